This is an optimization exercise on Yosys and OpenROAD, whose aim is small area, a short achievable clock period and few clock cycles, not a production implementation. Function was checked by simulation only, so behaviour that the tests miss may differ from the original. The runs stand in the order in which they began. Some may have run side by side, so a run need not build on the results above it, and the first need not be the original design. Not every run is shown, and edits may drop behaviour that the tests do not exercise.

$ cat design/flow/config.mk
export PLATFORM = sky130hd
export DESIGN_NAME = feedforward
export DESIGN_NICKNAME = feedforward
export VERILOG_FILES = /design/flow/design.v
export SDC_FILE = /design/flow/constraint.sdc
export NUM_CORES = 4
export LEC_CHECK = 0
export CAP_MARGIN = 20
export CORE_MARGIN = 2
export CORE_UTILIZATION = 40
export SLEW_MARGIN = 20
$ cat design/flow/constraint.sdc
create_clock -name core_clock -period 10.0 [get_ports {clk}]
set_input_delay 2.0000 -clock core_clock [delete_from_list [all_inputs] [get_ports {clk}]]
set_output_delay 2.0000 -clock core_clock [all_outputs]
set_load 0.01 [all_outputs]
$ cat design/flow/design.v
`timescale 1ns / 1ps
module multiplier(
    input [31:0] x_data,
    input [31:0] y_data,
    input clk,
    input rst,
    input x_rdy,
    input y_rdy,
    output reg [31:0] z_data,
    output reg done
    );
    reg x_s, y_s, z_s;  
    reg [9:0] x_e, y_e, z_e;  
    reg [23:0] x_m, y_m, z_m;  
    reg [49:0] product;
    reg guard, sticky, round;
    reg [3:0] state;
    always @(posedge clk) begin
        if (rst) begin
            state <= 11;
            done <= 0;
        end else
        case(state)
            0:  
                begin
                    x_e <= x_data[30:23] - 127;
                    y_e <= y_data[30:23] - 127;
                    x_s <= x_data[31];
                    y_s <= y_data[31];
                    x_m <= x_data[22:0];
                    y_m <= y_data[22:0];
                    state <= 1;
                end
            1:  
                begin 
                   if ((x_data[30:0] == 0) || (y_data[30:0] == 0)) begin  
                        z_data[31] <= x_s ^ y_s;
                        z_data[30:23] <= 0;
                        z_data[22:0] <= 0;
                        state <= 10;  
                   end else begin
                        state <= 2;
                   end
                   if ($signed(x_e) == -127) begin
                        x_e <= -126;
                   end else begin
                        x_m[23] <= 1;
                   end
                   if ($signed(y_e) == -127) begin
                        y_e <= -126;
                   end else begin
                        y_m[23] <= 1;
                   end
                end
            2:  
                begin
                    if (x_m[23]) begin
                        state <= 3;
                    end else begin
                        x_m <= x_m << 1;
                        x_e <= x_e - 1;
                    end  
                end
            3:  
                begin
                    if (y_m[23]) begin
                        state <= 4;
                    end else begin
                        y_m <= y_m << 1;
                        y_e <= y_e - 1;
                    end
                end
            4:  
                begin
                    z_s <=  x_s ^ y_s;  
                    z_e <= x_e + y_e + 1;  
                    product <= x_m * y_m * 4;  
                    state <= 5;
                end
            5:
                begin
                  z_m <= product[49:26];
                  guard <= product[25];
                  round <= product[24];
                  sticky <= (product[23:0]!= 0);
                  state <= 6;
                end
            6:
                begin
                    if (z_m[23] == 0) begin
                        z_e <= z_e - 1;
                        z_m <= z_m << 1;
                        z_m[0] <= guard;
                        guard <= round;
                        round <= 0;
                     end else begin
                        state <= 7;
                     end
                end
            7:
                begin
                    if($signed(z_e) < -126) begin
                       z_e <= z_e + 1;
                       z_m <= z_m >> 1;
                       guard <= z_m[0];
                       round <= guard;
                       sticky <= sticky | round;
                    end else begin
                        state <= 8;
                    end
                end
            8: 
                begin
                    if (guard && (round | sticky | z_m[0])) begin
                        z_m <= z_m + 1;
                        if (z_m == 24'hffffff) begin
                            z_e <= z_e + 1;
                        end
                    end
                    state <= 9;
                end
            9: 
                begin
                    z_data[31] <= z_s;
                    z_data[30:23] <= z_e + 127;
                    z_data[22:0] <= z_m[22:0];
                    state <= 10;
                end
           10:  
                begin
                    done <= 1;
                    state <= 10;
                end
           11:  
                begin
                    if (x_rdy && y_rdy) begin
                        state <= 0;
                    end else begin
                        state <= 11;
                    end
                end
        endcase
    end
endmodule
`timescale 1ns / 1ps
module adder(
    input [31:0] x_data,
    input [31:0] y_data,
    input clk,
    input rst,
    input x_rdy,
    input y_rdy,
    output reg [31:0] z_data,
    output reg done
    );
    reg x_s, y_s, z_s;  
    reg [9:0] x_e, y_e, z_e;  
    reg [26:0] x_m, y_m, z_m;  
    reg guard, round, sticky;
    reg [27:0] sum;
    reg [3:0] state;
    always @(posedge clk) begin
        if (rst) begin
            state <= 0;
            done <= 0;
        end else
        case(state)
            0:  
                begin
                    if(x_rdy && y_rdy) begin
                        state <= 1;
                    end
                end
            1:  
                begin
                    x_s <= x_data[31];
                    y_s <= y_data[31];
                    x_e <= x_data[30:23] - 127;  
                    y_e <= y_data[30:23] - 127;
                    x_m <= {x_data[22:0], 3'b000};
                    y_m <= {y_data[22:0], 3'b000};
                    state <= 2;
                end
            2:  
                begin
                    if (x_data[30:0] == 0) begin  
                        z_data[31] <= y_data[31];
                        z_data[30:23] <= y_data[30:23];
                        z_data[22:0] <= y_data[22:0];
                        state <= 10;  
                    end else if (y_data[30:0] == 0) begin  
                        z_data[31] <= x_data[31];
                        z_data[30:23] <= x_data[30:23];
                        z_data[22:0] <= x_data[22:0];
                        state <= 10;  
                    end
                    if ($signed(x_e) == -127) begin
                        x_e <= -126;
                    end else begin
                        x_m[26] <= 1;
                    end
                    if ($signed(y_e) == -127) begin
                        y_e <= -126;
                    end else begin
                        y_m[26] <= 1;
                    end
                    state <= 3;
                end
            3:  
                begin
                    if ($signed(x_e) > $signed(y_e)) begin  
                        y_e <= y_e + 1;  
                        y_m <= y_m >> 1;  
                        y_m[0] <= y_m[0] | y_m[1];
                    end else if ($signed(y_e) > $signed(x_e)) begin  
                        x_e <= x_e + 1;
                        x_m <= x_m >> 1;
                        x_m[0] <= x_m[0] | x_m[1];
                    end else begin
                        state <= 4;  
                    end
                end
            4:  
                begin
                    z_e <= x_e;
                    if(x_s == y_s) begin  
                        sum <= x_m + y_m;
                        z_s <= x_s; 
                    end else begin  
                        if(x_m >= y_m) begin
                            sum <= x_m - y_m;
                            z_s <= x_s;
                        end else begin
                            sum <= y_m - x_m;
                            z_s <= y_s;
                        end
                    end
                    state <= 5;
                end
            5:
                begin
                    if(sum[27]) begin
                        z_m <= sum[27:4];
                        guard <= sum[3];
                        round <= sum[2];
                        sticky <= sum[1] | sum[0];
                        z_e <= z_e + 1;
                    end else begin
                        z_m <= sum[26:3];
                        guard <= sum[2];
                        round <= sum[1];
                        sticky <= sum[0];
                    end
                    state <= 6;
                end
            6:  
                begin
                    if (z_m[23] == 0 && $signed(z_e) > -126) begin
                        z_e <= z_e - 1;
                        z_m <= z_m << 1;
                        z_m[0] <= guard;
                        guard <= round;
                        round <= 0;
                    end else begin
                        state <= 7;
                    end
                end
            7:  
                begin
                    if ($signed(z_e) < -126) begin
                        z_e <= z_e + 1;
                        z_m <= z_m >> 1;
                        guard <= z_m[0];
                        round <= guard;
                        sticky <= sticky | round;
                    end else begin
                        state <= 8;
                    end
                end
            8:  
                begin
                    if (guard && (round | sticky | z_m[0])) begin
                        z_m <= z_m + 1;
                        if (z_m == 24'hffffff) begin
                            z_e <= z_e + 1;
                        end
                    end
                    state <= 9;
                end
            9:  
                begin
                    z_data[22:0] <= z_m[22:0];
                    z_data[30:23] <= z_e[7:0] + 127;
                    z_data[31] <= z_s;
                    if ($signed(z_e) == -126 && z_m[23] == 0) begin
                        z_data[30:23] <= 0;
                    end
                    state <= 10;
                end
            10:  
                begin
                    state <= 10;
                    done <= 1;
                end
        endcase
    end
endmodule
`timescale 1ns / 1ps
module relu(
    input [31:0] x_data,
    input clk,
    input rst,
    input deriv,
    input rdy,
    output reg [31:0] z_data,
    output reg done
    );
    reg zero;
    reg negative;
    reg [2:0] state;
    always @(posedge clk) begin
        if (rst) begin
            state <= 4;
            done <= 0;
        end else
        case(state)
            0:  
                begin
                    if (x_data[30:0] == 0) begin
                        zero <= 1;
                    end else begin
                        zero <= 0;
                    end    
                    if (x_data[31]) begin
                        negative <= 1;
                    end else begin
                        negative <= 0;
                    end
                    if (deriv) begin
                        state <= 2;
                    end else begin
                        state <= 1;
                    end
                end
            1:  
                begin
                    if (negative || zero) begin
                        z_data[31] <= x_data[31];
                        z_data[30:0] <= 0;
                        state <= 3;
                    end else begin
                        z_data <= x_data;
                        state <= 3;
                    end
                end 
            2:  
                begin
                    if(negative || zero) begin
                        z_data <= 32'h00000000;  
                    end else begin
                         z_data <= 32'h3f800000;  
                    end
                end
            3:  
                begin
                    state <= 3;
                    done <= 1;
                end
            4:  
                begin
                    if (rdy) begin
                        state <= 0;
                    end else begin
                        state <= 4;
                    end
                end
         endcase
    end
endmodule
`timescale 1ns / 1ps
module feedforward(
    input [31:0] x1, x2, x3, x4,
    input [31:0] w1, w2, w3, w4,
    input clk,
    input rst,
    output wire [31:0] result,
    output wire done
    );
    wire [32:0] T1, T2, T3, T4, T5, T6, T7;
    wire rdy1 = 1'b1;
    wire rdy2 = 1'b1;
    wire deriv = 1'b0;
    multiplier m1(
        .clk(clk),
        .rst(rst),
        .x_rdy(rdy1),
        .y_rdy(rdy2),
        .x_data(x1),
        .y_data(w1),
        .z_data(T1[32:1]),
        .done(T1[0])
    );
    multiplier m2(
        .clk(clk),
        .rst(rst),
        .x_rdy(rdy1),
        .y_rdy(rdy2),
        .x_data(x2),
        .y_data(w2),
        .z_data(T2[32:1]),
        .done(T2[0])
    );
    multiplier m3(
        .clk(clk),
        .rst(rst),
        .x_rdy(rdy1),
        .y_rdy(rdy2),
        .x_data(x3),
        .y_data(w3),
        .z_data(T3[32:1]),
        .done(T3[0])
    );
    multiplier m4(
        .clk(clk),
        .rst(rst),
        .x_rdy(rdy1),
        .y_rdy(rdy2),
        .x_data(x4),
        .y_data(w4),
        .z_data(T4[32:1]),
        .done(T4[0])
    );  
    adder a1(
        .clk(clk),
        .rst(rst),
        .x_rdy(T1[0]),
        .y_rdy(T2[0]),
        .x_data(T1[32:1]),
        .y_data(T2[32:1]),
        .z_data(T5[32:1]),
        .done(T5[0])
    );
    adder a2(
        .clk(clk),
        .rst(rst),
        .x_rdy(T3[0]),
        .y_rdy(T4[0]),
        .x_data(T3[32:1]),
        .y_data(T4[32:1]),
        .z_data(T6[32:1]),
        .done(T6[0])
    );
    adder a3(
        .clk(clk),
        .rst(rst),
        .x_rdy(T5[0]),
        .y_rdy(T6[0]),
        .x_data(T5[32:1]),
        .y_data(T6[32:1]),
        .z_data(T7[32:1]),
        .done(T7[0])
    );
    relu r1(
        .clk(clk),
        .rst(rst),
        .rdy(T7[0]),
        .x_data(T7[32:1]),
        .z_data(result),
        .deriv(deriv),
        .done(done)
    );
endmodule
$ cat design/flow/run.sh
#!/bin/bash
# synth_recipe.tcl (not shown) runs the flow's synth.tcl, then flattens the netlist and writes it again
# the make line also repeats each setting of config.mk as NAME=value (left out here)
make -C /OpenROAD-flow-scripts/flow DESIGN_CONFIG=/design/flow/config.mk WORK_HOME=/design/flow/orfs CLKGATE_MAP_FILE= SYNTH_SCRIPT=/design/flow/synth_recipe.tcl finish
==> results.yml, run 1 <==
outcome:
  status: "no timing/DRC/antenna violations"
worst_setup_path:
  critical_path_class: "reg2reg"
  r2r-end: "m4.product[49]"
  cp-end-kind: "register"
  cp-start-kind: "register"
  path_max_fanout: 25
  arrival_ps: 9060
  reg2reg_from: "m4.y_m[3]"
  crit_required_ps: 10630
  reg2reg_slack_ps: 1570
  r2r_cells: 24
cts:
  tritoncts: "built"
  post_cts_buffers: 0
  cts_resized: 0
  cts_buffer_depth: 4
  cts_num_sinks: 1356
  cts_hold_buf: 0
  cts.reportedPaths.clkPinSlew_ps: 60
  insertion_delay_ps: 910
  root_buffer: "clkbuf_16"
  numCtsBuffers: 169
  htree_levels: 4
logic_synthesis:
  syn-cell-area_sq_um: 157000
  synthesis.yosys.warnings: 3
  synth.top_cell.area_share_pct: 25.20
  synth_commonest_cells: "2591 x inv_1, 2156 x nand2_1, 1948 x fa_1"
  synth_nets: 20072
  synth.largest_area_cell: "edfxtp_1"
  synth_compound_area_share_pct: 10.42
  synth_seq_cells: 1356
  synth_xor_area_share_pct: 4.073
  async_flop_share_pct: 0
  syn_inst: 16746
  synthSimpleGateAreaFrac_pct: 16.70
  synth_top_cells_by_area: "edfxtp_1 25%, fa_1 25%, ha_1 8.9%, inv_1 6.2%, nand2_1 5.2%"
  avgSynthCellArea_sq_um: 9.373
  synth_top_family_by_area: "adder cells"
  yosysSeqAreaShare_pct: 25.69
  synth_cell_types: 93
  synthFlopType: "edfxtp_1"
  synth-edff-count: 1317
  yosysMostFrequentCell: "inv_1"
  synthMuxAreaShare_pct: 1.047
  synth_adder_area_share_pct: 33.77
floorplanning:
  io_pins: 291
  core_sq_um: 391700
  dieWidth_um: 630.4
  rows: 230
  die_area_sq_um: 397400
  start_util_pct: 40.08
  die_h_um: 630.4
hold_path:
  hold_depth: 0
  min_path_type: "reg2reg"
  worstHoldEndpoint: "r1.negative"
  hold_start: "a3.z_data[31]"
sta:
  fin_setup_tns_ps: 0
  post-route-min-period_ps: 8434
  worst_pin_slew_ps: 1183
  finalHoldViolations: 0
  setup_viol: 0
  fmax_mhz: 118.6
  slew_headroom_pct: 21.14
  finalCritPeriodShare_pct: 84.34
  skew_ps: 57.78
  rsz0062_at_grt: "no"
  final_max_slew_viol_count: 0
drt:
  vias: 119278
  avgRoutedWirePerCell_um: 20.57
  via_per_inst: 5.434
  wl_mm: 451.4
  drt_iter0_drc: 11289
  ant_nets: 0
  drc: 0
  firstDrtPassIters: 9
global_route:
  grt_pass1_wl_mm: 709.6
  grt_max_degree: 115
  antenna_found_initial: 17
  grtUsageTotal_pct: 22.59
  grt_pass1_vias: 120596
  overflow: 0
place:
  port_buffers: 290
  hpwlAfterDp_mm: 348.9
  gp_congestion: 0.9356
flow_run:
  maxCapViolations: 0
finish:
  nets: 19922
  layout-drive-gt1-share_pct: 4.334
  syn2layout_area_growth_pct: 9.208
[worst max-delay path, cell delays in order, from the launching register on]
cell and delay, ps:
edfxtp_1 1030, nand2_1 190, fa_1 580, inv_1 50, fa_1 470, inv_1 50, fa_1 530, inv_1 50
fa_1 490, inv_1 50, fa_1 520, inv_1 50, fa_1 470, inv_1 50, fa_1 480, inv_1 50
ha_1 380, a211o_1 290, o31ai_1 920, a211oi_1 370, a41oi_1 560, o211a_1 220, o21bai_1 70, a21oi_1 170
xnor2_1 80
[routing by layer]
layer  up-vias  global-route usage (%)  routed length [um]
met4        10                   6.451               14130
met2      4117                   36.33              206200
li1      54610                       -                   -
met1     59868                   31.76              199200
met5         -                       0                  72
met3       673                   3.120               31830
[flip-flops by register name (all words and copies together), names as in the netlist, 28 cells and up]
name        flops
m1.product     48
m2.product     48
m3.product     48
m4.product     48
a1.z_data      32
a2.z_data      32
a3.z_data      32
m1.z_data      32
m2.z_data      32
m3.z_data      32
m4.z_data      32
r1.z_data      32
a1.sum         28
a2.sum         28
a3.sum         28
[layout make-up]
class,instances,area [sq um]
timing repair buffer,534,5077
multi-input combinational,11942,104000
tap,5220,6531
clock buffer,188,4332
fill,37854,220200
clock inverter,115,1365
antenna,3,7.507
sequential,1356,40330
inverter,2593,9733
[worst max path at each step]
stage | startpoint | end | cells after the start
2_1_floorplan | m2.y_m[3] | m2.product[49] | 26
3_3_place_gp | m4.y_m[3] | m4.product[49] | 24
3_5_place_dp | m2.x_m[10] | m2.product[48] | 24
4_1_cts | m2.x_m[10] | m2.product[48] | 24
5_1_grt | m2.y_m[9] | m2.product[48] | 24
6_report | m4.y_m[3] | m4.product[49] | 24
[logic make-up after synthesis]
family / count (synthesis)
flops: 1356
mux: 153
fa+ha+maj: 3068
compound gates: 2595
xor+xnor: 730
simple gates: 5396
buf+inv: 3448
[layout by cell type (no fill, tap or decap), drive strengths merged, types with 61 or more instances in the layout]
master / count
inv: 2608
nand2: 2156
fa: 1948
edfxtp: 1317
and2: 1234
ha: 1120
a21oi: 821
nor2: 703
o21ai: 644
xnor2: 482
clkdlybuf4s50: 289
xor2: 248
buf: 244
nand3: 236
nor3: 201
clkbuf: 189
nor4: 175
and3: 174
a21o: 170
nand4: 145
nor2b: 133
o22ai: 131
a211oi: 117
nand2b: 103
a222oi: 102
mux2: 90
o21bai: 70
clkinv: 67
mux2i: 63
a31oi: 63
o211ai: 61
[per-stage QoR]
step	setup WS [ps]	utilization [%]	std cells	hold slack, ps	area [sq um]
2_1_floorplan	2760	-	16746	418.0	157000
3_3_place_gp	1711	42.15	21613	430.5	165100
3_5_place_dp	1615	42.19	21620	443.4	165200
4_1_cts	1623	43.64	21923	454.0	170900
5_1_grt	1125	43.77	21950	470.7	171400
6_report	1566	43.77	21951	449.8	171400
Testbench counts, summed over its fixed seeds: cycles 68,208.
Power of run 1 is not shown: default switching activity piles up to over one toggle a cycle in this logic, so the estimate is an artifact.
==> run 2: changes to the inputs <==
==> design/flow/design.v (replaced) <==
module fmul_core(
    input  [23:0]       mx,
    input  [23:0]       my,
    input  signed [9:0] ex,      
    input  signed [9:0] ey,
    output [23:0]       m,
    output              g,
    output              st,
    output signed [9:0] e
    );
    wire [47:0] p = mx * my;
    assign m  = p[47] ? p[47:24] : p[46:23];
    assign g  = p[47] ? p[23]    : p[22];
    assign st = p[47] ? (|p[22:0]) : (|p[21:0]);
    assign e  = ex + ey - 10'sd126 - {9'd0, ~p[47]};
endmodule
module fadd_front(
    input  [31:0] x,
    input  [31:0] y,
    output [27:0] sum,
    output [7:0]  eb,      
    output        sign
    );
    wire        swap = y[30:0] > x[30:0];
    wire [31:0] b    = swap ? y : x;
    wire [31:0] a    = swap ? x : y;
    wire        hb   = |b[30:23];
    wire        ha   = |a[30:23];
    wire [7:0]  ea   = ha ? a[30:23] : 8'd1;
    wire [7:0]  d    = eb - ea;
    wire [26:0] mb   = {hb, b[22:0], 3'b000};
    wire [26:0] ma   = {ha, a[22:0], 3'b000};
    assign eb = hb ? b[30:23] : 8'd1;
    reg  [26:0] sa;
    always @* begin
        if (d > 26)
            sa = {26'd0, |ma};
        else
            sa = (ma >> d[4:0]) | {26'd0, |(ma & ~({27{1'b1}} << d[4:0]))};
    end
    wire sub = x[31] ^ y[31];
    assign sum  = sub ? {1'b0, mb} - {1'b0, sa} : {1'b0, mb} + {1'b0, sa};
    assign sign = b[31];
endmodule
module fadd_back(
    input  [27:0] sum,
    input  [7:0]  eb,
    input         sign,
    output [31:0] z
    );
    wire [9:0]  e0  = {2'b00, eb} + {9'd0, sum[27]};
    wire [25:0] v   = sum[27] ? sum[27:2] : sum[26:1];
    wire        st  = sum[27] ? (sum[1] | sum[0]) : sum[0];
    reg [4:0] lz;
    integer i;
    always @* begin
        lz = 26;
        for (i = 0; i < 26; i = i + 1)
            if (v[i]) lz = 25 - i;
    end
    wire [9:0]  lim = e0 - 10'd1;
    wire [4:0]  k   = ({5'd0, lz} > lim) ? lim[4:0] : lz;
    wire [25:0] vn  = v << k;
    wire [9:0]  e1  = (v == 0) ? 10'd1 : e0 - {5'd0, k};
    wire [23:0] m   = vn[25:2];
    wire        g   = vn[1];
    wire        r   = vn[0];
    wire        up  = g & (r | st | m[0]);
    wire [24:0] mr  = {1'b0, m} + {24'd0, up};
    wire [9:0]  e2  = e1 + {9'd0, mr[24]};
    wire [7:0]  ef  = (e2 == 10'd1 && !mr[23]) ? 8'd0 : e2[7:0];
    assign z = {sign, ef, mr[22:0]};
endmodule
module fround(
    input         s,
    input  [9:0]  e,
    input  [23:0] m,
    input         g,
    input         st,
    output [31:0] z
    );
    wire        up = g & (st | m[0]);
    wire [24:0] mr = {1'b0, m} + {24'd0, up};
    wire [7:0]  ef = e[7:0] + {7'd0, mr[24]};
    assign z = {s, ef, mr[22:0]};
endmodule
module relu(
    input  [31:0] x,
    output [31:0] z
    );
    wire clip = x[31] | (x[30:0] == 0);
    assign z = clip ? {x[31], 31'd0} : x;
endmodule
module feedforward(
    input [31:0] x1, x2, x3, x4,
    input [31:0] w1, w2, w3, w4,
    input clk,
    input rst,
    output wire [31:0] result,
    output wire done
    );
    localparam D_SR = 2'd0, D_UA = 2'd1, D_UB = 2'd2, D_RES = 2'd3;
    function [7:0] order;
        input [3:0] n;
        case (n)
            4'd0:  order = 8'b00000000;
            4'd1:  order = 8'b00000000;
            4'd2:  order = 8'b00000001;
            4'd3:  order = 8'b00000100;
            4'd4:  order = 8'b00000010;
            4'd5:  order = 8'b00001000;
            4'd6:  order = 8'b00001001;
            4'd7:  order = 8'b00100100;
            4'd8:  order = 8'b00000011;
            4'd9:  order = 8'b00001100;
            4'd10: order = 8'b00001101;
            4'd11: order = 8'b00110100;
            4'd12: order = 8'b00001110;
            4'd13: order = 8'b00001110;
            4'd14: order = 8'b00011110;
            default: order = 8'b11100100;
        endcase
    endfunction
    wire [3:0] nin = {(x4[30:0] != 0) && (w4[30:0] != 0),
                      (x3[30:0] != 0) && (w3[30:0] != 0),
                      (x2[30:0] != 0) && (w2[30:0] != 0),
                      (x1[30:0] != 0) && (w1[30:0] != 0)};
    wire sgn1 = x1[31] ^ w1[31];
    reg [3:0] nz;        
    reg [3:0] t;         
    reg       fin;       
    reg       v1;        
    reg       d1;        
    reg       v3;        
    reg [1:0] d3;        
    wire [7:0] ordr = order(nz);
    wire [2:0] kk   = {2'b00, nz[0]} + {2'b00, nz[1]} + {2'b00, nz[2]} + {2'b00, nz[3]};
    wire       lf   = nz[0] & nz[1];
    wire s2_act = !fin && (((kk == 3'd4) && (t == 4'd3 || t == 4'd5 || t == 4'd7)) ||
                           ((kk == 3'd3) && (t == 4'd3 || t == 4'd5)) ||
                           ((kk == 3'd2) && (t == 4'd3)) ||
                           ((kk == 3'd1) && (t == 4'd2)));
    wire opa_sr   = (kk == 3'd4) && (t == 4'd7);
    wire opb_zero = (kk == 3'd1);
    wire [1:0] s2_dest = (kk == 3'd4) ? ((t == 4'd3) ? D_SR : (t == 4'd5) ? D_UB : D_RES) :
                         (kk == 3'd3) ? ((t == 4'd3) ? (lf ? D_UA : D_UB) : D_RES) : D_RES;
    wire d1_next = (t == 4'd2) ? ((kk == 3'd4) ? 1'b0 : lf) : 1'b1;
    reg [23:0] nx, ny;
    reg signed [9:0] ex, ey;
    reg        ps;
    reg        ua_s, ub_s;
    reg [9:0]  ua_e, ub_e;
    reg [23:0] ua_m, ub_m;
    reg        ua_g, ub_g, ua_st, ub_st, ua_t, ub_t;
    reg [27:0] as_sum;
    reg [7:0]  as_eb;
    reg        as_sign, as_za;
    reg [31:0] sr;
    wire stall_n = v1 & (~nx[23] | ~ny[23]);
    wire stall_t = s2_act & ((~opa_sr & ua_t) | (~opb_zero & ub_t));
    wire adv     = !fin && !(stall_n | stall_t);
    reg [1:0] sel;
    always @* begin
        if (rst)
            sel = order(nin) & 2'b11;
        else case (t[1:0])
            2'd1:    sel = ordr[3:2];
            2'd2:    sel = ordr[5:4];
            default: sel = ordr[7:6];
        endcase
    end
    reg [31:0] ox, ow;
    always @* begin
        case (sel)
            2'd0: begin ox = x1; ow = w1; end
            2'd1: begin ox = x2; ow = w2; end
            2'd2: begin ox = x3; ow = w3; end
            default: begin ox = x4; ow = w4; end
        endcase
    end
    wire hx = |ox[30:23];
    wire hw = |ow[30:23];
    wire [23:0] pm;
    wire        pg, pst;
    wire signed [9:0] pe;
    fmul_core mc(.mx(nx), .my(ny), .ex(ex), .ey(ey), .m(pm), .g(pg), .st(pst), .e(pe));
    wire ptiny = pe[9] | (pe == 10'd0);
    wire [31:0] ra, rb;
    fround fra(.s(ua_s), .e(ua_e), .m(ua_m), .g(ua_g), .st(ua_st), .z(ra));
    fround frb(.s(ub_s), .e(ub_e), .m(ub_m), .g(ub_g), .st(ub_st), .z(rb));
    wire [31:0] opa = opa_sr ? sr : ra;
    wire [31:0] opb = opb_zero ? 32'd0 : rb;
    wire [27:0] fsum;
    wire [7:0]  feb;
    wire        fsign;
    fadd_front ff(.x(opa), .y(opb), .sum(fsum), .eb(feb), .sign(fsign));
    wire [31:0] sz;
    fadd_back fb(.sum(as_sum), .eb(as_eb), .sign(as_sign), .z(sz));
    wire outz = (sz[30:0] == 0);
    wire ovr  = !nz[0] && outz && (!nz[1] || as_za);
    wire [31:0] rv;
    relu rl(.x({ovr ? sgn1 : sz[31], sz[30:0]}), .z(rv));
    wire w3a = adv && v3 && (d3 == D_UA);
    wire w3b = adv && v3 && (d3 == D_UB);
    wire w1a = adv && v1 && !d1;
    wire w1b = adv && v1 && d1;
    always @(posedge clk) begin
        if (rst) begin
            nz  <= nin;
            t   <= 4'd1;
            fin <= 1'b0;
            v1  <= |nin;
            d1  <= 1'b0;
            v3  <= 1'b0;
            d3  <= D_SR;
        end else if (adv) begin
            t  <= t + 4'd1;
            v1 <= ({1'b0, t} < {2'b00, kk});
            d1 <= d1_next;
            v3 <= s2_act;
            d3 <= s2_dest;
            if ((v3 && d3 == D_RES) || kk == 3'd0)
                fin <= 1'b1;
        end
    end
    always @(posedge clk) begin
        if (rst || adv) begin
            nx <= {hx, ox[22:0]};
            ny <= {hw, ow[22:0]};
            ex <= hx ? {2'b00, ox[30:23]} : 10'sd1;
            ey <= hw ? {2'b00, ow[30:23]} : 10'sd1;
            ps <= ox[31] ^ ow[31];
        end else if (stall_n) begin
            if (!nx[23]) begin
                nx <= nx << 1;
                ex <= ex - 10'sd1;
            end
            if (!ny[23]) begin
                ny <= ny << 1;
                ey <= ey - 10'sd1;
            end
        end
    end
    always @(posedge clk) begin
        if (w1a) begin
            ua_s <= ps; ua_e <= pe; ua_m <= pm; ua_g <= pg; ua_st <= pst; ua_t <= ptiny;
        end else if (w3a) begin
            ua_s <= sz[31]; ua_e <= {2'b00, sz[30:23]}; ua_m <= {1'b0, sz[22:0]};
            ua_g <= 1'b0; ua_st <= 1'b0; ua_t <= 1'b0;
        end else if (stall_t && !opa_sr && ua_t) begin
            ua_m <= ua_m >> 1; ua_g <= ua_m[0]; ua_st <= ua_st | ua_g;
            ua_e <= ua_e + 10'd1; ua_t <= ua_e[9];
        end
    end
    always @(posedge clk) begin
        if (w1b) begin
            ub_s <= ps; ub_e <= pe; ub_m <= pm; ub_g <= pg; ub_st <= pst; ub_t <= ptiny;
        end else if (w3b) begin
            ub_s <= sz[31]; ub_e <= {2'b00, sz[30:23]}; ub_m <= {1'b0, sz[22:0]};
            ub_g <= 1'b0; ub_st <= 1'b0; ub_t <= 1'b0;
        end else if (stall_t && !opb_zero && ub_t) begin
            ub_m <= ub_m >> 1; ub_g <= ub_m[0]; ub_st <= ub_st | ub_g;
            ub_e <= ub_e + 10'd1; ub_t <= ub_e[9];
        end
    end
    always @(posedge clk) begin
        if (adv) begin
            as_sum  <= fsum;
            as_eb   <= feb;
            as_sign <= fsign;
            as_za   <= (opa[30:0] == 0);
        end
    end
    always @(posedge clk) begin
        if (adv && v3 && d3 == D_SR)
            sr <= sz;
        else if (adv && v3 && d3 == D_RES)
            sr <= rv;
        else if (adv && kk == 3'd0)
            sr <= {sgn1, 31'd0};
    end
    assign result = sr;
    assign done   = fin;
endmodule
==> run 2 against run 1 <==
Now fails the layout checks on setup timing. Fmax decreased by 17%. Final cell count decreased by 64%. Global-route usage increased by 7.3 points. Largest cell class unchanged. Clock skew grew 2.2 ps. Worst hold slack better by 130 ps. Critical path type unchanged.
==> results.yml, run 2 <==
outcome:
  status: "finished with violations"
  violations: "setup timing"
logic_synthesis:
  synthesis.yosys.warnings: 3
  yosysSeqAreaShare_pct: 15.19
  syn-cell-area_sq_um: 45330
  synth.top_cell.area_share_pct: 21.60
  synth-edff-count: 220
  synthFlopType: "edfxtp_1"
  synth.largest_area_cell: "fa_1"
  yosysMostFrequentCell: "nand2_1"
  synth_seq_cells: 234
  synth_nets: 6542
  synth_top_cells_by_area: "fa_1 22%, edfxtp_1 15%, ha_1 8.8%, nand2_1 6.3%, inv_1 5.4%"
  synth_cell_types: 106
  syn_inst: 5476
  async_flop_share_pct: 0
  avgSynthCellArea_sq_um: 8.277
  synth_commonest_cells: "758 x nand2_1, 651 x inv_1, 489 x fa_1"
finish:
  fill_cells: 10574
  nets: 7433
  syn2layout_area_growth_pct: 29.97
  utilization_pct: 52.37
  layout.cells.non_filler: 7896
global_route:
  grtUsageTotal_pct: 29.88
  overflow: 0
  grt_pass1_wl_mm: 268.5
  antenna_found_initial: 7
  grt_max_degree: 94
  grt_pass1_vias: 44622
cts:
  cts_buffer_depth: 3
  cts.reportedPaths.clkPinSlew_ps: 60
  numCtsBuffers: 30
  tritoncts: "built"
  cts_num_sinks: 234
  cts_hold_buf: 0
  insertion_delay_ps: 670
  root_buffer: "clkbuf_16"
  htree_levels: 1
floorplanning:
  start_util_pct: 40.29
  dieWidth_um: 340.6
  core_sq_um: 112500
  die_h_um: 340.6
  io_pins: 291
  rows: 123
  die_area_sq_um: 116000
worst_setup_path:
  slowest_delay_ps: 560
  path_max_fanout: 8
  arrival_ps: 10570
  r2r_cells: 50
  cp-end-kind: "register"
  r2r-end: "as_sum[25]"
  critical_path_class: "reg2reg"
  crit_required_ps: 10410
  critPathSlowestCell: "fa_1"
  reg2reg_from: "nz[3]"
  reg2reg_slack_ps: -170
  cp-start-kind: "register"
sta:
  rsz0062_at_grt: "yes"
  finalHoldViolations: 0
  slew_headroom_pct: 22.68
  skew_ps: 60.00
  worst_pin_slew_ps: 1159
  post-route-min-period_ps: 10170
  final_max_slew_viol_count: 0
  finalCritPeriodShare_pct: 101.7
  setup_viol: 10
  fmax_mhz: 98.36
  fin_setup_tns_ps: -1081
  whs_ps: 578.3
  setup_slack_ps: -166.4
drt:
  firstDrtPassIters: 6
  vias: 43997
  drc: 0
  drt_iter0_drc: 3477
  via_per_inst: 5.572
  wl_mm: 176.5
  avgRoutedWirePerCell_um: 22.36
  ant_nets: 0
place:
  gp_congestion: 1.010
  port_buffers: 290
  hpwlAfterDp_mm: 147.3
  placed_cells: 7731
hold_path:
  worstHoldEndpoint: "d1"
  hold_depth: 2
  min_path_type: "reg2reg"
  hold_start: "d1"
flow_run:
  maxCapViolations: 0
## run 2: through the flow
stage | area [sq um] | setup slack [ps]
6_report | 58910 | -166.4
5_1_grt | 58910 | -604.5
4_1_cts | 58020 | -352.0
3_5_place_dp | 55550 | -1062
3_3_place_gp | 55550 | -936.5
2_1_floorplan | 45780 | -271.1
## run 2: worst max path at each step
stage	slack, ps	from	end	cells past startpoint
6_report	-170	nz[3]	as_sum[25]	50
5_1_grt	-600	nz[3]	as_sum[25]	53
4_1_cts	-350	ny[16]	ub_t	44
3_5_place_dp	-1060	nz[3]	as_sum[25]	53
3_3_place_gp	-940	nz[3]	as_sum[25]	53
2_1_floorplan	-270	nz[1]	as_sum[23]	56
## run 2: kinds of logic after synthesis
| kind of cell | count (synthesis) | share of synthesized area (%) |
|---|---|---|
| adder cells (fa/ha/maj) | 809 | 30.43 |
| AO/OA/AOI/OAI | 1039 | 14.67 |
| flip-flops | 234 | 15.19 |
| multiplexers | 306 | 7.150 |
| buffers and inverters | 970 | 8.157 |
| AND/OR/NAND/NOR | 1928 | 20.74 |
| XOR/XNOR | 190 | 3.671 |
## run 2: area by class of cell
type,count,area [sq um],share of cell area [%]
diodes,6,15.01,0.02549
clock inverters,21,336.6,0.5713
multi-input cells,4274,36280,61.58
repair buffers,1171,10290,17.47
well taps,1500,1877,3.186
clock buffers,34,765.7,1.300
flip-flops and latches,234,6887,11.69
inverters,656,2462,4.180
## run 2: worst max-delay path: cells and delay by family (launching register included)
kind            cells  cell delay (ps)
compound gates     19             3220
mux                 1              300
simple gates       15             2750
fa+ha+maj           7             2010
buf+inv             6              800
xor+xnor            2              380
flops               1              420
## run 2: routing by layer
| metal | part of all wire (%) | track usage (%) | wire length, um |
|---|---|---|---|
| met1 | 40 | 37.16 | 71300 |
| met2 | 48 | 51.22 | 84240 |
| met3 | 6.1 | 3.866 | 10770 |
| met5 | 0 | 0 | 0 |
| met4 | 5.8 | 14.36 | 10220 |
## run 2: repair_timing
item / in CTS / in global routing
endpoints found under the setup margin: 28 / 64
pin swaps: 149 / 142
gates resized for setup: 170 / 136
setup buffers: 77 / 36
gates cloned: 4 / 1
Testbench counts for the RTL of run 2, summed over its fixed seeds: cycles 3,567.
Power of run 2 is left out for the same reason.
==> run 3: changes to the inputs <==
--- a/design/flow/design.v
+++ b/design/flow/design.v
@@ -3,4 +3,3 @@
     input  [23:0]       my,
-    input  signed [9:0] ex,      
-    input  signed [9:0] ey,
+    input  signed [9:0] es,      
     output [23:0]       m,
@@ -8,5 +7,44 @@
     output              st,
-    output signed [9:0] e
+    output signed [9:0] e,
+    output              tiny     
     );
-    wire [47:0] p = mx * my;
+    wire [26:0] yy = {3'b000, my};    
+    wire [12:0] one, two, neg;
+    genvar i;
+    generate
+        for (i = 0; i < 13; i = i + 1) begin : dig
+            wire y2 = yy[2*i+1];
+            wire y1 = yy[2*i];
+            wire y0;
+            if (i == 0) begin : lo
+                assign y0 = 1'b0;
+            end else begin : hi
+                assign y0 = yy[2*i-1];
+            end
+            assign one[i] = y1 ^ y0;
+            assign two[i] = (y2 & ~y1 & ~y0) | (~y2 & y1 & y0);
+            assign neg[i] = y2;
+        end
+    endgenerate
+    wire [47:0] row [0:12];
+    generate
+        for (i = 0; i < 13; i = i + 1) begin : pp
+            wire [24:0] a = one[i] ? {1'b0, mx} : (two[i] ? {mx, 1'b0} : 25'd0);
+            wire [25:0] r = {~neg[i], a ^ {25{neg[i]}}};
+            assign row[i] = {22'd0, r} << (2 * i);
+        end
+    endgenerate
+    wire [47:0] negs;
+    generate
+        for (i = 0; i < 48; i = i + 1) begin : nb
+            if (i % 2 == 0 && i / 2 < 13) begin : on
+                assign negs[i] = neg[i/2];
+            end else begin : off
+                assign negs[i] = 1'b0;
+            end
+        end
+    endgenerate
+    wire [47:0] p = row[0] + row[1] + row[2] + row[3] + row[4] + row[5] + row[6] +
+                    row[7] + row[8] + row[9] + row[10] + row[11] + row[12] +
+                    negs + 48'h555556000000;
     assign m  = p[47] ? p[47:24] : p[46:23];
@@ -14,3 +52,5 @@
     assign st = p[47] ? (|p[22:0]) : (|p[21:0]);
-    assign e  = ex + ey - 10'sd126 - {9'd0, ~p[47]};
+    wire signed [9:0] es1 = es - 10'sd1;
+    assign e    = p[47] ? es : es1;
+    assign tiny = p[47] ? (es < 10'sd1) : (es < 10'sd2);
 endmodule
@@ -21,3 +61,5 @@
     output [7:0]  eb,      
-    output        sign
+    output        sign,
+    output [4:0]  lim,     
+    output        nolim    
     );
@@ -33,2 +75,5 @@
     assign eb = hb ? b[30:23] : 8'd1;
+    wire [7:0] ebm1 = eb - 8'd1;
+    assign lim   = ebm1[4:0];
+    assign nolim = ebm1 > 8'd25;
     reg  [26:0] sa;
@@ -48,2 +93,4 @@
     input         sign,
+    input  [4:0]  lim,
+    input         nolim,
     output [31:0] z
@@ -60,4 +107,3 @@
     end
-    wire [9:0]  lim = e0 - 10'd1;
-    wire [4:0]  k   = ({5'd0, lz} > lim) ? lim[4:0] : lz;
+    wire [4:0]  k   = (!nolim && lz > lim) ? lim : lz;
     wire [25:0] vn  = v << k;
@@ -138,13 +184,27 @@
     wire       lf   = nz[0] & nz[1];
-    wire s2_act = !fin && (((kk == 3'd4) && (t == 4'd3 || t == 4'd5 || t == 4'd7)) ||
-                           ((kk == 3'd3) && (t == 4'd3 || t == 4'd5)) ||
-                           ((kk == 3'd2) && (t == 4'd3)) ||
-                           ((kk == 3'd1) && (t == 4'd2)));
-    wire opa_sr   = (kk == 3'd4) && (t == 4'd7);
-    wire opb_zero = (kk == 3'd1);
-    wire [1:0] s2_dest = (kk == 3'd4) ? ((t == 4'd3) ? D_SR : (t == 4'd5) ? D_UB : D_RES) :
-                         (kk == 3'd3) ? ((t == 4'd3) ? (lf ? D_UA : D_UB) : D_RES) : D_RES;
+    function [4:0] ctl;
+        input [3:0] n;
+        input [3:0] tt;
+        reg [2:0] k;
+        reg act, asr, bz;
+        reg [1:0] dst;
+        begin
+            k   = {2'b00, n[0]} + {2'b00, n[1]} + {2'b00, n[2]} + {2'b00, n[3]};
+            act = ((k == 3'd4) && (tt == 4'd3 || tt == 4'd5 || tt == 4'd7)) ||
+                  ((k == 3'd3) && (tt == 4'd3 || tt == 4'd5)) ||
+                  ((k == 3'd2) && (tt == 4'd3)) ||
+                  ((k == 3'd1) && (tt == 4'd2));
+            asr = (k == 3'd4) && (tt == 4'd7);
+            bz  = (k == 3'd1);
+            dst = (k == 3'd4) ? ((tt == 4'd3) ? D_SR : (tt == 4'd5) ? D_UB : D_RES) :
+                  (k == 3'd3) ? ((tt == 4'd3) ? ((n[0] & n[1]) ? D_UA : D_UB) : D_RES) : D_RES;
+            ctl = {act, asr, bz, dst};
+        end
+    endfunction
+    reg       s2_act, opa_sr, opb_zero;
+    reg [1:0] s2_dest;
+    wire [4:0] ctl_next = rst ? ctl(nin, 4'd1) : ctl(nz, t + 4'd1);
     wire d1_next = (t == 4'd2) ? ((kk == 3'd4) ? 1'b0 : lf) : 1'b1;
     reg [23:0] nx, ny;
-    reg signed [9:0] ex, ey;
+    reg signed [9:0] es;    
     reg        ps;
@@ -157,2 +217,4 @@
     reg        as_sign, as_za;
+    reg [4:0]  as_lim;
+    reg        as_nolim;
     reg [31:0] sr;
@@ -182,2 +244,3 @@
     wire hw = |ow[30:23];
+    wire [9:0] es_in = (hx ? {2'b00, ox[30:23]} : 10'd1) + (hw ? {2'b00, ow[30:23]} : 10'd1) - 10'd126;
     wire [23:0] pm;
@@ -185,4 +248,4 @@
     wire signed [9:0] pe;
-    fmul_core mc(.mx(nx), .my(ny), .ex(ex), .ey(ey), .m(pm), .g(pg), .st(pst), .e(pe));
-    wire ptiny = pe[9] | (pe == 10'd0);
+    wire        ptiny;
+    fmul_core mc(.mx(nx), .my(ny), .es(es), .m(pm), .g(pg), .st(pst), .e(pe), .tiny(ptiny));
     wire [31:0] ra, rb;
@@ -195,5 +258,7 @@
     wire        fsign;
-    fadd_front ff(.x(opa), .y(opb), .sum(fsum), .eb(feb), .sign(fsign));
+    wire [4:0]  flim;
+    wire        fnolim;
+    fadd_front ff(.x(opa), .y(opb), .sum(fsum), .eb(feb), .sign(fsign), .lim(flim), .nolim(fnolim));
     wire [31:0] sz;
-    fadd_back fb(.sum(as_sum), .eb(as_eb), .sign(as_sign), .z(sz));
+    fadd_back fb(.sum(as_sum), .eb(as_eb), .sign(as_sign), .lim(as_lim), .nolim(as_nolim), .z(sz));
     wire outz = (sz[30:0] == 0);
@@ -215,3 +280,5 @@
             d3  <= D_SR;
+            {s2_act, opa_sr, opb_zero, s2_dest} <= ctl_next;
         end else if (adv) begin
+            {s2_act, opa_sr, opb_zero, s2_dest} <= ctl_next;
             t  <= t + 4'd1;
@@ -229,14 +296,8 @@
             ny <= {hw, ow[22:0]};
-            ex <= hx ? {2'b00, ox[30:23]} : 10'sd1;
-            ey <= hw ? {2'b00, ow[30:23]} : 10'sd1;
+            es <= es_in;
             ps <= ox[31] ^ ow[31];
         end else if (stall_n) begin
-            if (!nx[23]) begin
-                nx <= nx << 1;
-                ex <= ex - 10'sd1;
-            end
-            if (!ny[23]) begin
-                ny <= ny << 1;
-                ey <= ey - 10'sd1;
-            end
+            if (!nx[23]) nx <= nx << 1;
+            if (!ny[23]) ny <= ny << 1;
+            es <= es - {9'd0, ~nx[23]} - {9'd0, ~ny[23]};
         end
@@ -271,2 +332,4 @@
             as_za   <= (opa[30:0] == 0);
+            as_lim  <= flim;
+            as_nolim <= fnolim;
         end
==> run 3 against run 2 <==
Register-to-register slack lost 270 ps. Utilization shrank 2.5 points. Critical path type unchanged. Highest routed layer unchanged. Clock skew shrank 26 ps. Non-clock buffer count shrank 189. Largest cell class unchanged. Worst setup slack lost 270 ps. Critical endpoint is now as_sum[13]. The layout still fails its checks (setup timing).
==> results.yml, run 3 <==
finish:
  nets: 7597
  syn2layout_area_growth_pct: 24.00
worst_setup_path:
  critical_path_class: "reg2reg"
  arrival_ps: 10810
  cp-end-kind: "register"
  cpMostUsedCell: "buf_4"
  path_max_fanout: 7
  cp-start-kind: "register"
  critPathSlowestCell: "or4_4"
  slowest_delay_ps: 540
  crit_required_ps: 10380
logic_synthesis:
  synth_nets: 7122
  avgSynthCellArea_sq_um: 7.244
  yosysSeqAreaShare_pct: 15.11
  synth_top_cells_by_area: "edfxtp_1 15%, fa_1 10%, nand2_1 9.2%, ha_1 8.7%, a21oi_1 5.6%"
  synth_commonest_cells: "1124 x nand2_1, 510 x a21oi_1, 481 x o21ai_0"
  synth.top_cell.area_share_pct: 14.50
  synthFlopType: "edfxtp_1"
  syn-cell-area_sq_um: 45760
  synthesis.yosys.warnings: 4
  yosysMostFrequentCell: "nand2_1"
  syn_inst: 6317
  synth_cell_types: 113
  synth_seq_cells: 235
  synth-edff-count: 221
  async_flop_share_pct: 0
  synth.largest_area_cell: "edfxtp_1"
cts:
  numCtsBuffers: 31
  cts_buffer_depth: 3
  root_buffer: "clkbuf_16"
  cts_hold_buf: 0
  htree_levels: 1
  insertion_delay_ps: 650
  cts_num_sinks: 235
  cts.reportedPaths.clkPinSlew_ps: 60
  tritoncts: "built"
place:
  gp_congestion: 1.045
  port_buffers: 290
  hpwlAfterDp_mm: 154.7
floorplanning:
  start_util_pct: 40.18
  die_h_um: 342.2
  rows: 124
  core_sq_um: 113900
  dieWidth_um: 342.2
  io_pins: 291
  die_area_sq_um: 117100
global_route:
  grt_pass1_wl_mm: 294.9
  grtUsageTotal_pct: 32.34
  grt_pass1_vias: 47284
  grt_max_degree: 92
  antenna_found_initial: 3
  overflow: 0
sta:
  fin_setup_tns_ps: -2311
  worst_pin_slew_ps: 1144
  finalHoldViolations: 0
  setup_viol: 9
  final_max_slew_viol_count: 0
  slew_headroom_pct: 23.07
  setup_slack_ps: -433.4
  finalCritPeriodShare_pct: 104.3
  whs_ps: 496.6
  rsz0062_at_grt: "yes"
  skew_ps: 33.71
  post-route-min-period_ps: 10430
  fmax_mhz: 95.85
drt:
  firstDrtPassIters: 8
  drt_iter0_drc: 5700
  vias: 50789
  via_per_inst: 6.098
  drc: 0
  avgRoutedWirePerCell_um: 23.70
  wl_mm: 197.4
  ant_nets: 0
flow_run:
  maxCapViolations: 0
outcome:
  violations: "setup timing"
  status: "finished with violations"
hold_path:
  min_path_type: "reg2reg"
run 3: cell count changes after synthesis, moves of 153 or more:
cell | previous run | this run
nand2_1 | 758 | 1124
inv_1 | 651 | 321
a21oi_1 | 248 | 510
fa_1 | 489 | 229
clkbuf_1 | 270 | 445
a221oi_1 | 9 | 176
nor2_1 | 308 | 463
o21ai_0 | 328 | 481
run 3: cell type report:
class	count	area, sq um
timing repair buffer	982	8454
fill	11023	57140
inverter	327	1232
multi-input combinational	5215	37230
clock buffer	47	929.6
sequential	235	6917
antenna	1	2.502
tap	1512	1892
clock inverter	10	82.58
run 3: cell families after synthesis:
group / share of synthesized area, %
flip-flops: 15.11
adder cells (fa/ha/maj): 18.73
multiplexers: 4.738
AO/OA/AOI/OAI: 26.05
buffers and inverters: 7.369
XOR/XNOR: 4.227
AND/OR/NAND/NOR: 23.77
run 3: timing repair:
action | 4_1_cts | 5_1_grt
endpoints found under the hold margin | 0 | 0
resized for setup | 79 | 294
setup buffers | 55 | 31
pin swaps | 29 | 162
endpoints found under the setup margin | 83 | 130
gates cloned | 2 | 2
run 3: worst max-delay path, delay by kind of cell, from the launching register on:
| family | cells | cell delay (ps) |
|---|---|---|
| buf+inv | 16 | 1910 |
| simple gates | 17 | 3380 |
| fa+ha+maj | 7 | 1740 |
| xor+xnor | 2 | 270 |
| flops | 1 | 360 |
| compound gates | 17 | 2490 |
run 3: final timing paths:
kind / startpoint / end / slack, ps / cells after the start
setup / recovery: ua_m[0] / as_sum[13] / -430 / 59
hold / removal: s2_dest[0] / d3[0] / 500 / 2
setup reg to reg: ua_m[0] / as_sum[13] / -430 / 59
hold reg to reg: s2_dest[0] / d3[0] / 500 / 2
run 3: metrics by stage:
step	cells	utilization (%)	setup slack (ps)	cell area, sq um
3_3_place_gp	8185	46.96	-378.6	53470
6_report	8329	49.83	-433.4	56740
4_1_cts	8298	48.54	-240.1	55280
2_1_floorplan	6317	-	-359.4	46130
5_1_grt	8328	49.82	-870.6	56740
3_5_place_dp	8185	46.96	-529.2	53470
run 3: per-layer routing:
metal | vias up | share of wire, % | wire, um | track usage (%)
met5 | - | 0 | 0 | 0
met4 | 0 | 6.7 | 13230 | 18.29
met3 | 479 | 7.9 | 15650 | 4.006
met2 | 2670 | 46 | 90590 | 52.84
met1 | 24034 | 39 | 77940 | 41.24
li1 | 23606 | - | - | -
Testbench counts for the RTL of run 3, summed over its fixed seeds: cycles 3,567.
Power of run 3 is left out for the same reason.
==> run 4: changes to the inputs <==
--- a/design/flow/design.v
+++ b/design/flow/design.v
@@ -51,3 +51,14 @@
     assign g  = p[47] ? p[23]    : p[22];
-    assign st = p[47] ? (|p[22:0]) : (|p[21:0]);
+    reg [4:0] tx, ty;
+    integer j;
+    always @* begin
+        tx = 0;
+        ty = 0;
+        for (j = 23; j >= 0; j = j - 1) begin
+            if (mx[j]) tx = j;
+            if (my[j]) ty = j;
+        end
+    end
+    wire [5:0] tz = {1'b0, tx} + {1'b0, ty};
+    assign st = p[47] ? (tz <= 6'd22) : (tz <= 6'd21);
     wire signed [9:0] es1 = es - 10'sd1;
@@ -56,5 +67,27 @@
 endmodule
+module finc #(parameter W = 24) (
+    input  [W-1:0] x,
+    input          c,
+    output [W:0]   z
+    );
+    genvar i;
+    generate
+        for (i = 0; i <= W; i = i + 1) begin : b
+            if (i == 0) begin : l
+                assign z[i] = x[0] ^ c;
+            end else if (i == W) begin : t
+                assign z[i] = c & (&x);
+            end else begin : m
+                assign z[i] = x[i] ^ (c & (&x[i-1:0]));
+            end
+        end
+    endgenerate
+endmodule
 module fadd_front(
-    input  [31:0] x,
-    input  [31:0] y,
+    input         xs,
+    input  [30:0] xa,
+    input         xu,
+    input         ys,
+    input  [30:0] ya,
+    input         yu,
     output [27:0] sum,
@@ -65,12 +98,26 @@
     );
-    wire        swap = y[30:0] > x[30:0];
-    wire [31:0] b    = swap ? y : x;
-    wire [31:0] a    = swap ? x : y;
-    wire        hb   = |b[30:23];
-    wire        ha   = |a[30:23];
-    wire [7:0]  ea   = ha ? a[30:23] : 8'd1;
-    wire [7:0]  d    = eb - ea;
-    wire [26:0] mb   = {hb, b[22:0], 3'b000};
-    wire [26:0] ma   = {ha, a[22:0], 3'b000};
-    assign eb = hb ? b[30:23] : 8'd1;
+    wire [31:0] px, py;
+    finc #(31) ix(.x(xa), .c(xu), .z(px));
+    finc #(31) iy(.x(ya), .c(yu), .z(py));
+    wire ovx = px[31];
+    wire ovy = py[31];
+    wire [31:0] xa1 = {1'b0, xa} + 32'd1;
+    wire gt  = ya > xa;
+    wire eq  = ya == xa;
+    wire eq1 = {1'b0, ya} == xa1;
+    wire sw0 = (gt & ~(eq1 & xu & ~yu)) | (eq & yu & ~xu);
+    wire swap = ovy ? 1'b0 : ovx ? ((|ya) | yu) : sw0;
+    wire [30:0] rx = px[30:0];
+    wire [30:0] ry = py[30:0];
+    wire hx = |rx[30:23];
+    wire hy = |ry[30:23];
+    wire [7:0] ex = hx ? rx[30:23] : 8'd1;
+    wire [7:0] ey = hy ? ry[30:23] : 8'd1;
+    wire [7:0] dxy = ex - ey;
+    wire [7:0] dyx = ey - ex;
+    wire [7:0] d = swap ? dyx : dxy;
+    wire [26:0] mb = swap ? {hy, ry[22:0], 3'b000} : {hx, rx[22:0], 3'b000};
+    wire [26:0] ma = swap ? {hx, rx[22:0], 3'b000} : {hy, ry[22:0], 3'b000};
+    assign eb   = swap ? ey : ex;
+    assign sign = swap ? ys : xs;
     wire [7:0] ebm1 = eb - 8'd1;
@@ -85,5 +132,4 @@
     end
-    wire sub = x[31] ^ y[31];
-    assign sum  = sub ? {1'b0, mb} - {1'b0, sa} : {1'b0, mb} + {1'b0, sa};
-    assign sign = b[31];
+    wire sub = xs ^ ys;
+    assign sum = sub ? {1'b0, mb} - {1'b0, sa} : {1'b0, mb} + {1'b0, sa};
 endmodule
@@ -114,3 +160,4 @@
     wire        up  = g & (r | st | m[0]);
-    wire [24:0] mr  = {1'b0, m} + {24'd0, up};
+    wire [24:0] mr;
+    finc #(24) im(.x(m), .c(up), .z(mr));
     wire [9:0]  e2  = e1 + {9'd0, mr[24]};
@@ -119,15 +166,2 @@
 endmodule
-module fround(
-    input         s,
-    input  [9:0]  e,
-    input  [23:0] m,
-    input         g,
-    input         st,
-    output [31:0] z
-    );
-    wire        up = g & (st | m[0]);
-    wire [24:0] mr = {1'b0, m} + {24'd0, up};
-    wire [7:0]  ef = e[7:0] + {7'd0, mr[24]};
-    assign z = {s, ef, mr[22:0]};
-endmodule
 module relu(
@@ -221,3 +255,3 @@
     wire stall_n = v1 & (~nx[23] | ~ny[23]);
-    wire stall_t = s2_act & ((~opa_sr & ua_t) | (~opb_zero & ub_t));
+    wire stall_t = s2_act & ((~opa_sr & (ua_t | qa)) | (~opb_zero & (ub_t | qb)));
     wire adv     = !fin && !(stall_n | stall_t);
@@ -250,7 +284,12 @@
     fmul_core mc(.mx(nx), .my(ny), .es(es), .m(pm), .g(pg), .st(pst), .e(pe), .tiny(ptiny));
-    wire [31:0] ra, rb;
-    fround fra(.s(ua_s), .e(ua_e), .m(ua_m), .g(ua_g), .st(ua_st), .z(ra));
-    fround frb(.s(ub_s), .e(ub_e), .m(ub_m), .g(ub_g), .st(ub_st), .z(rb));
-    wire [31:0] opa = opa_sr ? sr : ra;
-    wire [31:0] opb = opb_zero ? 32'd0 : rb;
+    wire ua_u = ua_g & (ua_st | ua_m[0]);
+    wire ub_u = ub_g & (ub_st | ub_m[0]);
+    wire qa = ~ua_m[23] & (&ua_m[22:0]) & ua_g;
+    wire qb = ~ub_m[23] & (&ub_m[22:0]) & ub_g;
+    wire        oas = opa_sr ? sr[31] : ua_s;
+    wire [30:0] oaa = opa_sr ? sr[30:0] : {ua_e[7:0], ua_m[22:0]};
+    wire        oau = opa_sr ? 1'b0 : ua_u;
+    wire        obs = opb_zero ? 1'b0 : ub_s;
+    wire [30:0] oba = opb_zero ? 31'd0 : {ub_e[7:0], ub_m[22:0]};
+    wire        obu = opb_zero ? 1'b0 : ub_u;
     wire [27:0] fsum;
@@ -260,3 +299,5 @@
     wire        fnolim;
-    fadd_front ff(.x(opa), .y(opb), .sum(fsum), .eb(feb), .sign(fsign), .lim(flim), .nolim(fnolim));
+    fadd_front ff(.xs(oas), .xa(oaa), .xu(oau), .ys(obs), .ya(oba), .yu(obu),
+                  .sum(fsum), .eb(feb), .sign(fsign), .lim(flim), .nolim(fnolim));
+    wire opa_zero = ((oaa == 31'd0) & ~oau) | ((&oaa) & oau);
     wire [31:0] sz;
@@ -313,2 +354,4 @@
             ua_e <= ua_e + 10'd1; ua_t <= ua_e[9];
+        end else if (stall_t && !opa_sr && qa) begin
+            ua_m <= 24'h800000; ua_g <= 1'b0; ua_st <= 1'b0;
         end
@@ -324,2 +367,4 @@
             ub_e <= ub_e + 10'd1; ub_t <= ub_e[9];
+        end else if (stall_t && !opb_zero && qb) begin
+            ub_m <= 24'h800000; ub_g <= 1'b0; ub_st <= 1'b0;
         end
@@ -331,3 +376,3 @@
             as_sign <= fsign;
-            as_za   <= (opa[30:0] == 0);
+            as_za   <= opa_zero;
             as_lim  <= flim;
==> run 4 against run 3 <==
Still fails the layout checks on setup timing. Clock skew rose by 30 ps. Area after synthesis grew 1.7%. Utilization fell by 0.96 points. Clock-buffer cell count shrank 14. Final area down 0.33%. Routed wire length is 4.6% higher. Via count is essentially flat. Register-to-register slack better by 40 ps. Worst setup slack better by 43 ps. Sequential share of layout area barely moved. Critical path depth down 14. Critical endpoint is now ua_m[20].
==> results.yml, run 4 <==
cts:
  htree_levels: 1
  root_buffer: "clkbuf_16"
  cts_num_sinks: 235
  tritoncts: "built"
  insertion_delay_ps: 640
  cts.reportedPaths.clkPinSlew_ps: 60
  cts_buffer_depth: 3
  numCtsBuffers: 30
  cts_hold_buf: 0
drt:
  wl_mm: 206.4
  firstDrtPassIters: 6
  drt_iter0_drc: 5755
  avgRoutedWirePerCell_um: 25.25
  ant_nets: 0
  via_per_inst: 6.215
  vias: 50804
  drc: 0
flow_run:
  maxCapViolations: 0
logic_synthesis:
  synth_commonest_cells: "794 x nand2_1, 521 x nor2_1, 482 x a21oi_1"
  synth_xor_area_share_pct: 5.608
  yosysSeqAreaShare_pct: 14.86
  synth_cell_types: 124
  synth_seq_cells: 235
  synthMuxAreaShare_pct: 7.379
  synth.top_cell.area_share_pct: 14.26
  synth.largest_area_cell: "edfxtp_1"
  syn-cell-area_sq_um: 46540
  synth_nets: 6974
  syn_inst: 6185
  avgSynthCellArea_sq_um: 7.525
  synth_top_family_by_area: "compound AO/OA/AOI/OAI gates"
  synth_compound_area_share_pct: 25.03
  yosysMostFrequentCell: "nand2_1"
  synthFlopType: "edfxtp_1"
  synth_top_cells_by_area: "edfxtp_1 14%, fa_1 9.9%, ha_1 8.1%, nand2_1 6.4%, a21oi_1 5.2%"
  async_flop_share_pct: 0
  synth_adder_area_share_pct: 18.01
  synthesis.yosys.warnings: 4
  synth-edff-count: 221
  synthSimpleGateAreaFrac_pct: 21.82
sta:
  fmax_mhz: 96.24
  worst_pin_slew_ps: 1215
  final_max_slew_viol_count: 0
  post-route-min-period_ps: 10390
  fin_setup_tns_ps: -15770
  setup_slack_ps: -390.4
  rsz0062_at_grt: "yes"
  slew_headroom_pct: 18.13
  setup_viol: 68
  skew_ps: 63.54
  finalCritPeriodShare_pct: 103.9
  finalHoldViolations: 0
  whs_ps: 491.9
worst_setup_path:
  cp-end-kind: "register"
  path_max_fanout: 6
  critPathSlowestCell: "fa_2"
  arrival_ps: 10840
  crit_required_ps: 10450
  cp-start-kind: "register"
  critical_path_class: "reg2reg"
  cpMostUsedCell: "a21oi_2"
  slowest_delay_ps: 580
floorplanning:
  core_sq_um: 115700
  dieWidth_um: 345.1
  io_pins: 291
  die_area_sq_um: 119100
  die_h_um: 345.1
  rows: 125
  start_util_pct: 40.22
global_route:
  antenna_found_initial: 7
  overflow: 0
  grt_pass1_wl_mm: 309.6
  grt_pass1_vias: 49052
  grt_max_degree: 93
  grtUsageTotal_pct: 33.32
finish:
  register_area_sq_um: 6917
  nets: 7411
  syn2layout_area_growth_pct: 21.51
  fill_cells: 11389
  multi_input_area_sq_um: 37320
outcome:
  violations: "setup timing"
  status: "finished with violations"
hold_path:
  min_path_type: "reg2reg"
place:
  hpwlAfterDp_mm: 164.5
  port_buffers: 290
  gp_congestion: 1.027
-- run 4: cell count changes after synthesis, sizes merged, moves of 37 or more --
cell / change
a211oi: +62
a21oi: -37
mux2: +42
mux2i: +50
nand2: -331
nor2: +57
o21ai: -49
xor2: +44
-- run 4: final timing paths --
path                                  from        to  slack [ps]  depth (start not counted)
worst min-delay path            s2_dest[0]     d3[0]         490                          2
worst max-delay path                 ny[1]  ua_m[20]        -390                         45
worst max register to register       ny[1]  ua_m[20]        -390                         45
worst min register to register  s2_dest[0]     d3[0]         490                          2
-- run 4: per-layer routing --
metal	up-vias	routed length (um)	track usage (%)
met1	24286	80810	41.45
met4	2	13750	18.73
met3	512	17000	4.992
li1	23338	-	-
met2	2666	94850	55.17
met5	-	12	0
-- run 4: repair_timing --
item | in CTS | in global routing
setup buffers | 15 | 25
gates resized for setup | 104 | 103
endpoints found under the setup margin | 96 | 111
pin swaps | 40 | 69
gates cloned | 2 | 1
-- run 4: cell families after synthesis --
family / Yosys count
and+or+nand+nor: 2160
AOI/OAI and AO/OA: 1788
buffers and inverters: 870
adders and majority gates: 532
muxes: 302
xor gates and xnor gates: 298
DFF: 235
-- run 4: layout make-up --
| type | instances | share of cell area (%) |
|---|---|---|
| inverter | 328 | 2.179 |
| multi-input combinational | 5080 | 65.99 |
| clock inverter | 23 | 0.4779 |
| clock buffer | 33 | 1.347 |
| sequential | 235 | 12.23 |
| antenna | 4 | 0.01770 |
| timing repair buffer | 947 | 14.39 |
| tap | 1524 | 3.372 |
-- run 4: metrics by stage --
| stage | worst slack, ps | instance area [sq um] | utilization, % | cells |
|---|---|---|---|---|
| final | -390.4 | 56560 | 48.87 | 8174 |
| after detailed placement | -478.4 | 54310 | 46.93 | 8071 |
| after CTS | -301.4 | 55880 | 48.28 | 8144 |
| after global placement | -387.6 | 54310 | 46.93 | 8071 |
| after floorplan | 3.934 | 46850 | - | 6185 |
| after global routing | -907.1 | 56550 | 48.86 | 8173 |
-- run 4: worst max-delay path, delay by kind of cell, from the launching register on --
family	cells	cell delay [ps]
AOI/OAI and AO/OA	29	4880
xor gates and xnor gates	2	380
adders and majority gates	7	2980
buffers and inverters	4	620
DFF	1	500
and+or+nand+nor	3	850
Testbench counts for the RTL of run 4, summed over its fixed seeds: cycles 3,567.
Power of run 4 is left out for the same reason.
==> run 5: changes to the inputs <==
==> design/flow/design.v (replaced) <==
module fmul_core(
    input  [23:0]       mx,
    input  [23:0]       my,
    input  signed [9:0] ex,      
    input  signed [9:0] ey,
    output [23:0]       m,
    output              g,
    output              st,
    output signed [9:0] e,
    output              tiny     
    );
    wire [26:0] yy = {3'b000, my};
    wire [12:0] one, two, neg;
    wire pp0_0, pp0_1, pp0_2, pp0_3, pp0_4, pp0_5, pp0_6, pp0_7, pp0_8, pp0_9, pp0_10, pp0_11;
    wire pp0_12, pp0_13, pp0_14, pp0_15, pp0_16, pp0_17, pp0_18, pp0_19, pp0_20, pp0_21, pp0_22, pp0_23;
    wire pp0_24, pp0_25, pp1_0, pp1_1, pp1_2, pp1_3, pp1_4, pp1_5, pp1_6, pp1_7, pp1_8, pp1_9;
    wire pp1_10, pp1_11, pp1_12, pp1_13, pp1_14, pp1_15, pp1_16, pp1_17, pp1_18, pp1_19, pp1_20, pp1_21;
    wire pp1_22, pp1_23, pp1_24, pp1_25, pp2_0, pp2_1, pp2_2, pp2_3, pp2_4, pp2_5, pp2_6, pp2_7;
    wire pp2_8, pp2_9, pp2_10, pp2_11, pp2_12, pp2_13, pp2_14, pp2_15, pp2_16, pp2_17, pp2_18, pp2_19;
    wire pp2_20, pp2_21, pp2_22, pp2_23, pp2_24, pp2_25, pp3_0, pp3_1, pp3_2, pp3_3, pp3_4, pp3_5;
    wire pp3_6, pp3_7, pp3_8, pp3_9, pp3_10, pp3_11, pp3_12, pp3_13, pp3_14, pp3_15, pp3_16, pp3_17;
    wire pp3_18, pp3_19, pp3_20, pp3_21, pp3_22, pp3_23, pp3_24, pp3_25, pp4_0, pp4_1, pp4_2, pp4_3;
    wire pp4_4, pp4_5, pp4_6, pp4_7, pp4_8, pp4_9, pp4_10, pp4_11, pp4_12, pp4_13, pp4_14, pp4_15;
    wire pp4_16, pp4_17, pp4_18, pp4_19, pp4_20, pp4_21, pp4_22, pp4_23, pp4_24, pp4_25, pp5_0, pp5_1;
    wire pp5_2, pp5_3, pp5_4, pp5_5, pp5_6, pp5_7, pp5_8, pp5_9, pp5_10, pp5_11, pp5_12, pp5_13;
    wire pp5_14, pp5_15, pp5_16, pp5_17, pp5_18, pp5_19, pp5_20, pp5_21, pp5_22, pp5_23, pp5_24, pp5_25;
    wire pp6_0, pp6_1, pp6_2, pp6_3, pp6_4, pp6_5, pp6_6, pp6_7, pp6_8, pp6_9, pp6_10, pp6_11;
    wire pp6_12, pp6_13, pp6_14, pp6_15, pp6_16, pp6_17, pp6_18, pp6_19, pp6_20, pp6_21, pp6_22, pp6_23;
    wire pp6_24, pp6_25, pp7_0, pp7_1, pp7_2, pp7_3, pp7_4, pp7_5, pp7_6, pp7_7, pp7_8, pp7_9;
    wire pp7_10, pp7_11, pp7_12, pp7_13, pp7_14, pp7_15, pp7_16, pp7_17, pp7_18, pp7_19, pp7_20, pp7_21;
    wire pp7_22, pp7_23, pp7_24, pp7_25, pp8_0, pp8_1, pp8_2, pp8_3, pp8_4, pp8_5, pp8_6, pp8_7;
    wire pp8_8, pp8_9, pp8_10, pp8_11, pp8_12, pp8_13, pp8_14, pp8_15, pp8_16, pp8_17, pp8_18, pp8_19;
    wire pp8_20, pp8_21, pp8_22, pp8_23, pp8_24, pp8_25, pp9_0, pp9_1, pp9_2, pp9_3, pp9_4, pp9_5;
    wire pp9_6, pp9_7, pp9_8, pp9_9, pp9_10, pp9_11, pp9_12, pp9_13, pp9_14, pp9_15, pp9_16, pp9_17;
    wire pp9_18, pp9_19, pp9_20, pp9_21, pp9_22, pp9_23, pp9_24, pp9_25, pp10_0, pp10_1, pp10_2, pp10_3;
    wire pp10_4, pp10_5, pp10_6, pp10_7, pp10_8, pp10_9, pp10_10, pp10_11, pp10_12, pp10_13, pp10_14, pp10_15;
    wire pp10_16, pp10_17, pp10_18, pp10_19, pp10_20, pp10_21, pp10_22, pp10_23, pp10_24, pp10_25, pp11_0, pp11_1;
    wire pp11_2, pp11_3, pp11_4, pp11_5, pp11_6, pp11_7, pp11_8, pp11_9, pp11_10, pp11_11, pp11_12, pp11_13;
    wire pp11_14, pp11_15, pp11_16, pp11_17, pp11_18, pp11_19, pp11_20, pp11_21, pp11_22, pp11_23, pp11_24, pp11_25;
    wire pp12_0, pp12_1, pp12_2, pp12_3, pp12_4, pp12_5, pp12_6, pp12_7, pp12_8, pp12_9, pp12_10, pp12_11;
    wire pp12_12, pp12_13, pp12_14, pp12_15, pp12_16, pp12_17, pp12_18, pp12_19, pp12_20, pp12_21, pp12_22, pp12_23;
    wire nneg0, hs0, hc0, hs1, hc1, fs0, fc0, hs2, hc2, fs1, fc1, hs3;
    wire hc3, fs2, fc2, fs3, fc3, hs4, hc4, fs4, fc4, fs5, fc5, hs5;
    wire hc5, fs6, fc6, fs7, fc7, fs8, fc8, hs6, hc6, fs9, fc9, fs10;
    wire fc10, fs11, fc11, hs7, hc7, fs12, fc12, fs13, fc13, fs14, fc14, fs15;
    wire fc15, fs16, fc16, fs17, fc17, fs18, fc18, fs19, fc19, fs20, fc20, fs21;
    wire fc21, fs22, fc22, fs23, fc23, fs24, fc24, fs25, fc25, fs26, fc26, fs27;
    wire fc27, fs28, fc28, fs29, fc29, fs30, fc30, hs8, hc8, fs31, fc31, fs32;
    wire fc32, fs33, fc33, fs34, fc34, fs35, fc35, hs9, hc9, fs36, fc36, fs37;
    wire fc37, fs38, fc38, hs10, hc10, fs39, fc39, hs11, hc11, hs12, hc12, hs13;
    wire hc13, fs40, fc40, hs14, hc14, fs41, fc41, hs15, hc15, fs42, fc42, fs43;
    wire fc43, hs16, hc16, fs44, fc44, fs45, fc45, hs17, hc17, fs46, fc46, fs47;
    wire fc47, fs48, fc48, fs49, fc49, fs50, fc50, fs51, fc51, fs52, fc52, fs53;
    wire fc53, fs54, fc54, fs55, fc55, fs56, fc56, fs57, fc57, fs58, fc58, fs59;
    wire fc59, fs60, fc60, fs61, fc61, fs62, fc62, fs63, fc63, fs64, fc64, fs65;
    wire fc65, fs66, fc66, fs67, fc67, fs68, fc68, fs69, fc69, fs70, fc70, fs71;
    wire fc71, fs72, fc72, fs73, fc73, fs74, fc74, fs75, fc75, fs76, fc76, fs77;
    wire fc77, fs78, fc78, fs79, fc79, fs80, fc80, fs81, fc81, fs82, fc82, fs83;
    wire fc83, fs84, fc84, fs85, fc85, fs86, fc86, fs87, fc87, fs88, fc88, fs89;
    wire fc89, fs90, fc90, fs91, fc91, fs92, fc92, fs93, fc93, fs94, fc94, fs95;
    wire fc95, fs96, fc96, fs97, fc97, fs98, fc98, fs99, fc99, fs100, fc100, fs101;
    wire fc101, fs102, fc102, fs103, fc103, fs104, fc104, fs105, fc105, fs106, fc106, fs107;
    wire fc107, hs18, hc18, fs108, fc108, fs109, fc109, fs110, fc110, hs19, hc19, fs111;
    wire fc111, hs20, hc20, hs21, hc21, hs22, hc22, fs112, fc112, hs23, hc23, fs113;
    wire fc113, hs24, hc24, fs114, fc114, fs115, fc115, fs116, fc116, fs117, fc117, fs118;
    wire fc118, fs119, fc119, fs120, fc120, fs121, fc121, fs122, fc122, fs123, fc123, fs124;
    wire fc124, fs125, fc125, fs126, fc126, fs127, fc127, fs128, fc128, fs129, fc129, fs130;
    wire fc130, fs131, fc131, fs132, fc132, fs133, fc133, fs134, fc134, fs135, fc135, fs136;
    wire fc136, fs137, fc137, fs138, fc138, fs139, fc139, fs140, fc140, fs141, fc141, fs142;
    wire fc142, fs143, fc143, fs144, fc144, fs145, fc145, fs146, fc146, fs147, fc147, fs148;
    wire fc148, fs149, fc149, fs150, fc150, fs151, fc151, fs152, fc152, fs153, fc153, fs154;
    wire fc154, fs155, fc155, fs156, fc156, fs157, fc157, fs158, fc158, fs159, fc159, fs160;
    wire fc160, fs161, fc161, fs162, fc162, fs163, fc163, fs164, fc164, fs165, fc165, fs166;
    wire fc166, fs167, fc167, fs168, fc168, fs169, fc169, fs170, fc170, fs171, fc171, fs172;
    wire fc172, fs173, fc173, fs174, fc174, fs175, fc175, fs176, fc176, fs177, fc177, fs178;
    wire fc178, hs25, hc25, fs179, fc179, hs26, hc26, hs27, hc27, hs28, hc28, fs180;
    wire fc180, fs181, fc181, fs182, fc182, fs183, fc183, fs184, fc184, fs185, fc185, fs186;
    wire fc186, fs187, fc187, fs188, fc188, fs189, fc189, fs190, fc190, fs191, fc191, fs192;
    wire fc192, fs193, fc193, fs194, fc194, fs195, fc195, fs196, fc196, fs197, fc197, fs198;
    wire fc198, fs199, fc199, fs200, fc200, fs201, fc201, fs202, fc202, fs203, fc203, fs204;
    wire fc204, fs205, fc205, fs206, fc206, fs207, fc207, fs208, fc208, fs209, fc209, fs210;
    wire fc210, fs211, fc211, fs212, fc212, fs213, fc213, fs214, fc214, fs215, fc215, fs216;
    wire fc216, fs217, fc217, fs218, fc218, fs219, fc219, hs29, hc29, hs30, hc30, hs31;
    wire hc31, fs220, fc220, fs221, fc221, fs222, fc222, fs223, fc223, fs224, fc224, fs225;
    wire fc225, fs226, fc226, fs227, fc227, fs228, fc228, fs229, fc229, fs230, fc230, fs231;
    wire fc231, fs232, fc232, fs233, fc233, fs234, fc234, fs235, fc235, fs236, fc236, fs237;
    wire fc237, fs238, fc238, fs239, fc239, fs240, fc240, fs241, fc241, fs242, fc242, fs243;
    wire fc243, fs244, fc244, fs245, fc245, fs246, fc246, fs247, fc247, fs248, fc248, fs249;
    wire fc249, fs250, fc250, fs251, fc251, fs252, fc252, fs253, fc253, fs254, fc254, fs255;
    wire fc255, fs256, fc256, fs257, fc257, fs258, fc258, fs259, fc259, fs260, fc260, fs261;
    wire fc261, fs262, fc262, fs263, fc263;
    assign one[0] = yy[0] ^ 1'b0;
    assign two[0] = (yy[1] & ~yy[0] & ~1'b0) | (~yy[1] & yy[0] & 1'b0);
    assign neg[0] = yy[1];
    assign pp0_0 = ((one[0] & mx[0]) | 1'b0) ^ neg[0];
    assign pp0_1 = ((one[0] & mx[1]) | (two[0] & mx[0])) ^ neg[0];
    assign pp0_2 = ((one[0] & mx[2]) | (two[0] & mx[1])) ^ neg[0];
    assign pp0_3 = ((one[0] & mx[3]) | (two[0] & mx[2])) ^ neg[0];
    assign pp0_4 = ((one[0] & mx[4]) | (two[0] & mx[3])) ^ neg[0];
    assign pp0_5 = ((one[0] & mx[5]) | (two[0] & mx[4])) ^ neg[0];
    assign pp0_6 = ((one[0] & mx[6]) | (two[0] & mx[5])) ^ neg[0];
    assign pp0_7 = ((one[0] & mx[7]) | (two[0] & mx[6])) ^ neg[0];
    assign pp0_8 = ((one[0] & mx[8]) | (two[0] & mx[7])) ^ neg[0];
    assign pp0_9 = ((one[0] & mx[9]) | (two[0] & mx[8])) ^ neg[0];
    assign pp0_10 = ((one[0] & mx[10]) | (two[0] & mx[9])) ^ neg[0];
    assign pp0_11 = ((one[0] & mx[11]) | (two[0] & mx[10])) ^ neg[0];
    assign pp0_12 = ((one[0] & mx[12]) | (two[0] & mx[11])) ^ neg[0];
    assign pp0_13 = ((one[0] & mx[13]) | (two[0] & mx[12])) ^ neg[0];
    assign pp0_14 = ((one[0] & mx[14]) | (two[0] & mx[13])) ^ neg[0];
    assign pp0_15 = ((one[0] & mx[15]) | (two[0] & mx[14])) ^ neg[0];
    assign pp0_16 = ((one[0] & mx[16]) | (two[0] & mx[15])) ^ neg[0];
    assign pp0_17 = ((one[0] & mx[17]) | (two[0] & mx[16])) ^ neg[0];
    assign pp0_18 = ((one[0] & mx[18]) | (two[0] & mx[17])) ^ neg[0];
    assign pp0_19 = ((one[0] & mx[19]) | (two[0] & mx[18])) ^ neg[0];
    assign pp0_20 = ((one[0] & mx[20]) | (two[0] & mx[19])) ^ neg[0];
    assign pp0_21 = ((one[0] & mx[21]) | (two[0] & mx[20])) ^ neg[0];
    assign pp0_22 = ((one[0] & mx[22]) | (two[0] & mx[21])) ^ neg[0];
    assign pp0_23 = ((one[0] & mx[23]) | (two[0] & mx[22])) ^ neg[0];
    assign pp0_24 = (1'b0 | (two[0] & mx[23])) ^ neg[0];
    assign pp0_25 = ~neg[0];
    assign one[1] = yy[2] ^ yy[1];
    assign two[1] = (yy[3] & ~yy[2] & ~yy[1]) | (~yy[3] & yy[2] & yy[1]);
    assign neg[1] = yy[3];
    assign pp1_0 = ((one[1] & mx[0]) | 1'b0) ^ neg[1];
    assign pp1_1 = ((one[1] & mx[1]) | (two[1] & mx[0])) ^ neg[1];
    assign pp1_2 = ((one[1] & mx[2]) | (two[1] & mx[1])) ^ neg[1];
    assign pp1_3 = ((one[1] & mx[3]) | (two[1] & mx[2])) ^ neg[1];
    assign pp1_4 = ((one[1] & mx[4]) | (two[1] & mx[3])) ^ neg[1];
    assign pp1_5 = ((one[1] & mx[5]) | (two[1] & mx[4])) ^ neg[1];
    assign pp1_6 = ((one[1] & mx[6]) | (two[1] & mx[5])) ^ neg[1];
    assign pp1_7 = ((one[1] & mx[7]) | (two[1] & mx[6])) ^ neg[1];
    assign pp1_8 = ((one[1] & mx[8]) | (two[1] & mx[7])) ^ neg[1];
    assign pp1_9 = ((one[1] & mx[9]) | (two[1] & mx[8])) ^ neg[1];
    assign pp1_10 = ((one[1] & mx[10]) | (two[1] & mx[9])) ^ neg[1];
    assign pp1_11 = ((one[1] & mx[11]) | (two[1] & mx[10])) ^ neg[1];
    assign pp1_12 = ((one[1] & mx[12]) | (two[1] & mx[11])) ^ neg[1];
    assign pp1_13 = ((one[1] & mx[13]) | (two[1] & mx[12])) ^ neg[1];
    assign pp1_14 = ((one[1] & mx[14]) | (two[1] & mx[13])) ^ neg[1];
    assign pp1_15 = ((one[1] & mx[15]) | (two[1] & mx[14])) ^ neg[1];
    assign pp1_16 = ((one[1] & mx[16]) | (two[1] & mx[15])) ^ neg[1];
    assign pp1_17 = ((one[1] & mx[17]) | (two[1] & mx[16])) ^ neg[1];
    assign pp1_18 = ((one[1] & mx[18]) | (two[1] & mx[17])) ^ neg[1];
    assign pp1_19 = ((one[1] & mx[19]) | (two[1] & mx[18])) ^ neg[1];
    assign pp1_20 = ((one[1] & mx[20]) | (two[1] & mx[19])) ^ neg[1];
    assign pp1_21 = ((one[1] & mx[21]) | (two[1] & mx[20])) ^ neg[1];
    assign pp1_22 = ((one[1] & mx[22]) | (two[1] & mx[21])) ^ neg[1];
    assign pp1_23 = ((one[1] & mx[23]) | (two[1] & mx[22])) ^ neg[1];
    assign pp1_24 = (1'b0 | (two[1] & mx[23])) ^ neg[1];
    assign pp1_25 = ~neg[1];
    assign one[2] = yy[4] ^ yy[3];
    assign two[2] = (yy[5] & ~yy[4] & ~yy[3]) | (~yy[5] & yy[4] & yy[3]);
    assign neg[2] = yy[5];
    assign pp2_0 = ((one[2] & mx[0]) | 1'b0) ^ neg[2];
    assign pp2_1 = ((one[2] & mx[1]) | (two[2] & mx[0])) ^ neg[2];
    assign pp2_2 = ((one[2] & mx[2]) | (two[2] & mx[1])) ^ neg[2];
    assign pp2_3 = ((one[2] & mx[3]) | (two[2] & mx[2])) ^ neg[2];
    assign pp2_4 = ((one[2] & mx[4]) | (two[2] & mx[3])) ^ neg[2];
    assign pp2_5 = ((one[2] & mx[5]) | (two[2] & mx[4])) ^ neg[2];
    assign pp2_6 = ((one[2] & mx[6]) | (two[2] & mx[5])) ^ neg[2];
    assign pp2_7 = ((one[2] & mx[7]) | (two[2] & mx[6])) ^ neg[2];
    assign pp2_8 = ((one[2] & mx[8]) | (two[2] & mx[7])) ^ neg[2];
    assign pp2_9 = ((one[2] & mx[9]) | (two[2] & mx[8])) ^ neg[2];
    assign pp2_10 = ((one[2] & mx[10]) | (two[2] & mx[9])) ^ neg[2];
    assign pp2_11 = ((one[2] & mx[11]) | (two[2] & mx[10])) ^ neg[2];
    assign pp2_12 = ((one[2] & mx[12]) | (two[2] & mx[11])) ^ neg[2];
    assign pp2_13 = ((one[2] & mx[13]) | (two[2] & mx[12])) ^ neg[2];
    assign pp2_14 = ((one[2] & mx[14]) | (two[2] & mx[13])) ^ neg[2];
    assign pp2_15 = ((one[2] & mx[15]) | (two[2] & mx[14])) ^ neg[2];
    assign pp2_16 = ((one[2] & mx[16]) | (two[2] & mx[15])) ^ neg[2];
    assign pp2_17 = ((one[2] & mx[17]) | (two[2] & mx[16])) ^ neg[2];
    assign pp2_18 = ((one[2] & mx[18]) | (two[2] & mx[17])) ^ neg[2];
    assign pp2_19 = ((one[2] & mx[19]) | (two[2] & mx[18])) ^ neg[2];
    assign pp2_20 = ((one[2] & mx[20]) | (two[2] & mx[19])) ^ neg[2];
    assign pp2_21 = ((one[2] & mx[21]) | (two[2] & mx[20])) ^ neg[2];
    assign pp2_22 = ((one[2] & mx[22]) | (two[2] & mx[21])) ^ neg[2];
    assign pp2_23 = ((one[2] & mx[23]) | (two[2] & mx[22])) ^ neg[2];
    assign pp2_24 = (1'b0 | (two[2] & mx[23])) ^ neg[2];
    assign pp2_25 = ~neg[2];
    assign one[3] = yy[6] ^ yy[5];
    assign two[3] = (yy[7] & ~yy[6] & ~yy[5]) | (~yy[7] & yy[6] & yy[5]);
    assign neg[3] = yy[7];
    assign pp3_0 = ((one[3] & mx[0]) | 1'b0) ^ neg[3];
    assign pp3_1 = ((one[3] & mx[1]) | (two[3] & mx[0])) ^ neg[3];
    assign pp3_2 = ((one[3] & mx[2]) | (two[3] & mx[1])) ^ neg[3];
    assign pp3_3 = ((one[3] & mx[3]) | (two[3] & mx[2])) ^ neg[3];
    assign pp3_4 = ((one[3] & mx[4]) | (two[3] & mx[3])) ^ neg[3];
    assign pp3_5 = ((one[3] & mx[5]) | (two[3] & mx[4])) ^ neg[3];
    assign pp3_6 = ((one[3] & mx[6]) | (two[3] & mx[5])) ^ neg[3];
    assign pp3_7 = ((one[3] & mx[7]) | (two[3] & mx[6])) ^ neg[3];
    assign pp3_8 = ((one[3] & mx[8]) | (two[3] & mx[7])) ^ neg[3];
    assign pp3_9 = ((one[3] & mx[9]) | (two[3] & mx[8])) ^ neg[3];
    assign pp3_10 = ((one[3] & mx[10]) | (two[3] & mx[9])) ^ neg[3];
    assign pp3_11 = ((one[3] & mx[11]) | (two[3] & mx[10])) ^ neg[3];
    assign pp3_12 = ((one[3] & mx[12]) | (two[3] & mx[11])) ^ neg[3];
    assign pp3_13 = ((one[3] & mx[13]) | (two[3] & mx[12])) ^ neg[3];
    assign pp3_14 = ((one[3] & mx[14]) | (two[3] & mx[13])) ^ neg[3];
    assign pp3_15 = ((one[3] & mx[15]) | (two[3] & mx[14])) ^ neg[3];
    assign pp3_16 = ((one[3] & mx[16]) | (two[3] & mx[15])) ^ neg[3];
    assign pp3_17 = ((one[3] & mx[17]) | (two[3] & mx[16])) ^ neg[3];
    assign pp3_18 = ((one[3] & mx[18]) | (two[3] & mx[17])) ^ neg[3];
    assign pp3_19 = ((one[3] & mx[19]) | (two[3] & mx[18])) ^ neg[3];
    assign pp3_20 = ((one[3] & mx[20]) | (two[3] & mx[19])) ^ neg[3];
    assign pp3_21 = ((one[3] & mx[21]) | (two[3] & mx[20])) ^ neg[3];
    assign pp3_22 = ((one[3] & mx[22]) | (two[3] & mx[21])) ^ neg[3];
    assign pp3_23 = ((one[3] & mx[23]) | (two[3] & mx[22])) ^ neg[3];
    assign pp3_24 = (1'b0 | (two[3] & mx[23])) ^ neg[3];
    assign pp3_25 = ~neg[3];
    assign one[4] = yy[8] ^ yy[7];
    assign two[4] = (yy[9] & ~yy[8] & ~yy[7]) | (~yy[9] & yy[8] & yy[7]);
    assign neg[4] = yy[9];
    assign pp4_0 = ((one[4] & mx[0]) | 1'b0) ^ neg[4];
    assign pp4_1 = ((one[4] & mx[1]) | (two[4] & mx[0])) ^ neg[4];
    assign pp4_2 = ((one[4] & mx[2]) | (two[4] & mx[1])) ^ neg[4];
    assign pp4_3 = ((one[4] & mx[3]) | (two[4] & mx[2])) ^ neg[4];
    assign pp4_4 = ((one[4] & mx[4]) | (two[4] & mx[3])) ^ neg[4];
    assign pp4_5 = ((one[4] & mx[5]) | (two[4] & mx[4])) ^ neg[4];
    assign pp4_6 = ((one[4] & mx[6]) | (two[4] & mx[5])) ^ neg[4];
    assign pp4_7 = ((one[4] & mx[7]) | (two[4] & mx[6])) ^ neg[4];
    assign pp4_8 = ((one[4] & mx[8]) | (two[4] & mx[7])) ^ neg[4];
    assign pp4_9 = ((one[4] & mx[9]) | (two[4] & mx[8])) ^ neg[4];
    assign pp4_10 = ((one[4] & mx[10]) | (two[4] & mx[9])) ^ neg[4];
    assign pp4_11 = ((one[4] & mx[11]) | (two[4] & mx[10])) ^ neg[4];
    assign pp4_12 = ((one[4] & mx[12]) | (two[4] & mx[11])) ^ neg[4];
    assign pp4_13 = ((one[4] & mx[13]) | (two[4] & mx[12])) ^ neg[4];
    assign pp4_14 = ((one[4] & mx[14]) | (two[4] & mx[13])) ^ neg[4];
    assign pp4_15 = ((one[4] & mx[15]) | (two[4] & mx[14])) ^ neg[4];
    assign pp4_16 = ((one[4] & mx[16]) | (two[4] & mx[15])) ^ neg[4];
    assign pp4_17 = ((one[4] & mx[17]) | (two[4] & mx[16])) ^ neg[4];
    assign pp4_18 = ((one[4] & mx[18]) | (two[4] & mx[17])) ^ neg[4];
    assign pp4_19 = ((one[4] & mx[19]) | (two[4] & mx[18])) ^ neg[4];
    assign pp4_20 = ((one[4] & mx[20]) | (two[4] & mx[19])) ^ neg[4];
    assign pp4_21 = ((one[4] & mx[21]) | (two[4] & mx[20])) ^ neg[4];
    assign pp4_22 = ((one[4] & mx[22]) | (two[4] & mx[21])) ^ neg[4];
    assign pp4_23 = ((one[4] & mx[23]) | (two[4] & mx[22])) ^ neg[4];
    assign pp4_24 = (1'b0 | (two[4] & mx[23])) ^ neg[4];
    assign pp4_25 = ~neg[4];
    assign one[5] = yy[10] ^ yy[9];
    assign two[5] = (yy[11] & ~yy[10] & ~yy[9]) | (~yy[11] & yy[10] & yy[9]);
    assign neg[5] = yy[11];
    assign pp5_0 = ((one[5] & mx[0]) | 1'b0) ^ neg[5];
    assign pp5_1 = ((one[5] & mx[1]) | (two[5] & mx[0])) ^ neg[5];
    assign pp5_2 = ((one[5] & mx[2]) | (two[5] & mx[1])) ^ neg[5];
    assign pp5_3 = ((one[5] & mx[3]) | (two[5] & mx[2])) ^ neg[5];
    assign pp5_4 = ((one[5] & mx[4]) | (two[5] & mx[3])) ^ neg[5];
    assign pp5_5 = ((one[5] & mx[5]) | (two[5] & mx[4])) ^ neg[5];
    assign pp5_6 = ((one[5] & mx[6]) | (two[5] & mx[5])) ^ neg[5];
    assign pp5_7 = ((one[5] & mx[7]) | (two[5] & mx[6])) ^ neg[5];
    assign pp5_8 = ((one[5] & mx[8]) | (two[5] & mx[7])) ^ neg[5];
    assign pp5_9 = ((one[5] & mx[9]) | (two[5] & mx[8])) ^ neg[5];
    assign pp5_10 = ((one[5] & mx[10]) | (two[5] & mx[9])) ^ neg[5];
    assign pp5_11 = ((one[5] & mx[11]) | (two[5] & mx[10])) ^ neg[5];
    assign pp5_12 = ((one[5] & mx[12]) | (two[5] & mx[11])) ^ neg[5];
    assign pp5_13 = ((one[5] & mx[13]) | (two[5] & mx[12])) ^ neg[5];
    assign pp5_14 = ((one[5] & mx[14]) | (two[5] & mx[13])) ^ neg[5];
    assign pp5_15 = ((one[5] & mx[15]) | (two[5] & mx[14])) ^ neg[5];
    assign pp5_16 = ((one[5] & mx[16]) | (two[5] & mx[15])) ^ neg[5];
    assign pp5_17 = ((one[5] & mx[17]) | (two[5] & mx[16])) ^ neg[5];
    assign pp5_18 = ((one[5] & mx[18]) | (two[5] & mx[17])) ^ neg[5];
    assign pp5_19 = ((one[5] & mx[19]) | (two[5] & mx[18])) ^ neg[5];
    assign pp5_20 = ((one[5] & mx[20]) | (two[5] & mx[19])) ^ neg[5];
    assign pp5_21 = ((one[5] & mx[21]) | (two[5] & mx[20])) ^ neg[5];
    assign pp5_22 = ((one[5] & mx[22]) | (two[5] & mx[21])) ^ neg[5];
    assign pp5_23 = ((one[5] & mx[23]) | (two[5] & mx[22])) ^ neg[5];
    assign pp5_24 = (1'b0 | (two[5] & mx[23])) ^ neg[5];
    assign pp5_25 = ~neg[5];
    assign one[6] = yy[12] ^ yy[11];
    assign two[6] = (yy[13] & ~yy[12] & ~yy[11]) | (~yy[13] & yy[12] & yy[11]);
    assign neg[6] = yy[13];
    assign pp6_0 = ((one[6] & mx[0]) | 1'b0) ^ neg[6];
    assign pp6_1 = ((one[6] & mx[1]) | (two[6] & mx[0])) ^ neg[6];
    assign pp6_2 = ((one[6] & mx[2]) | (two[6] & mx[1])) ^ neg[6];
    assign pp6_3 = ((one[6] & mx[3]) | (two[6] & mx[2])) ^ neg[6];
    assign pp6_4 = ((one[6] & mx[4]) | (two[6] & mx[3])) ^ neg[6];
    assign pp6_5 = ((one[6] & mx[5]) | (two[6] & mx[4])) ^ neg[6];
    assign pp6_6 = ((one[6] & mx[6]) | (two[6] & mx[5])) ^ neg[6];
    assign pp6_7 = ((one[6] & mx[7]) | (two[6] & mx[6])) ^ neg[6];
    assign pp6_8 = ((one[6] & mx[8]) | (two[6] & mx[7])) ^ neg[6];
    assign pp6_9 = ((one[6] & mx[9]) | (two[6] & mx[8])) ^ neg[6];
    assign pp6_10 = ((one[6] & mx[10]) | (two[6] & mx[9])) ^ neg[6];
    assign pp6_11 = ((one[6] & mx[11]) | (two[6] & mx[10])) ^ neg[6];
    assign pp6_12 = ((one[6] & mx[12]) | (two[6] & mx[11])) ^ neg[6];
    assign pp6_13 = ((one[6] & mx[13]) | (two[6] & mx[12])) ^ neg[6];
    assign pp6_14 = ((one[6] & mx[14]) | (two[6] & mx[13])) ^ neg[6];
    assign pp6_15 = ((one[6] & mx[15]) | (two[6] & mx[14])) ^ neg[6];
    assign pp6_16 = ((one[6] & mx[16]) | (two[6] & mx[15])) ^ neg[6];
    assign pp6_17 = ((one[6] & mx[17]) | (two[6] & mx[16])) ^ neg[6];
    assign pp6_18 = ((one[6] & mx[18]) | (two[6] & mx[17])) ^ neg[6];
    assign pp6_19 = ((one[6] & mx[19]) | (two[6] & mx[18])) ^ neg[6];
    assign pp6_20 = ((one[6] & mx[20]) | (two[6] & mx[19])) ^ neg[6];
    assign pp6_21 = ((one[6] & mx[21]) | (two[6] & mx[20])) ^ neg[6];
    assign pp6_22 = ((one[6] & mx[22]) | (two[6] & mx[21])) ^ neg[6];
    assign pp6_23 = ((one[6] & mx[23]) | (two[6] & mx[22])) ^ neg[6];
    assign pp6_24 = (1'b0 | (two[6] & mx[23])) ^ neg[6];
    assign pp6_25 = ~neg[6];
    assign one[7] = yy[14] ^ yy[13];
    assign two[7] = (yy[15] & ~yy[14] & ~yy[13]) | (~yy[15] & yy[14] & yy[13]);
    assign neg[7] = yy[15];
    assign pp7_0 = ((one[7] & mx[0]) | 1'b0) ^ neg[7];
    assign pp7_1 = ((one[7] & mx[1]) | (two[7] & mx[0])) ^ neg[7];
    assign pp7_2 = ((one[7] & mx[2]) | (two[7] & mx[1])) ^ neg[7];
    assign pp7_3 = ((one[7] & mx[3]) | (two[7] & mx[2])) ^ neg[7];
    assign pp7_4 = ((one[7] & mx[4]) | (two[7] & mx[3])) ^ neg[7];
    assign pp7_5 = ((one[7] & mx[5]) | (two[7] & mx[4])) ^ neg[7];
    assign pp7_6 = ((one[7] & mx[6]) | (two[7] & mx[5])) ^ neg[7];
    assign pp7_7 = ((one[7] & mx[7]) | (two[7] & mx[6])) ^ neg[7];
    assign pp7_8 = ((one[7] & mx[8]) | (two[7] & mx[7])) ^ neg[7];
    assign pp7_9 = ((one[7] & mx[9]) | (two[7] & mx[8])) ^ neg[7];
    assign pp7_10 = ((one[7] & mx[10]) | (two[7] & mx[9])) ^ neg[7];
    assign pp7_11 = ((one[7] & mx[11]) | (two[7] & mx[10])) ^ neg[7];
    assign pp7_12 = ((one[7] & mx[12]) | (two[7] & mx[11])) ^ neg[7];
    assign pp7_13 = ((one[7] & mx[13]) | (two[7] & mx[12])) ^ neg[7];
    assign pp7_14 = ((one[7] & mx[14]) | (two[7] & mx[13])) ^ neg[7];
    assign pp7_15 = ((one[7] & mx[15]) | (two[7] & mx[14])) ^ neg[7];
    assign pp7_16 = ((one[7] & mx[16]) | (two[7] & mx[15])) ^ neg[7];
    assign pp7_17 = ((one[7] & mx[17]) | (two[7] & mx[16])) ^ neg[7];
    assign pp7_18 = ((one[7] & mx[18]) | (two[7] & mx[17])) ^ neg[7];
    assign pp7_19 = ((one[7] & mx[19]) | (two[7] & mx[18])) ^ neg[7];
    assign pp7_20 = ((one[7] & mx[20]) | (two[7] & mx[19])) ^ neg[7];
    assign pp7_21 = ((one[7] & mx[21]) | (two[7] & mx[20])) ^ neg[7];
    assign pp7_22 = ((one[7] & mx[22]) | (two[7] & mx[21])) ^ neg[7];
    assign pp7_23 = ((one[7] & mx[23]) | (two[7] & mx[22])) ^ neg[7];
    assign pp7_24 = (1'b0 | (two[7] & mx[23])) ^ neg[7];
    assign pp7_25 = ~neg[7];
    assign one[8] = yy[16] ^ yy[15];
    assign two[8] = (yy[17] & ~yy[16] & ~yy[15]) | (~yy[17] & yy[16] & yy[15]);
    assign neg[8] = yy[17];
    assign pp8_0 = ((one[8] & mx[0]) | 1'b0) ^ neg[8];
    assign pp8_1 = ((one[8] & mx[1]) | (two[8] & mx[0])) ^ neg[8];
    assign pp8_2 = ((one[8] & mx[2]) | (two[8] & mx[1])) ^ neg[8];
    assign pp8_3 = ((one[8] & mx[3]) | (two[8] & mx[2])) ^ neg[8];
    assign pp8_4 = ((one[8] & mx[4]) | (two[8] & mx[3])) ^ neg[8];
    assign pp8_5 = ((one[8] & mx[5]) | (two[8] & mx[4])) ^ neg[8];
    assign pp8_6 = ((one[8] & mx[6]) | (two[8] & mx[5])) ^ neg[8];
    assign pp8_7 = ((one[8] & mx[7]) | (two[8] & mx[6])) ^ neg[8];
    assign pp8_8 = ((one[8] & mx[8]) | (two[8] & mx[7])) ^ neg[8];
    assign pp8_9 = ((one[8] & mx[9]) | (two[8] & mx[8])) ^ neg[8];
    assign pp8_10 = ((one[8] & mx[10]) | (two[8] & mx[9])) ^ neg[8];
    assign pp8_11 = ((one[8] & mx[11]) | (two[8] & mx[10])) ^ neg[8];
    assign pp8_12 = ((one[8] & mx[12]) | (two[8] & mx[11])) ^ neg[8];
    assign pp8_13 = ((one[8] & mx[13]) | (two[8] & mx[12])) ^ neg[8];
    assign pp8_14 = ((one[8] & mx[14]) | (two[8] & mx[13])) ^ neg[8];
    assign pp8_15 = ((one[8] & mx[15]) | (two[8] & mx[14])) ^ neg[8];
    assign pp8_16 = ((one[8] & mx[16]) | (two[8] & mx[15])) ^ neg[8];
    assign pp8_17 = ((one[8] & mx[17]) | (two[8] & mx[16])) ^ neg[8];
    assign pp8_18 = ((one[8] & mx[18]) | (two[8] & mx[17])) ^ neg[8];
    assign pp8_19 = ((one[8] & mx[19]) | (two[8] & mx[18])) ^ neg[8];
    assign pp8_20 = ((one[8] & mx[20]) | (two[8] & mx[19])) ^ neg[8];
    assign pp8_21 = ((one[8] & mx[21]) | (two[8] & mx[20])) ^ neg[8];
    assign pp8_22 = ((one[8] & mx[22]) | (two[8] & mx[21])) ^ neg[8];
    assign pp8_23 = ((one[8] & mx[23]) | (two[8] & mx[22])) ^ neg[8];
    assign pp8_24 = (1'b0 | (two[8] & mx[23])) ^ neg[8];
    assign pp8_25 = ~neg[8];
    assign one[9] = yy[18] ^ yy[17];
    assign two[9] = (yy[19] & ~yy[18] & ~yy[17]) | (~yy[19] & yy[18] & yy[17]);
    assign neg[9] = yy[19];
    assign pp9_0 = ((one[9] & mx[0]) | 1'b0) ^ neg[9];
    assign pp9_1 = ((one[9] & mx[1]) | (two[9] & mx[0])) ^ neg[9];
    assign pp9_2 = ((one[9] & mx[2]) | (two[9] & mx[1])) ^ neg[9];
    assign pp9_3 = ((one[9] & mx[3]) | (two[9] & mx[2])) ^ neg[9];
    assign pp9_4 = ((one[9] & mx[4]) | (two[9] & mx[3])) ^ neg[9];
    assign pp9_5 = ((one[9] & mx[5]) | (two[9] & mx[4])) ^ neg[9];
    assign pp9_6 = ((one[9] & mx[6]) | (two[9] & mx[5])) ^ neg[9];
    assign pp9_7 = ((one[9] & mx[7]) | (two[9] & mx[6])) ^ neg[9];
    assign pp9_8 = ((one[9] & mx[8]) | (two[9] & mx[7])) ^ neg[9];
    assign pp9_9 = ((one[9] & mx[9]) | (two[9] & mx[8])) ^ neg[9];
    assign pp9_10 = ((one[9] & mx[10]) | (two[9] & mx[9])) ^ neg[9];
    assign pp9_11 = ((one[9] & mx[11]) | (two[9] & mx[10])) ^ neg[9];
    assign pp9_12 = ((one[9] & mx[12]) | (two[9] & mx[11])) ^ neg[9];
    assign pp9_13 = ((one[9] & mx[13]) | (two[9] & mx[12])) ^ neg[9];
    assign pp9_14 = ((one[9] & mx[14]) | (two[9] & mx[13])) ^ neg[9];
    assign pp9_15 = ((one[9] & mx[15]) | (two[9] & mx[14])) ^ neg[9];
    assign pp9_16 = ((one[9] & mx[16]) | (two[9] & mx[15])) ^ neg[9];
    assign pp9_17 = ((one[9] & mx[17]) | (two[9] & mx[16])) ^ neg[9];
    assign pp9_18 = ((one[9] & mx[18]) | (two[9] & mx[17])) ^ neg[9];
    assign pp9_19 = ((one[9] & mx[19]) | (two[9] & mx[18])) ^ neg[9];
    assign pp9_20 = ((one[9] & mx[20]) | (two[9] & mx[19])) ^ neg[9];
    assign pp9_21 = ((one[9] & mx[21]) | (two[9] & mx[20])) ^ neg[9];
    assign pp9_22 = ((one[9] & mx[22]) | (two[9] & mx[21])) ^ neg[9];
    assign pp9_23 = ((one[9] & mx[23]) | (two[9] & mx[22])) ^ neg[9];
    assign pp9_24 = (1'b0 | (two[9] & mx[23])) ^ neg[9];
    assign pp9_25 = ~neg[9];
    assign one[10] = yy[20] ^ yy[19];
    assign two[10] = (yy[21] & ~yy[20] & ~yy[19]) | (~yy[21] & yy[20] & yy[19]);
    assign neg[10] = yy[21];
    assign pp10_0 = ((one[10] & mx[0]) | 1'b0) ^ neg[10];
    assign pp10_1 = ((one[10] & mx[1]) | (two[10] & mx[0])) ^ neg[10];
    assign pp10_2 = ((one[10] & mx[2]) | (two[10] & mx[1])) ^ neg[10];
    assign pp10_3 = ((one[10] & mx[3]) | (two[10] & mx[2])) ^ neg[10];
    assign pp10_4 = ((one[10] & mx[4]) | (two[10] & mx[3])) ^ neg[10];
    assign pp10_5 = ((one[10] & mx[5]) | (two[10] & mx[4])) ^ neg[10];
    assign pp10_6 = ((one[10] & mx[6]) | (two[10] & mx[5])) ^ neg[10];
    assign pp10_7 = ((one[10] & mx[7]) | (two[10] & mx[6])) ^ neg[10];
    assign pp10_8 = ((one[10] & mx[8]) | (two[10] & mx[7])) ^ neg[10];
    assign pp10_9 = ((one[10] & mx[9]) | (two[10] & mx[8])) ^ neg[10];
    assign pp10_10 = ((one[10] & mx[10]) | (two[10] & mx[9])) ^ neg[10];
    assign pp10_11 = ((one[10] & mx[11]) | (two[10] & mx[10])) ^ neg[10];
    assign pp10_12 = ((one[10] & mx[12]) | (two[10] & mx[11])) ^ neg[10];
    assign pp10_13 = ((one[10] & mx[13]) | (two[10] & mx[12])) ^ neg[10];
    assign pp10_14 = ((one[10] & mx[14]) | (two[10] & mx[13])) ^ neg[10];
    assign pp10_15 = ((one[10] & mx[15]) | (two[10] & mx[14])) ^ neg[10];
    assign pp10_16 = ((one[10] & mx[16]) | (two[10] & mx[15])) ^ neg[10];
    assign pp10_17 = ((one[10] & mx[17]) | (two[10] & mx[16])) ^ neg[10];
    assign pp10_18 = ((one[10] & mx[18]) | (two[10] & mx[17])) ^ neg[10];
    assign pp10_19 = ((one[10] & mx[19]) | (two[10] & mx[18])) ^ neg[10];
    assign pp10_20 = ((one[10] & mx[20]) | (two[10] & mx[19])) ^ neg[10];
    assign pp10_21 = ((one[10] & mx[21]) | (two[10] & mx[20])) ^ neg[10];
    assign pp10_22 = ((one[10] & mx[22]) | (two[10] & mx[21])) ^ neg[10];
    assign pp10_23 = ((one[10] & mx[23]) | (two[10] & mx[22])) ^ neg[10];
    assign pp10_24 = (1'b0 | (two[10] & mx[23])) ^ neg[10];
    assign pp10_25 = ~neg[10];
    assign one[11] = yy[22] ^ yy[21];
    assign two[11] = (yy[23] & ~yy[22] & ~yy[21]) | (~yy[23] & yy[22] & yy[21]);
    assign neg[11] = yy[23];
    assign pp11_0 = ((one[11] & mx[0]) | 1'b0) ^ neg[11];
    assign pp11_1 = ((one[11] & mx[1]) | (two[11] & mx[0])) ^ neg[11];
    assign pp11_2 = ((one[11] & mx[2]) | (two[11] & mx[1])) ^ neg[11];
    assign pp11_3 = ((one[11] & mx[3]) | (two[11] & mx[2])) ^ neg[11];
    assign pp11_4 = ((one[11] & mx[4]) | (two[11] & mx[3])) ^ neg[11];
    assign pp11_5 = ((one[11] & mx[5]) | (two[11] & mx[4])) ^ neg[11];
    assign pp11_6 = ((one[11] & mx[6]) | (two[11] & mx[5])) ^ neg[11];
    assign pp11_7 = ((one[11] & mx[7]) | (two[11] & mx[6])) ^ neg[11];
    assign pp11_8 = ((one[11] & mx[8]) | (two[11] & mx[7])) ^ neg[11];
    assign pp11_9 = ((one[11] & mx[9]) | (two[11] & mx[8])) ^ neg[11];
    assign pp11_10 = ((one[11] & mx[10]) | (two[11] & mx[9])) ^ neg[11];
    assign pp11_11 = ((one[11] & mx[11]) | (two[11] & mx[10])) ^ neg[11];
    assign pp11_12 = ((one[11] & mx[12]) | (two[11] & mx[11])) ^ neg[11];
    assign pp11_13 = ((one[11] & mx[13]) | (two[11] & mx[12])) ^ neg[11];
    assign pp11_14 = ((one[11] & mx[14]) | (two[11] & mx[13])) ^ neg[11];
    assign pp11_15 = ((one[11] & mx[15]) | (two[11] & mx[14])) ^ neg[11];
    assign pp11_16 = ((one[11] & mx[16]) | (two[11] & mx[15])) ^ neg[11];
    assign pp11_17 = ((one[11] & mx[17]) | (two[11] & mx[16])) ^ neg[11];
    assign pp11_18 = ((one[11] & mx[18]) | (two[11] & mx[17])) ^ neg[11];
    assign pp11_19 = ((one[11] & mx[19]) | (two[11] & mx[18])) ^ neg[11];
    assign pp11_20 = ((one[11] & mx[20]) | (two[11] & mx[19])) ^ neg[11];
    assign pp11_21 = ((one[11] & mx[21]) | (two[11] & mx[20])) ^ neg[11];
    assign pp11_22 = ((one[11] & mx[22]) | (two[11] & mx[21])) ^ neg[11];
    assign pp11_23 = ((one[11] & mx[23]) | (two[11] & mx[22])) ^ neg[11];
    assign pp11_24 = (1'b0 | (two[11] & mx[23])) ^ neg[11];
    assign pp11_25 = ~neg[11];
    assign one[12] = yy[24] ^ yy[23];
    assign two[12] = (yy[25] & ~yy[24] & ~yy[23]) | (~yy[25] & yy[24] & yy[23]);
    assign neg[12] = yy[25];
    assign pp12_0 = ((one[12] & mx[0]) | 1'b0) ^ neg[12];
    assign pp12_1 = ((one[12] & mx[1]) | (two[12] & mx[0])) ^ neg[12];
    assign pp12_2 = ((one[12] & mx[2]) | (two[12] & mx[1])) ^ neg[12];
    assign pp12_3 = ((one[12] & mx[3]) | (two[12] & mx[2])) ^ neg[12];
    assign pp12_4 = ((one[12] & mx[4]) | (two[12] & mx[3])) ^ neg[12];
    assign pp12_5 = ((one[12] & mx[5]) | (two[12] & mx[4])) ^ neg[12];
    assign pp12_6 = ((one[12] & mx[6]) | (two[12] & mx[5])) ^ neg[12];
    assign pp12_7 = ((one[12] & mx[7]) | (two[12] & mx[6])) ^ neg[12];
    assign pp12_8 = ((one[12] & mx[8]) | (two[12] & mx[7])) ^ neg[12];
    assign pp12_9 = ((one[12] & mx[9]) | (two[12] & mx[8])) ^ neg[12];
    assign pp12_10 = ((one[12] & mx[10]) | (two[12] & mx[9])) ^ neg[12];
    assign pp12_11 = ((one[12] & mx[11]) | (two[12] & mx[10])) ^ neg[12];
    assign pp12_12 = ((one[12] & mx[12]) | (two[12] & mx[11])) ^ neg[12];
    assign pp12_13 = ((one[12] & mx[13]) | (two[12] & mx[12])) ^ neg[12];
    assign pp12_14 = ((one[12] & mx[14]) | (two[12] & mx[13])) ^ neg[12];
    assign pp12_15 = ((one[12] & mx[15]) | (two[12] & mx[14])) ^ neg[12];
    assign pp12_16 = ((one[12] & mx[16]) | (two[12] & mx[15])) ^ neg[12];
    assign pp12_17 = ((one[12] & mx[17]) | (two[12] & mx[16])) ^ neg[12];
    assign pp12_18 = ((one[12] & mx[18]) | (two[12] & mx[17])) ^ neg[12];
    assign pp12_19 = ((one[12] & mx[19]) | (two[12] & mx[18])) ^ neg[12];
    assign pp12_20 = ((one[12] & mx[20]) | (two[12] & mx[19])) ^ neg[12];
    assign pp12_21 = ((one[12] & mx[21]) | (two[12] & mx[20])) ^ neg[12];
    assign pp12_22 = ((one[12] & mx[22]) | (two[12] & mx[21])) ^ neg[12];
    assign pp12_23 = ((one[12] & mx[23]) | (two[12] & mx[22])) ^ neg[12];
    assign nneg0 = ~neg[0];
    assign {hc0, hs0} = pp0_16 + pp1_14;
    assign {hc1, hs1} = pp0_17 + pp1_15;
    assign {fc0, fs0} = pp0_18 + pp1_16 + pp2_14;
    assign {hc2, hs2} = pp3_12 + pp4_10;
    assign {fc1, fs1} = pp0_19 + pp1_17 + pp2_15;
    assign {hc3, hs3} = pp3_13 + pp4_11;
    assign {fc2, fs2} = pp0_20 + pp1_18 + pp2_16;
    assign {fc3, fs3} = pp3_14 + pp4_12 + pp5_10;
    assign {hc4, hs4} = pp6_8 + pp7_6;
    assign {fc4, fs4} = pp0_21 + pp1_19 + pp2_17;
    assign {fc5, fs5} = pp3_15 + pp4_13 + pp5_11;
    assign {hc5, hs5} = pp6_9 + pp7_7;
    assign {fc6, fs6} = pp0_22 + pp1_20 + pp2_18;
    assign {fc7, fs7} = pp3_16 + pp4_14 + pp5_12;
    assign {fc8, fs8} = pp6_10 + pp7_8 + pp8_6;
    assign {hc6, hs6} = pp9_4 + pp10_2;
    assign {fc9, fs9} = pp0_23 + pp1_21 + pp2_19;
    assign {fc10, fs10} = pp3_17 + pp4_15 + pp5_13;
    assign {fc11, fs11} = pp6_11 + pp7_9 + pp8_7;
    assign {hc7, hs7} = pp9_5 + pp10_3;
    assign {fc12, fs12} = pp0_24 + pp1_22 + pp2_20;
    assign {fc13, fs13} = pp3_18 + pp4_16 + pp5_14;
    assign {fc14, fs14} = pp6_12 + pp7_10 + pp8_8;
    assign {fc15, fs15} = pp9_6 + pp10_4 + pp11_2;
    assign {fc16, fs16} = pp1_23 + pp2_21 + pp3_19;
    assign {fc17, fs17} = pp4_17 + pp5_15 + pp6_13;
    assign {fc18, fs18} = pp7_11 + pp8_9 + pp9_7;
    assign {fc19, fs19} = pp10_5 + pp11_3 + pp12_1;
    assign {fc20, fs20} = pp1_24 + pp2_22 + pp3_20;
    assign {fc21, fs21} = pp4_18 + pp5_16 + pp6_14;
    assign {fc22, fs22} = pp7_12 + pp8_10 + pp9_8;
    assign {fc23, fs23} = pp10_6 + pp11_4 + pp12_2;
    assign {fc24, fs24} = pp1_25 + pp2_23 + pp3_21;
    assign {fc25, fs25} = pp4_19 + pp5_17 + pp6_15;
    assign {fc26, fs26} = pp7_13 + pp8_11 + pp9_9;
    assign {fc27, fs27} = pp10_7 + pp11_5 + pp12_3;
    assign {fc28, fs28} = pp2_24 + pp3_22 + pp4_20;
    assign {fc29, fs29} = pp5_18 + pp6_16 + pp7_14;
    assign {fc30, fs30} = pp8_12 + pp9_10 + pp10_8;
    assign {hc8, hs8} = pp11_6 + pp12_4;
    assign {fc31, fs31} = pp2_25 + pp3_23 + pp4_21;
    assign {fc32, fs32} = pp5_19 + pp6_17 + pp7_15;
    assign {fc33, fs33} = pp8_13 + pp9_11 + pp10_9;
    assign {fc34, fs34} = pp3_24 + pp4_22 + pp5_20;
    assign {fc35, fs35} = pp6_18 + pp7_16 + pp8_14;
    assign {hc9, hs9} = pp9_12 + pp10_10;
    assign {fc36, fs36} = pp3_25 + pp4_23 + pp5_21;
    assign {fc37, fs37} = pp6_19 + pp7_17 + pp8_15;
    assign {fc38, fs38} = pp4_24 + pp5_22 + pp6_20;
    assign {hc10, hs10} = pp7_18 + pp8_16;
    assign {fc39, fs39} = pp4_25 + pp5_23 + pp6_21;
    assign {hc11, hs11} = pp5_24 + pp6_22;
    assign {hc12, hs12} = pp0_10 + pp1_8;
    assign {hc13, hs13} = pp0_11 + pp1_9;
    assign {fc40, fs40} = pp0_12 + pp1_10 + pp2_8;
    assign {hc14, hs14} = pp3_6 + pp4_4;
    assign {fc41, fs41} = pp0_13 + pp1_11 + pp2_9;
    assign {hc15, hs15} = pp3_7 + pp4_5;
    assign {fc42, fs42} = pp0_14 + pp1_12 + pp2_10;
    assign {fc43, fs43} = pp3_8 + pp4_6 + pp5_4;
    assign {hc16, hs16} = pp6_2 + pp7_0;
    assign {fc44, fs44} = pp0_15 + pp1_13 + pp2_11;
    assign {fc45, fs45} = pp3_9 + pp4_7 + pp5_5;
    assign {hc17, hs17} = pp6_3 + pp7_1;
    assign {fc46, fs46} = hs0 + pp2_12 + pp3_10;
    assign {fc47, fs47} = pp4_8 + pp5_6 + pp6_4;
    assign {fc48, fs48} = pp7_2 + pp8_0 + neg[8];
    assign {fc49, fs49} = hs1 + pp2_13 + pp3_11;
    assign {fc50, fs50} = pp4_9 + pp5_7 + pp6_5;
    assign {fc51, fs51} = pp7_3 + pp8_1 + hc0;
    assign {fc52, fs52} = fs0 + hs2 + pp5_8;
    assign {fc53, fs53} = pp6_6 + pp7_4 + pp8_2;
    assign {fc54, fs54} = pp9_0 + neg[9] + hc1;
    assign {fc55, fs55} = fs1 + hs3 + pp5_9;
    assign {fc56, fs56} = pp6_7 + pp7_5 + pp8_3;
    assign {fc57, fs57} = pp9_1 + fc0 + hc2;
    assign {fc58, fs58} = fs2 + fs3 + hs4;
    assign {fc59, fs59} = pp8_4 + pp9_2 + pp10_0;
    assign {fc60, fs60} = neg[10] + fc1 + hc3;
    assign {fc61, fs61} = fs4 + fs5 + hs5;
    assign {fc62, fs62} = pp8_5 + pp9_3 + pp10_1;
    assign {fc63, fs63} = fc2 + fc3 + hc4;
    assign {fc64, fs64} = fs6 + fs7 + fs8;
    assign {fc65, fs65} = hs6 + pp11_0 + neg[11];
    assign {fc66, fs66} = fc4 + fc5 + hc5;
    assign {fc67, fs67} = fs9 + fs10 + fs11;
    assign {fc68, fs68} = hs7 + pp11_1 + fc6;
    assign {fc69, fs69} = fc7 + fc8 + hc6;
    assign {fc70, fs70} = fs12 + fs13 + fs14;
    assign {fc71, fs71} = fs15 + pp12_0 + fc9;
    assign {fc72, fs72} = fc10 + fc11 + hc7;
    assign {fc73, fs73} = fs16 + fs17 + fs18;
    assign {fc74, fs74} = fs19 + neg[0] + fc12;
    assign {fc75, fs75} = fc13 + fc14 + fc15;
    assign {fc76, fs76} = fs20 + fs21 + fs22;
    assign {fc77, fs77} = fs23 + neg[0] + fc16;
    assign {fc78, fs78} = fc17 + fc18 + fc19;
    assign {fc79, fs79} = fs24 + fs25 + fs26;
    assign {fc80, fs80} = fs27 + nneg0 + fc20;
    assign {fc81, fs81} = fc21 + fc22 + fc23;
    assign {fc82, fs82} = fs28 + fs29 + fs30;
    assign {fc83, fs83} = hs8 + 1'b1 + fc24;
    assign {fc84, fs84} = fc25 + fc26 + fc27;
    assign {fc85, fs85} = fs31 + fs32 + fs33;
    assign {fc86, fs86} = pp11_7 + pp12_5 + fc28;
    assign {fc87, fs87} = fc29 + fc30 + hc8;
    assign {fc88, fs88} = fs34 + fs35 + hs9;
    assign {fc89, fs89} = pp11_8 + pp12_6 + 1'b1;
    assign {fc90, fs90} = fc31 + fc32 + fc33;
    assign {fc91, fs91} = fs36 + fs37 + pp9_13;
    assign {fc92, fs92} = pp10_11 + pp11_9 + pp12_7;
    assign {fc93, fs93} = fc34 + fc35 + hc9;
    assign {fc94, fs94} = fs38 + hs10 + pp9_14;
    assign {fc95, fs95} = pp10_12 + pp11_10 + pp12_8;
    assign {fc96, fs96} = 1'b1 + fc36 + fc37;
    assign {fc97, fs97} = fs39 + pp7_19 + pp8_17;
    assign {fc98, fs98} = pp9_15 + pp10_13 + pp11_11;
    assign {fc99, fs99} = pp12_9 + fc38 + hc10;
    assign {fc100, fs100} = hs11 + pp7_20 + pp8_18;
    assign {fc101, fs101} = pp9_16 + pp10_14 + pp11_12;
    assign {fc102, fs102} = pp12_10 + 1'b1 + fc39;
    assign {fc103, fs103} = pp5_25 + pp6_23 + pp7_21;
    assign {fc104, fs104} = pp8_19 + pp9_17 + pp10_15;
    assign {fc105, fs105} = pp11_13 + pp12_11 + hc11;
    assign {fc106, fs106} = pp6_24 + pp7_22 + pp8_20;
    assign {fc107, fs107} = pp9_18 + pp10_16 + pp11_14;
    assign {hc18, hs18} = pp12_12 + 1'b1;
    assign {fc108, fs108} = pp6_25 + pp7_23 + pp8_21;
    assign {fc109, fs109} = pp9_19 + pp10_17 + pp11_15;
    assign {fc110, fs110} = pp7_24 + pp8_22 + pp9_20;
    assign {hc19, hs19} = pp10_18 + pp11_16;
    assign {fc111, fs111} = pp7_25 + pp8_23 + pp9_21;
    assign {hc20, hs20} = pp8_24 + pp9_22;
    assign {hc21, hs21} = pp0_6 + pp1_4;
    assign {hc22, hs22} = pp0_7 + pp1_5;
    assign {fc112, fs112} = pp0_8 + pp1_6 + pp2_4;
    assign {hc23, hs23} = pp3_2 + pp4_0;
    assign {fc113, fs113} = pp0_9 + pp1_7 + pp2_5;
    assign {hc24, hs24} = pp3_3 + pp4_1;
    assign {fc114, fs114} = hs12 + pp2_6 + pp3_4;
    assign {fc115, fs115} = pp4_2 + pp5_0 + neg[5];
    assign {fc116, fs116} = hs13 + pp2_7 + pp3_5;
    assign {fc117, fs117} = pp4_3 + pp5_1 + hc12;
    assign {fc118, fs118} = fs40 + hs14 + pp5_2;
    assign {fc119, fs119} = pp6_0 + neg[6] + hc13;
    assign {fc120, fs120} = fs41 + hs15 + pp5_3;
    assign {fc121, fs121} = pp6_1 + fc40 + hc14;
    assign {fc122, fs122} = fs42 + fs43 + hs16;
    assign {fc123, fs123} = neg[7] + fc41 + hc15;
    assign {fc124, fs124} = fs44 + fs45 + hs17;
    assign {fc125, fs125} = fc42 + fc43 + hc16;
    assign {fc126, fs126} = fs46 + fs47 + fs48;
    assign {fc127, fs127} = fc44 + fc45 + hc17;
    assign {fc128, fs128} = fs49 + fs50 + fs51;
    assign {fc129, fs129} = fc46 + fc47 + fc48;
    assign {fc130, fs130} = fs52 + fs53 + fs54;
    assign {fc131, fs131} = fc49 + fc50 + fc51;
    assign {fc132, fs132} = fs55 + fs56 + fs57;
    assign {fc133, fs133} = fc52 + fc53 + fc54;
    assign {fc134, fs134} = fs58 + fs59 + fs60;
    assign {fc135, fs135} = fc55 + fc56 + fc57;
    assign {fc136, fs136} = fs61 + fs62 + fs63;
    assign {fc137, fs137} = fc58 + fc59 + fc60;
    assign {fc138, fs138} = fs64 + fs65 + fs66;
    assign {fc139, fs139} = fc61 + fc62 + fc63;
    assign {fc140, fs140} = fs67 + fs68 + fs69;
    assign {fc141, fs141} = fc64 + fc65 + fc66;
    assign {fc142, fs142} = fs70 + fs71 + fs72;
    assign {fc143, fs143} = fc67 + fc68 + fc69;
    assign {fc144, fs144} = fs73 + fs74 + fs75;
    assign {fc145, fs145} = fc70 + fc71 + fc72;
    assign {fc146, fs146} = fs76 + fs77 + fs78;
    assign {fc147, fs147} = fc73 + fc74 + fc75;
    assign {fc148, fs148} = fs79 + fs80 + fs81;
    assign {fc149, fs149} = fc76 + fc77 + fc78;
    assign {fc150, fs150} = fs82 + fs83 + fs84;
    assign {fc151, fs151} = fc79 + fc80 + fc81;
    assign {fc152, fs152} = fs85 + fs86 + fs87;
    assign {fc153, fs153} = fc82 + fc83 + fc84;
    assign {fc154, fs154} = fs88 + fs89 + fs90;
    assign {fc155, fs155} = fc85 + fc86 + fc87;
    assign {fc156, fs156} = fs91 + fs92 + fs93;
    assign {fc157, fs157} = fc88 + fc89 + fc90;
    assign {fc158, fs158} = fs94 + fs95 + fs96;
    assign {fc159, fs159} = fc91 + fc92 + fc93;
    assign {fc160, fs160} = fs97 + fs98 + fs99;
    assign {fc161, fs161} = fc94 + fc95 + fc96;
    assign {fc162, fs162} = fs100 + fs101 + fs102;
    assign {fc163, fs163} = fc97 + fc98 + fc99;
    assign {fc164, fs164} = fs103 + fs104 + fs105;
    assign {fc165, fs165} = fc100 + fc101 + fc102;
    assign {fc166, fs166} = fs106 + fs107 + hs18;
    assign {fc167, fs167} = fc103 + fc104 + fc105;
    assign {fc168, fs168} = fs108 + fs109 + pp12_13;
    assign {fc169, fs169} = fc106 + fc107 + hc18;
    assign {fc170, fs170} = fs110 + hs19 + pp12_14;
    assign {fc171, fs171} = 1'b1 + fc108 + fc109;
    assign {fc172, fs172} = fs111 + pp10_19 + pp11_17;
    assign {fc173, fs173} = pp12_15 + fc110 + hc19;
    assign {fc174, fs174} = hs20 + pp10_20 + pp11_18;
    assign {fc175, fs175} = pp12_16 + 1'b1 + fc111;
    assign {fc176, fs176} = pp8_25 + pp9_23 + pp10_21;
    assign {fc177, fs177} = pp11_19 + pp12_17 + hc20;
    assign {fc178, fs178} = pp9_24 + pp10_22 + pp11_20;
    assign {hc25, hs25} = pp12_18 + 1'b1;
    assign {fc179, fs179} = pp9_25 + pp10_23 + pp11_21;
    assign {hc26, hs26} = pp10_24 + pp11_22;
    assign {hc27, hs27} = pp0_4 + pp1_2;
    assign {hc28, hs28} = pp0_5 + pp1_3;
    assign {fc180, fs180} = hs21 + pp2_2 + pp3_0;
    assign {fc181, fs181} = hs22 + pp2_3 + pp3_1;
    assign {fc182, fs182} = fs112 + hs23 + neg[4];
    assign {fc183, fs183} = fs113 + hs24 + fc112;
    assign {fc184, fs184} = fs114 + fs115 + fc113;
    assign {fc185, fs185} = fs116 + fs117 + fc114;
    assign {fc186, fs186} = fs118 + fs119 + fc116;
    assign {fc187, fs187} = fs120 + fs121 + fc118;
    assign {fc188, fs188} = fs122 + fs123 + fc120;
    assign {fc189, fs189} = fs124 + fs125 + fc122;
    assign {fc190, fs190} = fs126 + fs127 + fc124;
    assign {fc191, fs191} = fs128 + fs129 + fc126;
    assign {fc192, fs192} = fs130 + fs131 + fc128;
    assign {fc193, fs193} = fs132 + fs133 + fc130;
    assign {fc194, fs194} = fs134 + fs135 + fc132;
    assign {fc195, fs195} = fs136 + fs137 + fc134;
    assign {fc196, fs196} = fs138 + fs139 + fc136;
    assign {fc197, fs197} = fs140 + fs141 + fc138;
    assign {fc198, fs198} = fs142 + fs143 + fc140;
    assign {fc199, fs199} = fs144 + fs145 + fc142;
    assign {fc200, fs200} = fs146 + fs147 + fc144;
    assign {fc201, fs201} = fs148 + fs149 + fc146;
    assign {fc202, fs202} = fs150 + fs151 + fc148;
    assign {fc203, fs203} = fs152 + fs153 + fc150;
    assign {fc204, fs204} = fs154 + fs155 + fc152;
    assign {fc205, fs205} = fs156 + fs157 + fc154;
    assign {fc206, fs206} = fs158 + fs159 + fc156;
    assign {fc207, fs207} = fs160 + fs161 + fc158;
    assign {fc208, fs208} = fs162 + fs163 + fc160;
    assign {fc209, fs209} = fs164 + fs165 + fc162;
    assign {fc210, fs210} = fs166 + fs167 + fc164;
    assign {fc211, fs211} = fs168 + fs169 + fc166;
    assign {fc212, fs212} = fs170 + fs171 + fc168;
    assign {fc213, fs213} = fs172 + fs173 + fc170;
    assign {fc214, fs214} = fs174 + fs175 + fc172;
    assign {fc215, fs215} = fs176 + fs177 + fc174;
    assign {fc216, fs216} = fs178 + hs25 + fc176;
    assign {fc217, fs217} = fs179 + pp12_19 + fc178;
    assign {fc218, fs218} = hs26 + pp12_20 + 1'b1;
    assign {fc219, fs219} = pp10_25 + pp11_23 + pp12_21;
    assign {hc29, hs29} = pp11_24 + pp12_22;
    assign {hc30, hs30} = pp0_2 + pp1_0;
    assign {hc31, hs31} = pp0_3 + pp1_1;
    assign {fc220, fs220} = hs27 + pp2_0 + neg[2];
    assign {fc221, fs221} = hs28 + pp2_1 + hc27;
    assign {fc222, fs222} = fs180 + neg[3] + hc28;
    assign {fc223, fs223} = fs181 + hc21 + fc180;
    assign {fc224, fs224} = fs182 + hc22 + fc181;
    assign {fc225, fs225} = fs183 + hc23 + fc182;
    assign {fc226, fs226} = fs184 + hc24 + fc183;
    assign {fc227, fs227} = fs185 + fc115 + fc184;
    assign {fc228, fs228} = fs186 + fc117 + fc185;
    assign {fc229, fs229} = fs187 + fc119 + fc186;
    assign {fc230, fs230} = fs188 + fc121 + fc187;
    assign {fc231, fs231} = fs189 + fc123 + fc188;
    assign {fc232, fs232} = fs190 + fc125 + fc189;
    assign {fc233, fs233} = fs191 + fc127 + fc190;
    assign {fc234, fs234} = fs192 + fc129 + fc191;
    assign {fc235, fs235} = fs193 + fc131 + fc192;
    assign {fc236, fs236} = fs194 + fc133 + fc193;
    assign {fc237, fs237} = fs195 + fc135 + fc194;
    assign {fc238, fs238} = fs196 + fc137 + fc195;
    assign {fc239, fs239} = fs197 + fc139 + fc196;
    assign {fc240, fs240} = fs198 + fc141 + fc197;
    assign {fc241, fs241} = fs199 + fc143 + fc198;
    assign {fc242, fs242} = fs200 + fc145 + fc199;
    assign {fc243, fs243} = fs201 + fc147 + fc200;
    assign {fc244, fs244} = fs202 + fc149 + fc201;
    assign {fc245, fs245} = fs203 + fc151 + fc202;
    assign {fc246, fs246} = fs204 + fc153 + fc203;
    assign {fc247, fs247} = fs205 + fc155 + fc204;
    assign {fc248, fs248} = fs206 + fc157 + fc205;
    assign {fc249, fs249} = fs207 + fc159 + fc206;
    assign {fc250, fs250} = fs208 + fc161 + fc207;
    assign {fc251, fs251} = fs209 + fc163 + fc208;
    assign {fc252, fs252} = fs210 + fc165 + fc209;
    assign {fc253, fs253} = fs211 + fc167 + fc210;
    assign {fc254, fs254} = fs212 + fc169 + fc211;
    assign {fc255, fs255} = fs213 + fc171 + fc212;
    assign {fc256, fs256} = fs214 + fc173 + fc213;
    assign {fc257, fs257} = fs215 + fc175 + fc214;
    assign {fc258, fs258} = fs216 + fc177 + fc215;
    assign {fc259, fs259} = fs217 + hc25 + fc216;
    assign {fc260, fs260} = fs218 + fc179 + fc217;
    assign {fc261, fs261} = fs219 + hc26 + fc218;
    assign {fc262, fs262} = hs29 + 1'b1 + fc219;
    assign {fc263, fs263} = pp11_25 + pp12_23 + hc29;
    wire [47:0] ra = {fs263, fs262, fs261, fs260, fs259, fs258, fs257, fs256, fs255, fs254, fs253, fs252, fs251, fs250, fs249, fs248, fs247, fs246, fs245, fs244, fs243, fs242, fs241, fs240, fs239, fs238, fs237, fs236, fs235, fs234, fs233, fs232, fs231, fs230, fs229, fs228, fs227, fs226, fs225, fs224, fs223, fs222, fs221, fs220, hs31, hs30, pp0_1, pp0_0};
    wire [47:0] rb = {fc262, fc261, fc260, fc259, fc258, fc257, fc256, fc255, fc254, fc253, fc252, fc251, fc250, fc249, fc248, fc247, fc246, fc245, fc244, fc243, fc242, fc241, fc240, fc239, fc238, fc237, fc236, fc235, fc234, fc233, fc232, fc231, fc230, fc229, fc228, fc227, fc226, fc225, fc224, fc223, fc222, fc221, fc220, hc31, hc30, neg[1], 1'b0, neg[0]};
    wire [47:0] p = ra + rb;
    assign m  = p[47] ? p[47:24] : p[46:23];
    assign g  = p[47] ? p[23]    : p[22];
    reg [4:0] tx, ty;
    integer j;
    always @* begin
        tx = 0;
        ty = 0;
        for (j = 23; j >= 0; j = j - 1) begin
            if (mx[j]) tx = j;
            if (my[j]) ty = j;
        end
    end
    wire [5:0] tz = {1'b0, tx} + {1'b0, ty};
    assign st = p[47] ? (tz <= 6'd22) : (tz <= 6'd21);
    wire signed [9:0] es  = ex + ey - 10'sd126;    
    wire signed [9:0] es1 = ex + ey - 10'sd127;
    assign e    = p[47] ? es : es1;
    assign tiny = p[47] ? (es < 10'sd1) : (es < 10'sd2);
endmodule
module finc #(parameter W = 24) (
    input  [W-1:0] x,
    input          c,
    output [W:0]   z
    );
    genvar i;
    generate
        for (i = 0; i <= W; i = i + 1) begin : b
            if (i == 0) begin : l
                assign z[i] = x[0] ^ c;
            end else if (i == W) begin : t
                assign z[i] = c & (&x);
            end else begin : m
                assign z[i] = x[i] ^ (c & (&x[i-1:0]));
            end
        end
    endgenerate
endmodule
module fadd_front(
    input         xs,
    input  [30:0] xa,
    input         xu,
    input         ys,
    input  [30:0] ya,
    input         yu,
    output [27:0] sum,
    output [7:0]  eb,      
    output        sign,
    output [4:0]  lim,     
    output        nolim    
    );
    wire [31:0] px, py;
    finc #(31) ix(.x(xa), .c(xu), .z(px));
    finc #(31) iy(.x(ya), .c(yu), .z(py));
    wire ovx = px[31];
    wire ovy = py[31];
    wire [31:0] xa1 = {1'b0, xa} + 32'd1;
    wire gt  = ya > xa;
    wire eq  = ya == xa;
    wire eq1 = {1'b0, ya} == xa1;
    wire sw0 = (gt & ~(eq1 & xu & ~yu)) | (eq & yu & ~xu);
    wire swap = ovy ? 1'b0 : ovx ? ((|ya) | yu) : sw0;
    wire [30:0] rx = px[30:0];
    wire [30:0] ry = py[30:0];
    wire hx = |rx[30:23];
    wire hy = |ry[30:23];
    wire [7:0] ex = hx ? rx[30:23] : 8'd1;
    wire [7:0] ey = hy ? ry[30:23] : 8'd1;
    wire [8:0] dxy = {1'b0, ex} - {1'b0, ey};
    wire [7:0] dyx = ey - ex;
    wire       ygt = dxy[8];
    wire       expeq = (ex == ey);
    wire [7:0] d = ygt ? dyx : dxy[7:0];
    wire [26:0] mx = {hx, rx[22:0], 3'b000};
    wire [26:0] my = {hy, ry[22:0], 3'b000};
    wire [26:0] ms = ygt ? mx : my;
    reg  [26:0] sh;
    always @* begin
        if (d > 26)
            sh = {26'd0, |ms};
        else
            sh = (ms >> d[4:0]) | {26'd0, |(ms & ~({27{1'b1}} << d[4:0]))};
    end
    wire [26:0] sa = expeq ? (swap ? mx : my) : sh;
    wire [26:0] mb = swap ? my : mx;
    assign eb   = swap ? ey : ex;
    assign sign = swap ? ys : xs;
    wire [7:0] ebm1 = eb - 8'd1;
    assign lim   = ebm1[4:0];
    assign nolim = ebm1 > 8'd25;
    wire sub = xs ^ ys;
    assign sum = sub ? {1'b0, mb} - {1'b0, sa} : {1'b0, mb} + {1'b0, sa};
endmodule
module fadd_back(
    input  [27:0] sum,
    input  [7:0]  eb,
    input         sign,
    input  [4:0]  lim,
    input         nolim,
    output [31:0] z
    );
    wire [9:0]  e0  = {2'b00, eb} + {9'd0, sum[27]};
    wire [25:0] v   = sum[27] ? sum[27:2] : sum[26:1];
    wire        st  = sum[27] ? (sum[1] | sum[0]) : sum[0];
    wire [25:0] cap = nolim ? 26'd0 : (26'h2000000 >> lim);
    wire [25:0] vm  = v | cap;
    reg [4:0] k;
    integer i;
    always @* begin
        k = 0;
        for (i = 0; i < 26; i = i + 1)
            if (vm[i]) k = 25 - i;
    end
    wire [25:0] vn  = v << k;
    wire [9:0]  e1  = (v == 0) ? 10'd1 : e0 - {5'd0, k};
    wire [23:0] m   = vn[25:2];
    wire        g   = vn[1];
    wire        r   = vn[0];
    wire        up  = g & (r | st | m[0]);
    wire [24:0] mr;
    finc #(24) im(.x(m), .c(up), .z(mr));
    wire [9:0]  e2  = e1 + {9'd0, mr[24]};
    wire [7:0]  ef  = (e2 == 10'd1 && !mr[23]) ? 8'd0 : e2[7:0];
    assign z = {sign, ef, mr[22:0]};
endmodule
module relu(
    input  [31:0] x,
    output [31:0] z
    );
    wire clip = x[31] | (x[30:0] == 0);
    assign z = clip ? {x[31], 31'd0} : x;
endmodule
module feedforward(
    input [31:0] x1, x2, x3, x4,
    input [31:0] w1, w2, w3, w4,
    input clk,
    input rst,
    output wire [31:0] result,
    output wire done
    );
    localparam D_SR = 2'd0, D_UA = 2'd1, D_UB = 2'd2, D_RES = 2'd3;
    wire [3:0] nin = {(x4[30:0] != 0) && (w4[30:0] != 0),
                      (x3[30:0] != 0) && (w3[30:0] != 0),
                      (x2[30:0] != 0) && (w2[30:0] != 0),
                      (x1[30:0] != 0) && (w1[30:0] != 0)};
    wire sgn1 = x1[31] ^ w1[31];
    reg [3:0] nz;        
    reg [3:0] t;         
    reg       fin;       
    reg       v1;        
    reg       d1;        
    reg       v3;        
    reg [1:0] d3;        
    wire [7:0] ordr, ordi;
    ff_order oz(.n(nz), .o(ordr));
    ff_order oi(.n(nin), .o(ordi));
    wire [2:0] kk   = {2'b00, nz[0]} + {2'b00, nz[1]} + {2'b00, nz[2]} + {2'b00, nz[3]};
    wire       lf   = nz[0] & nz[1];
    reg       s2_act;
    reg [1:0] s2_dest;
    wire [2:0] ctl_z, ctl_i;
    ff_ctl cz(.n(nz), .tt(t + 4'd1), .c(ctl_z));
    ff_ctl ci(.n(nin), .tt(4'd1), .c(ctl_i));
    wire [2:0] ctl_next = rst ? ctl_i : ctl_z;
    wire d1_next = (t == 4'd2) ? ((kk == 3'd4) ? 1'b0 : lf) : 1'b1;
    wire cpy = (kk == 3'd4) && (t == 4'd6);
    wire clr = (kk == 3'd1) && (t == 4'd1);
    reg [23:0] nx, ny;
    reg signed [9:0] ex, ey;    
    reg        ps;
    reg        ua_s, ub_s;
    reg [9:0]  ua_e, ub_e;
    reg [23:0] ua_m, ub_m;
    reg        ua_g, ub_g, ua_st, ub_st, ua_t, ub_t;
    reg [27:0] as_sum;
    reg [7:0]  as_eb;
    reg        as_sign, as_za;
    reg [4:0]  as_lim;
    reg        as_nolim;
    reg [31:0] sr;
    reg        sg1;      
    reg        za_fin;   
    wire qa = ~ua_m[23] & (&ua_m[22:0]) & ua_g;
    wire qb = ~ub_m[23] & (&ub_m[22:0]) & ub_g;
    wire stall_n = v1 & (~nx[23] | ~ny[23]);
    wire stall_t = s2_act & (ua_t | qa | ub_t | qb);
    wire adv     = !fin && !(stall_n | stall_t);
    reg [1:0] sel;
    always @* begin
        if (rst)
            sel = ordi[1:0];
        else case (t[1:0])
            2'd1:    sel = ordr[3:2];
            2'd2:    sel = ordr[5:4];
            default: sel = ordr[7:6];
        endcase
    end
    reg [31:0] ox, ow;
    always @* begin
        case (sel)
            2'd0: begin ox = x1; ow = w1; end
            2'd1: begin ox = x2; ow = w2; end
            2'd2: begin ox = x3; ow = w3; end
            default: begin ox = x4; ow = w4; end
        endcase
    end
    wire hx = |ox[30:23];
    wire hw = |ow[30:23];
    wire [23:0] pm;
    wire        pg, pst;
    wire signed [9:0] pe;
    wire        ptiny;
    fmul_core mc(.mx(nx), .my(ny), .ex(ex), .ey(ey), .m(pm), .g(pg), .st(pst), .e(pe), .tiny(ptiny));
    wire ua_u = ua_g & (ua_st | ua_m[0]);
    wire ub_u = ub_g & (ub_st | ub_m[0]);
    wire [30:0] oaa = {ua_e[7:0], ua_m[22:0]};
    wire [30:0] oba = {ub_e[7:0], ub_m[22:0]};
    wire [27:0] fsum;
    wire [7:0]  feb;
    wire        fsign;
    wire [4:0]  flim;
    wire        fnolim;
    fadd_front ff(.xs(ua_s), .xa(oaa), .xu(ua_u), .ys(ub_s), .ya(oba), .yu(ub_u),
                  .sum(fsum), .eb(feb), .sign(fsign), .lim(flim), .nolim(fnolim));
    wire opa_zero = ((oaa == 31'd0) & ~ua_u) | ((&oaa) & ua_u);
    wire [31:0] sz;
    fadd_back fb(.sum(as_sum), .eb(as_eb), .sign(as_sign), .lim(as_lim), .nolim(as_nolim), .z(sz));
    wire outz = (sr[30:0] == 0);
    wire ovr  = !nz[0] && outz && (!nz[1] || za_fin);
    relu rl(.x({ovr ? sg1 : sr[31], sr[30:0]}), .z(result));
    wire w1a = adv && v1 && !d1;
    wire w1b = adv && v1 && d1;
    wire w3a = adv && v3 && (d3 == D_UA);
    wire w3b = adv && v3 && (d3 == D_UB);
    wire wca = adv && cpy;
    wire wcb = adv && clr;
    wire sha = stall_t && ua_t;
    wire shb = stall_t && ub_t;
    wire fxa = stall_t && !ua_t && qa;
    wire fxb = stall_t && !ub_t && qb;
    wire [31:0] pka = w3a ? sz : sr;
    wire [31:0] pkb = w3b ? sz : 32'd0;
    always @(posedge clk) begin
        if (rst) begin
            nz  <= nin;
            t   <= 4'd1;
            fin <= 1'b0;
            v1  <= |nin;
            d1  <= 1'b0;
            v3  <= 1'b0;
            d3  <= D_SR;
            {s2_act, s2_dest} <= ctl_next;
            sg1 <= sgn1;
            za_fin <= 1'b0;
        end else if (adv) begin
            {s2_act, s2_dest} <= ctl_next;
            if (v3 && d3 == D_RES)
                za_fin <= as_za;
            t  <= t + 4'd1;
            v1 <= ({1'b0, t} < {2'b00, kk});
            d1 <= d1_next;
            v3 <= s2_act;
            d3 <= s2_dest;
            if ((v3 && d3 == D_RES) || kk == 3'd0)
                fin <= 1'b1;
        end
    end
    always @(posedge clk) begin
        if (rst || adv) begin
            nx <= {hx, ox[22:0]};
            ny <= {hw, ow[22:0]};
            ex <= hx ? {2'b00, ox[30:23]} : 10'sd1;
            ey <= hw ? {2'b00, ow[30:23]} : 10'sd1;
            ps <= ox[31] ^ ow[31];
        end else if (stall_n) begin
            if (!nx[23]) begin
                nx <= nx << 1;
                ex <= ex - 10'sd1;
            end
            if (!ny[23]) begin
                ny <= ny << 1;
                ey <= ey - 10'sd1;
            end
        end
    end
    always @(posedge clk) begin
        if (w1a) begin
            ua_s <= ps; ua_e <= pe; ua_m <= pm; ua_g <= pg; ua_st <= pst; ua_t <= ptiny;
        end else if (w3a || wca) begin
            ua_s <= pka[31]; ua_e <= {2'b00, pka[30:23]}; ua_m <= {1'b0, pka[22:0]};
            ua_g <= 1'b0; ua_st <= 1'b0; ua_t <= 1'b0;
        end else if (sha) begin
            ua_m <= ua_m >> 1; ua_g <= ua_m[0]; ua_st <= ua_st | ua_g;
            ua_e <= ua_e + 10'd1; ua_t <= ua_e[9];
        end else if (fxa) begin
            ua_m <= 24'h800000; ua_g <= 1'b0; ua_st <= 1'b0;
        end
    end
    always @(posedge clk) begin
        if (w1b) begin
            ub_s <= ps; ub_e <= pe; ub_m <= pm; ub_g <= pg; ub_st <= pst; ub_t <= ptiny;
        end else if (w3b || wcb) begin
            ub_s <= pkb[31]; ub_e <= {2'b00, pkb[30:23]}; ub_m <= {1'b0, pkb[22:0]};
            ub_g <= 1'b0; ub_st <= 1'b0; ub_t <= 1'b0;
        end else if (shb) begin
            ub_m <= ub_m >> 1; ub_g <= ub_m[0]; ub_st <= ub_st | ub_g;
            ub_e <= ub_e + 10'd1; ub_t <= ub_e[9];
        end else if (fxb) begin
            ub_m <= 24'h800000; ub_g <= 1'b0; ub_st <= 1'b0;
        end
    end
    always @(posedge clk) begin
        if (adv) begin
            as_sum   <= fsum;
            as_eb    <= feb;
            as_sign  <= fsign;
            as_za    <= opa_zero;
            as_lim   <= flim;
            as_nolim <= fnolim;
        end
    end
    always @(posedge clk) begin
        if (adv && v3 && (d3 == D_SR || d3 == D_RES))
            sr <= sz;
        else if (adv && kk == 3'd0)
            sr <= 32'd0;
    end
    assign done = fin;
endmodule
module ff_order(
    input      [3:0] n,
    output reg [7:0] o
    );
    always @* begin
        case (n)
            4'd0:  o = 8'b00000000;
            4'd1:  o = 8'b00000000;
            4'd2:  o = 8'b00000001;
            4'd3:  o = 8'b00000100;
            4'd4:  o = 8'b00000010;
            4'd5:  o = 8'b00001000;
            4'd6:  o = 8'b00001001;
            4'd7:  o = 8'b00100100;
            4'd8:  o = 8'b00000011;
            4'd9:  o = 8'b00001100;
            4'd10: o = 8'b00001101;
            4'd11: o = 8'b00110100;
            4'd12: o = 8'b00001110;
            4'd13: o = 8'b00001110;
            4'd14: o = 8'b00011110;
            default: o = 8'b11100100;
        endcase
    end
endmodule
module ff_ctl(
    input  [3:0] n,
    input  [3:0] tt,
    output [2:0] c
    );
    wire [2:0] k = {2'b00, n[0]} + {2'b00, n[1]} + {2'b00, n[2]} + {2'b00, n[3]};
    wire act = ((k == 3'd4) && (tt == 4'd3 || tt == 4'd5 || tt == 4'd7)) ||
               ((k == 3'd3) && (tt == 4'd3 || tt == 4'd5)) ||
               ((k == 3'd2) && (tt == 4'd3)) ||
               ((k == 3'd1) && (tt == 4'd2));
    wire [1:0] dst = (k == 3'd4) ? ((tt == 4'd3) ? 2'd0 : (tt == 4'd5) ? 2'd2 : 2'd3) :
                     (k == 3'd3) ? ((tt == 4'd3) ? ((n[0] & n[1]) ? 2'd1 : 2'd2) : 2'd3) : 2'd3;
    assign c = {act, dst};
endmodule
==> run 5 against run 4 <==
The run now finishes clean. Flip-flop and latch count is 10 higher. Critical path depth fell by 18. Highest routed layer is now met4. Synthesized cell count is 0.55% higher. First-iteration DRC count up 16%. Final area down 6.0%. Fmax is 11% higher. Area after synthesis rose by 0.26%. Non-clock buffer count is 335 lower. Final cell count down 4.3%. Sequential share of layout area rose by 1.3 points. Clock-buffer cell count rose by 8.
==> results.yml, run 5 <==
logic_synthesis:
  yosysSeqAreaShare_pct: 15.44
  synth_cell_types: 106
  syn-cell-area_sq_um: 46660
  async_flop_share_pct: 0
  synth_nets: 6943
  synthesis.yosys.warnings: 5
  synth.top_cell.area_share_pct: 14.80
  avgSynthCellArea_sq_um: 7.503
  yosysMostFrequentCell: "nand2_1"
  syn_inst: 6219
  synth_commonest_cells: "663 x nand2_1, 497 x nor2_1, 494 x clkbuf_1"
  synth_top_cells_by_area: "edfxtp_1 15%, fa_1 11%, ha_1 5.7%, nand2_1 5.3%, o21ai_0 4.9%"
  synth.largest_area_cell: "edfxtp_1"
  synthFlopType: "edfxtp_1"
  synth-edff-count: 230
  synth_seq_cells: 245
cts:
  root_buffer: "clkbuf_16"
  cts_num_sinks: 245
  cts_buffer_depth: 3
  numCtsBuffers: 36
  htree_levels: 2
  insertion_delay_ps: 620
  tritoncts: "built"
  cts.reportedPaths.clkPinSlew_ps: 60
place:
  gp_congestion: 1.098
  hpwlAfterDp_mm: 173.7
  port_buffers: 290
  placed_cells: 7734
sta:
  slew_headroom_pct: 16.96
  worst_pin_slew_ps: 1246
  rsz0062_at_grt: "no"
  finalCritPeriodShare_pct: 93.97
  whs_ps: 488.1
  post-route-min-period_ps: 9397
  final_max_slew_viol_count: 0
  skew_ps: 71.97
  fmax_mhz: 106.4
  fin_setup_tns_ps: 0
  finalHoldViolations: 0
  setup_viol: 0
drt:
  wl_mm: 219.5
  avgRoutedWirePerCell_um: 28.06
  drt_iter0_drc: 6704
  via_per_inst: 6.512
  firstDrtPassIters: 9
  drc: 0
  ant_nets: 0
  vias: 50934
flow_run:
  maxCapViolations: 0
outcome:
  status: "no timing/DRC/antenna violations"
hold_path:
  min_path_type: "reg2reg"
floorplanning:
  die_h_um: 345.6
  io_pins: 291
  die_area_sq_um: 119400
  dieWidth_um: 345.6
  start_util_pct: 40.26
  core_sq_um: 115900
  rows: 125
global_route:
  grtUsageTotal_pct: 35.28
  grt_max_degree: 129
  grt_pass1_wl_mm: 320.4
  antenna_found_initial: 7
  grt_pass1_vias: 47762
  overflow: 0
finish:
  regMostFlops: "sr"
  most-common-layout-cells: "663 x nand2_1, 483 x nor2_1, 454 x o21ai_0"
  layout-drive-gt1-share_pct: 9.282
  largestRegisters: "sr x32, as_sum x28"
  nets: 6989
  syn2layout_area_growth_pct: 13.88
  layout.cells.non_filler: 7822
  largest_reg_flops: 32
  layout_commonest_cell: "nand2_1"
worst_setup_path:
  reg2reg_slack_ps: 600
  cp-start-kind: "register"
  arrival_ps: 9700
  path_max_fanout: 18
  crit_required_ps: 10300
  cp-end-kind: "register"
  critical_path_class: "reg2reg"
## run 5: cell types whose count changed after synthesis, sizes merged, moves of 36 or more
cell / change
a221oi: -89
a22oi: +124
clkbuf: +39
nor3: +36
and2: +48
ha: -90
nand2: -131
nor2b: -42
## run 5: final cells by class
type	instances	area, sq um
Antenna cell	6	15.01
Clock buffer	41	919.6
Clock inverter	24	262.8
Fill cell	11608	62750
Inverter	326	1224
Multi-Input combinational cell	5044	36140
Sequential cell	245	7207
Tap cell	1524	1907
Timing Repair Buffer	612	5465
## run 5: stage by stage
step | worst slack [ps] | cell area (sq um) | utilization [%]
2_1_floorplan | 873.8 | 46660 | -
3_3_place_gp | 318.4 | 51720 | 44.63
3_5_place_dp | 243.4 | 51750 | 44.66
4_1_cts | 157.2 | 52940 | 45.68
5_1_grt | 16.77 | 53140 | 45.85
6_report | 603.4 | 53140 | 45.85
## run 5: metal layers
layer  global-route usage [%]  up-vias  routed length (um)
met3                    7.934      490               23850
li1                         -    22797                   -
met1                    46.22    24405               86980
met2                    53.82     3242               94470
met5                        0        -                   0
met4                    19.22        0               14200
## run 5: path summary, 6_finish.rpt
check	startpoint	cells after the start	end
worst min register to register	s2_dest[0]	2	d3[0]
worst min-delay path	s2_dest[0]	2	d3[0]
worst max-delay path	ny[9]	27	ub_st
worst max register to register	ny[9]	27	ub_st
## run 5: cells by family after synthesis
family                   share of synthesized area (%)
AND/OR/NAND/NOR                                  20.64
AO/OA/AOI/OAI                                    27.32
buffers and inverters                            7.607
adder cells (fa/ha/maj)                          16.96
multiplexers                                     6.727
XOR/XNOR                                         5.293
flip-flops                                       15.44
## run 5: repair_timing
action | in CTS | in global routing
hold buffers | 0 | 0
gates resized for setup | 0 | 12
buffers inserted | 0 | 17
endpoints found under the setup margin | 0 | 10
## run 5: critical path: stages (launching register included)
cell and delay, ps:
edfxtp_1 690, buf_4 330, nor2_2 600, buf_4 410, a211oi_1 70, o21ai_0 390, fa_1 510, fa_1 520
fa_1 450, fa_1 510, fa_1 580, inv_1 50, ha_1 340, nand4_1 240, nor4_1 290, nand3_1 120
nand3_1 290, a211oi_1 160, buf_4 180, a211o_1 310, a21oi_1 450, xor2_4 560, o21a_1 200, a211oi_1 50
o21ba_2 200, a221oi_1 250, buf_4 240, o31ai_1 80
Testbench counts for the RTL of run 5, summed over its fixed seeds: cycles 3,567.
Power of run 5 is left out for the same reason.
==> run 6: changes to the inputs <==
--- a/design/flow/config.mk
+++ b/design/flow/config.mk
@@ -9,3 +9,4 @@
 export CORE_MARGIN = 2
-export CORE_UTILIZATION = 40
+export CORE_UTILIZATION = 55
+export SETUP_SLACK_MARGIN = 0.6
 export SLEW_MARGIN = 20
==> run 6 against run 5 <==
Sequential share of layout area up 0.15 points. Clock skew down 31 ps. Clock-buffer cell count down 11. Area after synthesis unchanged. Critical path depth up 2. Register-to-register slack better by 150 ps. Worst hold slack better by 10 ps. Via count up 0.35%. Routed wire length down 9.3%. Final area down 1.1%. Synthesized cell count unchanged.
==> results.yml, run 6 <==
logic_synthesis:
  synth_cell_types: 106
  synth.largest_area_cell: "edfxtp_1"
  synth_commonest_cells: "663 x nand2_1, 497 x nor2_1, 494 x clkbuf_1"
  async_flop_share_pct: 0
  syn_inst: 6219
  synth.top_cell.area_share_pct: 14.80
  synth_seq_cells: 245
  synthesis.yosys.warnings: 5
  synth_top_cells_by_area: "edfxtp_1 15%, fa_1 11%, ha_1 5.7%, nand2_1 5.3%, o21ai_0 4.9%"
  syn-cell-area_sq_um: 46660
  synthFlopType: "edfxtp_1"
  synth-edff-count: 230
  yosysSeqAreaShare_pct: 15.44
  avgSynthCellArea_sq_um: 7.503
  synth_nets: 6943
  yosysMostFrequentCell: "nand2_1"
cts:
  tritoncts: "built"
  cts_buffer_depth: 3
  root_buffer: "clkbuf_16"
  cts.reportedPaths.clkPinSlew_ps: 60
  cts_num_sinks: 245
  numCtsBuffers: 28
  htree_levels: 1
  insertion_delay_ps: 610
sta:
  rsz0062_at_grt: "yes"
  post-route-min-period_ps: 9245
  finalHoldViolations: 0
  final_max_slew_viol_count: 0
  setup_viol: 0
  skew_ps: 41.27
  worst_pin_slew_ps: 1291
  finalCritPeriodShare_pct: 92.45
  fmax_mhz: 108.2
  slew_headroom_pct: 13.11
  fin_setup_tns_ps: 0
floorplanning:
  core_sq_um: 83820
  die_h_um: 295.3
  dieWidth_um: 295.3
  io_pins: 291
  die_area_sq_um: 87190
  start_util_pct: 55.67
  rows: 106
worst_setup_path:
  critPathSlowestCell: "edfxtp_1"
  cp-end-kind: "register"
  cp-start-kind: "register"
  cpMostUsedCell: "fa_1"
  arrival_ps: 9540
  slowest_delay_ps: 590
  crit_required_ps: 10300
  path_max_fanout: 16
  critical_path_class: "reg2reg"
place:
  gp_congestion: 1.145
  port_buffers: 290
  hpwlAfterDp_mm: 155.2
global_route:
  overflow: 0
  antenna_found_initial: 5
  grt_max_degree: 129
  met3_usage_pct: 9.818
  grt_pass1_wl_mm: 296.7
  grtUsageTotal_pct: 44.25
  grt.met1_usage_pct: 52.73
  grt.busiest_layer: "met2"
  grt_pass1_vias: 48049
  grt_use_met2_pct: 70.83
finish:
  largestRegisters: "sr x32, as_sum x28"
  regMostFlops: "sr"
  largest_reg_flops: 32
  layout-drive-gt1-share_pct: 9.452
  most-common-layout-cells: "661 x nand2_1, 482 x nor2_1, 453 x o21ai_0"
  nets: 6977
  syn2layout_area_growth_pct: 12.63
  layout_commonest_cell: "nand2_1"
  utilization_pct: 62.70
drt:
  ant_nets: 0
  avgRoutedWirePerCell_um: 26.85
  vias: 51112
  wl_mm: 199.0
  drc: 0
  via_per_inst: 6.895
  drt_iter0_drc: 7106
  firstDrtPassIters: 9
flow_run:
  maxCapViolations: 0
hold_path:
  min_path_type: "reg2reg"
outcome:
  status: "no timing/DRC/antenna violations"
==> run 6: cell count changes in the layout (fill, tap and decap cells not counted), moves of 3 or more <==
cell	previous run	this run
clkinv_2	9	5
clkbuf_16	36	28
and2_2	0	3
buf_6	0	4
buf_12	11	4
clkbuf_1	5	2
a21oi_4	1	4
nor2_4	4	7
buf_4	310	305
==> run 6: per-layer routing <==
metal  part of all wire [%]  up-vias  wire length [um]
met5                 0.0065        -                13
met4                    8.8        2             17520
met3                     11      866             21700
met2                     45     3522             88890
met1                     36    23943             70930
li1                       -    22779                 -
==> run 6: cell type report <==
class,instances,area (sq um)
Antenna cell,5,12.51
Inverter,326,1231
Timing Repair Buffer,607,5391
Sequential cell,245,7207
Tap cell,1134,1419
Multi-Input combinational cell,5045,36360
Clock buffer,30,708.2
Fill cell,7639,31260
Clock inverter,21,232.7
==> run 6: path summary, 6_finish.rpt <==
path | startpoint | endpoint | slack (ps) | cells past startpoint
worst min-delay path | s2_dest[1] | d3[1] | 500 | 2
worst max register to register | ny[9] | ua_st | 750 | 29
worst max-delay path | ny[9] | ua_st | 750 | 29
worst min register to register | s2_dest[1] | d3[1] | 500 | 2
==> run 6: critical path: cells and delay by family, from the launching register on <==
family	cells	cell delay, ps
buf+inv	5	970
flops	1	590
xor+xnor	2	820
compound gates	12	2650
fa+ha+maj	6	2870
simple gates	4	1020
==> run 6: logic make-up (layout without fill, tap and decap cells) <==
| kind of cell | Yosys count | in the layout | synth area share, % |
|---|---|---|---|
| DFF | 245 | 245 | 15.44 |
| AOI/OAI and AO/OA | 1953 | 1954 | 27.32 |
| buffers and inverters | 930 | 984 | 7.607 |
| xor gates and xnor gates | 282 | 282 | 5.293 |
| other | 0 | 5 | 0 |
| adders and majority gates | 483 | 483 | 16.96 |
| and+or+nand+nor | 2030 | 2030 | 20.64 |
| muxes | 296 | 296 | 6.727 |
==> run 6: metrics by stage <==
stage | hold WS (ps) | setup slack, ps | instance area [sq um] | instances
floorplan | 452.5 | 873.8 | 46660 | 6219
global placement | 462.7 | 149.2 | 51010 | 7324
detailed placement | 477.1 | 17.63 | 51050 | 7326
CTS | 496.0 | 616.3 | 52060 | 7380
global route | 555.0 | 588.0 | 52550 | 7410
finish | 498.5 | 754.5 | 52560 | 7413
==> run 6: timing repair <==
item,4_1_cts,5_1_grt
resized for setup,10,54
setup endpoints to repair,11,28
pin swaps,3,11
buffers inserted,3,26
hold buffers,0,0
cloned,0,1
Power of run 6 is left out for the same reason.
==> run 7: changes to the inputs <==
--- a/design/flow/design.v
+++ b/design/flow/design.v
@@ -819,4 +819,4 @@
     finc #(31) iy(.x(ya), .c(yu), .z(py));
-    wire ovx = px[31];
-    wire ovy = py[31];
+    wire [30:0] rx = px[30:0];
+    wire [30:0] ry = py[30:0];
     wire [31:0] xa1 = {1'b0, xa} + 32'd1;
@@ -825,27 +825,49 @@
     wire eq1 = {1'b0, ya} == xa1;
-    wire sw0 = (gt & ~(eq1 & xu & ~yu)) | (eq & yu & ~xu);
-    wire swap = ovy ? 1'b0 : ovx ? ((|ya) | yu) : sw0;
-    wire [30:0] rx = px[30:0];
-    wire [30:0] ry = py[30:0];
-    wire hx = |rx[30:23];
-    wire hy = |ry[30:23];
-    wire [7:0] ex = hx ? rx[30:23] : 8'd1;
-    wire [7:0] ey = hy ? ry[30:23] : 8'd1;
-    wire [8:0] dxy = {1'b0, ex} - {1'b0, ey};
-    wire [7:0] dyx = ey - ex;
+    wire swap = (gt & ~(eq1 & xu & ~yu)) | (eq & yu & ~xu);
+    wire [7:0] fx  = xa[30:23];
+    wire [7:0] fy  = ya[30:23];
+    wire       fxz = (fx == 8'd0);
+    wire       fyz = (fy == 8'd0);
+    wire [7:0] fx0 = fxz ? 8'd1 : fx;
+    wire [7:0] fy0 = fyz ? 8'd1 : fy;
+    wire       cx  = xu & (&xa[22:0]);
+    wire       cy  = yu & (&ya[22:0]);
+    wire       icx = cx & ~fxz;
+    wire       icy = cy & ~fyz;
+    wire [7:0] ex  = fx0 + {7'd0, icx};
+    wire [7:0] ey  = fy0 + {7'd0, icy};
+    wire [8:0] dxy0 = {1'b0, fx0} - {1'b0, fy0};
+    wire [8:0] dxyp = {1'b0, fx0} - {1'b0, fy0} + 9'd1;
+    wire [8:0] dxym = {1'b0, fx0} - {1'b0, fy0} - 9'd1;
+    wire [8:0] dyx0 = {1'b0, fy0} - {1'b0, fx0};
+    wire [8:0] dyxp = {1'b0, fy0} - {1'b0, fx0} + 9'd1;
+    wire [8:0] dyxm = {1'b0, fy0} - {1'b0, fx0} - 9'd1;
+    wire [8:0] dxy = (icx == icy) ? dxy0 : (icx ? dxyp : dxym);
+    wire [8:0] dyx = (icx == icy) ? dyx0 : (icy ? dyxp : dyxm);
     wire       ygt = dxy[8];
-    wire       expeq = (ex == ey);
-    wire [7:0] d = ygt ? dyx : dxy[7:0];
-    wire [26:0] mx = {hx, rx[22:0], 3'b000};
-    wire [26:0] my = {hy, ry[22:0], 3'b000};
-    wire [26:0] ms = ygt ? mx : my;
-    reg  [26:0] sh;
+    wire       expeq = (dxy == 9'd0);
+    wire [7:0] d = ygt ? dyx[7:0] : dxy[7:0];
+    wire        hx = ~fxz | cx;
+    wire        hy = ~fyz | cy;
+    wire [23:0] nx = {hx, rx[22:0]};
+    wire [23:0] ny = {hy, ry[22:0]};
+    reg  [4:0]  tx, ty;
+    integer j;
     always @* begin
-        if (d > 26)
-            sh = {26'd0, |ms};
-        else
-            sh = (ms >> d[4:0]) | {26'd0, |(ms & ~({27{1'b1}} << d[4:0]))};
+        tx = 0;
+        ty = 0;
+        for (j = 23; j >= 0; j = j - 1) begin
+            if (nx[j]) tx = j;
+            if (ny[j]) ty = j;
+        end
     end
-    wire [26:0] sa = expeq ? (swap ? mx : my) : sh;
-    wire [26:0] mb = swap ? my : mx;
+    wire [26:0] mx = {nx, 3'b000};
+    wire [26:0] my = {ny, 3'b000};
+    wire [26:0] ms = ygt ? mx : my;
+    wire        msz = ygt ? (nx == 24'd0) : (ny == 24'd0);
+    wire [5:0]  tms = (ygt ? {1'b0, tx} : {1'b0, ty}) + 6'd3;
+    wire        stk = ~msz & ({2'b00, tms} < d);
+    wire [26:0] sh  = ((d > 8'd26) ? 27'd0 : (ms >> d[4:0])) | {26'd0, stk};
+    wire [26:0] sa  = expeq ? (swap ? mx : my) : sh;
+    wire [26:0] mb  = swap ? my : mx;
     assign eb   = swap ? ey : ex;
@@ -949,4 +971,6 @@
     wire qb = ~ub_m[23] & (&ub_m[22:0]) & ub_g;
+    wire oa = (&ua_e[7:0]) & (&ua_m[22:0]) & ua_g & (ua_st | ua_m[0]);
+    wire ob = (&ub_e[7:0]) & (&ub_m[22:0]) & ub_g & (ub_st | ub_m[0]);
     wire stall_n = v1 & (~nx[23] | ~ny[23]);
-    wire stall_t = s2_act & (ua_t | qa | ub_t | qb);
+    wire stall_t = s2_act & (ua_t | qa | oa | ub_t | qb | ob);
     wire adv     = !fin && !(stall_n | stall_t);
@@ -1005,2 +1029,4 @@
     wire fxb = stall_t && !ub_t && qb;
+    wire fza = stall_t && !ua_t && oa;
+    wire fzb = stall_t && !ub_t && ob;
     wire [31:0] pka = w3a ? sz : sr;
@@ -1061,2 +1087,4 @@
             ua_m <= 24'h800000; ua_g <= 1'b0; ua_st <= 1'b0;
+        end else if (fza) begin
+            ua_e <= 10'd0; ua_m <= 24'd0; ua_g <= 1'b0; ua_st <= 1'b0;
         end
@@ -1074,2 +1102,4 @@
             ub_m <= 24'h800000; ub_g <= 1'b0; ub_st <= 1'b0;
+        end else if (fzb) begin
+            ub_e <= 10'd0; ub_m <= 24'd0; ub_g <= 1'b0; ub_st <= 1'b0;
         end
--- a/design/flow/config.mk
+++ b/design/flow/config.mk
@@ -9,4 +9,3 @@
 export CORE_MARGIN = 2
-export CORE_UTILIZATION = 55
-export SETUP_SLACK_MARGIN = 0.6
+export CORE_UTILIZATION = 40
 export SLEW_MARGIN = 20
==> run 7 against run 6 <==
Largest cell class unchanged. Highest routed layer unchanged. Critical path depth is 19 higher. Fmax is 3.4% lower. First-iteration DRC count is 13% lower. Area after synthesis up 5.0%. Sequential share of layout area shrank 0.66 points. Routed wire length increased by 7.2%. Clock skew shrank 13 ps. Flip-flop and latch count stayed put. Critical endpoint is now as_sum[24]. Final cell count is 9.8% higher.
==> results.yml, run 7 <==
logic_synthesis:
  synth_seq_cells: 245
  synth.top_cell.area_share_pct: 14.10
  async_flop_share_pct: 0
  synth_top_cells_by_area: "edfxtp_1 14%, fa_1 11%, ha_1 6.1%, nand2_1 5.3%, a21oi_1 5.1%"
  synth_nets: 7206
  yosysSeqAreaShare_pct: 14.71
  yosysMostFrequentCell: "nand2_1"
  avgSynthCellArea_sq_um: 7.591
  synth_cell_types: 130
  syn_inst: 6454
  syn-cell-area_sq_um: 48990
  synthesis.yosys.warnings: 5
  synth.largest_area_cell: "edfxtp_1"
  synth_commonest_cells: "696 x nand2_1, 501 x a21oi_1, 489 x o21ai_0"
  synth-edff-count: 230
  synthFlopType: "edfxtp_1"
global_route:
  overflow: 0
  grt_pass1_vias: 49505
  grt_max_degree: 76
  grtUsageTotal_pct: 32.73
  grt_pass1_wl_mm: 317.7
  antenna_found_initial: 2
floorplanning:
  die_area_sq_um: 125300
  start_util_pct: 40.25
  io_pins: 291
  rows: 128
  dieWidth_um: 354.0
  core_sq_um: 121700
  die_h_um: 354.0
flow_run:
  maxCapViolations: 0
worst_setup_path:
  path_buf_inv: 4
  crit_required_ps: 10350
  critPathSlowestCell: "or4_1"
  cp-start-kind: "register"
  crit_cells: 48
  cp-end-kind: "register"
  critical_path_class: "reg2reg"
  path_max_fanout: 7
  arrival_ps: 9920
  cp-startpoint: "ua_e[7]"
  slowest_delay_ps: 530
  reg2reg_from: "ua_e[7]"
  path_delay_family: "compound AO/OA/AOI/OAI gates"
  r2r_cells: 48
  cpMostUsedCell: "ha_1"
finish:
  layout_commonest_cell: "nand2_1"
  regMostFlops: "sr"
  syn2layout_area_growth_pct: 12.71
  largestRegisters: "sr x32, as_sum x28"
  layout-drive-gt1-share_pct: 9.919
  nets: 7242
  largest_reg_flops: 32
  most-common-layout-cells: "695 x nand2_1, 496 x a21oi_1, 484 x o21ai_0"
sta:
  finalHoldViolations: 0
  final_max_slew_viol_count: 0
  setup_viol: 0
  post-route-min-period_ps: 9568
  skew_ps: 28.59
  fin_setup_tns_ps: 0
  finalCritPeriodShare_pct: 95.68
  slew_headroom_pct: 15.80
  fmax_mhz: 104.5
  worst_pin_slew_ps: 1254
cts:
  insertion_delay_ps: 620
  root_buffer: "clkbuf_16"
  numCtsBuffers: 29
  cts_num_sinks: 245
  htree_levels: 1
  tritoncts: "built"
  cts.reportedPaths.clkPinSlew_ps: 60
  cts_buffer_depth: 3
place:
  hpwlAfterDp_mm: 166.9
  gp_congestion: 1.029
  port_buffers: 290
hold_path:
  hold_depth: 2
  hold_start: "s2_dest[1]"
  min_path_type: "reg2reg"
drt:
  firstDrtPassIters: 7
  avgRoutedWirePerCell_um: 26.22
  ant_nets: 0
  drc: 0
  vias: 51849
  via_per_inst: 6.370
  wl_mm: 213.4
  drt_iter0_drc: 6189
outcome:
  status: "no timing/DRC/antenna violations"
-- run 7: area by class of cell --
| cell class | instances | area (sq um) |
|---|---|---|
| flip-flops and latches | 245 | 7207 |
| diodes | 1 | 2.502 |
| repair buffers | 612 | 5428 |
| multi-input cells | 5267 | 38310 |
| clock buffers | 39 | 783.3 |
| clock inverters | 15 | 195.2 |
| fillers | 12356 | 66500 |
| well taps | 1625 | 2033 |
| inverters | 335 | 1259 |
-- run 7: what timing repair did --
action / in CTS / in global routing
hold endpoints to repair: 0 / 0
buffers inserted: 0 / 3
resized for setup: 0 / 35
endpoints found under the setup margin: 0 / 28
hold buffers: 0 / 0
-- run 7: through the flow --
stage | worst slack, ps | instance area (sq um) | instances | utilization [%] | hold slack (ps)
finish | 431.5 | 55220 | 8139 | 45.37 | 479.4
global route | -36.64 | 55220 | 8138 | 45.36 | 514.7
CTS | 111.7 | 55060 | 8135 | 45.23 | 480.7
detailed placement | 162.8 | 54080 | 8081 | 44.43 | 465.3
global placement | 249.1 | 54050 | 8080 | 44.41 | 454.9
floorplan | 220.6 | 48990 | 6454 | - | 447.4
-- run 7: final timing paths --
path | to | slack [ps]
max reg2reg | as_sum[24] | 430
min reg2reg | d3[1] | 480
min | d3[1] | 480
max | as_sum[24] | 430
-- run 7: routing by layer --
layer	vias up	wire [um]	global-route usage, %
li1	23585	-	-
met1	24791	82320	40.21
met2	2823	97310	53.49
met3	648	17640	5.304
met4	2	16100	20.55
met5	-	9	0
-- run 7: cell families after synthesis --
group / Yosys count / share of synthesized area, %
simple gates: 2102 / 21.01
flops: 245 / 14.71
compound gates: 1997 / 26.38
buf+inv: 942 / 7.708
mux: 345 / 7.585
fa+ha+maj: 513 / 16.94
xor+xnor: 309 / 5.659
other cells: 1 / 0.007654
-- run 7: worst register-to-register path, delay by kind of cell, from the launching register on --
family	cells	cell delay (ps)
compound gates	20	3420
simple gates	16	3400
fa+ha+maj	5	1320
flops	1	440
xor+xnor	3	390
buf+inv	4	350
Testbench counts for the RTL of run 7, summed over its fixed seeds: cycles 3,567.
Power of run 7 is left out for the same reason.
==> run 8: changes to the inputs <==
--- a/design/flow/config.mk
+++ b/design/flow/config.mk
@@ -9,3 +9,4 @@
 export CORE_MARGIN = 2
-export CORE_UTILIZATION = 40
+export CORE_UTILIZATION = 60
+export SETUP_SLACK_MARGIN = 1.2
 export SLEW_MARGIN = 20
==> run 8 against run 7 <==
Clock skew fell by 7.9 ps. Register-to-register slack better by 180 ps. Flip-flop and latch count stayed put. Utilization rose by 24 points. Non-clock buffer count increased by 62. Fmax is 1.9% higher. Critical path type unchanged. Critical endpoint is now as_sum[27]. Largest cell class unchanged. Highest routed layer unchanged.
==> results.yml, run 8 <==
outcome:
  status: "no timing/DRC/antenna violations"
finish:
  largestRegisters: "sr x32, as_sum x28"
  largest_reg_flops: 32
  nets: 7306
  layout.cells.non_filler: 7640
  layout_commonest_cell: "nand2_1"
  regMostFlops: "sr"
  fill_cells: 6694
  syn2layout_area_growth_pct: 13.96
  multi_input_area_sq_um: 38970
  register_area_sq_um: 7207
  layout-drive-gt1-share_pct: 12.50
  most-common-layout-cells: "685 x nand2_1, 480 x a21oi_1, 471 x o21ai_0"
place:
  gp_congestion: 1.081
  port_buffers: 290
  placed_cells: 7482
  hpwlAfterDp_mm: 162.0
floorplanning:
  die_h_um: 289.8
  rows: 104
  start_util_pct: 60.73
  io_pins: 291
  core_sq_um: 80680
  dieWidth_um: 289.8
  die_area_sq_um: 83960
cts:
  root_buffer: "clkbuf_16"
  insertion_delay_ps: 630
  cts_buffer_depth: 3
  cts_num_sinks: 245
  numCtsBuffers: 31
  tritoncts: "built"
  cts.reportedPaths.clkPinSlew_ps: 70
  htree_levels: 1
drt:
  firstDrtPassIters: 9
  drt_iter0_drc: 8403
  wl_mm: 213.3
  vias: 54869
  drc: 0
  via_per_inst: 7.182
  ant_nets: 0
  avgRoutedWirePerCell_um: 27.92
global_route:
  antenna_found_initial: 6
  overflow: 0
  grt_pass1_wl_mm: 313.8
  grt_max_degree: 99
  grt_pass1_vias: 50807
  grtUsageTotal_pct: 48.72
sta:
  fmax_mhz: 106.5
  skew_ps: 20.72
  slew_headroom_pct: 20.80
  finalCritPeriodShare_pct: 93.91
  fin_setup_tns_ps: 0
  final_max_slew_viol_count: 0
  post-route-min-period_ps: 9391
  finalHoldViolations: 0
  rsz0062_at_grt: "yes"
  setup_viol: 0
  worst_pin_slew_ps: 1176
logic_synthesis:
  synth_top_cells_by_area: "edfxtp_1 14%, fa_1 11%, ha_1 6.1%, nand2_1 5.3%, a21oi_1 5.1%"
  synth_commonest_cells: "696 x nand2_1, 501 x a21oi_1, 489 x o21ai_0"
  synth.top_cell.area_share_pct: 14.10
  async_flop_share_pct: 0
  synth_nets: 7206
  yosysMostFrequentCell: "nand2_1"
  avgSynthCellArea_sq_um: 7.591
  synth_seq_cells: 245
  syn-cell-area_sq_um: 48990
  synthesis.yosys.warnings: 5
  synthFlopType: "edfxtp_1"
  yosysSeqAreaShare_pct: 14.71
  syn_inst: 6454
  synth.largest_area_cell: "edfxtp_1"
  synth_cell_types: 130
  synth-edff-count: 230
worst_setup_path:
  critPathSlowestCell: "or4_4"
  critical_path_class: "reg2reg"
  slowest_delay_ps: 540
  cpMostUsedCell: "nand3_4"
  cp-start-kind: "register"
  cp-end-kind: "register"
  cp-startpoint: "ua_e[7]"
  path_max_fanout: 6
  reg2reg_from: "ua_e[7]"
  r2r_cells: 47
  arrival_ps: 9770
  crit_required_ps: 10380
flow_run:
  maxCapViolations: 0
hold_path:
  min_path_type: "reg2reg"
  hold_depth: 2
  hold_start: "za_fin"
## run 8: cell counts after synthesis
No cell type changed its count.
## run 8: cell families (layout without fill, tap and decap cells)
kind of cell | count (synthesis) | count (layout) | synth area share, %
AND/OR/NAND/NOR | 2102 | 2102 | 21.01
AO/OA/AOI/OAI | 1997 | 1997 | 26.38
buffers and inverters | 942 | 1066 | 7.708
adder cells (fa/ha/maj) | 513 | 513 | 16.94
multiplexers | 345 | 345 | 7.585
XOR/XNOR | 309 | 309 | 5.659
flip-flops | 245 | 245 | 14.71
other | 1 | 3 | 0.007654
## run 8: worst paths after layout
path,to,slack (ps)
min,za_fin,500
min reg2reg,za_fin,500
max,as_sum[27],610
max reg2reg,as_sum[27],610
## run 8: routing by layer
layer / vias to the layer above / wire (um) / global-route usage, %
met4: 8 / 20060 / 33.92
met1: 25625 / 74140 / 59.03
met3: 1135 / 27850 / 13.34
met2: 4375 / 91240 / 75.21
li1: 23726 / - / -
met5: - / 47 / 0
## run 8: area by class of cell
class / instances / share of cell area, %
antenna: 2 / 0.008964
clock buffer: 33 / 1.403
clock inverter: 24 / 0.5423
inverter: 335 / 2.268
multi-input combinational: 5267 / 69.81
sequential: 245 / 12.91
tap: 1060 / 2.376
timing repair buffer: 674 / 10.69
## run 8: what timing repair did
| item | in CTS | in global routing |
|---|---|---|
| gates resized for setup | 51 | 107 |
| endpoints found under the setup margin | 89 | 95 |
| hold buffers | 0 | 0 |
| pin swaps | 49 | 64 |
| buffers inserted | 49 | 48 |
## run 8: worst max-delay path, delay by kind of cell (launching register included)
family,cells,cell delay (ps)
AOI/OAI and AO/OA,17,2810
xor gates and xnor gates,2,300
adders and majority gates,5,1280
buffers and inverters,4,430
DFF,1,440
and+or+nand+nor,19,3890
## run 8: per-stage QoR
stage	area (sq um)	setup WS [ps]	hold WS, ps	util (%)
final	55830	609.1	495.8	69.20
after global routing	55830	284.0	515.3	69.20
after CTS	54870	925.7	501.1	68.01
after detailed placement	53200	267.7	487.2	65.94
after global placement	53190	499.9	463.8	65.94
after floorplan	49230	870.9	447.4	-
Power of run 8 is left out for the same reason.
==> run 9: changes to the inputs <==
--- a/design/flow/design.v
+++ b/design/flow/design.v
@@ -878,3 +878,3 @@
     wire sub = xs ^ ys;
-    assign sum = sub ? {1'b0, mb} - {1'b0, sa} : {1'b0, mb} + {1'b0, sa};
+    assign sum = {1'b0, mb} + ({1'b0, sa} ^ {28{sub}}) + {27'd0, sub};
 endmodule
--- a/design/flow/config.mk
+++ b/design/flow/config.mk
@@ -7,6 +7,7 @@
 export LEC_CHECK = 0
+export ABC_AREA = 1
 export CAP_MARGIN = 20
 export CORE_MARGIN = 2
-export CORE_UTILIZATION = 60
-export SETUP_SLACK_MARGIN = 1.2
+export CORE_UTILIZATION = 55
+export SETUP_SLACK_MARGIN = 0.6
 export SLEW_MARGIN = 20
==> run 9 against run 8 <==
Still clean on timing, DRC and antenna. Worst setup slack better by 560 ps. Die area decreased by 7.3%. Non-clock buffer count fell by 264. Critical path depth is 16 lower. Routed wire length shrank 20%. Final area is 17% lower. Sequential share of layout area rose by 2.6 points. Global-route usage is 5.8 points lower. Flip-flop and latch count unchanged. Synthesized cell count down 8.4%. First-iteration DRC count shrank 36%. Via count down 19%. Critical endpoint is now ua_m[19].
==> results.yml, run 9 <==
outcome:
  status: "no timing/DRC/antenna violations"
worst_setup_path:
  cp-start-kind: "register"
  cpMostUsedCell: "a21oi_1"
  critPathSlowestCell: "edfxtp_1"
  slowest_delay_ps: 990
  arrival_ps: 9280
  reg2reg_slack_ps: 1170
  r2r-end: "ua_m[19]"
  path_max_fanout: 28
  crit_required_ps: 10450
  reg2reg_from: "ny[9]"
  critical_path_class: "reg2reg"
  r2r_cells: 31
  cp-end-kind: "register"
logic_synthesis:
  synthesis.yosys.warnings: 5
  synth_top_cells_by_area: "edfxtp_1 17%, fa_1 12%, xor2_1 10%, nand2_1 10%, ha_1 7.1%"
  yosysSeqAreaShare_pct: 17.34
  synth_cell_types: 72
  synth_commonest_cells: "1103 x nand2_1, 779 x inv_1, 485 x nor2_1"
  synth_nets: 6664
  synth-edff-count: 230
  async_flop_share_pct: 0
  avgSynthCellArea_sq_um: 7.030
  syn_inst: 5913
  synth_seq_cells: 245
  synth.top_cell.area_share_pct: 16.61
  synth.largest_area_cell: "edfxtp_1"
  syn-cell-area_sq_um: 41570
  yosysMostFrequentCell: "nand2_1"
  synthFlopType: "edfxtp_1"
hold_path:
  hold_depth: 2
  worstHoldEndpoint: "za_fin"
  hold_start: "za_fin"
  min_path_type: "reg2reg"
floorplanning:
  dieWidth_um: 278.9
  die_h_um: 278.9
  core_sq_um: 74570
  io_pins: 291
  rows: 100
  start_util_pct: 55.74
  die_area_sq_um: 77790
finish:
  most-common-layout-cells: "1102 x nand2_1, 779 x inv_1, 479 x nor2_1"
  syn2layout_area_growth_pct: 11.69
  largest_reg_flops: 32
  fill_cells: 7018
  regMostFlops: "sr"
  multi_input_area_sq_um: 30040
  register_area_sq_um: 7207
  layout-drive-gt1-share_pct: 4.516
  utilization_pct: 62.26
  nets: 6793
  largestRegisters: "sr x32, as_sum x28"
  layout_commonest_cell: "nand2_1"
drt:
  wl_mm: 170.8
  vias: 44569
  via_per_inst: 6.328
  avgRoutedWirePerCell_um: 24.26
  ant_nets: 0
  drc: 0
  drt_iter0_drc: 5415
  firstDrtPassIters: 7
sta:
  post-route-min-period_ps: 8829
  finalCritPeriodShare_pct: 88.29
  rsz0062_at_grt: "no"
  final_max_slew_viol_count: 0
  fmax_mhz: 113.3
  fin_setup_tns_ps: 0
  slew_headroom_pct: 25.43
  setup_viol: 0
  finalHoldViolations: 0
  whs_ps: 499.3
  worst_pin_slew_ps: 1107
  skew_ps: 20.64
place:
  gp_congestion: 1.105
  port_buffers: 290
  hpwlAfterDp_mm: 136.2
cts:
  tritoncts: "built"
  cts_hold_buf: 0
  insertion_delay_ps: 630
  htree_levels: 1
  cts.reportedPaths.clkPinSlew_ps: 60
  numCtsBuffers: 31
  root_buffer: "clkbuf_16"
  cts_buffer_depth: 3
  cts_num_sinks: 245
global_route:
  grtUsageTotal_pct: 42.87
  overflow: 0
  grt_pass1_wl_mm: 257.1
  grt_max_degree: 95
  antenna_found_initial: 7
  grt_pass1_vias: 43043
flow_run:
  maxCapViolations: 0
[run 9: cell types whose count changed in the layout (fill, tap and decap cells not counted), moves of 85 or more]
cell	change
a211oi_1	-116
inv_1	+467
xnor2_1	-145
mux2i_1	-205
o22ai_1	+302
buf_4	-242
a22oi_1	-236
nand3_1	+152
and2_1	-90
a21oi_1	-221
mux2_2	-116
nand2_1	+417
nor3_1	-85
xor2_1	+373
[run 9: repair_timing]
| action | CTS | global route |
|---|---|---|
| endpoints found under the setup margin | 0 | 17 |
| setup buffers | 0 | 0 |
| gates resized for setup | 0 | 7 |
[run 9: kinds of logic (layout without fill, tap and decap cells)]
| family | Yosys count | after routing | synth area share, % |
|---|---|---|---|
| xor gates and xnor gates | 527 | 527 | 11.18 |
| other | 1 | 8 | 0.009021 |
| AOI/OAI and AO/OA | 1282 | 1282 | 18.26 |
| buffers and inverters | 1148 | 1302 | 10.71 |
| and+or+nand+nor | 2203 | 2203 | 22.68 |
| adders and majority gates | 493 | 493 | 19.48 |
| muxes | 14 | 14 | 0.3401 |
| DFF | 245 | 245 | 17.34 |
[run 9: metal layers]
metal,track usage (%),vias to the layer above,wire [um]
met5,0,-,0
met4,29.32,0,14530
met3,7.924,733,18160
met2,69.95,3031,76890
met1,51.49,20623,61270
li1,-,20182,-
[run 9: layout make-up]
cell class / instances / share of cell area [%]
repair buffers: 410 / 8.236
flip-flops and latches: 245 / 15.52
multi-input cells: 4520 / 64.69
inverters: 834 / 6.770
clock buffers: 43 / 1.854
diodes: 7 / 0.03773
well taps: 969 / 2.611
clock inverters: 15 / 0.2749
[run 9: worst max-delay path by stage]
stage / start / end / slack [ps] / cells after the start
2_1_floorplan: ny[5] / ua_m[5] / 2740 / 29
3_3_place_gp: ub_e[0] / as_sum[26] / 1170 / 43
3_5_place_dp: ua_e[6] / as_sum[26] / 910 / 40
4_1_cts: ua_e[6] / as_sum[26] / 900 / 40
5_1_grt: ua_m[0] / as_sum[23] / 610 / 47
6_report: ny[9] / ua_m[19] / 1170 / 31
[run 9: worst max-delay path: cells and delay by family (launching register included)]
family | cells | cell delay [ps]
xor+xnor | 1 | 190
flops | 1 | 990
buf+inv | 5 | 980
fa+ha+maj | 5 | 2140
compound gates | 15 | 3630
simple gates | 5 | 730
[run 9: metrics by stage]
stage / setup WS (ps) / std cells / instance area [sq um]
finish: 1171 / 7043 / 46430
global route: 607.1 / 7042 / 46430
CTS: 899.5 / 7036 / 46380
detailed placement: 911.0 / 6978 / 45390
global placement: 1166 / 6977 / 45360
floorplan: 2744 / 5913 / 41570
Testbench counts for the RTL of run 9, summed over its fixed seeds: cycles 3,567.
Power of run 9 is left out for the same reason.
==> run 10: changes to the inputs <==
--- a/design/flow/config.mk
+++ b/design/flow/config.mk
@@ -7,3 +7,2 @@
 export LEC_CHECK = 0
-export ABC_AREA = 1
 export CAP_MARGIN = 20
==> run 10 against run 9 <==
Worst setup slack got worse by 250 ps. Register-to-register slack lost 250 ps. Final cell count up 8.6%. Worst hold slack worse by 24 ps. Area after synthesis up 16%. Critical endpoint is now as_sum[26]. Global-route usage is 0.079 points lower. Non-clock buffer count up 141. Final area rose by 15%. First-iteration DRC count grew 25%. Sequential share of layout area fell by 2.1 points. Clock-buffer cell count down 10.
==> results.yml, run 10 <==
logic_synthesis:
  synth.top_cell.area_share_pct: 14.27
  yosysSeqAreaShare_pct: 14.89
  synth_compound_area_share_pct: 28.07
  synth_adder_area_share_pct: 17.11
  avgSynthCellArea_sq_um: 7.433
  syn-cell-area_sq_um: 48390
  synth_nets: 7261
  async_flop_share_pct: 0
  synth_top_cells_by_area: "edfxtp_1 14%, fa_1 11%, ha_1 6.1%, nand2_1 6.0%, a21oi_1 5.1%"
  synthFlopType: "edfxtp_1"
  syn_inst: 6510
  synth_seq_cells: 245
  synth-edff-count: 230
  synthMuxAreaShare_pct: 5.544
  synth_top_family_by_area: "compound AO/OA/AOI/OAI gates"
  synth_cell_types: 118
  synthSimpleGateAreaFrac_pct: 21.06
  synth.largest_area_cell: "edfxtp_1"
  synthesis.yosys.warnings: 5
  yosysMostFrequentCell: "nand2_1"
  synth_commonest_cells: "770 x nand2_1, 540 x nor2_1, 494 x a21oi_1, 494 x clkbuf_1, 480 x o21ai_0"
  synth_xor_area_share_pct: 5.658
place:
  hpwlAfterDp_mm: 155.1
  gp_congestion: 1.080
  port_buffers: 290
  dpl_worst_slack_ps: 426.9
finish:
  largestRegisters: "sr x32, as_sum x28"
  syn2layout_area_growth_pct: 10.61
  nets: 7225
  n_antenna_cell: 0
  most-common-layout-cells: "769 x nand2_1, 525 x nor2_1, 491 x a21oi_1"
  regMostFlops: "sr"
  layout-drive-gt1-share_pct: 8.223
  largest_reg_flops: 32
  layout_commonest_cell: "nand2_1"
  fill_cells: 8056
cts:
  cts_buffer_depth: 3
  tritoncts: "built"
  htree_levels: 1
  cts_num_sinks: 245
  cts.reportedPaths.clkPinSlew_ps: 70
  numCtsBuffers: 27
  insertion_delay_ps: 580
  cts_hold_buf: 0
  root_buffer: "clkbuf_16"
global_route:
  grt_pass1_vias: 49095
  grt_pass1_wl_mm: 301.2
  grtUsageTotal_pct: 42.80
  antenna_found_initial: 3
  grt_max_degree: 135
  overflow: 0
sta:
  setup_slack_ps: 919.8
  slew_headroom_pct: 11.56
  rsz0062_at_grt: "yes"
  finalCritPeriodShare_pct: 90.80
  final_max_slew_viol_count: 0
  setup_viol: 0
  post-route-min-period_ps: 9080
  finalHoldViolations: 0
  fmax_mhz: 110.1
  skew_ps: 25.35
  worst_pin_slew_ps: 1317
  fin_setup_tns_ps: 0
worst_setup_path:
  path_buf_inv: 4
  slowest_delay_ps: 620
  path_delay_family: "compound AO/OA/AOI/OAI gates"
  cp-startpoint: "ua_e[0]"
  r2r-end: "as_sum[26]"
  arrival_ps: 9400
  critical_path_class: "reg2reg"
  cp-start-kind: "register"
  r2r_cells: 37
  reg2reg_from: "ua_e[0]"
  reg2reg_slack_ps: 920
  cp-end-kind: "register"
  crit_required_ps: 10320
  cpMostUsedCell: "ha_1"
  worstSetupEndpoint: "as_sum[26]"
  critPathSlowestCell: "fa_1"
  path_max_fanout: 5
  crit_cells: 37
drt:
  wl_mm: 201.1
  via_per_inst: 6.894
  firstDrtPassIters: 7
  drt_iter0_drc: 6765
  avgRoutedWirePerCell_um: 26.29
  ant_nets: 0
  vias: 52729
  drc: 0
floorplanning:
  die_h_um: 300.6
  start_util_pct: 55.60
  die_area_sq_um: 90370
  dieWidth_um: 300.6
  rows: 108
  io_pins: 291
  core_sq_um: 87020
hold_path:
  hold_depth: 2
  min_path_type: "reg2reg"
flow_run:
  maxCapViolations: 0
outcome:
  status: "no timing/DRC/antenna violations"
[run 10: cell count changes in the layout (fill, tap and decap cells not counted), sizes merged, moves of 82 or more]
cell,delta
buf,+141
a211oi,+164
mux2i,+150
and2,+99
a21oi,+231
inv,-461
xor2,-381
xnor2,+164
nand3,-180
o22ai,-300
nor3,+82
a22oi,+245
nand2,-345
[run 10: worst min-delay path by stage]
stage	from	slack, ps	endpoint
CTS	s2_dest[0]	490	d3[0]
detailed placement	as_za	480	za_fin
floorplan	as_za	450	za_fin
finish	s2_dest[0]	480	d3[0]
global route	s2_dest[0]	510	d3[0]
global placement	s2_dest[1]	460	d3[1]
[run 10: worst reg2reg max path, delay by kind of cell, from the launching register on]
kind / cells / cell delay, ps
compound gates: 18 / 3820
fa+ha+maj: 8 / 2420
simple gates: 6 / 1250
buf+inv: 4 / 550
flops: 1 / 480
mux: 1 / 320
[run 10: repair_timing]
action,4_1_cts,5_1_grt
hold endpoints to repair,0,0
endpoints found under the setup margin,3,84
pin swaps,2,4
gates cloned,1,0
resized for setup,2,34
setup buffers,4,16
[run 10: kinds of logic after synthesis]
logic type | after synthesis
fa+ha+maj | 511
mux | 244
simple gates | 2161
compound gates | 2074
other cells | 1
xor+xnor | 310
flops | 245
buf+inv | 964
[run 10: metrics by stage]
step,cells,util (%),instance area (sq um),hold WS (ps)
6_report,7649,61.50,53520,475.2
5_1_grt,7649,61.50,53520,512.1
4_1_cts,7631,61.20,53250,485.2
3_5_place_dp,7577,60.16,52350,482.7
3_3_place_gp,7577,60.16,52350,461.6
2_1_floorplan,6510,-,48390,452.5
[run 10: layout make-up]
| class | instances | area [sq um] | share of cell area, % |
|---|---|---|---|
| clock buffer | 33 | 718.2 | 1.342 |
| clock inverter | 16 | 138.9 | 0.2595 |
| inverter | 347 | 1305 | 2.438 |
| multi-input combinational | 5302 | 37790 | 70.60 |
| sequential | 245 | 7207 | 13.47 |
| tap | 1155 | 1445 | 2.700 |
| timing repair buffer | 551 | 4923 | 9.199 |
[run 10: routing by layer]
layer  vias up  track usage, %  routed length [um]
met5         -               0                  31
met4         4           25.05               15070
met3       783           7.193               21350
met2      3586           70.06               91380
met1     24790           53.22               73220
li1      23566               -                   -
Power of run 10 is left out for the same reason.
==> run 11: changes to the inputs <==
==> design/flow/flow/run.sh (new file) <==
#!/bin/bash
# The standard layout (standard.sh: ORFS from synthesis to the final
# layout), except that the buffer put on every input and output port is the
# smallest plain buffer, sky130_fd_sc_hd__buf_1, rather than the default.
set -e
export BUFFER_PORTS_ARGS="-buffer_cell sky130_fd_sc_hd__buf_1"
bash standard.sh > standard_flow.log 2>&1
==> design/flow/standard.sh (new file) <==
#!/bin/bash
# synth_recipe.tcl (not shown) runs the flow's synth.tcl, then flattens the netlist and writes it again
# the make line also repeats each setting of config.mk as NAME=value (left out here)
make -C /OpenROAD-flow-scripts/flow DESIGN_CONFIG=/design/flow/config.mk WORK_HOME=/design/flow/orfs CLKGATE_MAP_FILE= SYNTH_SCRIPT=/design/flow/synth_recipe.tcl "${@:-finish}"
removed: design/flow/run.sh
==> run 11 against run 10 <==
Still clean. Final cell count about the same. Via count about the same. Sequential share of layout area rose by 0.44 points. Final area down 3.1%. Worst setup slack improved by 17 ps. Worst hold slack improved by 3.0 ps. Non-clock buffer count shrank 11. Synthesized cell count is the same. Die area stayed put. Routed wire length increased by 0.52%. Flip-flop and latch count unchanged. Highest routed layer is now met4.
==> results.yml, run 11 <==
global_route:
  grt_pass1_wl_mm: 302.1
  grt_max_degree: 138
  grtUsageTotal_pct: 43.09
  antenna_found_initial: 3
  overflow: 0
  grt_pass1_vias: 48881
sta:
  worst_pin_slew_ps: 1230
  skew_ps: 21.37
  finalCritPeriodShare_pct: 90.63
  fin_setup_tns_ps: 0
  fmax_mhz: 110.3
  final_max_slew_viol_count: 0
  setup_viol: 0
  rsz0062_at_grt: "yes"
  post-route-min-period_ps: 9063
  slew_headroom_pct: 17.72
  finalHoldViolations: 0
floorplanning:
  core_sq_um: 87020
  die_area_sq_um: 90370
  io_pins: 291
  start_util_pct: 55.60
  die_h_um: 300.6
  rows: 108
  dieWidth_um: 300.6
drt:
  ant_nets: 0
  via_per_inst: 6.891
  avgRoutedWirePerCell_um: 26.44
  vias: 52677
  drt_iter0_drc: 7113
  drc: 0
  wl_mm: 202.1
  firstDrtPassIters: 6
logic_synthesis:
  synth_commonest_cells: "770 x nand2_1, 540 x nor2_1, 494 x a21oi_1, 494 x clkbuf_1, 480 x o21ai_0"
  synthesis.yosys.warnings: 5
  avgSynthCellArea_sq_um: 7.433
  synth_seq_cells: 245
  synth.top_cell.area_share_pct: 14.27
  synth_nets: 7261
  synth_cell_types: 118
  syn_inst: 6510
  yosysSeqAreaShare_pct: 14.89
  async_flop_share_pct: 0
  synth-edff-count: 230
  synth_top_cells_by_area: "edfxtp_1 14%, fa_1 11%, ha_1 6.1%, nand2_1 6.0%, a21oi_1 5.1%"
  synth.largest_area_cell: "edfxtp_1"
  synthFlopType: "edfxtp_1"
  yosysMostFrequentCell: "nand2_1"
  syn-cell-area_sq_um: 48390
finish:
  regMostFlops: "sr"
  fill_cells: 8196
  syn2layout_area_growth_pct: 7.126
  largest_reg_flops: 32
  final_area_sq_um: 51840
  utilization_pct: 59.57
  layout-drive-gt1-share_pct: 8.065
  nets: 7214
  layout_commonest_cell: "nand2_1"
  most-common-layout-cells: "769 x nand2_1, 526 x nor2_1, 492 x a21oi_1"
  largestRegisters: "sr x32, as_sum x28"
worst_setup_path:
  cpMostUsedCell: "ha_1"
  cp-start-kind: "register"
  r2r-end: "as_sum[26]"
  arrival_ps: 9400
  reg2reg_slack_ps: 940
  path_max_fanout: 50
  crit_required_ps: 10340
  critical_path_class: "reg2reg"
  cp-end-kind: "register"
  slowest_delay_ps: 610
  critPathSlowestCell: "fa_2"
  r2r_cells: 38
  reg2reg_from: "ua_e[0]"
cts:
  insertion_delay_ps: 590
  cts_hold_buf: 0
  tritoncts: "built"
  numCtsBuffers: 28
  htree_levels: 1
  cts.reportedPaths.clkPinSlew_ps: 60
  cts_buffer_depth: 3
  root_buffer: "clkbuf_16"
  cts_num_sinks: 245
place:
  gp_congestion: 1.034
  placed_cell_area_sq_um: 50580
  hpwlAfterDp_mm: 157.5
  port_buffers: 290
hold_path:
  worstHoldEndpoint: "d3[1]"
  min_path_type: "reg2reg"
  hold_start: "s2_dest[1]"
  hold_depth: 2
outcome:
  status: "no timing/DRC/antenna violations"
flow_run:
  maxCapViolations: 0
## run 11: cell types whose count changed in the layout (fill, tap and decap cells not counted), sizes merged
cell	previous run	this run
and3	58	57
buf	261	540
bufinv	1	7
clkbuf	33	28
clkdlybuf4s50	290	0
clkinv	14	16
clkinvlp	2	4
diode	0	4
inv	346	344
## run 11: metal layers
| layer | up-vias | GRT usage [%] | part of all wire [%] |
|---|---|---|---|
| met4 | 0 | 27.08 | 7.8 |
| li1 | 23534 | - | - |
| met3 | 769 | 7.922 | 11 |
| met5 | - | 0 | 0 |
| met1 | 24843 | 53.04 | 36 |
| met2 | 3531 | 69.83 | 45 |
## run 11: logic make-up after synthesis
kind of cell / Yosys count / share of synthesized area [%]
compound gates: 2074 / 28.07
simple gates: 2161 / 21.06
xor+xnor: 310 / 5.658
flops: 245 / 14.89
other cells: 1 / 0.007750
fa+ha+maj: 511 / 17.11
buf+inv: 964 / 7.667
mux: 244 / 5.544
## run 11: critical path: cells and delay by family (launching register included)
family / cells / cell delay [ps]
AO/OA/AOI/OAI: 18 / 3890
adder cells (fa/ha/maj): 8 / 2450
buffers and inverters: 5 / 780
flip-flops: 1 / 450
multiplexers: 2 / 630
AND/OR/NAND/NOR: 5 / 600
## run 11: stage by stage
stage / hold slack (ps) / setup WS (ps) / std cells
2_1_floorplan: 452.5 / 906.6 / 6510
3_3_place_gp: 470.7 / 644.9 / 7572
3_5_place_dp: 471.2 / 441.3 / 7573
4_1_cts: 496.0 / 660.8 / 7627
5_1_grt: 520.6 / 475.9 / 7643
6_report: 478.3 / 936.9 / 7644
## run 11: area by class of cell
| type | instances | area [sq um] | area share, % |
|---|---|---|---|
| antenna | 4 | 10.01 | 0.01931 |
| inverter | 347 | 1303 | 2.513 |
| clock buffer | 28 | 700.7 | 1.352 |
| timing repair buffer | 540 | 3052 | 5.887 |
| clock inverter | 24 | 327.8 | 0.6324 |
| multi-input combinational | 5301 | 37790 | 72.91 |
| tap | 1155 | 1445 | 2.788 |
| sequential | 245 | 7207 | 13.90 |
## run 11: how the worst max path moves through the flow
stage | endpoint | startpoint | depth (start not counted)
after global placement | as_sum[26] | ub_e[4] | 40
final | as_sum[26] | ua_e[0] | 38
after global routing | as_sum[26] | ub_e[4] | 40
after detailed placement | as_sum[26] | ub_e[4] | 41
after CTS | as_sum[26] | ua_e[0] | 41
after floorplan | as_sum[26] | ua_e[1] | 43
## run 11: timing repair
item	4_1_cts	5_1_grt
endpoints found under the setup margin	4	43
buffers inserted	2	13
pin swaps	1	0
gates resized for setup	3	19
Power of run 11 is left out for the same reason.
==> run 12: changes to the inputs <==
--- a/design/flow/design.v
+++ b/design/flow/design.v
@@ -812,5 +812,3 @@
     output [7:0]  eb,      
-    output        sign,
-    output [4:0]  lim,     
-    output        nolim    
+    output        sign
     );
@@ -874,5 +872,2 @@
     assign sign = swap ? ys : xs;
-    wire [7:0] ebm1 = eb - 8'd1;
-    assign lim   = ebm1[4:0];
-    assign nolim = ebm1 > 8'd25;
     wire sub = xs ^ ys;
@@ -884,6 +879,7 @@
     input         sign,
-    input  [4:0]  lim,
-    input         nolim,
     output [31:0] z
     );
+    wire [7:0]  ebm1  = eb - 8'd1;
+    wire [4:0]  lim   = ebm1[4:0];
+    wire        nolim = ebm1 > 8'd25;
     wire [9:0]  e0  = {2'b00, eb} + {9'd0, sum[27]};
@@ -964,4 +960,2 @@
     reg        as_sign, as_za;
-    reg [4:0]  as_lim;
-    reg        as_nolim;
     reg [31:0] sr;
@@ -1009,9 +1003,7 @@
     wire        fsign;
-    wire [4:0]  flim;
-    wire        fnolim;
     fadd_front ff(.xs(ua_s), .xa(oaa), .xu(ua_u), .ys(ub_s), .ya(oba), .yu(ub_u),
-                  .sum(fsum), .eb(feb), .sign(fsign), .lim(flim), .nolim(fnolim));
+                  .sum(fsum), .eb(feb), .sign(fsign));
     wire opa_zero = ((oaa == 31'd0) & ~ua_u) | ((&oaa) & ua_u);
     wire [31:0] sz;
-    fadd_back fb(.sum(as_sum), .eb(as_eb), .sign(as_sign), .lim(as_lim), .nolim(as_nolim), .z(sz));
+    fadd_back fb(.sum(as_sum), .eb(as_eb), .sign(as_sign), .z(sz));
     wire outz = (sr[30:0] == 0);
@@ -1112,4 +1104,2 @@
             as_za    <= opa_zero;
-            as_lim   <= flim;
-            as_nolim <= fnolim;
         end
--- a/design/flow/config.mk
+++ b/design/flow/config.mk
@@ -7,2 +7,3 @@
 export LEC_CHECK = 0
+export ABC_AREA = 1
 export CAP_MARGIN = 20
==> run 12 against run 11 <==
Worst hold slack got worse by 2.9 ps. Area after synthesis decreased by 15%. Routed wire length decreased by 18%.
==> results.yml, run 12 <==
outcome:
  status: "no timing/DRC/antenna violations"
logic_synthesis:
  synth.top_cell.area_share_pct: 16.30
  synth_commonest_cells: "1105 x nand2_1, 801 x inv_1, 471 x xor2_1"
  syn-cell-area_sq_um: 41280
  async_flop_share_pct: 0
  synth_seq_cells: 239
  synth_nets: 6612
  synth_top_cells_by_area: "edfxtp_1 16%, fa_1 12%, nand2_1 10%, xor2_1 10%, inv_1 7.3%"
  yosysMostFrequentCell: "nand2_1"
  synth_cell_types: 79
  synth-edff-count: 224
  syn_inst: 5864
  synthesis.yosys.warnings: 5
  synthFlopType: "edfxtp_1"
  avgSynthCellArea_sq_um: 7.039
  synth.largest_area_cell: "edfxtp_1"
  yosysSeqAreaShare_pct: 17.02
global_route:
  grt.met1_usage_pct: 50.35
  grt_max_degree: 100
  grtUsageTotal_pct: 41.87
  overflow: 0
  grt.busiest_layer: "met2"
  grt_pass1_wl_mm: 249.0
  grt_use_met2_pct: 68.69
  antenna_found_initial: 9
  grt_pass1_vias: 41596
  met3_usage_pct: 7.127
cts:
  cts.reportedPaths.clkPinSlew_ps: 60
  root_buffer: "clkbuf_16"
  cts_buffer_depth: 3
  tritoncts: "built"
  numCtsBuffers: 30
  cts_num_sinks: 239
  htree_levels: 1
  insertion_delay_ps: 610
finish:
  most-common-layout-cells: "1104 x nand2_1, 800 x inv_1, 470 x xor2_1"
  largest_reg_flops: 32
  nets: 6761
  syn2layout_area_growth_pct: 7.578
  largestRegisters: "sr x32, as_sum x28"
  layout-drive-gt1-share_pct: 5.085
  layout_commonest_cell: "nand2_1"
  regMostFlops: "sr"
  fill_cells: 7227
drt:
  drc: 0
  via_per_inst: 6.215
  wl_mm: 166.6
  ant_nets: 0
  vias: 43581
  firstDrtPassIters: 7
  drt_iter0_drc: 5441
  avgRoutedWirePerCell_um: 23.76
flow_run:
  maxCapViolations: 0
hold_path:
  hold_start: "za_fin"
  hold_depth: 2
  min_path_type: "reg2reg"
  worstHoldEndpoint: "za_fin"
sta:
  fmax_mhz: 115.9
  finalCritPeriodShare_pct: 86.29
  post-route-min-period_ps: 8629
  setup_viol: 0
  final_max_slew_viol_count: 0
  finalHoldViolations: 0
  slew_headroom_pct: 20.17
  rsz0062_at_grt: "no"
  fin_setup_tns_ps: 0
  setup_slack_ps: 1371
  skew_ps: 35.56
  worst_pin_slew_ps: 1186
worst_setup_path:
  slowest_delay_ps: 570
  cp-start-kind: "register"
  r2r_cells: 34
  path_buf_inv: 5
  crit_cells: 34
  path_delay_family: "compound AO/OA/AOI/OAI gates"
  reg2reg_slack_ps: 1370
  cpMostUsedCell: "nand2_1"
  crit_required_ps: 10320
  path_max_fanout: 25
  critical_path_class: "reg2reg"
  arrival_ps: 8950
  critPathSlowestCell: "fa_1"
  r2r-end: "ub_g"
  cp-end-kind: "register"
  reg2reg_from: "ny[1]"
floorplanning:
  rows: 100
  die_area_sq_um: 77260
  start_util_pct: 55.54
  core_sq_um: 74320
  io_pins: 291
  dieWidth_um: 278.0
  die_h_um: 278.0
place:
  hpwlAfterDp_mm: 133.6
  port_buffers: 290
  dpl_worst_slack_ps: 761.9
  gp_congestion: 1.083
run 12: worst reg2reg max path, delay by kind of cell (launching register included):
kind / cells / cell delay [ps]
AOI/OAI and AO/OA: 12 / 2730
xor gates and xnor gates: 2 / 540
adders and majority gates: 5 / 2440
buffers and inverters: 5 / 830
DFF: 1 / 460
muxes: 1 / 280
and+or+nand+nor: 9 / 1100
run 12: layout make-up:
class	instances	area, sq um	area share (%)
repair buffers	428	2128	4.793
multi-input cells	4458	29870	67.28
clock inverters	23	163.9	0.3691
repair inverters	2	10.01	0.02254
clock buffers	33	762.0	1.716
well taps	969	1212	2.730
flip-flops and latches	239	7027	15.82
diodes	6	15.01	0.03381
inverters	854	3212	7.233
run 12: per-layer routing:
layer / up-vias / share of wire, %
li1: 20050 / -
met3: 682 / 9.6
met1: 20092 / 36
met2: 2753 / 45
met5: - / 0.016
met4: 4 / 8.8
run 12: logic make-up (layout without fill, tap and decap cells):
kind of cell | count (synthesis) | in the layout | share of synthesized area, %
adder cells (fa/ha/maj) | 490 | 490 | 19.53
multiplexers | 16 | 16 | 0.3880
AO/OA/AOI/OAI | 1261 | 1261 | 18.33
AND/OR/NAND/NOR | 2169 | 2169 | 22.76
buffers and inverters | 1167 | 1340 | 10.90
XOR/XNOR | 521 | 521 | 11.07
other | 1 | 7 | 0.009085
flip-flops | 239 | 239 | 17.02
run 12: through the flow:
step / hold WS [ps] / instance area (sq um) / util, % / instances
floorplan: 439.5 / 41280 / - / 5864
global placement: 453.5 / 43340 / 58.31 / 6937
detailed placement: 474.8 / 43340 / 58.32 / 6937
CTS: 484.0 / 44270 / 59.57 / 6993
global route: 496.8 / 44400 / 59.74 / 7011
finish: 475.4 / 44410 / 59.75 / 7012
run 12: worst max-delay path by stage:
stage,from,end
2_1_floorplan,ny[9],ub_g
3_3_place_gp,ny[1],ub_g
3_5_place_dp,ny[1],ub_g
4_1_cts,ny[1],ub_g
5_1_grt,ny[1],ua_e[3]
6_report,ny[1],ub_g
run 12: what timing repair did:
item	CTS	global route
gates resized for setup	0	6
buffers inserted	0	11
endpoints found under the setup margin	0	74
hold buffers	0	0
hold endpoints to repair	0	0
Testbench counts for the RTL of run 12, summed over its fixed seeds: cycles 3,567.
Power of run 12 is left out for the same reason.
==> run 13: changes to the inputs <==
==> design/flow/run.sh (new file) <==
#!/bin/bash
# synth_recipe.tcl (not shown) runs the flow's synth.tcl, then flattens the netlist and writes it again
# the make line also repeats each setting of config.mk as NAME=value (left out here)
make -C /OpenROAD-flow-scripts/flow DESIGN_CONFIG=/design/flow/config.mk WORK_HOME=/design/flow/orfs CLKGATE_MAP_FILE= SYNTH_SCRIPT=/design/flow/synth_recipe.tcl finish
--- a/design/flow/config.mk
+++ b/design/flow/config.mk
@@ -11,3 +11,3 @@
 export CORE_UTILIZATION = 55
-export SETUP_SLACK_MARGIN = 0.6
+export SETUP_SLACK_MARGIN = 1.5
 export SLEW_MARGIN = 20
removed: design/flow/flow/run.sh
removed: design/flow/standard.sh
==> run 13 against run 12 <==
Still clean on timing, DRC and antenna. Via count rose by 0.81%. Global-route usage rose by 0.50 points. Routed wire length rose by 1.0%. Clock skew rose by 5.4 ps. Final cell count rose by 0.24%. Clock-buffer cell count rose by 1. Worst setup slack improved by 430 ps. First-iteration DRC count fell by 4.6%. Area after synthesis did not move. Register-to-register slack improved by 430 ps. Synthesized cell count did not move. Critical path depth fell by 2. Critical path type unchanged.
==> results.yml, run 13 <==
place:
  hpwlAfterDp_mm: 133.2
  gp_congestion: 1.082
  port_buffers: 290
hold_path:
  min_path_type: "reg2reg"
  hold_depth: 2
finish:
  syn2layout_area_growth_pct: 12.75
  utilization_pct: 62.62
  largest_reg_flops: 32
  layout_commonest_cell: "nand2_1"
  regMostFlops: "sr"
  largestRegisters: "sr x32, as_sum x28"
  layout-drive-gt1-share_pct: 5.622
  most-common-layout-cells: "1102 x nand2_1, 796 x inv_1, 469 x xor2_1"
  nets: 6773
flow_run:
  maxCapViolations: 0
cts:
  root_buffer: "clkbuf_16"
  cts_hold_buf: 0
  numCtsBuffers: 29
  tritoncts: "built"
  insertion_delay_ps: 620
  htree_levels: 1
  cts_num_sinks: 239
  cts_buffer_depth: 3
  cts.reportedPaths.clkPinSlew_ps: 80
logic_synthesis:
  yosysMostFrequentCell: "nand2_1"
  synth.largest_area_cell: "edfxtp_1"
  yosysSeqAreaShare_pct: 17.02
  synth_nets: 6612
  async_flop_share_pct: 0
  syn-cell-area_sq_um: 41280
  synth_cell_types: 79
  synth-edff-count: 224
  avgSynthCellArea_sq_um: 7.039
  synth.top_cell.area_share_pct: 16.30
  syn_inst: 5864
  synth_commonest_cells: "1105 x nand2_1, 801 x inv_1, 471 x xor2_1"
  synthesis.yosys.warnings: 5
  synth_seq_cells: 239
  synthFlopType: "edfxtp_1"
  synth_top_cells_by_area: "edfxtp_1 16%, fa_1 12%, nand2_1 10%, xor2_1 10%, inv_1 7.3%"
sta:
  slew_headroom_pct: 16.78
  post-route-min-period_ps: 8200
  setup_viol: 0
  skew_ps: 40.97
  fin_setup_tns_ps: 0
  finalHoldViolations: 0
  finalCritPeriodShare_pct: 82.00
  final_max_slew_viol_count: 0
  fmax_mhz: 122.0
  worst_pin_slew_ps: 1232
  rsz0062_at_grt: "yes"
floorplanning:
  core_sq_um: 74320
  die_h_um: 278.0
  rows: 100
  dieWidth_um: 278.0
  start_util_pct: 55.54
  die_area_sq_um: 77260
  io_pins: 291
drt:
  drt_iter0_drc: 5189
  avgRoutedWirePerCell_um: 23.95
  ant_nets: 0
  via_per_inst: 6.250
  vias: 43932
  firstDrtPassIters: 9
  wl_mm: 168.3
  drc: 0
global_route:
  grt_max_degree: 99
  grt_pass1_vias: 41788
  grtUsageTotal_pct: 42.36
  grt_pass1_wl_mm: 252.2
  overflow: 0
  antenna_found_initial: 11
worst_setup_path:
  crit_required_ps: 10330
  cp-end-kind: "register"
  r2r_cells: 32
  path_max_fanout: 27
  cp-start-kind: "register"
  arrival_ps: 8530
  critPathSlowestCell: "a21oi_1"
  slowest_delay_ps: 630
  critical_path_class: "reg2reg"
outcome:
  status: "no timing/DRC/antenna violations"
-- run 13: cell count changes in the layout (fill, tap and decap cells not counted), moves of 5 or more --
cell / before / now
buf_1: 290 / 0
clkdlybuf4s50_1: 0 / 290
buf_4: 137 / 149
o21ai_0: 349 / 342
a21oi_1: 260 / 254
clkinv_1: 37 / 31
diode_2: 6 / 12
a21oi_2: 2 / 7
bufinv_16: 1 / 6
o21ai_1: 44 / 49
-- run 13: final cells by class --
class,instances,area [sq um]
Clock inverter,20,275.3
Timing Repair inverter,2,12.51
Multi-Input combinational cell,4458,29950
Timing Repair Buffer,441,4061
Antenna cell,12,30.03
Fill cell,7022,27780
Inverter,854,3223
Tap cell,969,1212
Sequential cell,239,7027
Clock buffer,34,744.5
-- run 13: path summary, 6_finish.rpt --
kind / end / start / slack, ps
max reg2reg: ub_g / ny[9] / 1800
min: za_fin / za_fin / 470
max: ub_g / ny[9] / 1800
min reg2reg: za_fin / za_fin / 470
-- run 13: logic make-up after synthesis --
kind of cell               count (synthesis)  share of synthesized area, %
and+or+nand+nor                         2169                         22.76
AOI/OAI and AO/OA                       1261                         18.33
buffers and inverters                   1167                         10.90
xor gates and xnor gates                 521                         11.07
adders and majority gates                490                         19.53
DFF                                      239                         17.02
muxes                                     16                        0.3880
other                                      1                      0.009085
-- run 13: worst max-delay path, delay by kind of cell (launching register included) --
family | cells | cell delay, ps
DFF | 1 | 620
xor gates and xnor gates | 2 | 490
AOI/OAI and AO/OA | 11 | 2280
muxes | 1 | 280
and+or+nand+nor | 10 | 1160
buffers and inverters | 2 | 260
adders and majority gates | 6 | 2820
-- run 13: metrics by stage --
step                hold WS, ps  area (sq um)  setup slack, ps  std cells
global route              496.2         46530             1391       7024
CTS                       476.8         46250             1569       6997
global placement          455.0         45090            979.3       6930
detailed placement        468.1         45090            722.2       6930
finish                    474.7         46540             1800       7029
floorplan                 439.5         41280             2085       5864
-- run 13: repair_timing --
item | 4_1_cts | 5_1_grt
setup endpoints to repair | 81 | 98
pin swaps | 0 | 3
resized for setup | 14 | 31
buffers inserted | 11 | 20
gates cloned | 2 | 0
-- run 13: per-layer routing --
metal  track usage (%)  wire length, um  vias to the layer above
met5                 0               45                        -
met4             29.27            14470                        6
met3             8.160            17050                      705
met2             68.99            75880                     2828
met1             50.66            60890                    20314
li1                  -                -                    20079
Power of run 13 is left out for the same reason.
==> run 14: changes to the inputs <==
==> design/flow/flow/run.sh (new file) <==
#!/bin/bash
# The standard layout (standard.sh: ORFS from synthesis to the final
# layout), except that the buffer put on every input and output port is the
# smallest plain buffer, sky130_fd_sc_hd__buf_1, rather than the default.
set -e
export BUFFER_PORTS_ARGS="-buffer_cell sky130_fd_sc_hd__buf_1"
bash standard.sh > standard_flow.log 2>&1
==> design/flow/standard.sh (new file) <==
#!/bin/bash
# synth_recipe.tcl (not shown) runs the flow's synth.tcl, then flattens the netlist and writes it again
# the make line also repeats each setting of config.mk as NAME=value (left out here)
make -C /OpenROAD-flow-scripts/flow DESIGN_CONFIG=/design/flow/config.mk WORK_HOME=/design/flow/orfs CLKGATE_MAP_FILE= SYNTH_SCRIPT=/design/flow/synth_recipe.tcl "${@:-finish}"
--- a/design/flow/config.mk
+++ b/design/flow/config.mk
@@ -10,4 +10,4 @@
 export CORE_MARGIN = 2
-export CORE_UTILIZATION = 55
-export SETUP_SLACK_MARGIN = 1.5
+export CORE_UTILIZATION = 65
+export SETUP_SLACK_MARGIN = 0.6
 export SLEW_MARGIN = 20
removed: design/flow/run.sh
==> run 14 against run 13 <==
Critical endpoint is now ua_e[3]. Register-to-register slack got worse by 710 ps. Utilization up 7.7 points. Final area decreased by 4.8%. Via count up 2.6%. Fmax down 8.0%. Still clean on timing, DRC and antenna. First-iteration DRC count grew 25%. Die area decreased by 15%. Worst setup slack worse by 710 ps. Synthesized cell count is the same. Sequential share of layout area increased by 0.76 points.
==> results.yml, run 14 <==
cts:
  insertion_delay_ps: 610
  cts.reportedPaths.clkPinSlew_ps: 70
  root_buffer: "clkbuf_16"
  cts_hold_buf: 0
  cts_num_sinks: 239
  htree_levels: 1
  tritoncts: "built"
  cts_buffer_depth: 3
  numCtsBuffers: 29
global_route:
  grtUsageTotal_pct: 48.67
  overflow: 0
  grt_max_degree: 100
  grt_pass1_vias: 42573
  antenna_found_initial: 10
  grt_pass1_wl_mm: 247.0
sta:
  finalCritPeriodShare_pct: 89.14
  finalHoldViolations: 0
  worst_pin_slew_ps: 1153
  fin_setup_tns_ps: 0
  rsz0062_at_grt: "yes"
  skew_ps: 25.34
  setup_viol: 0
  slew_headroom_pct: 22.41
  fmax_mhz: 112.2
  final_max_slew_viol_count: 0
  post-route-min-period_ps: 8914
logic_synthesis:
  synthesis.yosys.warnings: 5
  synth_cell_types: 79
  synth_seq_cells: 239
  avgSynthCellArea_sq_um: 7.039
  synth_top_cells_by_area: "edfxtp_1 16%, fa_1 12%, nand2_1 10%, xor2_1 10%, inv_1 7.3%"
  synth_commonest_cells: "1105 x nand2_1, 801 x inv_1, 471 x xor2_1"
  syn_inst: 5864
  syn-cell-area_sq_um: 41280
  synth.largest_area_cell: "edfxtp_1"
  synth_nets: 6612
  yosysMostFrequentCell: "nand2_1"
  synth.top_cell.area_share_pct: 16.30
  async_flop_share_pct: 0
  synth-edff-count: 224
  synthFlopType: "edfxtp_1"
  yosysSeqAreaShare_pct: 17.02
floorplanning:
  start_util_pct: 65.56
  core_sq_um: 62970
  rows: 92
  die_area_sq_um: 65540
  dieWidth_um: 256
  io_pins: 291
  die_h_um: 256
outcome:
  status: "no timing/DRC/antenna violations"
drt:
  via_per_inst: 6.547
  firstDrtPassIters: 9
  avgRoutedWirePerCell_um: 24.01
  vias: 45091
  ant_nets: 0
  drt_iter0_drc: 6502
  wl_mm: 165.3
  drc: 0
worst_setup_path:
  cp-start-kind: "register"
  path_max_fanout: 27
  critical_path_class: "reg2reg"
  path_delay_family: "compound AO/OA/AOI/OAI gates"
  cpMostUsedCell: "nand2_1"
  critPathSlowestCell: "clkinv_1"
  arrival_ps: 9370
  cp-end-kind: "register"
  path_buf_inv: 3
  crit_required_ps: 10460
  reg2reg_slack_ps: 1090
  slowest_delay_ps: 890
finish:
  layout-drive-gt1-share_pct: 5.155
  fill_cells: 5521
  largest_reg_flops: 32
  register_area_sq_um: 7027
  layout_commonest_cell: "nand2_1"
  nets: 6758
  most-common-layout-cells: "1104 x nand2_1, 798 x inv_1, 470 x xor2_1"
  largestRegisters: "sr x32, as_sum x28"
  final_area_sq_um: 44300
  syn2layout_area_growth_pct: 7.314
  multi_input_area_sq_um: 29880
  regMostFlops: "sr"
place:
  gp_congestion: 1.114
  placed_cell_area_sq_um: 43110
  port_buffers: 290
  hpwlAfterDp_mm: 128.1
flow_run:
  maxCapViolations: 0
hold_path:
  min_path_type: "reg2reg"
run 14: changes by cell type in the layout (fill, tap and decap cells not counted), sizes merged:
cell	delta
inv	+3
clkinv	-5
clkbuf	+8
buf	+273
clkdlybuf4s50	-290
bufinv	-4
diode	-4
run 14: area by class of cell:
class                           count  share of cell area [%]
Sequential cell                   239                   15.86
Clock inverter                     14                  0.3277
Multi-Input combinational cell   4458                   67.45
Antenna cell                        8                 0.04519
Timing Repair Buffer              426                   4.810
Tap cell                          846                   2.390
Inverter                          854                   7.268
Clock buffer                       40                   1.825
Timing Repair inverter              2                 0.02260
run 14: per-layer routing:
metal  vias to the layer above  wire (um)  global-route usage, %
li1                      20049          -                      -
met5                         -         41                 0.2924
met4                         6      17910                  40.89
met3                      1050      21050                  13.72
met2                      3701      71270                  76.21
met1                     20285      55060                  55.19
run 14: per-stage QoR:
step	hold WS (ps)	instances	setup WS, ps	utilization (%)
after detailed placement	462.0	6805	915.1	68.46
final	475.9	6887	1086	70.35
after global placement	458.2	6804	960.2	68.45
after CTS	476.3	6859	889.4	69.98
after floorplan	439.5	5864	2085	-
after global routing	497.7	6886	577.0	70.35
run 14: path summary, 6_finish.rpt:
check | from | to | depth (start not counted)
setup / recovery | nx[1] | ua_e[3] | 32
hold / removal | za_fin | za_fin | 2
setup reg to reg | nx[1] | ua_e[3] | 32
hold reg to reg | za_fin | za_fin | 2
run 14: kinds of logic (layout without fill, tap and decap cells):
group           Yosys count  count (layout)  synth area share, %
other cells               1               9             0.009085
simple gates           2169            2169                22.76
compound gates         1261            1261                18.33
flops                   239             239                17.02
fa+ha+maj               490             490                19.53
mux                      16              16               0.3880
buf+inv                1167            1336                10.90
xor+xnor                521             521                11.07
run 14: repair_timing:
item	in CTS	in global routing
endpoints found under the setup margin	0	80
setup buffers	0	14
resized for setup	0	9
run 14: worst reg2reg max path: cells and delay by family (launching register included):
| kind | cells | cell delay, ps |
|---|---|---|
| adder cells (fa/ha/maj) | 5 | 2390 |
| buffers and inverters | 3 | 1180 |
| AND/OR/NAND/NOR | 11 | 1230 |
| AO/OA/AOI/OAI | 11 | 2900 |
| XOR/XNOR | 2 | 700 |
| flip-flops | 1 | 380 |
Power of run 14 is left out for the same reason.
==> run 15: changes to the inputs <==
--- a/design/flow/config.mk
+++ b/design/flow/config.mk
@@ -10,4 +10,4 @@
 export CORE_MARGIN = 2
-export CORE_UTILIZATION = 65
-export SETUP_SLACK_MARGIN = 0.6
+export CORE_UTILIZATION = 55
+export SETUP_SLACK_MARGIN = 2.5
 export SLEW_MARGIN = 20
==> run 15 against run 14 <==
Via count grew 1.0%. Critical endpoint is now ub_m[14]. Critical path type unchanged. Still clean on timing, DRC and antenna. Global-route usage is 5.5 points lower. Final cell count grew 4.6%. Worst setup slack better by 1300 ps.
==> results.yml, run 15 <==
floorplanning:
  core_sq_um: 74320
  die_h_um: 278.0
  io_pins: 291
  rows: 100
  die_area_sq_um: 77260
  dieWidth_um: 278.0
  start_util_pct: 55.54
worst_setup_path:
  cpMostUsedCell: "fa_1"
  cp-end-kind: "register"
  cp-start-kind: "register"
  r2r_cells: 35
  critPathSlowestCell: "fa_1"
  cp-startpoint: "nx[17]"
  path_buf_inv: 5
  critical_path_class: "reg2reg"
  path_max_fanout: 6
  reg2reg_from: "nx[17]"
  slowest_delay_ps: 590
  crit_required_ps: 10340
  arrival_ps: 7910
  crit_cells: 35
  worstSetupEndpoint: "ub_m[14]"
  path_delay_family: "adder cells"
  r2r-end: "ub_m[14]"
  reg2reg_slack_ps: 2430
drt:
  firstDrtPassIters: 14
  dr_wl_met3_mm: 18.55
  drt_iter0_drc: 5587
  wl_mm: 177.2
  avgRoutedWirePerCell_um: 24.59
  wl_met2_mm: 78.39
  highest_layer: "met5"
  drc: 0
  ant_nets: 0
  wl_met1_mm: 62.55
  vias: 45553
  via_per_inst: 6.321
global_route:
  overflow: 0
  grt_max_degree: 100
  antenna_found_initial: 6
  grt_pass1_vias: 42334
  grtUsageTotal_pct: 43.17
  grt_pass1_wl_mm: 255.0
cts:
  root_buffer: "clkbuf_16"
  cts_buffer_depth: 3
  cts_hold_buf: 0
  insertion_delay_ps: 600
  htree_levels: 1
  tritoncts: "built"
  cts_num_sinks: 239
  numCtsBuffers: 29
  cts.reportedPaths.clkPinSlew_ps: 60
logic_synthesis:
  synth.top_cell.area_share_pct: 16.30
  syn-cell-area_sq_um: 41280
  async_flop_share_pct: 0
  yosysSeqAreaShare_pct: 17.02
  synth_nets: 6612
  synth_seq_cells: 239
  syn_inst: 5864
  synth-edff-count: 224
  synth_top_cells_by_area: "edfxtp_1 16%, fa_1 12%, nand2_1 10%, xor2_1 10%, inv_1 7.3%"
  synthFlopType: "edfxtp_1"
  synth_cell_types: 79
  avgSynthCellArea_sq_um: 7.039
  synthesis.yosys.warnings: 5
  yosysMostFrequentCell: "nand2_1"
  synth.largest_area_cell: "edfxtp_1"
  synth_commonest_cells: "1105 x nand2_1, 801 x inv_1, 471 x xor2_1"
hold_path:
  min_path_type: "reg2reg"
finish:
  register_area_sq_um: 7027
  largest_reg_flops: 32
  fill_cells: 6805
  layout-drive-gt1-share_pct: 12.30
  regMostFlops: "sr"
  largestRegisters: "sr x32, as_sum x28"
  nets: 6959
  layout_commonest_cell: "nand2_1"
  utilization_pct: 64.21
  layout.cells.non_filler: 7207
  most-common-layout-cells: "1061 x nand2_1, 766 x inv_1, 459 x xor2_1"
  multi_input_area_sq_um: 31230
  syn2layout_area_growth_pct: 15.61
place:
  port_buffers: 290
  placed_cells: 6933
  gp_congestion: 1.076
  hpwlAfterDp_mm: 133.7
sta:
  fmax_mhz: 132.1
  rsz0062_at_grt: "yes"
  finalHoldViolations: 0
  final_max_slew_viol_count: 0
  setup_viol: 0
  worst_pin_slew_ps: 1042
  fin_setup_tns_ps: 0
  post-route-min-period_ps: 7570
  skew_ps: 30.20
  slew_headroom_pct: 30.30
  finalCritPeriodShare_pct: 75.70
flow_run:
  maxCapViolations: 0
outcome:
  status: "no timing/DRC/antenna violations"
-- run 15: layout make-up --
class | instances | share of cell area [%]
flip-flops and latches | 239 | 14.72
clock buffers | 32 | 1.544
repair inverters | 3 | 0.03933
inverters | 854 | 6.943
diodes | 4 | 0.02098
multi-input cells | 4462 | 65.44
clock inverters | 22 | 0.5270
repair buffers | 622 | 8.217
well taps | 969 | 2.541
-- run 15: cell families (layout without fill, tap and decap cells) --
| group | after synthesis | in the layout | synth area share [%] |
|---|---|---|---|
| AO/OA/AOI/OAI | 1261 | 1261 | 18.33 |
| XOR/XNOR | 521 | 521 | 11.07 |
| adder cells (fa/ha/maj) | 490 | 490 | 19.53 |
| buffers and inverters | 1167 | 1533 | 10.90 |
| flip-flops | 239 | 239 | 17.02 |
| multiplexers | 16 | 16 | 0.3880 |
| other | 1 | 5 | 0.009085 |
| AND/OR/NAND/NOR | 2169 | 2173 | 22.76 |
-- run 15: timing repair --
action,4_1_cts,5_1_grt
pin swaps,27,163
resized for setup,97,360
endpoints found under the setup margin,101,102
gates cloned,6,14
buffers inserted,71,124
-- run 15: routing by layer --
layer | global-route usage, % | vias to the layer above
li1 | - | 20450
met1 | 50.63 | 21081
met2 | 68.96 | 3105
met3 | 9.385 | 911
met4 | 33.53 | 6
met5 | 0 | -
-- run 15: per-stage QoR --
step	area, sq um	hold WS [ps]	setup WS, ps
after detailed placement	43310	456.9	1005
after CTS	45210	464.9	2499
after global placement	43310	454.2	1180
after global routing	47720	478.2	2149
final	47720	466.3	2430
after floorplan	41300	439.5	2502
-- run 15: how the worst min path moves through the flow --
stage	end	slack (ps)	cells past startpoint	startpoint
4_1_cts	za_fin	460	2	za_fin
2_1_floorplan	za_fin	440	2	za_fin
3_3_place_gp	za_fin	450	2	za_fin
3_5_place_dp	za_fin	460	2	za_fin
5_1_grt	za_fin	480	2	za_fin
6_report	za_fin	470	2	za_fin
-- run 15: worst register-to-register path: cells and delay by family, from the launching register on --
kind | cells | cell delay (ps)
adder cells (fa/ha/maj) | 6 | 2820
buffers and inverters | 5 | 1050
XOR/XNOR | 2 | 270
AND/OR/NAND/NOR | 10 | 820
AO/OA/AOI/OAI | 12 | 1930
flip-flops | 1 | 410
Power of run 15 is left out for the same reason.
==> run 16: changes to the inputs <==
--- a/design/flow/config.mk
+++ b/design/flow/config.mk
@@ -11,3 +11,3 @@
 export CORE_UTILIZATION = 55
-export SETUP_SLACK_MARGIN = 2.5
+export SETUP_SLACK_MARGIN = 1.5
 export SLEW_MARGIN = 20
==> run 16 against run 15 <==
Highest routed layer unchanged. Register-to-register slack worse by 530 ps. Critical endpoint is now ub_m[22]. Non-clock buffer count down 171. Synthesized cell count unchanged. Still clean on timing, DRC and antenna. Flip-flop and latch count unchanged. Worst setup slack lost 530 ps.
==> results.yml, run 16 <==
cts:
  cts_hold_buf: 0
  numCtsBuffers: 30
  cts_num_sinks: 239
  root_buffer: "clkbuf_16"
  tritoncts: "built"
  cts.reportedPaths.clkPinSlew_ps: 60
  cts_buffer_depth: 3
  insertion_delay_ps: 610
  htree_levels: 1
hold_path:
  min_path_type: "reg2reg"
  hold_start: "za_fin"
  worstHoldEndpoint: "za_fin"
  hold_depth: 2
drt:
  drt_iter0_drc: 5449
  wl_mm: 167.6
  avgRoutedWirePerCell_um: 23.82
  drc: 0
  via_per_inst: 6.203
  ant_nets: 0
  vias: 43660
  firstDrtPassIters: 7
sta:
  finalHoldViolations: 0
  fin_setup_tns_ps: 0
  worst_pin_slew_ps: 1213
  finalCritPeriodShare_pct: 81.01
  slew_headroom_pct: 18.38
  rsz0062_at_grt: "no"
  post-route-min-period_ps: 8101
  setup_viol: 0
  final_max_slew_viol_count: 0
  skew_ps: 31.48
  fmax_mhz: 123.4
finish:
  nets: 6785
  syn2layout_area_growth_pct: 8.472
  regMostFlops: "sr"
  largest_reg_flops: 32
  most-common-layout-cells: "1103 x nand2_1, 794 x inv_1, 470 x xor2_1"
  fill_cells: 7196
  largestRegisters: "sr x32, as_sum x28"
  layout_commonest_cell: "nand2_1"
  layout-drive-gt1-share_pct: 5.923
logic_synthesis:
  synth-edff-count: 224
  yosysMostFrequentCell: "nand2_1"
  synth_adder_area_share_pct: 19.53
  synth_cell_types: 79
  syn-cell-area_sq_um: 41280
  synth_top_cells_by_area: "edfxtp_1 16%, fa_1 12%, nand2_1 10%, xor2_1 10%, inv_1 7.3%"
  syn_inst: 5864
  synth_compound_area_share_pct: 18.33
  avgSynthCellArea_sq_um: 7.039
  synthFlopType: "edfxtp_1"
  async_flop_share_pct: 0
  synth_xor_area_share_pct: 11.07
  synthSimpleGateAreaFrac_pct: 22.76
  synth_seq_cells: 239
  synth.top_cell.area_share_pct: 16.30
  synthesis.yosys.warnings: 5
  synth_top_family_by_area: "simple AND/OR/NAND/NOR gates"
  synth_commonest_cells: "1105 x nand2_1, 801 x inv_1, 471 x xor2_1"
  synth.largest_area_cell: "edfxtp_1"
  synth_nets: 6612
  synthMuxAreaShare_pct: 0.3880
  yosysSeqAreaShare_pct: 17.02
worst_setup_path:
  reg2reg_from: "ny[21]"
  cp-start-kind: "register"
  cpMostUsedCell: "fa_1"
  path_delay_family: "adder cells"
  crit_cells: 29
  cp-end-kind: "register"
  r2r-end: "ub_m[22]"
  arrival_ps: 8550
  crit_required_ps: 10450
  critPathSlowestCell: "edfxtp_1"
  r2r_cells: 29
  path_max_fanout: 23
  reg2reg_slack_ps: 1900
  slowest_delay_ps: 700
  critical_path_class: "reg2reg"
  path_buf_inv: 6
floorplanning:
  die_area_sq_um: 77260
  rows: 100
  core_sq_um: 74320
  io_pins: 291
  start_util_pct: 55.54
  die_h_um: 278.0
  dieWidth_um: 278.0
flow_run:
  maxCapViolations: 0
global_route:
  grtUsageTotal_pct: 41.96
  antenna_found_initial: 7
  overflow: 0
  grt_pass1_wl_mm: 249.6
  grt_pass1_vias: 41659
  grt_max_degree: 100
place:
  gp_congestion: 1.083
  hpwlAfterDp_mm: 133.6
  port_buffers: 290
outcome:
  status: "no timing/DRC/antenna violations"
## run 16: cell counts after synthesis
No cell type changed its count.
## run 16: cells by family after synthesis
kind of cell    after synthesis
simple gates               2169
xor+xnor                    521
buf+inv                    1167
mux                          16
other cells                   1
compound gates             1261
flops                       239
fa+ha+maj                   490
## run 16: layout make-up
cell class | instances | area (sq um) | share of cell area [%]
inverters | 854 | 3219 | 7.190
repair buffers | 451 | 2327 | 5.198
clock buffers | 33 | 762.0 | 1.702
repair inverters | 2 | 12.51 | 0.02794
multi-input cells | 4459 | 30030 | 67.07
flip-flops and latches | 239 | 7027 | 15.69
well taps | 969 | 1212 | 2.708
diodes | 8 | 20.02 | 0.04471
clock inverters | 23 | 163.9 | 0.3661
## run 16: timing repair
action | in CTS | in global routing
gates resized for setup | 7 | 46
pin swaps | 0 | 4
cloned | 2 | 1
endpoints found under the setup margin | 74 | 99
buffers inserted | 8 | 26
## run 16: per-layer routing
layer  part of all wire, %  vias up  global-route usage (%)
li1                      -    20086                       -
met1                    36    20206                   50.34
met2                    45     2701                   68.50
met3                   9.6      663                   7.429
met4                   8.7        4                   29.30
met5                 0.019        -                       0
## run 16: through the flow
step | hold WS (ps) | std cells | setup WS, ps | util, % | area (sq um)
finish | 475.2 | 7038 | 1899 | 60.24 | 44770
global route | 496.8 | 7035 | 1439 | 60.23 | 44770
CTS | 484.0 | 7003 | 1472 | 59.70 | 44370
detailed placement | 474.8 | 6937 | 761.9 | 58.32 | 43340
global placement | 453.5 | 6937 | 883.0 | 58.31 | 43340
floorplan | 439.5 | 5864 | 2085 | - | 41280
## run 16: worst max path at each step
stage / startpoint / endpoint / slack, ps
floorplan: ny[9] / ub_g / 2090
global placement: ny[1] / ub_g / 880
detailed placement: ny[1] / ub_g / 760
CTS: ny[1] / ub_m[2] / 1470
global route: ny[1] / ub_m[3] / 1440
finish: ny[21] / ub_m[22] / 1900
## run 16: worst min-delay path: cells and delay by family (launching register included)
family          cells  cell delay, ps
flops               1             320
compound gates      1              50
simple gates        1              60
Power of run 16 is left out for the same reason.
==> run 17: changes to the inputs <==
--- a/design/flow/config.mk
+++ b/design/flow/config.mk
@@ -11,3 +11,3 @@
 export CORE_UTILIZATION = 55
-export SETUP_SLACK_MARGIN = 1.5
+export SETUP_SLACK_MARGIN = 3.5
 export SLEW_MARGIN = 20
==> run 17 against run 16 <==
Now fails the layout checks on capacitance limit, slew limit. Flip-flop and latch count unchanged. Clock skew down 6.1 ps. Critical path depth down 1. Fmax down 12%. Routed wire length up 19%. Final cell count up 4.8%. Clock-buffer cell count down 3. Non-clock buffer count up 340. Utilization up 8.9 points. Sequential share of layout area down 2.0 points. Worst setup slack worse by 1100 ps.
==> results.yml, run 17 <==
outcome:
  status: "finished with violations"
  violations: "capacitance limit, slew limit"
drt:
  via_per_inst: 6.565
  avgRoutedWirePerCell_um: 26.96
  vias: 48440
  firstDrtPassIters: 14
  ant_nets: 0
  drt_iter0_drc: 7341
  drc: 0
  wl_mm: 198.9
finish:
  layout_commonest_cell: "nand2_1"
  largest_reg_flops: 32
  layout-drive-gt1-share_pct: 18.82
  nets: 7127
  layout.cells.non_filler: 7379
  regMostFlops: "sr"
  most-common-layout-cells: "1010 x nand2_1, 752 x inv_1, 431 x xor2_1"
  utilization_pct: 69.14
  largestRegisters: "sr x32, as_sum x28"
  fill_cells: 6113
  syn2layout_area_growth_pct: 24.48
floorplanning:
  die_area_sq_um: 77260
  rows: 100
  core_sq_um: 74320
  io_pins: 291
  start_util_pct: 55.54
  die_h_um: 278.0
  dieWidth_um: 278.0
sta:
  post-route-min-period_ps: 9212
  worst_pin_slew_ps: 2685
  final_max_slew_viol_count: 2
  fin_setup_tns_ps: 0
  skew_ps: 25.40
  finalHoldViolations: 0
  finalCritPeriodShare_pct: 92.12
  rsz0062_at_grt: "yes"
  setup_viol: 0
  slew_headroom_pct: -80.91
  setup_slack_ps: 787.6
  fmax_mhz: 108.5
place:
  port_buffers: 290
  dpl_worst_slack_ps: 1342
  hpwlAfterDp_mm: 132.1
  placed_cells: 6932
  gp_congestion: 1.093
global_route:
  grt_pass1_vias: 44308
  grtUsageTotal_pct: 44.62
  antenna_found_initial: 11
  grt_pass1_wl_mm: 265.7
  grt_max_degree: 100
  overflow: 0
cts:
  insertion_delay_ps: 610
  cts.reportedPaths.clkPinSlew_ps: 70
  cts_buffer_depth: 3
  numCtsBuffers: 29
  htree_levels: 1
  cts_num_sinks: 239
  tritoncts: "built"
  root_buffer: "clkbuf_16"
logic_synthesis:
  synth_nets: 6612
  synth.top_cell.area_share_pct: 16.30
  yosysSeqAreaShare_pct: 17.02
  synthFlopType: "edfxtp_1"
  yosysMostFrequentCell: "nand2_1"
  synth_top_cells_by_area: "edfxtp_1 16%, fa_1 12%, nand2_1 10%, xor2_1 10%, inv_1 7.3%"
  synth_commonest_cells: "1105 x nand2_1, 801 x inv_1, 471 x xor2_1"
  avgSynthCellArea_sq_um: 7.039
  synth.largest_area_cell: "edfxtp_1"
  synthesis.yosys.warnings: 5
  synth_seq_cells: 239
  async_flop_share_pct: 0
  syn_inst: 5864
  synth-edff-count: 224
  syn-cell-area_sq_um: 41280
  synth_cell_types: 79
worst_setup_path:
  cp-start-kind: "register"
  crit_required_ps: 10320
  slowest_delay_ps: 2100
  cp-end-kind: "register"
  critPathSlowestCell: "o21ai_0"
  critical_path_class: "reg2reg"
  path_max_fanout: 99
  arrival_ps: 9530
hold_path:
  min_path_type: "reg2reg"
flow_run:
  maxCapViolations: 1
==> run 17: changes by cell type in the layout (fill, tap and decap cells not counted), moves of 50 or more <==
cell	delta
o21ai_0	-87
a21oi_1	-50
buf_4	+205
nor2_1	-56
nand2_2	+56
o21ai_2	+55
buf_6	+102
nand2_1	-93
==> run 17: final timing paths <==
kind	startpoint	cells past startpoint	end	slack, ps
worst max-delay path	ua_m[1]	28	as_sum[17]	790
worst min-delay path	za_fin	2	za_fin	470
worst max register to register	ua_m[1]	28	as_sum[17]	790
worst min register to register	za_fin	2	za_fin	470
==> run 17: through the flow <==
step	instance area [sq um]	hold WS [ps]
finish	51380	469.1
floorplan	41550	439.5
detailed placement	43430	460.6
global route	51380	516.0
global placement	43430	450.6
CTS	48300	469.1
==> run 17: cell type report <==
type | instances | area, sq um | share of cell area (%)
Multi-Input combinational cell | 4462 | 33210 | 64.64
Sequential cell | 239 | 7027 | 13.68
Timing Repair Buffer | 791 | 5658 | 11.01
Inverter | 854 | 3311 | 6.443
Tap cell | 969 | 1212 | 2.360
Clock buffer | 30 | 729.5 | 1.420
Clock inverter | 24 | 200.2 | 0.3896
Antenna cell | 8 | 20.02 | 0.03896
Timing Repair inverter | 2 | 12.51 | 0.02435
==> run 17: what timing repair did <==
item                       4_1_cts  5_1_grt
buffers inserted               266       97
cloned                          15        5
setup endpoints to repair      111      115
pin swaps                      165      216
hold buffers                     0        0
gates resized for setup        466      468
==> run 17: metal layers <==
| layer | global-route usage (%) | vias to the layer above | wire length (um) |
|---|---|---|---|
| li1 | - | 20794 | - |
| met1 | 53.29 | 22363 | 66540 |
| met2 | 72.69 | 3950 | 85060 |
| met3 | 9.058 | 1313 | 26410 |
| met4 | 30.03 | 20 | 20320 |
| met5 | 0.6879 | - | 586 |
==> run 17: cell families after synthesis <==
kind of cell             share of synthesized area, %
AO/OA/AOI/OAI                                   18.33
XOR/XNOR                                        11.07
adder cells (fa/ha/maj)                         19.53
buffers and inverters                           10.90
flip-flops                                      17.02
multiplexers                                   0.3880
other                                        0.009085
AND/OR/NAND/NOR                                 22.76
==> run 17: critical path: cells and delay by family (launching register included) <==
kind	cells	cell delay, ps
XOR/XNOR	2	520
AND/OR/NAND/NOR	15	3520
adder cells (fa/ha/maj)	2	660
AO/OA/AOI/OAI	3	2610
flip-flops	1	500
buffers and inverters	6	1010
Power of run 17 is left out for the same reason.
==> run 18: changes to the inputs <==
--- a/design/flow/config.mk
+++ b/design/flow/config.mk
@@ -10,4 +10,4 @@
 export CORE_MARGIN = 2
-export CORE_UTILIZATION = 55
-export SETUP_SLACK_MARGIN = 3.5
+export CORE_UTILIZATION = 45
+export SETUP_SLACK_MARGIN = 2.5
 export SLEW_MARGIN = 20
==> run 18 against run 17 <==
The run now finishes clean. First-iteration DRC count down 32%. Worst hold slack better by 5.0 ps. Critical path depth up 17. Clock skew up 6.6 ps. Non-clock buffer count down 237. Area after synthesis unchanged. Via count down 9.1%. Worst setup slack better by 1900 ps. Final area down 8.4%. Synthesized cell count unchanged. Sequential share of layout area up 1.3 points. Critical path type unchanged. Critical endpoint is now as_sum[27].
==> results.yml, run 18 <==
sta:
  slew_headroom_pct: 22.85
  fmax_mhz: 136.5
  worst_pin_slew_ps: 1148
  setup_viol: 0
  finalCritPeriodShare_pct: 73.26
  rsz0062_at_grt: "yes"
  whs_ps: 474.1
  fin_setup_tns_ps: 0
  final_max_slew_viol_count: 0
  post-route-min-period_ps: 7326
  finalHoldViolations: 0
  skew_ps: 31.99
finish:
  largestRegisters: "sr x32, as_sum x28"
  regMostFlops: "sr"
  layout_commonest_cell: "nand2_1"
  layout.cells.non_filler: 7363
  layout-drive-gt1-share_pct: 10.54
  largest_reg_flops: 32
  utilization_pct: 51.58
  syn2layout_area_growth_pct: 14.02
  most-common-layout-cells: "1080 x nand2_1, 775 x inv_1, 461 x xor2_1"
  nets: 6892
  fill_cells: 9332
floorplanning:
  start_util_pct: 45.24
  rows: 111
  die_h_um: 306.9
  dieWidth_um: 306.9
  io_pins: 291
  die_area_sq_um: 94170
  core_sq_um: 91250
worst_setup_path:
  reg2reg_slack_ps: 2670
  crit_required_ps: 10330
  r2r-end: "as_sum[27]"
  r2r_cells: 45
  critical_path_class: "reg2reg"
  path_max_fanout: 20
  arrival_ps: 7660
  cp-start-kind: "register"
  critPathSlowestCell: "edfxtp_1"
  cpMostUsedCell: "nand2_1"
  cp-end-kind: "register"
  reg2reg_from: "ua_m[1]"
  slowest_delay_ps: 510
logic_synthesis:
  yosysSeqAreaShare_pct: 17.02
  synth_top_cells_by_area: "edfxtp_1 16%, fa_1 12%, nand2_1 10%, xor2_1 10%, inv_1 7.3%"
  synth_cell_types: 79
  synth_commonest_cells: "1105 x nand2_1, 801 x inv_1, 471 x xor2_1"
  yosysMostFrequentCell: "nand2_1"
  async_flop_share_pct: 0
  syn-cell-area_sq_um: 41280
  avgSynthCellArea_sq_um: 7.039
  syn_inst: 5864
  synth.top_cell.area_share_pct: 16.30
  synth-edff-count: 224
  synth_seq_cells: 239
  synthFlopType: "edfxtp_1"
  synth.largest_area_cell: "edfxtp_1"
  synth_nets: 6612
  synthesis.yosys.warnings: 5
cts:
  root_buffer: "clkbuf_16"
  insertion_delay_ps: 610
  cts_buffer_depth: 3
  tritoncts: "built"
  cts_hold_buf: 0
  htree_levels: 1
  numCtsBuffers: 30
  cts_num_sinks: 239
  cts.reportedPaths.clkPinSlew_ps: 60
drt:
  firstDrtPassIters: 7
  avgRoutedWirePerCell_um: 24.57
  vias: 44032
  ant_nets: 0
  wl_mm: 180.9
  drt_iter0_drc: 5012
  via_per_inst: 5.980
  drc: 0
place:
  port_buffers: 290
  placed_cells: 7151
  hpwlAfterDp_mm: 142.0
  gp_congestion: 1.049
hold_path:
  min_path_type: "reg2reg"
  worstHoldEndpoint: "za_fin"
  hold_start: "za_fin"
  hold_depth: 2
global_route:
  grt_max_degree: 99
  grt.met1_usage_pct: 44.62
  overflow: 0
  antenna_found_initial: 10
  grt_pass1_vias: 41685
  grt.busiest_layer: "met2"
  grtUsageTotal_pct: 37.07
  grt_use_met2_pct: 61.32
  met3_usage_pct: 5.024
  grt_pass1_wl_mm: 263.2
outcome:
  status: "no timing/DRC/antenna violations"
flow_run:
  maxCapViolations: 0
==> run 18: final cells by class <==
class                   count  area (sq um)  area share, %
repair inverters            2         15.01        0.03190
diodes                      9         22.52        0.04785
inverters                 854          3273          6.954
clock buffers              38         810.8          1.723
clock inverters            18         195.2         0.4147
repair buffers            554          3294          7.000
well taps                1186          1484          3.153
flip-flops and latches    239          7027          14.93
multi-input cells        4463         30940          65.75
==> run 18: worst max-delay path: cells and delay by family (launching register included) <==
kind	cells	cell delay, ps
compound gates	14	2320
xor+xnor	3	410
fa+ha+maj	3	970
buf+inv	6	650
flops	1	510
mux	1	120
simple gates	18	2040
==> run 18: per-layer routing <==
| metal | routed length (um) | vias to the layer above |
|---|---|---|
| met5 | 0 | - |
| met4 | 15370 | 0 |
| met3 | 14620 | 582 |
| met2 | 83470 | 2503 |
| met1 | 67480 | 20596 |
| li1 | - | 20351 |
==> run 18: timing repair <==
action / 4_1_cts / 5_1_grt
gates cloned: 6 / 9
pin swaps: 45 / 70
gates resized for setup: 120 / 220
endpoints found under the setup margin: 99 / 102
setup buffers: 75 / 55
==> run 18: logic make-up (layout without fill, tap and decap cells) <==
group | after synthesis | in the layout | synth area share [%]
DFF | 239 | 239 | 17.02
other | 1 | 10 | 0.009085
adders and majority gates | 490 | 490 | 19.53
muxes | 16 | 16 | 0.3880
xor gates and xnor gates | 521 | 522 | 11.07
and+or+nand+nor | 2169 | 2173 | 22.76
buffers and inverters | 1167 | 1466 | 10.90
AOI/OAI and AO/OA | 1261 | 1261 | 18.33
==> run 18: per-stage QoR <==
step | area (sq um) | worst slack [ps]
2_1_floorplan | 41300 | 2502
3_3_place_gp | 43610 | 1279
3_5_place_dp | 43610 | 1200
4_1_cts | 45660 | 2510
5_1_grt | 47060 | 2360
6_report | 47070 | 2674
==> run 18: worst max path at each step <==
stage	startpoint	endpoint	slack, ps	cells after the start
2_1_floorplan	ny[9]	ub_g	2500	36
3_3_place_gp	ny[3]	ua_e[2]	1280	35
3_5_place_dp	ny[3]	ua_e[2]	1200	34
4_1_cts	ua_m[1]	as_sum[14]	2510	48
5_1_grt	ub_m[0]	as_sum[27]	2360	44
6_report	ua_m[1]	as_sum[27]	2670	45
Power of run 18 is left out for the same reason.
==> run 19: changes to the inputs <==
--- a/design/flow/config.mk
+++ b/design/flow/config.mk
@@ -10,3 +10,3 @@
 export CORE_MARGIN = 2
-export CORE_UTILIZATION = 45
+export CORE_UTILIZATION = 35
 export SETUP_SLACK_MARGIN = 2.5
==> run 19 against run 18 <==
Synthesized cell count unchanged. Still clean. Area after synthesis unchanged. Sequential share of layout area decreased by 0.26 points. Critical path type unchanged. Via count unchanged. Die area increased by 28%. Highest routed layer is now met5. Utilization decreased by 10 points. Register-to-register slack improved by 50 ps.
==> results.yml, run 19 <==
outcome:
  status: "no timing/DRC/antenna violations"
sta:
  fmax_mhz: 137.4
  finalCritPeriodShare_pct: 72.80
  post-route-min-period_ps: 7280
  fin_setup_tns_ps: 0
  worst_pin_slew_ps: 994.8
  slew_headroom_pct: 32.96
  finalHoldViolations: 0
  skew_ps: 27.96
  setup_viol: 0
  rsz0062_at_grt: "yes"
  final_max_slew_viol_count: 0
global_route:
  grt.met1_usage_pct: 35.52
  grt_use_met2_pct: 45.45
  grt_max_degree: 99
  grtUsageTotal_pct: 28.00
  grt.busiest_layer: "met2"
  met3_usage_pct: 5.819
  antenna_found_initial: 7
  grt_pass1_vias: 41887
  overflow: 0
  grt_pass1_wl_mm: 261.3
drt:
  vias: 44032
  firstDrtPassIters: 6
  drc: 0
  drt_iter0_drc: 4580
  ant_nets: 0
  via_per_inst: 5.700
  avgRoutedWirePerCell_um: 22.90
  wl_mm: 176.9
finish:
  syn2layout_area_growth_pct: 16.04
  most-common-layout-cells: "1081 x nand2_1, 778 x inv_1, 461 x xor2_1"
  layout_commonest_cell: "nand2_1"
  regMostFlops: "sr"
  nets: 6925
  fill_cells: 12217
  layout-drive-gt1-share_pct: 11.17
  largestRegisters: "sr x32, as_sum x28"
  largest_reg_flops: 32
cts:
  root_buffer: "clkbuf_16"
  tritoncts: "built"
  cts_hold_buf: 0
  cts_buffer_depth: 3
  htree_levels: 1
  numCtsBuffers: 29
  cts_num_sinks: 239
  cts.reportedPaths.clkPinSlew_ps: 60
  insertion_delay_ps: 600
floorplanning:
  die_area_sq_um: 120700
  rows: 125
  io_pins: 291
  dieWidth_um: 347.4
  die_h_um: 347.4
  core_sq_um: 116500
  start_util_pct: 35.43
logic_synthesis:
  synth.top_cell.area_share_pct: 16.30
  avgSynthCellArea_sq_um: 7.039
  async_flop_share_pct: 0
  synth_cell_types: 79
  synth_seq_cells: 239
  synth_top_cells_by_area: "edfxtp_1 16%, fa_1 12%, nand2_1 10%, xor2_1 10%, inv_1 7.3%"
  yosysMostFrequentCell: "nand2_1"
  syn_inst: 5864
  syn-cell-area_sq_um: 41280
  synth_nets: 6612
  synthFlopType: "edfxtp_1"
  synth-edff-count: 224
  synth_commonest_cells: "1105 x nand2_1, 801 x inv_1, 471 x xor2_1"
  synthesis.yosys.warnings: 5
  yosysSeqAreaShare_pct: 17.02
  synth.largest_area_cell: "edfxtp_1"
worst_setup_path:
  cp-start-kind: "register"
  cpMostUsedCell: "fa_1"
  slowest_delay_ps: 540
  critPathSlowestCell: "fa_1"
  crit_required_ps: 10430
  critical_path_class: "reg2reg"
  cp-end-kind: "register"
  path_max_fanout: 26
  arrival_ps: 7710
place:
  gp_congestion: 1.038
  hpwlAfterDp_mm: 141.6
  port_buffers: 290
hold_path:
  min_path_type: "reg2reg"
flow_run:
  maxCapViolations: 0
==> run 19: cell types whose count changed in the layout (fill, tap and decap cells not counted), moves of 6 or more <==
| cell | delta |
|---|---|
| buf_4 | +24 |
| o21ai_1 | -13 |
| o21ai_0 | +11 |
| ha_4 | +8 |
| buf_12 | +7 |
| ha_1 | -7 |
| nor2_1 | -6 |
==> run 19: routing by layer <==
metal	wire, um	part of all wire [%]	vias up
met5	35	0.020	-
met3	17180	9.7	463
li1	-	-	20359
met1	70150	40	20812
met4	10170	5.7	6
met2	79380	45	2392
==> run 19: stage by stage <==
stage                     setup WS (ps)  utilization [%]  hold slack (ps)  instance area, sq um  cells
after global routing               2365            41.11            519.2                 47900   7725
after global placement             1228            37.72            460.8                 43950   7480
after CTS                          2500            39.52            476.5                 46050   7621
after detailed placement           1070            37.75            466.9                 43980   7481
final                              2720            41.11            481.2                 47900   7725
after floorplan                    2502                -            439.5                 41300   5864
==> run 19: path summary, 6_finish.rpt <==
kind | startpoint | endpoint | slack [ps] | cells after the start
setup / recovery | ny[1] | ub_m[1] | 2720 | 36
hold / removal | za_fin | za_fin | 480 | 2
setup reg to reg | ny[1] | ub_m[1] | 2720 | 36
hold reg to reg | za_fin | za_fin | 480 | 2
==> run 19: timing repair <==
item | CTS | global route
gates cloned | 5 | 6
buffers inserted | 84 | 93
gates resized for setup | 129 | 255
setup endpoints to repair | 103 | 102
pin swaps | 47 | 117
==> run 19: cells by family (layout without fill, tap and decap cells) <==
group / Yosys count / in the layout / share of synthesized area [%]
adders and majority gates: 490 / 490 / 19.53
muxes: 16 / 16 / 0.3880
xor gates and xnor gates: 521 / 521 / 11.07
buffers and inverters: 1167 / 1496 / 10.90
and+or+nand+nor: 2169 / 2172 / 22.76
DFF: 239 / 239 / 17.02
AOI/OAI and AO/OA: 1261 / 1262 / 18.33
other: 1 / 5 / 0.009085
==> run 19: worst max-delay path: cells and delay by family, from the launching register on <==
family	cells	cell delay, ps
buffers and inverters	5	700
AND/OR/NAND/NOR	8	670
flip-flops	1	430
AO/OA/AOI/OAI	15	2220
adder cells (fa/ha/maj)	6	2660
XOR/XNOR	2	400
==> run 19: final cells by class <==
cell class	count	area, sq um	area share, %
Antenna cell	4	10.01	0.02090
Clock buffer	32	737.0	1.539
Clock inverter	19	187.7	0.3918
Inverter	854	3278	6.844
Multi-Input combinational cell	4462	31100	64.93
Sequential cell	239	7027	14.67
Tap cell	1524	1907	3.981
Timing Repair Buffer	590	3649	7.617
Timing Repair inverter	1	5.005	0.01045
Power of run 19 is left out for the same reason.
==> run 20: changes to the inputs <==
--- a/design/flow/config.mk
+++ b/design/flow/config.mk
@@ -10,4 +10,4 @@
 export CORE_MARGIN = 2
-export CORE_UTILIZATION = 35
-export SETUP_SLACK_MARGIN = 2.5
+export CORE_UTILIZATION = 40
+export SETUP_SLACK_MARGIN = 3.0
 export SLEW_MARGIN = 20
==> run 20 against run 19 <==
Sequential share of layout area fell by 1.0 points. Final area rose by 7.7%. Via count is 5.0% higher. Clock skew is 40 ps higher. Worst setup slack worse by 290 ps. Area after synthesis unchanged. Critical endpoint is now ub_m[18]. Highest routed layer unchanged.
==> results.yml, run 20 <==
cts:
  cts_buffer_depth: 3
  cts.reportedPaths.clkPinSlew_ps: 60
  htree_levels: 1
  numCtsBuffers: 30
  tritoncts: "built"
  insertion_delay_ps: 630
  root_buffer: "clkbuf_16"
  cts_hold_buf: 0
  cts_num_sinks: 239
logic_synthesis:
  async_flop_share_pct: 0
  synth_seq_cells: 239
  synth_nets: 6612
  synth_top_cells_by_area: "edfxtp_1 16%, fa_1 12%, nand2_1 10%, xor2_1 10%, inv_1 7.3%"
  synth_cell_types: 79
  syn-cell-area_sq_um: 41280
  avgSynthCellArea_sq_um: 7.039
  synth-edff-count: 224
  syn_inst: 5864
  synthFlopType: "edfxtp_1"
  yosysMostFrequentCell: "nand2_1"
  synth.largest_area_cell: "edfxtp_1"
  yosysSeqAreaShare_pct: 17.02
  synth_commonest_cells: "1105 x nand2_1, 801 x inv_1, 471 x xor2_1"
  synth.top_cell.area_share_pct: 16.30
  synthesis.yosys.warnings: 5
sta:
  setup_viol: 0
  skew_ps: 68.23
  fin_setup_tns_ps: 0
  final_max_slew_viol_count: 0
  setup_slack_ps: 2434
  rsz0062_at_grt: "yes"
  fmax_mhz: 132.2
  finalHoldViolations: 0
  post-route-min-period_ps: 7566
  slew_headroom_pct: 14.05
  finalCritPeriodShare_pct: 75.66
  worst_pin_slew_ps: 1276
finish:
  largestRegisters: "sr x32, as_sum x28"
  most-common-layout-cells: "1007 x nand2_1, 750 x inv_1, 443 x xor2_1"
  fill_cells: 10124
  largest_reg_flops: 32
  register_area_sq_um: 7027
  nets: 7112
  regMostFlops: "sr"
  syn2layout_area_growth_pct: 24.94
  layout-drive-gt1-share_pct: 18.26
  layout_commonest_cell: "nand2_1"
  final_area_sq_um: 51570
  multi_input_area_sq_um: 33010
global_route:
  antenna_found_initial: 15
  overflow: 0
  grtUsageTotal_pct: 33.69
  grt_pass1_vias: 43428
  grt_max_degree: 90
  grt_pass1_wl_mm: 274.2
drt:
  firstDrtPassIters: 9
  wl_mm: 189.0
  ant_nets: 0
  avgRoutedWirePerCell_um: 24.34
  drt_iter0_drc: 5801
  drc: 0
  vias: 46248
  via_per_inst: 5.957
worst_setup_path:
  crit_required_ps: 10460
  slowest_delay_ps: 570
  critPathSlowestCell: "fa_1"
  cp-start-kind: "register"
  arrival_ps: 8030
  critical_path_class: "reg2reg"
  path_max_fanout: 7
  cp-end-kind: "register"
floorplanning:
  io_pins: 291
  die_area_sq_um: 105800
  die_h_um: 325.2
  core_sq_um: 102000
  start_util_pct: 40.45
  rows: 117
  dieWidth_um: 325.2
outcome:
  status: "no timing/DRC/antenna violations"
place:
  placed_cell_area_sq_um: 43870
  hpwlAfterDp_mm: 142.2
  port_buffers: 290
  gp_congestion: 1.076
  dpl_worst_slack_ps: 1196
hold_path:
  min_path_type: "reg2reg"
flow_run:
  maxCapViolations: 0
==> run 20: worst max-delay path, delay by kind of cell, from the launching register on <==
family	cells	cell delay [ps]
flops	1	490
simple gates	11	960
compound gates	15	2180
xor+xnor	2	490
fa+ha+maj	5	2200
buf+inv	8	1050
==> run 20: metrics by stage <==
step / std cells / util, % / hold slack (ps)
6_report: 7764 / 50.54 / 505.6
5_1_grt: 7761 / 50.54 / 522.2
3_5_place_dp: 7323 / 42.99 / 496.5
4_1_cts: 7627 / 47.54 / 504.5
3_3_place_gp: 7323 / 42.99 / 493.9
2_1_floorplan: 5864 / - / 439.5
==> run 20: cell families (layout without fill, tap and decap cells) <==
logic type / Yosys count / count (layout) / share of synthesized area, %
and+or+nand+nor: 2169 / 2174 / 22.76
AOI/OAI and AO/OA: 1261 / 1262 / 18.33
buffers and inverters: 1167 / 1683 / 10.90
xor gates and xnor gates: 521 / 521 / 11.07
adders and majority gates: 490 / 490 / 19.53
DFF: 239 / 239 / 17.02
muxes: 16 / 16 / 0.3880
other: 1 / 11 / 0.009085
==> run 20: layer usage <==
metal,GRT usage [%],share of wire (%),vias to the layer above
li1,-,-,20762
met1,43.12,38,22022
met2,53.23,44,2890
met3,7.104,11,566
met4,17.89,6.7,8
met5,0,0.030,-
==> run 20: final cells by class <==
type | instances | share of cell area [%]
antenna | 10 | 0.04852
sequential | 239 | 13.63
timing repair buffer | 770 | 10.66
timing repair inverter | 5 | 0.07521
tap | 1368 | 3.319
inverter | 854 | 6.446
clock buffer | 39 | 1.521
clock inverter | 15 | 0.3008
multi-input combinational | 4464 | 64.00
==> run 20: worst paths after layout <==
| path | slack [ps] | depth (start not counted) | from | end |
|---|---|---|---|---|
| max | 2430 | 41 | ny[1] | ub_m[18] |
| min | 510 | 2 | d3[0] | d3[0] |
| max reg2reg | 2430 | 41 | ny[1] | ub_m[18] |
| min reg2reg | 510 | 2 | d3[0] | d3[0] |
==> run 20: timing repair <==
action,4_1_cts,5_1_grt
buffers inserted,232,123
endpoints found under the setup margin,104,106
endpoints found under the hold margin,0,0
pin swaps,118,212
resized for setup,424,473
gates cloned,18,4
Power of run 20 is left out for the same reason.
==> run 21: changes to the inputs <==
--- a/design/flow/config.mk
+++ b/design/flow/config.mk
@@ -10,4 +10,4 @@
 export CORE_MARGIN = 2
-export CORE_UTILIZATION = 40
-export SETUP_SLACK_MARGIN = 3.0
+export CORE_UTILIZATION = 45
+export SETUP_SLACK_MARGIN = 2.0
 export SLEW_MARGIN = 20
==> run 21 against run 20 <==
Still clean. Utilization down 0.40 points. Via count down 6.7%. Clock-buffer cell count rose by 2. Critical path depth shrank 4. Clock skew is 45 ps lower. Synthesized cell count is the same. Non-clock buffer count fell by 268. Global-route usage rose by 2.7 points. Largest cell class unchanged.
==> results.yml, run 21 <==
logic_synthesis:
  synth_nets: 6612
  syn-cell-area_sq_um: 41280
  synth.top_cell.area_share_pct: 16.30
  yosysMostFrequentCell: "nand2_1"
  synth.largest_area_cell: "edfxtp_1"
  avgSynthCellArea_sq_um: 7.039
  async_flop_share_pct: 0
  yosysSeqAreaShare_pct: 17.02
  synthFlopType: "edfxtp_1"
  syn_inst: 5864
  synth_cell_types: 79
  synth_commonest_cells: "1105 x nand2_1, 801 x inv_1, 471 x xor2_1"
  synthesis.yosys.warnings: 5
  synth_top_cells_by_area: "edfxtp_1 16%, fa_1 12%, nand2_1 10%, xor2_1 10%, inv_1 7.3%"
  synth-edff-count: 224
  synth_seq_cells: 239
cts:
  numCtsBuffers: 31
  tritoncts: "built"
  insertion_delay_ps: 610
  cts_num_sinks: 239
  htree_levels: 1
  cts.reportedPaths.clkPinSlew_ps: 60
  cts_buffer_depth: 3
  root_buffer: "clkbuf_16"
  cts_hold_buf: 0
worst_setup_path:
  reg2reg_from: "ny[1]"
  reg2reg_slack_ps: 2260
  slowest_delay_ps: 560
  r2r_cells: 37
  critPathSlowestCell: "fa_1"
  cpMostUsedCell: "fa_1"
  worstSetupEndpoint: "ub_e[1]"
  critical_path_class: "reg2reg"
  cp-startpoint: "ny[1]"
  cp-start-kind: "register"
  cp-end-kind: "register"
  crit_required_ps: 10440
  arrival_ps: 8190
  r2r-end: "ub_e[1]"
  path_max_fanout: 6
global_route:
  grt_max_degree: 99
  grt_pass1_wl_mm: 259.5
  antenna_found_initial: 5
  grt_pass1_vias: 41257
  grtUsageTotal_pct: 36.39
  overflow: 0
sta:
  setup_viol: 0
  whs_ps: 477.3
  worst_pin_slew_ps: 1257
  slew_headroom_pct: 15.43
  skew_ps: 22.75
  rsz0062_at_grt: "no"
  finalCritPeriodShare_pct: 77.44
  fin_setup_tns_ps: 0
  post-route-min-period_ps: 7744
  finalHoldViolations: 0
  final_max_slew_viol_count: 0
  fmax_mhz: 129.1
finish:
  nets: 6840
  syn2layout_area_growth_pct: 10.84
  layout_commonest_cell: "nand2_1"
  final_area_sq_um: 45750
  layout-drive-gt1-share_pct: 7.275
  regMostFlops: "sr"
  most-common-layout-cells: "1101 x nand2_1, 790 x inv_1, 470 x xor2_1"
  largestRegisters: "sr x32, as_sum x28"
  largest_reg_flops: 32
  layout.cells.non_filler: 7308
outcome:
  status: "no timing/DRC/antenna violations"
hold_path:
  min_path_type: "reg2reg"
floorplanning:
  dieWidth_um: 306.9
  start_util_pct: 45.24
  die_area_sq_um: 94170
  die_h_um: 306.9
  io_pins: 291
  rows: 111
  core_sq_um: 91250
drt:
  wl_mm: 177.0
  ant_nets: 0
  firstDrtPassIters: 9
  avgRoutedWirePerCell_um: 24.22
  via_per_inst: 5.905
  drc: 0
  vias: 43155
  drt_iter0_drc: 4626
place:
  placed_cell_area_sq_um: 43660
  hpwlAfterDp_mm: 142.0
  gp_congestion: 1.044
  placed_cells: 7160
  port_buffers: 290
flow_run:
  maxCapViolations: 0
run 21: cell counts after synthesis:
No cell type changed its count.
run 21: worst min path at each step:
stage / to / slack [ps] / startpoint / depth (start not counted)
after CTS: za_fin / 480 / za_fin / 2
after global routing: za_fin / 520 / za_fin / 2
after floorplan: za_fin / 440 / za_fin / 2
after global placement: za_fin / 460 / za_fin / 2
after detailed placement: za_fin / 470 / za_fin / 2
final: za_fin / 480 / za_fin / 2
run 21: logic make-up after synthesis:
kind of cell,after synthesis,synth area share (%)
and+or+nand+nor,2169,22.76
AOI/OAI and AO/OA,1261,18.33
buffers and inverters,1167,10.90
xor gates and xnor gates,521,11.07
adders and majority gates,490,19.53
DFF,239,17.02
muxes,16,0.3880
other,1,0.009085
run 21: what timing repair did:
action / in CTS / in global routing
cloned: 1 / 6
resized for setup: 32 / 94
pin swaps: 2 / 29
setup endpoints to repair: 88 / 99
setup buffers: 19 / 58
hold endpoints to repair: 0 / 0
run 21: layer usage:
layer	part of all wire, %	global-route usage (%)
met1	38	43.40
met2	45	59.84
met3	7.6	5.327
met4	8.9	26.71
met5	0	0
run 21: cell type report:
cell class                      instances  area [sq um]
Inverter                              854          3241
Fill cell                            9442         45490
Timing Repair inverter                  3         17.52
Clock inverter                         17         183.9
Antenna cell                            5         12.51
Timing Repair Buffer                  502          2808
Tap cell                             1186          1484
Clock buffer                           41         823.3
Sequential cell                       239          7027
Multi-Input combinational cell       4461         30160
run 21: critical path, delay by kind of cell, from the launching register on:
family          cells  cell delay (ps)
flops               1              410
simple gates        9              830
xor+xnor            2              400
compound gates     14             2340
fa+ha+maj           6             2820
buf+inv             6              800
run 21: stage by stage:
step                      setup WS, ps  utilization (%)
final                             2256            50.14
after global routing              1956            50.14
after CTS                         2018            49.20
after detailed placement          1062            47.85
after global placement            1224            47.85
after floorplan                   2085                -
Power of run 21 is left out for the same reason.
==> run 22: changes to the inputs <==
--- a/design/flow/config.mk
+++ b/design/flow/config.mk
@@ -10,4 +10,4 @@
 export CORE_MARGIN = 2
-export CORE_UTILIZATION = 45
-export SETUP_SLACK_MARGIN = 2.0
+export CORE_UTILIZATION = 40
+export SETUP_SLACK_MARGIN = 2.5
 export SLEW_MARGIN = 20
==> run 22 against run 21 <==
Global-route usage down 4.1 points. Critical path depth up 1. Final cell count up 4.2%. Critical endpoint is now ub_m[8].
==> results.yml, run 22 <==
sta:
  slew_headroom_pct: 19.56
  fmax_mhz: 133.4
  rsz0062_at_grt: "yes"
  whs_ps: 473.3
  finalHoldViolations: 0
  fin_setup_tns_ps: 0
  worst_pin_slew_ps: 1196
  final_max_slew_viol_count: 0
  post-route-min-period_ps: 7494
  setup_viol: 0
  finalCritPeriodShare_pct: 74.94
  setup_slack_ps: 2506
  skew_ps: 68.04
outcome:
  status: "no timing/DRC/antenna violations"
drt:
  avgRoutedWirePerCell_um: 23.71
  via_per_inst: 5.847
  ant_nets: 0
  vias: 44518
  firstDrtPassIters: 6
  wl_mm: 180.5
  drt_iter0_drc: 4683
  drc: 0
logic_synthesis:
  async_flop_share_pct: 0
  synth_seq_cells: 239
  synth_cell_types: 79
  synthesis.yosys.warnings: 5
  yosysSeqAreaShare_pct: 17.02
  avgSynthCellArea_sq_um: 7.039
  yosysMostFrequentCell: "nand2_1"
  synthFlopType: "edfxtp_1"
  synth-edff-count: 224
  synthMuxAreaShare_pct: 0.3880
  synth.largest_area_cell: "edfxtp_1"
  synth_compound_area_share_pct: 18.33
  syn_inst: 5864
  synthSimpleGateAreaFrac_pct: 22.76
  synth_nets: 6612
  synth_xor_area_share_pct: 11.07
  synth_adder_area_share_pct: 19.53
  synth_top_cells_by_area: "edfxtp_1 16%, fa_1 12%, nand2_1 10%, xor2_1 10%, inv_1 7.3%"
  syn-cell-area_sq_um: 41280
  synth_commonest_cells: "1105 x nand2_1, 801 x inv_1, 471 x xor2_1"
  synth.top_cell.area_share_pct: 16.30
  synth_top_family_by_area: "simple AND/OR/NAND/NOR gates"
worst_setup_path:
  cpMostUsedCell: "fa_2"
  path_delay_family: "adder cells"
  path_buf_inv: 8
  critPathSlowestCell: "fa_2"
  cp-start-kind: "register"
  cp-end-kind: "register"
  crit_required_ps: 10320
  critical_path_class: "reg2reg"
  arrival_ps: 7820
  slowest_delay_ps: 590
  path_max_fanout: 7
floorplanning:
  start_util_pct: 40.45
  io_pins: 291
  dieWidth_um: 325.2
  rows: 117
  die_h_um: 325.2
  core_sq_um: 102000
  die_area_sq_um: 105800
cts:
  root_buffer: "clkbuf_16"
  tritoncts: "built"
  cts.reportedPaths.clkPinSlew_ps: 60
  cts_hold_buf: 0
  numCtsBuffers: 30
  cts_buffer_depth: 3
  cts_num_sinks: 239
  htree_levels: 1
  insertion_delay_ps: 620
global_route:
  grt_pass1_vias: 41956
  overflow: 0
  grtUsageTotal_pct: 32.31
  antenna_found_initial: 12
  grt_max_degree: 99
  grt_pass1_wl_mm: 263.9
hold_path:
  min_path_type: "reg2reg"
finish:
  nets: 6966
  fill_cells: 10367
  largest_reg_flops: 32
  layout_commonest_cell: "nand2_1"
  most-common-layout-cells: "1050 x nand2_1, 772 x inv_1, 456 x xor2_1"
  largestRegisters: "sr x32, as_sum x28"
  regMostFlops: "sr"
  layout-drive-gt1-share_pct: 13.39
  syn2layout_area_growth_pct: 17.98
  layout.cells.non_filler: 7614
place:
  dpl_worst_slack_ps: 872.6
  port_buffers: 290
  hpwlAfterDp_mm: 141.5
  placed_cells: 7324
  gp_congestion: 1.065
flow_run:
  maxCapViolations: 0
## run 22: cell counts after synthesis
No cell type changed its count.
## run 22: kinds of logic (layout without fill, tap and decap cells)
family                   Yosys count  count (layout)
other                              1               5
AO/OA/AOI/OAI                   1261            1262
flip-flops                       239             239
AND/OR/NAND/NOR                 2169            2173
XOR/XNOR                         521             521
adder cells (fa/ha/maj)          490             490
buffers and inverters           1167            1540
multiplexers                      16              16
## run 22: area by class of cell
| type | count | area (sq um) | share of cell area, % |
|---|---|---|---|
| inverter | 854 | 3304 | 6.786 |
| clock buffer | 44 | 853.3 | 1.752 |
| tap | 1368 | 1712 | 3.515 |
| clock inverter | 12 | 126.4 | 0.2595 |
| timing repair buffer | 629 | 4026 | 8.268 |
| antenna | 4 | 10.01 | 0.02055 |
| multi-input combinational | 4463 | 31630 | 64.95 |
| sequential | 239 | 7027 | 14.43 |
| timing repair inverter | 1 | 7.507 | 0.01542 |
## run 22: metrics by stage
| step | area, sq um | utilization [%] |
|---|---|---|
| floorplan | 41300 | - |
| CTS | 46480 | 45.55 |
| detailed placement | 43770 | 42.90 |
| global placement | 43760 | 42.89 |
| global route | 48700 | 47.72 |
| finish | 48700 | 47.73 |
## run 22: layer usage
layer / up-vias / global-route usage, % / part of all wire (%)
met2: 2594 / 51.26 / 44
met1: 20904 / 41.68 / 39
met3: 542 / 6.635 / 10
met5: - / 0 / 0.058
li1: 20464 / - / -
met4: 14 / 16.09 / 6.6
## run 22: worst paths after layout
kind | slack, ps | cells after the start | startpoint | to
min reg2reg | 470 | 2 | za_fin | za_fin
min | 470 | 2 | za_fin | za_fin
max | 2510 | 38 | ny[1] | ub_m[8]
max reg2reg | 2510 | 38 | ny[1] | ub_m[8]
## run 22: timing repair
item | CTS | global route
resized for setup | 198 | 343
pin swaps | 64 | 153
setup buffers | 111 | 101
cloned | 12 | 4
setup endpoints to repair | 103 | 96
## run 22: worst reg2reg max path: cells and delay by family, from the launching register on
kind / cells / cell delay (ps)
adder cells (fa/ha/maj): 6 / 2790
XOR/XNOR: 2 / 290
AND/OR/NAND/NOR: 11 / 970
buffers and inverters: 8 / 1070
flip-flops: 1 / 420
AO/OA/AOI/OAI: 10 / 1460
multiplexers: 1 / 180
Power of run 22 is left out for the same reason.
==> run 23: changes to the inputs <==
--- a/design/flow/config.mk
+++ b/design/flow/config.mk
@@ -10,3 +10,3 @@
 export CORE_MARGIN = 2
-export CORE_UTILIZATION = 40
+export CORE_UTILIZATION = 50
 export SETUP_SLACK_MARGIN = 2.5
==> run 23 against run 22 <==
Worst setup slack gained 75 ps. Still clean. First-iteration DRC count grew 4.9%. Routed wire length down 1.4%. Clock skew is 51 ps lower. Clock-buffer cell count down 6. Largest cell class unchanged. Flip-flop and latch count stayed put.
==> results.yml, run 23 <==
outcome:
  status: "no timing/DRC/antenna violations"
cts:
  cts.reportedPaths.clkPinSlew_ps: 60
  cts_num_sinks: 239
  tritoncts: "built"
  insertion_delay_ps: 600
  root_buffer: "clkbuf_16"
  numCtsBuffers: 30
  htree_levels: 1
  cts_buffer_depth: 3
worst_setup_path:
  reg2reg_from: "ny[8]"
  arrival_ps: 7770
  cpMostUsedCell: "fa_1"
  crit_required_ps: 10350
  cp-end-kind: "register"
  cp-startpoint: "ny[8]"
  critPathSlowestCell: "fa_1"
  slowest_delay_ps: 580
  critical_path_class: "reg2reg"
  path_max_fanout: 6
  cp-start-kind: "register"
flow_run:
  maxCapViolations: 0
global_route:
  met3_usage_pct: 6.795
  antenna_found_initial: 3
  grt_pass1_vias: 41810
  grt_max_degree: 100
  grt.met1_usage_pct: 48.66
  grt_pass1_wl_mm: 258.1
  grtUsageTotal_pct: 39.85
  grt_use_met2_pct: 65.29
  grt.busiest_layer: "met2"
  overflow: 0
floorplanning:
  core_sq_um: 81850
  io_pins: 291
  start_util_pct: 50.43
  die_area_sq_um: 84870
  dieWidth_um: 291.3
  die_h_um: 291.3
  rows: 105
finish:
  layout_commonest_cell: "nand2_1"
  nets: 6956
  layout-drive-gt1-share_pct: 12.20
  largestRegisters: "sr x32, as_sum x28"
  utilization_pct: 58.46
  most-common-layout-cells: "1070 x nand2_1, 777 x inv_1, 459 x xor2_1"
  largest_reg_flops: 32
  syn2layout_area_growth_pct: 15.91
  regMostFlops: "sr"
logic_synthesis:
  synth_commonest_cells: "1105 x nand2_1, 801 x inv_1, 471 x xor2_1"
  synthSimpleGateAreaFrac_pct: 22.76
  synth_cell_types: 79
  synth-edff-count: 224
  yosysMostFrequentCell: "nand2_1"
  synth_adder_area_share_pct: 19.53
  synth_compound_area_share_pct: 18.33
  synth_top_cells_by_area: "edfxtp_1 16%, fa_1 12%, nand2_1 10%, xor2_1 10%, inv_1 7.3%"
  async_flop_share_pct: 0
  synthFlopType: "edfxtp_1"
  synth_nets: 6612
  synth.top_cell.area_share_pct: 16.30
  synth.largest_area_cell: "edfxtp_1"
  synth_xor_area_share_pct: 11.07
  synth_top_family_by_area: "simple AND/OR/NAND/NOR gates"
  synthesis.yosys.warnings: 5
  avgSynthCellArea_sq_um: 7.039
  synthMuxAreaShare_pct: 0.3880
  synth_seq_cells: 239
  syn-cell-area_sq_um: 41280
  yosysSeqAreaShare_pct: 17.02
  syn_inst: 5864
place:
  gp_congestion: 1.054
  dpl_worst_slack_ps: 1054
  port_buffers: 290
  hpwlAfterDp_mm: 138.0
drt:
  firstDrtPassIters: 7
  wl_mm: 178.0
  drc: 0
  via_per_inst: 6.092
  vias: 44517
  ant_nets: 0
  avgRoutedWirePerCell_um: 24.36
  drt_iter0_drc: 4913
sta:
  setup_slack_ps: 2581
  worst_pin_slew_ps: 1127
  fin_setup_tns_ps: 0
  final_max_slew_viol_count: 0
  rsz0062_at_grt: "yes"
  skew_ps: 16.83
  post-route-min-period_ps: 7419
  finalHoldViolations: 0
  finalCritPeriodShare_pct: 74.19
  setup_viol: 0
  whs_ps: 474.1
  fmax_mhz: 134.8
  slew_headroom_pct: 24.27
hold_path:
  hold_start: "za_fin"
  min_path_type: "reg2reg"
## run 23: repair_timing
item,4_1_cts,5_1_grt
pin swaps,70,95
hold buffers,0,0
buffers inserted,89,99
resized for setup,179,280
endpoints found under the setup margin,102,104
gates cloned,8,8
## run 23: worst paths after layout
check / end / slack (ps) / cells past startpoint
worst min-delay path: za_fin / 470 / 2
worst max register to register: ub_m[8] / 2580 / 36
worst max-delay path: ub_m[8] / 2580 / 36
worst min register to register: za_fin / 470 / 2
## run 23: critical path, delay by kind of cell (launching register included)
kind	cells	cell delay (ps)
adder cells (fa/ha/maj)	6	2750
AO/OA/AOI/OAI	14	1850
buffers and inverters	6	930
AND/OR/NAND/NOR	7	600
flip-flops	1	500
XOR/XNOR	2	340
multiplexers	1	180
## run 23: final cells by class
class	count	area (sq um)
fillers	7955	34000
multi-input cells	4461	31280
flip-flops and latches	239	7027
repair buffers	621	3971
inverters	854	3284
well taps	1070	1339
clock buffers	38	802.0
clock inverters	18	122.6
diodes	6	15.01
repair inverters	1	7.507
## run 23: cells by family (layout without fill, tap and decap cells)
kind of cell | Yosys count | after routing
and+or+nand+nor | 2169 | 2172
AOI/OAI and AO/OA | 1261 | 1261
buffers and inverters | 1167 | 1532
xor gates and xnor gates | 521 | 521
adders and majority gates | 490 | 490
DFF | 239 | 239
muxes | 16 | 16
other | 1 | 7
## run 23: per-stage QoR
step           cells  cell area [sq um]
2_1_floorplan   5864              41300
3_3_place_gp    7042              43510
3_5_place_dp    7042              43520
4_1_cts         7195              45910
5_1_grt         7305              47840
6_report        7308              47850
## run 23: layer usage
layer  vias to the layer above  wire length (um)
met5                         -                 0
met2                      2615             81220
li1                      20434                 -
met3                       632             16350
met1                     20836             66180
met4                         0             14240
Power of run 23 is left out for the same reason.
==> run 24: changes to the inputs <==
--- a/design/flow/config.mk
+++ b/design/flow/config.mk
@@ -10,3 +10,4 @@
 export CORE_MARGIN = 2
-export CORE_UTILIZATION = 50
+export CORE_UTILIZATION = 45
+export PLACE_DENSITY = 0.7
 export SETUP_SLACK_MARGIN = 2.5
==> run 24 against run 23 <==
Largest cell class unchanged. Still clean on timing, DRC and antenna. Flip-flop and latch count is the same. Sequential share of layout area hardly changed. Register-to-register slack about the same. Global-route usage down 3.4 points. Worst setup slack better by 1.9 ps.
==> results.yml, run 24 <==
hold_path:
  hold_start: "za_fin"
  worstHoldEndpoint: "za_fin"
  min_path_type: "reg2reg"
  hold_depth: 2
worst_setup_path:
  cpMostUsedCell: "fa_1"
  cp-start-kind: "register"
  crit_required_ps: 10310
  reg2reg_slack_ps: 2580
  path_max_fanout: 12
  cp-end-kind: "register"
  reg2reg_from: "ny[5]"
  r2r-end: "ua_m[14]"
  critPathSlowestCell: "fa_1"
  r2r_cells: 39
  slowest_delay_ps: 530
  arrival_ps: 7730
  critical_path_class: "reg2reg"
sta:
  setup_viol: 0
  post-route-min-period_ps: 7417
  finalCritPeriodShare_pct: 74.17
  final_max_slew_viol_count: 0
  finalHoldViolations: 0
  slew_headroom_pct: 19.34
  rsz0062_at_grt: "yes"
  fin_setup_tns_ps: 0
  worst_pin_slew_ps: 1197
  skew_ps: 40.53
  fmax_mhz: 134.8
cts:
  htree_levels: 1
  root_buffer: "clkbuf_16"
  cts.reportedPaths.clkPinSlew_ps: 70
  cts_buffer_depth: 3
  insertion_delay_ps: 600
  numCtsBuffers: 27
  tritoncts: "built"
  cts_num_sinks: 239
logic_synthesis:
  syn_inst: 5864
  synthFlopType: "edfxtp_1"
  synth.top_cell.area_share_pct: 16.30
  avgSynthCellArea_sq_um: 7.039
  synth-edff-count: 224
  async_flop_share_pct: 0
  synth_cell_types: 79
  synth.largest_area_cell: "edfxtp_1"
  synth_commonest_cells: "1105 x nand2_1, 801 x inv_1, 471 x xor2_1"
  yosysMostFrequentCell: "nand2_1"
  synth_seq_cells: 239
  syn-cell-area_sq_um: 41280
  synthesis.yosys.warnings: 5
  synth_top_cells_by_area: "edfxtp_1 16%, fa_1 12%, nand2_1 10%, xor2_1 10%, inv_1 7.3%"
  synth_nets: 6612
  yosysSeqAreaShare_pct: 17.02
global_route:
  grt_max_degree: 99
  grt_pass1_vias: 42459
  overflow: 0
  grtUsageTotal_pct: 36.45
  grt_pass1_wl_mm: 262.9
  antenna_found_initial: 12
drt:
  avgRoutedWirePerCell_um: 24.46
  ant_nets: 0
  drt_iter0_drc: 6040
  drc: 0
  firstDrtPassIters: 9
  via_per_inst: 6.139
  vias: 45399
  wl_mm: 180.9
finish:
  fill_cells: 8944
  nets: 6925
  regMostFlops: "sr"
  largestRegisters: "sr x32, as_sum x28"
  most-common-layout-cells: "1080 x nand2_1, 771 x inv_1, 455 x xor2_1"
  layout-drive-gt1-share_pct: 12.00
  layout_commonest_cell: "nand2_1"
  syn2layout_area_growth_pct: 16.18
  largest_reg_flops: 32
flow_run:
  maxCapViolations: 0
floorplanning:
  die_area_sq_um: 94170
  core_sq_um: 91250
  rows: 111
  dieWidth_um: 306.9
  die_h_um: 306.9
  start_util_pct: 45.24
  io_pins: 291
place:
  gp_congestion: 1.064
  port_buffers: 290
  hpwlAfterDp_mm: 139.8
outcome:
  status: "no timing/DRC/antenna violations"
[run 24: changes by cell type in the layout (fill, tap and decap cells not counted), sizes merged]
cell,previous run,this run
clkinv,37,39
buf,616,583
diode,6,11
clkbuf,42,35
bufinv,1,5
bufbuf,1,0
inv,821,820
clkinvlp,14,16
[run 24: cell type report]
class | count | area [sq um] | share of cell area (%)
Clock buffer | 28 | 679.4 | 1.417
Antenna cell | 11 | 27.53 | 0.05740
Tap cell | 1186 | 1484 | 3.094
Timing Repair inverter | 4 | 30.03 | 0.06262
Timing Repair Buffer | 590 | 3766 | 7.853
Inverter | 854 | 3283 | 6.846
Sequential cell | 239 | 7027 | 14.65
Clock inverter | 22 | 260.3 | 0.5427
Multi-Input combinational cell | 4461 | 31400 | 65.47
[run 24: repair_timing]
item                                    CTS  global route
gates resized for setup                 156           312
buffers inserted                        105            73
endpoints found under the setup margin  102           100
hold buffers                              0             0
cloned                                   10            13
pin swaps                                77           149
[run 24: critical path, delay by kind of cell, from the launching register on]
family	cells	cell delay, ps
fa+ha+maj	6	2680
compound gates	14	1770
buf+inv	7	990
simple gates	10	840
flops	1	450
xor+xnor	2	400
[run 24: per-stage QoR]
step                      instance area, sq um  setup slack [ps]  std cells  hold slack (ps)  utilization (%)
final                                    47960              2583       7395            475.3            52.56
after global routing                     47960              2298       7395            497.1            52.56
after CTS                                45890              2496       7297            477.0            50.29
after detailed placement                 43470             807.8       7132            464.1            47.64
after global placement                   43430             990.9       7130            454.4            47.60
after floorplan                          41300              2502       5864            439.5                -
[run 24: layer usage]
metal | global-route usage, % | vias up | wire length, um
li1 | - | 20385 | -
met3 | 8.318 | 704 | 20790
met2 | 58.51 | 3032 | 80070
met1 | 44.58 | 21274 | 65650
met4 | 22.05 | 4 | 14350
met5 | 0 | - | 15
[run 24: worst max path at each step]
stage,startpoint,end,slack [ps]
3_3_place_gp,ny[3],ua_t,990
2_1_floorplan,ny[9],ub_g,2500
5_1_grt,ub_e[1],as_sum[27],2300
3_5_place_dp,ny[3],ub_g,810
6_report,ny[5],ua_m[14],2580
4_1_cts,ny[1],ub_m[7],2500
[run 24: kinds of logic (layout without fill, tap and decap cells)]
| group | count (synthesis) | count (layout) | synth area share, % |
|---|---|---|---|
| other | 1 | 12 | 0.009085 |
| and+or+nand+nor | 2169 | 2172 | 22.76 |
| buffers and inverters | 1167 | 1498 | 10.90 |
| DFF | 239 | 239 | 17.02 |
| muxes | 16 | 16 | 0.3880 |
| AOI/OAI and AO/OA | 1261 | 1261 | 18.33 |
| adders and majority gates | 490 | 490 | 19.53 |
| xor gates and xnor gates | 521 | 521 | 11.07 |
Power of run 24 is left out for the same reason.

## afterwards: timing with drivers on the ports
The results above use ideal ports. As a check the final layouts listed here were re-extracted and re-timed, cells and wires unchanged. Step 1 (the two cells are an assumption about what drives the block):
set clk [get_ports {clk}]
set_driving_cell -lib_cell sky130_fd_sc_hd__clkbuf_16 $clk
set_driving_cell -lib_cell sky130_fd_sc_hd__buf_2 [delete_from_list [all_inputs] $clk]
Step 2 times the ports against the registers' clock, not the clock port: input delays grow and output delays shrink by t, the midpoint of the rising clock arrivals with the driver on. a / b / c = ideal ports / drivers / drivers and shift; a / b = the first two.
run	shift t [ns]	slack for setup (ns)	slew at the worst register clock pin (ns)	worst data-port slew with drivers (ns)
run 1	1.000	1.566 / 1.566 / 1.566	0.08 / 0.08	0.16
run 5	0.664	0.603 / 0.603 / 0.603	0.08 / 0.08	0.11
run 6	0.670	0.755 / 0.755 / 0.755	0.08 / 0.08	0.13
run 7	0.680	0.432 / 0.432 / 0.432	0.08 / 0.08	0.08
run 8	0.684	0.609 / 0.609 / 0.609	0.07 / 0.07	0.13
run 9	0.686	1.171 / 1.171 / 1.171	0.07 / 0.07	0.13
run 10	0.639	0.920 / 0.920 / 0.920	0.07 / 0.07	0.11
run 11	0.649	0.937 / 0.937 / 0.937	0.07 / 0.07	0.13
run 12	0.655	1.371 / 1.371 / 1.371	0.07 / 0.07	0.16
run 13	0.665	1.800 / 1.800 / 1.800	0.08 / 0.08	0.14
run 14	0.673	1.086 / 1.086 / 1.086	0.07 / 0.07	0.14
run 15	0.654	2.430 / 2.430 / 2.430	0.08 / 0.08	0.14
run 16	0.657	1.899 / 1.899 / 1.899	0.07 / 0.07	0.15
run 17	0.664	0.788 / 0.788 / 0.788	0.08 / 0.08	0.14
run 18	0.671	2.674 / 2.674 / 2.614	0.08 / 0.08	0.13
run 19	0.663	2.720 / 2.720 / 2.720	0.07 / 0.07	0.13
run 20	0.666	2.434 / 2.434 / 2.434	0.07 / 0.07	0.19
run 21	0.681	2.256 / 2.256 / 2.256	0.08 / 0.08	0.14
run 22	0.661	2.506 / 2.506 / 2.301	0.07 / 0.07	0.15
run 23	0.661	2.581 / 2.581 / 2.581	0.07 / 0.07	0.14
run 24	0.645	2.583 / 2.583 / 2.552	0.07 / 0.07	0.23
For run 22, which loses most, drivers alone change the setup slack by 0.000 ns; drivers and shift together by -0.205 ns.
